This design comes from an exercise in tuning for small area, a short achievable clock period and few clock cycles per item on the open sky130 flow, not from production work.
The RTL was checked by simulation tests, not by an equivalence proof against the original design.
Order is by start time. A run may have started before the one above it ended, and the first run may already hold edits.
Not every run is shown, and edits may drop behaviour that the tests do not exercise.

`design.v`:
```
module k_rom_ip (
	input  [5:0]  address,
	input         clken,
	input         clock,
	output reg [31:0] q
);
reg [5:0] addr_r;
reg [31:0] k;
always @ (*)
	case (addr_r)
	6'd0: k = 32'h428A2F98;
	6'd1: k = 32'h71374491;
	6'd2: k = 32'hB5C0FBCF;
	6'd3: k = 32'hE9B5DBA5;
	6'd4: k = 32'h3956C25B;
	6'd5: k = 32'h59F111F1;
	6'd6: k = 32'h923F82A4;
	6'd7: k = 32'hAB1C5ED5;
	6'd8: k = 32'hD807AA98;
	6'd9: k = 32'h12835B01;
	6'd10: k = 32'h243185BE;
	6'd11: k = 32'h550C7DC3;
	6'd12: k = 32'h72BE5D74;
	6'd13: k = 32'h80DEB1FE;
	6'd14: k = 32'h9BDC06A7;
	6'd15: k = 32'hC19BF174;
	6'd16: k = 32'hE49B69C1;
	6'd17: k = 32'hEFBE4786;
	6'd18: k = 32'h0FC19DC6;
	6'd19: k = 32'h240CA1CC;
	6'd20: k = 32'h2DE92C6F;
	6'd21: k = 32'h4A7484AA;
	6'd22: k = 32'h5CB0A9DC;
	6'd23: k = 32'h76F988DA;
	6'd24: k = 32'h983E5152;
	6'd25: k = 32'hA831C66D;
	6'd26: k = 32'hB00327C8;
	6'd27: k = 32'hBF597FC7;
	6'd28: k = 32'hC6E00BF3;
	6'd29: k = 32'hD5A79147;
	6'd30: k = 32'h06CA6351;
	6'd31: k = 32'h14292967;
	6'd32: k = 32'h27B70A85;
	6'd33: k = 32'h2E1B2138;
	6'd34: k = 32'h4D2C6DFC;
	6'd35: k = 32'h53380D13;
	6'd36: k = 32'h650A7354;
	6'd37: k = 32'h766A0ABB;
	6'd38: k = 32'h81C2C92E;
	6'd39: k = 32'h92722C85;
	6'd40: k = 32'hA2BFE8A1;
	6'd41: k = 32'hA81A664B;
	6'd42: k = 32'hC24B8B70;
	6'd43: k = 32'hC76C51A3;
	6'd44: k = 32'hD192E819;
	6'd45: k = 32'hD6990624;
	6'd46: k = 32'hF40E3585;
	6'd47: k = 32'h106AA070;
	6'd48: k = 32'h19A4C116;
	6'd49: k = 32'h1E376C08;
	6'd50: k = 32'h2748774C;
	6'd51: k = 32'h34B0BCB5;
	6'd52: k = 32'h391C0CB3;
	6'd53: k = 32'h4ED8AA4A;
	6'd54: k = 32'h5B9CCA4F;
	6'd55: k = 32'h682E6FF3;
	6'd56: k = 32'h748F82EE;
	6'd57: k = 32'h78A5636F;
	6'd58: k = 32'h84C87814;
	6'd59: k = 32'h8CC70208;
	6'd60: k = 32'h90BEFFFA;
	6'd61: k = 32'hA4506CEB;
	6'd62: k = 32'hBEF9A3F7;
	6'd63: k = 32'hC67178F2;
	default: k = 32'h0;
	endcase
always @ (posedge clock)
	if (clken)
		begin
			addr_r <= address;
			q <= k;
		end
endmodule
module ram_abc_ip (
	input  [3:0]  address_a,
	input  [3:0]  address_b,
	input         clock,
	input  [31:0] data_a,
	input  [31:0] data_b,
	input         enable,
	input         wren_a,
	input         wren_b,
	output reg [31:0] q_a,
	output reg [31:0] q_b
);
always @ (posedge clock)
	if (enable)
		begin
			if (wren_a)
				q_a <= data_a;
			if (wren_b)
				q_b <= data_b;
		end
endmodule
module m1_header_ram_ip (
	input  [4:0]  address_a,
	input  [4:0]  address_b,
	input         clock,
	input  [31:0] data_a,
	input  [31:0] data_b,
	input         enable,
	input         wren_a,
	input         wren_b,
	output reg [31:0] q_a,
	output reg [31:0] q_b
);
reg [31:0] mem [0:11];
reg [31:0] rd_a, rd_b;
function [31:0] rd;
	input [4:0] addr;
	begin
		if (addr < 5'd12)
			rd = mem[addr[3:0]];
		else if (addr == 5'd12)
			rd = 32'h80000000;
		else if (addr == 5'd23)
			rd = 32'h00000280;
		else
			rd = 32'h0;
	end
endfunction
always @ (posedge clock)
	if (enable)
		begin
			if (wren_a && address_a < 5'd12)
				mem[address_a[3:0]] <= data_a;
			if (wren_b && address_b < 5'd12)
				mem[address_b[3:0]] <= data_b;
			rd_a <= (wren_a && address_a < 5'd12) ? data_a : rd(address_a);
			rd_b <= (wren_b && address_b < 5'd12) ? data_b : rd(address_b);
			q_a <= rd_a;
			q_b <= rd_b;
		end
endmodule
module m2_header_ram_ip (
	input  [3:0]  address_a,
	input  [3:0]  address_b,
	input         clock,
	input  [31:0] data_a,
	input  [31:0] data_b,
	input         enable,
	input         wren_a,
	input         wren_b,
	output reg [31:0] q_a,
	output reg [31:0] q_b
);
reg [31:0] mem [0:7];
reg [31:0] rd_a, rd_b;
function [31:0] rd;
	input [3:0] addr;
	begin
		if (!addr[3])
			rd = mem[addr[2:0]];
		else if (addr == 4'd8)
			rd = 32'h80000000;
		else if (addr == 4'd15)
			rd = 32'h00000100;
		else
			rd = 32'h0;
	end
endfunction
always @ (posedge clock)
	if (enable)
		begin
			if (wren_a && !address_a[3])
				mem[address_a[2:0]] <= data_a;
			if (wren_b && !address_b[3])
				mem[address_b[2:0]] <= data_b;
			rd_a <= (wren_a && !address_a[3]) ? data_a : rd(address_a);
			rd_b <= (wren_b && !address_b[3]) ? data_b : rd(address_b);
			q_a <= rd_a;
			q_b <= rd_b;
		end
endmodule
module m1_comby (
input wire [31:0]	a,
input wire [31:0]	b,
input wire [31:0]	c,
input wire [31:0]	d,
input wire [31:0]	e,
input wire [31:0]	f,
input wire [31:0]	g,
input wire [31:0]	h,
input wire [31:0]	k,
input wire [31:0]	wt_in,
output wire [31:0] t1t2,
output wire [31:0] dt1
);
wire [31:0]	t1;
wire [31:0]	t2;
wire [31:0]	big_sigma0;
wire [31:0]	big_sigma1;
wire [31:0]	ch;
wire [31:0]	maj;
assign t1 = h + big_sigma1 + ch + k + wt_in;
assign t2 = big_sigma0 + maj;
assign t1t2 = t1 + t2;
assign dt1 = d + t1;
assign big_sigma0 = {a[1:0],a[31:2]} ^ {a[12:0],a[31:13]} ^ {a[21:0],a[31:22]};
assign big_sigma1 = {e[5:0],e[31:6]} ^ {e[10:0],e[31:11]} ^ {e[24:0],e[31:25]};
assign ch = (e & f) ^ (~e & g);
assign maj = (a & b) ^ (a & c) ^ (b & c);
endmodule
module m1_wt_reg
(
	input clk_h, 
	input m1_wt_reg_en,
	input [31:0] 	w_in,
	output reg 	[31:0] 	w14_t_2,
	output reg 	[31:0] 	w9_t_7,	
	output reg	[31:0] 	w1_t_15,						
	output reg	[31:0] 	w0_t_16
);
reg [31:0]		w15;
reg [31:0]		w13;
reg [31:0]		w12;
reg [31:0]		w11;
reg [31:0]		w10;
reg [31:0]		w8;
reg [31:0]		w7;
reg [31:0]		w6;
reg [31:0]		w5;
reg [31:0]		w4;
reg [31:0]		w3;
reg [31:0]		w2;
always @ (posedge clk_h)
				if (m1_wt_reg_en)
					begin
						w15 <= w_in;
						w14_t_2 <= w15;
						w13 <= w14_t_2;
						w12 <= w13;
						w11 <= w12;
						w10 <= w11;
					end
always @ (posedge clk_h)
				if (m1_wt_reg_en)
				begin
						w9_t_7 <= w10;
						w8 <= w9_t_7;
						w7 <= w8;
						w6 <= w7;
						w5 <= w6;
						w4 <= w5;
						w3 <= w4;
						w2 <= w3;
						w1_t_15 <= w2;
						w0_t_16 <= w1_t_15;
				end
endmodule
module m1_abc_reg (
		input clk_h, 
		input clk_h_en,
		input	[31:0]		m1_abc_data_in,
		input [31:0]		m1_e_data_in,
		input		wire			m1_abc_en,
output wire [31:0]	a,
output wire [31:0]	b,
output wire [31:0]	c,
output wire [31:0]	d,
output wire [31:0]	e,
output wire [31:0]	f,
output wire [31:0]	g,
output wire [31:0]	h
);
ram_abc_ip	ram_abc_ip_ab (
	.address_a ( 4'b0000 ),
	.address_b ( 4'b0001 ),
	.clock ( clk_h ),
	.data_a ( m1_abc_data_in ),
	.data_b ( a ),
	.enable ( 1'b1 ), 
	.wren_a ( m1_abc_en ),
	.wren_b ( m1_abc_en ),
	.q_a ( a ),
	.q_b ( b )
	);
ram_abc_ip	ram_abc_ip_cd (
	.address_a ( 4'b0000 ),
	.address_b ( 4'b0001 ),
	.clock ( clk_h ),
	.data_a ( b ),
	.data_b ( c),
	.enable ( 1'b1 ), 
	.wren_a ( m1_abc_en ),
	.wren_b ( m1_abc_en ),
	.q_a ( c ),
	.q_b ( d )
	);
ram_abc_ip	ram_abc_ip_ef (
	.address_a ( 4'b0000 ),
	.address_b ( 4'b0001 ),
	.clock ( clk_h ),
	.data_a ( m1_e_data_in ),
	.data_b ( e ),
	.enable ( 1'b1 ), 
	.wren_a ( m1_abc_en ),
	.wren_b ( m1_abc_en ),
	.q_a ( e ),
	.q_b ( f )
	);
ram_abc_ip	ram_abc_ip_gh (
	.address_a ( 4'b0000 ),
	.address_b ( 4'b0001 ),
	.clock ( clk_h ),
	.data_a ( f ),
	.data_b ( g ),
	.enable ( 1'b1 ), 
	.wren_a ( m1_abc_en ),
	.wren_b ( m1_abc_en ),
	.q_a ( g ),
	.q_b ( h )
	);
endmodule
module m1 (
		input 		clk_h, 
		input [31:0]	m1_next_nonce,
		input 		m1_wr_nonce,		
		input [4:0] 	m1_header_ram_addr_a,
		input [4:0] 	m1_header_ram_addr_b,
		input [31:0]	data_from_host,
		input				m1_header_ram_wren_a,
		input					m1_abc_en,
		input 				m1_abc_load,
		input 				m1_wt_reg_en,		
		input 				m1_wt_sw,
		input [5:0] 	m1_k_rom_address,
		input 			m1_k_rom_clkh_en,	
output wire [31:0]	m1_h_0_3,
output wire [31:0]	m1_h_4_7		
			);		
wire [31:0]			m1_header_ram_outa;
wire [31:0]			m1_header_ram_outb;
wire [31:0]			m1_abc_data_in;
wire [31:0]			m1_e_data_in;
wire [31:0]			a;
wire [31:0]			b;
wire [31:0]			c;
wire [31:0]			d;
wire [31:0]			e;
wire [31:0]			f;
wire [31:0]			g;
wire [31:0]			h;
wire [31:0]			wt_in_wire;
wire [31:0]			wt_in;
wire [31:0]			sigma0;
wire [31:0]			sigma1;
wire 	[31:0] 	w14_t_2;
wire 	[31:0] 	w9_t_7;
wire	[31:0] 	w1_t_15;					
wire	[31:0] 	w0_t_16;
wire [31:0] k;
wire [31:0] t1t2;
wire [31:0] dt1;
m1_header_ram_ip	m1_header_ram_ip (
	.address_a ( m1_header_ram_addr_a ),
	.address_b ( m1_header_ram_addr_b ),
	.clock ( clk_h ),	
	.data_a ( data_from_host ),
	.data_b ( m1_next_nonce ),	
	.enable ( 1'b1 ),	
	.wren_a ( m1_header_ram_wren_a ),
	.wren_b ( m1_wr_nonce ),
	.q_a ( m1_header_ram_outa ),
	.q_b ( m1_header_ram_outb )	
	);
assign m1_h_0_3 = m1_header_ram_outa + a;
assign m1_h_4_7 = m1_header_ram_outb + e;
m1_abc_reg m1_abc_reg  (
		.clk_h(clk_h), 
		.clk_h_en(m1_abc_en),
		.m1_abc_data_in(m1_abc_data_in),
		.m1_e_data_in(m1_e_data_in),
		.m1_abc_en(m1_abc_en),
		.a(a),
		.b(b),
		.c(c),
		.d(d),
		.e(e),
		.f(f),
		.g(g),
		.h(h)
);
assign m1_abc_data_in = m1_abc_load ? m1_header_ram_outa : t1t2;
assign m1_e_data_in  = m1_abc_load ?  m1_header_ram_outb : dt1;
m1_wt_reg 	m1_wt_reg (
	.clk_h(clk_h), 
	.m1_wt_reg_en(m1_wt_reg_en),
	.w_in(wt_in),
	.w14_t_2(w14_t_2),
	.w9_t_7(w9_t_7),	
	.w1_t_15(w1_t_15),						
	.w0_t_16(w0_t_16)
							);
assign sigma0 = {w1_t_15[6:0],w1_t_15[31:7]} ^ {w1_t_15[17:0],w1_t_15[31:18]} ^ {3'b000,w1_t_15[31:3]};
assign sigma1 = {w14_t_2[16:0],w14_t_2[31:17]} ^ {w14_t_2[18:0],w14_t_2[31:19]} ^ {10'b00_0000_0000,w14_t_2[31:10]};
assign wt_in_wire = sigma1 + w9_t_7 + sigma0 +  w0_t_16;
assign wt_in = m1_wt_sw ? wt_in_wire : m1_header_ram_outa;														
k_rom_ip	k_rom_ip (
	.address ( m1_k_rom_address ),
	.clken ( m1_k_rom_clkh_en ),
	.clock ( clk_h ),
	.q ( k )
	);
m1_comby m1_comby(
					.a(a),
					.b(b),
					.c(c),
					.d(d),
					.e(e),
					.f(f),
					.g(g),
					.h(h),
					.k(k),
					.wt_in(wt_in),
					.t1t2(t1t2),
					.dt1(dt1)
							);	
endmodule							
module m2_abc_reg (
		input clk_h, 
		input clk_h_en,
		input m2_abc_load,
		input	[31:0]		m2_abc_data_in,
		input [31:0]		m2_e_data_in,
output reg [31:0]	a,
output reg [31:0]	b,
output reg [31:0]	c,
output reg [31:0]	d,
output reg [31:0]	e,
output reg [31:0]	f,
output reg [31:0]	g,
output reg [31:0]	h
);
always @ (posedge clk_h)
			begin
					if (m2_abc_load)
						begin
								a <= 32'h6a09e667; 
								b <= 32'hbb67ae85; 
								c <= 32'h3c6ef372; 
								d <= 32'ha54ff53a; 
								e <= 32'h510e527f; 
								f <= 32'h9b05688c; 
								g <= 32'h1f83d9ab; 
								h <= 32'h5be0cd19; 
						end
					else if (clk_h_en)
						begin
								a <= m2_abc_data_in;
								b <= a;
								c <= b;
								d <= c;
								e <= m2_e_data_in;
								f <= e;
								g <= f;
								h <= g;
						end
			end
endmodule	
module m2 (
		input 	clk_h,  
		input	[31:0]	data_from_host,
		input 			target_en,
		input [3:0] 	m2_header_ram_addr_a,
		input [3:0] 	m2_header_ram_addr_b,
		input [31:0]	m1_h_0_3,
		input [31:0]	m1_h_4_7,	
		input				m2_header_ram_wren,
		input				m2_abc_en,
		input 			m2_abc_load,
		input				m2_wt_reg_en,
		input				m2_wt_sw,
		input [5:0] 	m2_k_rom_address,
		input 			m2_k_rom_clkh_en,
		input 			catch_bits,
		input 			host_break,		
output reg 			m2_ticket2moon
			);
wire [31:0]			m2_header_ram_outa;
wire [31:0]			m2_header_ram_outb;
wire [31:0]			m2_abc_data_in;
wire [31:0]			m2_e_data_in;
wire [31:0]			a;
wire [31:0]			b;
wire [31:0]			c;
wire [31:0]			d;
wire [31:0]			e;
wire [31:0]			f;
wire [31:0]			g;
wire [31:0]			h;
wire [31:0] 	m2_init_a;
wire [31:0] 	m2_init_b;
wire [31:0]			wt_in_wire;
wire [31:0]			wt_in;
wire [31:0]			sigma0;
wire [31:0]			sigma1;
wire 	[31:0] 	w14_t_2;
wire 	[31:0] 	w9_t_7;
wire	[31:0] 	w1_t_15;					
wire	[31:0] 	w0_t_16;
wire [31:0] k;
wire [31:0] t1t2;
wire [31:0] dt1;			
reg [31:0]	hash0, hash1,hash2,hash3,hash4,hash5,hash6,hash7;
reg 			catch_bits_r;
reg [255:0] target;
always @ (posedge clk_h)
	begin
		if (target_en)
			begin	
				target[31:0] <= data_from_host;
				target[63:32] <= target[31:0];
				target[95:64] <= target[63:32];
				target[127:96] <= target[95:64];
				target[159:128] <= target[127:96];
				target[191:160] <= target[159:128];
				target[223:192] <= target[191:160];
				target[255:224] <= target[223:192];
			end
	end
m2_header_ram_ip 	m2_header_ram_ip (
							.address_a ( m2_header_ram_addr_a ),
							.address_b ( m2_header_ram_addr_b ),
							.clock ( clk_h ),
							.data_a ( m1_h_0_3 ),
							.data_b ( m1_h_4_7 ),
							.enable ( 1'b1 ),
							.wren_a ( m2_header_ram_wren ),
							.wren_b ( m2_header_ram_wren ),
							.q_a ( m2_header_ram_outa ),
							.q_b ( m2_header_ram_outb )
							);
m2_abc_reg m2_abc_reg  (
		.clk_h(clk_h), 
		.clk_h_en(m2_abc_en),
		.m2_abc_load(m2_abc_load),
		.m2_abc_data_in(m2_abc_data_in),
		.m2_e_data_in(m2_e_data_in),
		.a(a),
		.b(b),
		.c(c),
		.d(d),
		.e(e),
		.f(f),
		.g(g),
		.h(h)
);
assign m2_abc_data_in =  t1t2; 
assign m2_e_data_in  =  dt1; 
m1_wt_reg 	m2_wt_reg (
	.clk_h(clk_h), 
	.m1_wt_reg_en(m2_wt_reg_en),
	.w_in(wt_in),
	.w14_t_2(w14_t_2),
	.w9_t_7(w9_t_7),	
	.w1_t_15(w1_t_15),						
	.w0_t_16(w0_t_16)
							);
assign sigma0 = {w1_t_15[6:0],w1_t_15[31:7]} ^ {w1_t_15[17:0],w1_t_15[31:18]} ^ {3'b000,w1_t_15[31:3]};
assign sigma1 = {w14_t_2[16:0],w14_t_2[31:17]} ^ {w14_t_2[18:0],w14_t_2[31:19]} ^ {10'b00_0000_0000,w14_t_2[31:10]};
assign wt_in_wire = sigma1 + w9_t_7 + sigma0 +  w0_t_16;
assign wt_in = m2_wt_sw ? wt_in_wire : m2_header_ram_outa;	
k_rom_ip	m2_k_rom_ip (
	.address ( m2_k_rom_address ),
	.clken ( m2_k_rom_clkh_en ),
	.clock ( clk_h ),
	.q ( k )
	);						
m1_comby m2_comby(
					.a(a),
					.b(b),
					.c(c),
					.d(d),
					.e(e),
					.f(f),
					.g(g),
					.h(h),
					.k(k),
					.wt_in(wt_in),
					.t1t2(t1t2),
					.dt1(dt1)
							);	
		always @ (posedge clk_h)
				catch_bits_r <= catch_bits;
		always @ (posedge clk_h)
			if (catch_bits)
				begin
					hash0 <= a + 32'h6a09e667; 
					hash1 <= b + 32'hbb67ae85; 
					hash2 <= c + 32'h3c6ef372; 
					hash3 <= d + 32'ha54ff53a; 
					hash4 <= e + 32'h510e527f; 
					hash5 <= f + 32'h9b05688c; 
					hash6 <= g + 32'h1f83d9ab; 
					hash7 <= h + 32'h5be0cd19; 
				end
		always @ (posedge clk_h)
			 if (catch_bits_r)
				m2_ticket2moon <= {hash7,hash6,hash5,hash4,hash3,hash2,hash1,hash0} <= target; 
			else	
				m2_ticket2moon <= 1'b0;
endmodule							
 module m1m2 (		
		input clk_h, 		 
		input [31:0]	m1_next_nonce,
		input 			m1_wr_nonce,		
		input [4:0] 	m1_header_ram_addr_a,
		input [4:0] 	m1_header_ram_addr_b,
		input [31:0]	data_from_host,
		input				m1_header_ram_wren_a,
		input					m1_abc_en,
		input 				m1_abc_load,
		input 				m1_wt_reg_en,		
		input 				m1_wt_sw,
		input [5:0] 	m1_k_rom_address,
		input 			m1_k_rom_clkh_en,	
		input				m2_target_en_t0,
		input [3:0] 	m2_header_ram_addr_a,
		input [3:0] 	m2_header_ram_addr_b,
		input				m2_header_ram_wren,
		input				m2_abc_en,
		input 			m2_abc_load,
		input				m2_wt_reg_en,
		input				m2_wt_sw,
		input [5:0] 	m2_k_rom_address,
		input 			m2_k_rom_clkh_en,
		input 			catch_bits,
		input 			host_break,
		output wire m2_ticket2moon
					);
wire [31:0]	m1_h_0_3;
wire [31:0]	m1_h_4_7;
wire [31:0]	m2_h_0_3;
wire [31:0]	m2_h_4_7;
m1 m1 (
		.clk_h(clk_h), 
		.m1_next_nonce(m1_next_nonce),
		.m1_wr_nonce(m1_wr_nonce),		
		.m1_header_ram_addr_a(m1_header_ram_addr_a),
		.m1_header_ram_addr_b(m1_header_ram_addr_b),
		.data_from_host(data_from_host),
		.m1_header_ram_wren_a(m1_header_ram_wren_a),
		.m1_abc_en(m1_abc_en),
		.m1_abc_load(m1_abc_load),
		.m1_wt_reg_en(m1_wt_reg_en),		
		.m1_wt_sw(m1_wt_sw),
		.m1_k_rom_address(m1_k_rom_address),
		.m1_k_rom_clkh_en(m1_k_rom_clkh_en),	
		.m1_h_0_3(m1_h_0_3),
		.m1_h_4_7(m1_h_4_7)	
							);
m2 m2 (
					.clk_h(clk_h),  
					.data_from_host(data_from_host),
					.target_en(m2_target_en_t0),
					.m2_header_ram_addr_a(m2_header_ram_addr_a),
					.m2_header_ram_addr_b(m2_header_ram_addr_b),
					.m1_h_0_3(m1_h_0_3),
					.m1_h_4_7(m1_h_4_7),	
					.m2_header_ram_wren(m2_header_ram_wren),
					.m2_abc_en(m2_abc_en),
					.m2_abc_load(m2_abc_load),
					.m2_wt_reg_en(m2_wt_reg_en),
					.m2_wt_sw(m2_wt_sw),
					.m2_k_rom_address(m2_k_rom_address),
					.m2_k_rom_clkh_en(m2_k_rom_clkh_en),
			.catch_bits(catch_bits),
			.host_break(host_break),
			.m2_ticket2moon(m2_ticket2moon)
							);
endmodule
module m1_sm (
		input clk_h, 
		input host_break,
		input lock,
		input	block_data_en,
		input header_rdy,
		input start_stop,
output reg		m1_header_ram_wren_a,
output reg		load_bits,
output reg		m1_abc_load_r,
output reg		m1_abc_en_r,
output reg		m1_wt_reg_en,
output reg		m1_wt_sw,
output reg		m1_wr_nonce,
output reg	[4:0] 	m1_header_ram_addr_a,
output reg	[4:0] 	m1_header_ram_addr_b,
output reg	[5:0] 	m1_k_rom_address,
output reg				m1_k_rom_clkh_en,
output reg 			go_m2
);
 localparam		M1_IDLE			 				= 4'b0000,
					M1_LOAD_HEADER_RDHOST		= 4'b0001,
					M1_LOAD_HEADER_BITS			= 4'b0010,
					M1_LOAD_HEADER_NONCE			= 4'b0011,
					M1_LOAD_HEADER_WRHDR			= 4'b0100,
					M1_INIT_M1		   			= 4'b0101,
					M1_INIT_K		   			= 4'b0110,
					M1_INIT_ABC						= 4'b0111,				
					M1_FIRST16			   = 4'b1000,
					M1_READ_HEADER_HASHS	= 4'b1001,
					M1_CALC_HASHS			= 4'b1010,
					M1_FINISH            = 4'b1011,
					M1_WAIT_INIT_M1		= 4'b1100;
reg [4:0]	load_num;
reg			load_num_en;
reg			time2k;
reg			time2abc;
reg			time2wt_sw;
reg			time2finish;
reg 			m1_time2rd_hashs;
reg 			round_abc_wt_one_shoot;
reg [6:0]	round_abc_wt;
reg			round_abc_wt_en;
reg			round_abc_wt_res;
(* keep *) reg [3:0]	hash_state;
(* keep *) reg [3:0]	hash_next_state;
reg 			header_loded;
reg			read_header;
reg				k_res;
reg				go_m2_r;
reg		m1_abc_load;
reg		m1_abc_en;
reg		time2loadnonce;
always @ (posedge clk_h)
begin
	if (host_break )
	hash_state <= M1_IDLE;
	else
	hash_state <= hash_next_state;
end
always @ (posedge clk_h)
begin
	m1_abc_load_r <= m1_abc_load;
	m1_abc_en_r <= m1_abc_en;
	go_m2 <= go_m2_r;
end
always @ (*)
begin
	load_num_en <= 1'b0;
	m1_header_ram_wren_a <= 1'b0;
	load_bits <= 1'b0;
	round_abc_wt_one_shoot <= 1'b0;
	round_abc_wt_en <= 1'b0;
	read_header <= 1'b0;
	m1_wr_nonce <= 1'b0;
	m1_abc_load <= 1'b0;
	m1_abc_en <= 1'b0;
	m1_wt_reg_en <= 1'b0;
	read_header <= 1'b0;		
	m1_k_rom_clkh_en <= 1'b0; 
	k_res <= 1'b0;
	m1_wt_sw <= 1'b0;
	go_m2_r <= 1'b0;
	time2loadnonce <= 1'b0;
	round_abc_wt_res <= 1'b0;
	case (hash_state)
			M1_IDLE: begin 
									if (block_data_en)
										begin
											hash_next_state <= M1_LOAD_HEADER_RDHOST; 
										end
									else 				
										begin
											hash_next_state <= M1_IDLE; 				
										end
						end
			M1_LOAD_HEADER_RDHOST: begin 	 
											m1_header_ram_wren_a <= 1'b1;
											load_num_en <= 1'b1;
											hash_next_state <= M1_LOAD_HEADER_BITS;
								end
			M1_LOAD_HEADER_BITS: begin  
											if (block_data_en)
												begin
													load_num_en <= 1'b1;
													m1_header_ram_wren_a <= 1'b1;
													hash_next_state <= M1_LOAD_HEADER_BITS;
												end
											else if (start_stop)  
														begin
															hash_next_state <= M1_INIT_M1;
														end
											else if (host_break)
															hash_next_state <= M1_IDLE;
											else 
															hash_next_state <= M1_LOAD_HEADER_BITS;
								end
			M1_LOAD_HEADER_NONCE: begin  
											load_num_en <= 1'b1;
											m1_header_ram_wren_a <= 1'b0; 
											hash_next_state <= M1_LOAD_HEADER_WRHDR;	
								end					
			M1_LOAD_HEADER_WRHDR: begin  
											load_num_en <= 1'b1;
											m1_header_ram_wren_a <= 1'b1;
											if (header_loded)
												begin	
													round_abc_wt_one_shoot <= 1'b1;
													round_abc_wt_en <= 1'b1;
													hash_next_state <= M1_INIT_M1;
												end
											else 
													hash_next_state <= M1_LOAD_HEADER_WRHDR;
								end
			M1_INIT_M1: begin  
											m1_abc_load <= 1'b1;
											m1_abc_en <= 1'b1;
											round_abc_wt_en <= 1'b1;
											read_header <= 1'b1;
											k_res <= 1'b1;
											hash_next_state <= M1_INIT_K;
								end
			M1_INIT_K: begin  
											round_abc_wt_en <= 1'b1;
											read_header <= 1'b1;
											m1_abc_load <= 1'b1;
											m1_abc_en <= 1'b1;
											if (time2k)
											begin 
											m1_k_rom_clkh_en <= 1'b1;
											m1_wt_reg_en <= 1'b1;
											hash_next_state <= M1_INIT_ABC;
											end
											else 
											hash_next_state <= M1_INIT_K;		
							end
			M1_INIT_ABC: begin  
											round_abc_wt_en <= 1'b1;
											read_header <= 1'b1;
											m1_abc_load <= 1'b1;
											m1_abc_en <= 1'b1;
											m1_k_rom_clkh_en <= 1'b1;
											m1_wt_reg_en <= 1'b1;
									if (time2abc)	begin
											m1_abc_load <= 1'b0;
											time2loadnonce <= 1'b1;
											hash_next_state <= M1_FIRST16;
														end
									else 				begin
											hash_next_state <= M1_INIT_ABC; 
														end
							end
			M1_FIRST16: begin  
											round_abc_wt_en <= 1'b1;
											read_header <= 1'b1;
											m1_abc_en <= 1'b1;
											m1_k_rom_clkh_en <= 1'b1;
											m1_wt_reg_en <= 1'b1;
											time2loadnonce <= 1'b1;
											if (time2wt_sw)
												begin
													m1_wr_nonce <= 1'b1;
													m1_wt_sw <= 1'b1;
													hash_next_state <= M1_READ_HEADER_HASHS;
												end
											else
											hash_next_state <= M1_FIRST16;
							end
			M1_READ_HEADER_HASHS: begin  
											round_abc_wt_en <= 1'b1;
											m1_abc_en <= 1'b1;
											m1_k_rom_clkh_en <= 1'b1;
											m1_wt_reg_en <= 1'b1;
											m1_wt_sw <= 1'b1;
											if (m1_time2rd_hashs)
											begin
											go_m2_r <= 1'b1;	
											hash_next_state <= M1_CALC_HASHS;
											end
											else
											hash_next_state <= M1_READ_HEADER_HASHS;
							end
			M1_CALC_HASHS: begin  
											round_abc_wt_en <= 1'b1;
											m1_abc_en <= 1'b1;
											m1_k_rom_clkh_en <= 1'b1;
											m1_wt_reg_en <= 1'b1;
											m1_wt_sw <= 1'b1;
											read_header <= 1'b1;
											if (time2finish)
												begin
												round_abc_wt_res <= 1'b1;
												read_header <= 1'b0;
												round_abc_wt_one_shoot <= 1'b1;
												round_abc_wt_en <= 1'b1;
												hash_next_state <= M1_FINISH;
												end
											else
													hash_next_state <= M1_CALC_HASHS;	
							end
			M1_FINISH	: begin  
										if (start_stop)
											begin
													round_abc_wt_en <= 1'b1;
													m1_abc_en <= 1'b1;
													m1_k_rom_clkh_en <= 1'b1;
													m1_wt_reg_en <= 1'b1;
													m1_wt_sw <= 1'b1;
													hash_next_state <= M1_INIT_M1;
											end
										else 
												hash_next_state <= M1_IDLE;
								end
			M1_WAIT_INIT_M1: begin 
													round_abc_wt_one_shoot <= 1'b1;
													round_abc_wt_en <= 1'b1;
													hash_next_state <= M1_INIT_M1;
							end
	default: 	begin 	hash_next_state <= M1_IDLE; end
	endcase
end
	always @ (posedge clk_h)
		begin		
				if (host_break)
							m1_header_ram_addr_a <= 5'b0;
				else if (round_abc_wt_one_shoot | m1_time2rd_hashs)
							m1_header_ram_addr_a <= 5'b00100;
				else if (read_header)
						m1_header_ram_addr_a <= m1_header_ram_addr_a + 5'b1;
				else if (m1_header_ram_wren_a | m1_wr_nonce)
							m1_header_ram_addr_a <= m1_header_ram_addr_a + 5'b1;			
		end
	always @ (posedge clk_h)
		begin		
				if (host_break | time2abc | time2loadnonce)
					m1_header_ram_addr_b <= 5'hb;
				else if (round_abc_wt_one_shoot | m1_time2rd_hashs)
							m1_header_ram_addr_b <= 5'b0;
				else if (read_header)
						m1_header_ram_addr_b <= m1_header_ram_addr_b + 5'b1;
		end						
	always @ (posedge clk_h)
				if (k_res)
					m1_k_rom_address <= 6'b0;
				else if (m1_k_rom_clkh_en)
					m1_k_rom_address <= m1_k_rom_address + 6'b000001;	
	always @ (posedge clk_h)
	begin
		if (host_break | ~load_num_en)
			load_num <= 5'b0;
		else if (load_num_en)
			load_num <= load_num + 5'b1;
	end
	always @ (posedge clk_h)
	begin				
		header_loded <= load_num == 5'h18; 
	end
	always @ (posedge clk_h)
	begin
		if (host_break | round_abc_wt_res)
				round_abc_wt <= 7'b0;
		else if (round_abc_wt_en )
				round_abc_wt <= round_abc_wt + 7'b1;
	end	
	always @ (posedge clk_h)
	begin
			time2k <= round_abc_wt == 7'h4; 
			time2abc <= round_abc_wt == 7'h5; 
			time2wt_sw <= round_abc_wt == 7'h16; 
			m1_time2rd_hashs <= round_abc_wt == 7'h40; 
			time2finish <= round_abc_wt == 7'h45; 
	end
endmodule
module m2_sm (
		input clk_h, 
		input host_break,
		input start_stop,
		input go_m2,
output reg		m2_header_ram_wren_a,
output reg		m2_abc_load,
output reg		m2_abc_en,
output reg		m2_wt_reg_en,
output reg		m2_wt_sw,
output reg	[3:0] 	m2_header_ram_addr_a,
output reg	[3:0] 	m2_header_ram_addr_b,
output reg	[5:0] 	m2_k_rom_address,
output reg				m2_k_rom_clkh_en,
output reg				catch_bits
);
 localparam		M2_IDLE			 				= 4'b0000,
					M2_LOAD_HEADER_WRHDR			= 4'b0001,
					M2_INIT_M2		   			= 4'b0010,
					M2_INIT_K		   			= 4'b0011,
					M2_INIT_K1						= 4'b0100,
					M2_INIT_ABC						= 4'b0101, 
					M2_FIRST16			   		= 4'b0110,
					M2_READ_HEADER_HASHS			= 4'b0111,
					M2_CALC_HASHS 					= 4'b1000;
reg		 	load_one_shoot_start;
reg [24:0]	load_num;
reg			load_num_en;
reg			read_header;
reg			time2k;
reg			time2wt_sw;
reg 			round_abc_wt_one_shoot;
reg [4:0]	round_abc_wt;
reg			round_abc_wt_en;
reg			round_abc_wt_res;
reg [3:0]	hash_state;
reg [3:0]	hash_next_state;
reg				k_res;
always @ (posedge clk_h)
begin
	if (host_break | ~start_stop)
	hash_state <= M2_IDLE;
	else
	hash_state <= hash_next_state;
end
always @ (*)
begin
	load_one_shoot_start <= 1'b0;
	load_num_en <= 1'b0;
	m2_header_ram_wren_a <= 1'b0;
	round_abc_wt_one_shoot <= 1'b0;
	round_abc_wt_en <= 1'b0;
	read_header <= 1'b0;
	m2_k_rom_clkh_en <= 1'b0;
	m2_abc_load <= 1'b0;
	m2_abc_en <= 1'b0;
	m2_wt_reg_en <= 1'b0;
	k_res <= 1'b0;
	m2_wt_sw <= 1'b0;
	catch_bits <= 1'b0;
	case (hash_state)
			M2_IDLE: begin 
									if (go_m2) 
										begin
											hash_next_state <= M2_LOAD_HEADER_WRHDR; 
										end
									else 				
										begin
											hash_next_state <= M2_IDLE; 				
										end
						end
			M2_LOAD_HEADER_WRHDR: begin  
												begin
													round_abc_wt_one_shoot <= 1'b1;
													round_abc_wt_en <= 1'b1;
													hash_next_state <= M2_INIT_M2;
												round_abc_wt_en <= 1'b1;
												m2_k_rom_clkh_en <= 1'b1;
												m2_wt_sw <= 1'b1;
												end		
								end
			M2_INIT_M2: begin  
											round_abc_wt_en <= 1'b1;
											m2_header_ram_wren_a <= 1'b1;
											k_res <= 1'b1;
												round_abc_wt_en <= 1'b1;
												m2_k_rom_clkh_en <= 1'b1;
												m2_wt_sw <= 1'b1;
											catch_bits <= 1'b1;
											hash_next_state <= M2_INIT_K;
								end
			M2_INIT_K: begin  
											m2_header_ram_wren_a <= 1'b1;
											round_abc_wt_en <= 1'b1;
											if (time2k)
											begin
											m2_k_rom_clkh_en <= 1'b1;
											read_header <= 1'b1;
											m2_header_ram_wren_a <= 1'b1;
											hash_next_state <= M2_INIT_K1;
											end
											else 
											hash_next_state <= M2_INIT_K;		
							end
			M2_INIT_K1: begin  
											round_abc_wt_en <= 1'b1;
											m2_abc_load <= 1'b1;
											m2_abc_en <= 1'b1;
											m2_k_rom_clkh_en <= 1'b1;
											read_header <= 1'b1;
											m2_wt_reg_en <= 1'b1;
											hash_next_state <= M2_INIT_ABC;
							end
			M2_INIT_ABC: begin  
												round_abc_wt_en <= 1'b1;
												read_header <= 1'b1;
												m2_abc_en <= 1'b1;
												m2_k_rom_clkh_en <= 1'b1;
												m2_wt_reg_en <= 1'b1;
												hash_next_state <= M2_FIRST16;
								end
			M2_FIRST16: begin  
												round_abc_wt_en <= 1'b1;
												read_header <= 1'b1;
												m2_abc_en <= 1'b1;
												m2_k_rom_clkh_en <= 1'b1;
												m2_wt_reg_en <= 1'b1;
												if (time2wt_sw)
													begin 
															m2_wt_sw <= 1'b1;
															hash_next_state <= M2_CALC_HASHS;
													end
												else
												hash_next_state <= M2_FIRST16;	
							end
			M2_CALC_HASHS: begin  
												m2_abc_en <= 1'b1;
												m2_wt_reg_en <= 1'b1;
												m2_k_rom_clkh_en <= 1'b1;
												m2_wt_sw <= 1'b1;	
												if (go_m2)
												begin
												m2_abc_en <= 1'b0;
												m2_wt_reg_en <= 1'b1;
												m2_k_rom_clkh_en <= 1'b1;
												m2_wt_sw <= 1'b1;	
												hash_next_state <= M2_LOAD_HEADER_WRHDR;
												end
											else
												hash_next_state <= M2_CALC_HASHS;
								end
									default: 	begin 	hash_next_state <= M2_IDLE; end
	endcase
end
	always @ (posedge clk_h)
		begin		
				if (host_break)
					begin
							m2_header_ram_addr_a <= 4'b0011;
							m2_header_ram_addr_b <= 4'b0111;
					end
				else if (round_abc_wt_one_shoot)
					begin
							m2_header_ram_addr_a <= 4'b0011;
							m2_header_ram_addr_b <= 4'b0111;
					end
							else if (read_header)
					begin
						m2_header_ram_addr_a <= m2_header_ram_addr_a + 1'b1;
						m2_header_ram_addr_b <= m2_header_ram_addr_b + 1'b1;
					end	
				else if (m2_header_ram_wren_a )
					begin
							m2_header_ram_addr_a <= m2_header_ram_addr_a - 1'b1;
							m2_header_ram_addr_b <= m2_header_ram_addr_b - 1'b1;
					end					
		end
	always @ (posedge clk_h)
				if (k_res)
					m2_k_rom_address <= 6'b0;
				else if (m2_k_rom_clkh_en)
					m2_k_rom_address <= m2_k_rom_address + 6'b000001;	
	always @ (posedge clk_h)
	begin
		if (load_num_en)
		begin
			load_num[24:1] <= load_num[23:0];
			load_num[0] <= load_one_shoot_start;
		end
	end
	always @ (posedge clk_h)
	begin
		if (host_break | round_abc_wt_res)
				round_abc_wt <= 5'b0;
		else if (round_abc_wt_en )
				round_abc_wt <= round_abc_wt + 5'b1;
	end	
	always @ (posedge clk_h)
	begin
			time2k <= round_abc_wt == 5'h3; 
			time2wt_sw <= round_abc_wt == 5'h15; 
			round_abc_wt_res <= round_abc_wt == 5'h17; 
	end	
	endmodule
module sha256d_miner (
	input             clk,
	input             rst,         
	input             run,         
	input             wr_blk,      
	input             wr_tgt,      
	input             wr_nonce,    
	input      [31:0] wdata,
	output reg        found,
	output reg [31:0] found_nonce
);
wire host_break = rst;
wire start_stop = run;
reg  [31:0] data_from_host;
reg         block_data_en;
reg         target_en;
reg         wr_start_nonce;
always @ (posedge clk)
	begin
		if (wr_blk | wr_tgt | wr_nonce)
			data_from_host <= wdata;
		block_data_en <= wr_blk;
		target_en <= wr_tgt;
		wr_start_nonce <= wr_nonce;
	end
reg [31:0]			m1_next_nonce_t0;
reg 					m1_wr_nonce_t0;
reg [4:0]			m1_header_ram_addr_a_t0;
reg [4:0]			m1_header_ram_addr_b_t0;
reg [31:0]			data_from_host_t0;
reg 					m1_header_ram_wren_a_t0;
reg 					m1_abc_en_t0;
reg 					m1_abc_load_t0;
reg 					m1_wt_reg_en_t0;
reg 					m1_wt_sw_t0;
reg [5:0]			m1_k_rom_address_t0;
reg 					m1_k_rom_clkh_en_t0;
reg [3:0]			m2_header_ram_addr_a_t0;
reg [3:0]			m2_header_ram_addr_b_t0;
reg 					m2_header_ram_wren_a_t0;
reg 					m2_abc_en_t0;
reg 					m2_abc_load_t0;
reg 					m2_wt_reg_en_t0;
reg 					m2_wt_sw_t0;
reg [5:0]			m2_k_rom_address_t0;
reg 					m2_k_rom_clkh_en_t0;
reg 					catch_bits_t0;
reg					m2_target_en_t0;
wire					m2_ticket2moon_t0;
wire 			m1_wr_nonce;
wire 			load_bits;
wire			go_m2;
wire [4:0] 		m1_header_ram_addr_a;
wire [4:0] 		m1_header_ram_addr_b;
wire			m1_header_ram_wren_a;
wire			m1_abc_en;
wire	 		m1_abc_load;
wire 			m1_wt_reg_en;
wire 			m1_wt_sw;
wire [5:0] 		m1_k_rom_address;
wire 			m1_k_rom_clkh_en;
wire [3:0] 		m2_header_ram_addr_a;
wire [3:0] 		m2_header_ram_addr_b;
wire			m2_header_ram_wren_a;
wire			m2_abc_en;
wire			m2_abc_load;
wire			m2_wt_reg_en;
wire			m2_wt_sw;
wire [5:0] 		m2_k_rom_address;
wire 			m2_k_rom_clkh_en;
wire 			catch_bits;
	m1_sm m1_sm(
					.clk_h(clk),
					.host_break(host_break),
					.lock(1'b1),
					.block_data_en(block_data_en),
					.header_rdy(block_data_en),
					.start_stop(start_stop),
					.m1_header_ram_wren_a(m1_header_ram_wren_a),
					.load_bits(load_bits),
					.m1_abc_load_r(m1_abc_load),
					.m1_abc_en_r(m1_abc_en),
					.m1_wt_reg_en(m1_wt_reg_en),
					.m1_wt_sw(m1_wt_sw),
					.m1_wr_nonce(m1_wr_nonce),
					.m1_header_ram_addr_a(m1_header_ram_addr_a),
					.m1_header_ram_addr_b(m1_header_ram_addr_b),
					.m1_k_rom_address(m1_k_rom_address),
					.m1_k_rom_clkh_en(m1_k_rom_clkh_en),
					.go_m2(go_m2)
					);
	m2_sm m2_sm(
					.clk_h(clk),
					.host_break(host_break),
					.start_stop(start_stop),
					.go_m2(go_m2),
					.m2_header_ram_wren_a(m2_header_ram_wren_a),
					.m2_abc_load(m2_abc_load),
					.m2_abc_en(m2_abc_en),
					.m2_wt_reg_en(m2_wt_reg_en),
					.m2_wt_sw(m2_wt_sw),
					.m2_header_ram_addr_a(m2_header_ram_addr_a),
					.m2_header_ram_addr_b(m2_header_ram_addr_b),
					.m2_k_rom_address(m2_k_rom_address),
					.m2_k_rom_clkh_en(m2_k_rom_clkh_en),
					.catch_bits(catch_bits)
					);
always @ (posedge clk)
		if (wr_start_nonce)
			m1_next_nonce_t0 <= {data_from_host[7:0],data_from_host[15:8],data_from_host[23:16],data_from_host[31:24]};
		else if (m1_wr_nonce_t0)
			m1_next_nonce_t0 <= m1_next_nonce_t0 + 32'h1;
always @ (posedge clk)
	begin
		m1_wr_nonce_t0 <= m1_wr_nonce;
		data_from_host_t0 <= {data_from_host[7:0],data_from_host[15:8],data_from_host[23:16],data_from_host[31:24]};
		m1_header_ram_addr_a_t0 <= m1_header_ram_addr_a;
		m1_header_ram_addr_b_t0 <= m1_header_ram_addr_b;
		m1_header_ram_wren_a_t0 <= m1_header_ram_wren_a;
		m1_abc_en_t0 <= m1_abc_en;
		m1_abc_load_t0 <= m1_abc_load;
		m1_wt_reg_en_t0 <= m1_wt_reg_en;
		m1_wt_sw_t0 <= m1_wt_sw;
		m1_k_rom_address_t0 <= m1_k_rom_address;
		m1_k_rom_clkh_en_t0 <= m1_k_rom_clkh_en;
		m2_target_en_t0 <= target_en;
		m2_header_ram_addr_a_t0 <= m2_header_ram_addr_a;
		m2_header_ram_addr_b_t0 <= m2_header_ram_addr_b;
		m2_header_ram_wren_a_t0 <= m2_header_ram_wren_a;
		m2_abc_en_t0 <= m2_abc_en;
		m2_abc_load_t0 <= m2_abc_load;
		m2_wt_reg_en_t0 <= m2_wt_reg_en;
		m2_wt_sw_t0 <= m2_wt_sw;
		m2_k_rom_address_t0 <= m2_k_rom_address;
		m2_k_rom_clkh_en_t0 <= m2_k_rom_clkh_en;
		catch_bits_t0 <= catch_bits;
	end
	m1m2 m1m2_t0 (
		.clk_h(clk),
		.m1_next_nonce(m1_next_nonce_t0),
		.m1_wr_nonce(m1_wr_nonce_t0),
		.m1_header_ram_addr_a(m1_header_ram_addr_a_t0),
		.m1_header_ram_addr_b(m1_header_ram_addr_b_t0),
		.data_from_host(data_from_host_t0),
		.m1_header_ram_wren_a(m1_header_ram_wren_a_t0),
		.m1_abc_en(m1_abc_en_t0),
		.m1_abc_load(m1_abc_load_t0),
		.m1_wt_reg_en(m1_wt_reg_en_t0),
		.m1_wt_sw(m1_wt_sw_t0),
		.m1_k_rom_address(m1_k_rom_address_t0),
		.m1_k_rom_clkh_en(m1_k_rom_clkh_en_t0),
		.m2_target_en_t0(m2_target_en_t0),
		.m2_header_ram_addr_a(m2_header_ram_addr_a_t0),
		.m2_header_ram_addr_b(m2_header_ram_addr_b_t0),
		.m2_header_ram_wren(m2_header_ram_wren_a_t0),
		.m2_abc_en(m2_abc_en_t0),
		.m2_abc_load(m2_abc_load_t0),
		.m2_wt_reg_en(m2_wt_reg_en_t0),
		.m2_wt_sw(m2_wt_sw_t0),
		.m2_k_rom_address(m2_k_rom_address_t0),
		.m2_k_rom_clkh_en(m2_k_rom_clkh_en_t0),
		.catch_bits(catch_bits_t0),
		.host_break(host_break),
		.m2_ticket2moon(m2_ticket2moon_t0)
				);
reg [1:0] catch_cnt;
always @ (posedge clk)
	if (host_break | ~start_stop)
		catch_cnt <= 2'd0;
	else if (catch_bits_t0 & (catch_cnt != 2'd3))
		catch_cnt <= catch_cnt + 2'd1;
always @ (posedge clk)
	begin
		found <= m2_ticket2moon_t0 & (catch_cnt == 2'd3);
		if (m2_ticket2moon_t0)
			found_nonce <= m1_next_nonce_t0 - 32'd3;
	end
endmodule
```
`run.sh`:
```
#!/bin/bash
# synth_recipe.tcl (not shown) runs the flow's synth.tcl, then flattens the netlist and writes it again
# the make line also repeats each setting of config.mk as NAME=value (left out here)
make -C /OpenROAD-flow-scripts/flow DESIGN_CONFIG=/design/flow/config.mk WORK_HOME=/design/flow/orfs CLKGATE_MAP_FILE= SYNTH_SCRIPT=/design/flow/synth_recipe.tcl finish
```
`config.mk`:
```
export PLATFORM = sky130hd
export DESIGN_NAME = sha256d_miner
export DESIGN_NICKNAME = sha256d_miner
export VERILOG_FILES = /design/flow/design.v
export SDC_FILE = /design/flow/constraint.sdc
export NUM_CORES = 4
export LEC_CHECK = 0
export CAP_MARGIN = 20
export CORE_MARGIN = 2
export CORE_UTILIZATION = 40
export SLEW_MARGIN = 20
```
`constraint.sdc`:
```
create_clock -name core_clock -period 12.0 [get_ports {clk}]
set_input_delay 2.4000 -clock core_clock [delete_from_list [all_inputs] [get_ports {clk}]]
set_output_delay 2.4000 -clock core_clock [all_outputs]
set_load 0.01 [all_outputs]
```
==> tab_implementation.tex, run 1 <==
\begin{tabular}{lr}
\hline
Metric & Value \\
\hline
\multicolumn{2}{l}{\textbf{STA}} \\
\quad Post-layout min period & roughly 11,000 ps \\
\quad RSZ-0062 raised after global routing & false \\
\quad Crit share post-route & between 80\% and 90\% \\
\quad Hold slack & between 300 and 400 ps \\
\quad Pins over their slew limit & 0 \\
\quad Maximum clock skew at final layout & between 50 and 60 ps \\
\quad Setup TNS after final layout & 0 ps \\
\quad Slew at the pin with the worst max-slew slack & 1240 ps \\
\quad Final Worst Setup Slack & roughly 1200 ps \\
\quad Fmax & approximately 93 MHz \\
\quad Relative max-transition margin & 16.7\% \\
\quad Number of failing setup endpoints in the final timing report & 0 \\
\quad Fin. Hold Viols & 0 \\
\multicolumn{2}{l}{\textbf{Routing}} \\
\quad Number of nets still failing antenna checks after routing & 0 \\
\quad Remaining design rule violation count & 0 \\
\quad Wire length per cell & roughly 26 um \\
\quad Routed Wire Length & approximately 470,000 um \\
\quad Routed vias & between 100k and 150k \\
\quad Via count normalized by instance count & between 5 and 6 \\
\quad First drt pass iteration count & 8 \\
\quad Starting DRT DRC Count & 11,600 \\
\multicolumn{2}{l}{\textbf{Cells and area}} \\
\quad Most common library cell in the layout ignoring fill and taps & edfxtp\_1 \\
\quad Final core occ & between 40 and 50\% \\
\quad Share of cells above drive strength 1 & 12.4\% \\
\quad Reg area & $\sim$90,000 um2 \\
\quad Multi-input combinational cell area & 66,700 um2 \\
\quad Area Overhead vs Synth & 11.4\% \\
\quad Flip-flop count of the largest register, all copies and words added & 384 \\
\quad Final-layout fill cell count & approximately 36,000 \\
\quad Most used cells in the layout excluding fill and tap cells & edfxtp\_1, nand2\_1, xnor2\_1, inv\_1, o21ai\_0 \\
\quad Net total in the final layout & 13,600 \\
\multicolumn{2}{l}{\textbf{Die}} \\
\quad Std cell rows & roughly 230 \\
\quad Core footprint & slightly above 400,000 um2 \\
\quad Floorplan die area & 409,000 um2 \\
\quad Initial cell density of the core & $\sim$40\% \\
\quad Die Width & 640 um \\
\quad Die outline height & $\sim$640 um \\
\quad I/O pins & 71 \\
\multicolumn{2}{l}{\textbf{Placement}} \\
\quad Worst setup timing slack at the placement stage & 1500 ps \\
\quad Count of port buffers added during placement & 70 \\
\quad Sum of net half-perimeters after detailed placement & 329,000 um \\
\quad GPL Wtd Cong & between 0.9 and 1 \\
\multicolumn{2}{l}{\textbf{Global routing}} \\
\quad Largest net degree at the start of global routing & around 180 \\
\quad Via count of the first global-routing pass & 97,500 \\
\quad Wire length of the first global-routing pass & 679,000 um \\
\quad Number of antenna violations at the first check in global routing & 25 \\
\quad Global-route congestion overflow total & 0 \\
\quad Global Route Usage Sum & $\sim$22\% \\
\multicolumn{2}{l}{\textbf{Clock network}} \\
\quad Clock tree from TritonCTS & built \\
\quad TritonCTS buffer count & around 340 \\
\quad Clock buffer depth & 4 \\
\quad Post-CTS resize count & 0 \\
\quad Hold-fix buffer count after cts & 0 \\
\quad Worst-Skew Late Latency & 990 ps \\
\quad Root cell of the clock tree & clkbuf\_16 \\
\quad CTS H-tree depth & 5 \\
\quad Clk pin slew, worst setup/hold paths & $\sim$70 ps \\
\quad Number of buffers inserted by post-CTS setup repair & 0 \\
\quad Clock net sink count & 3,203 \\
\multicolumn{2}{l}{\textbf{Setup path}} \\
\quad Max incr delay on CP & just over 700 ps \\
\quad Data required time at the worst endpoint & about 13,000 ps \\
\quad Signal arrival time at the worst endpoint & 11,630 ps \\
\quad Worst path slowest cell & o311ai\_0 \\
\quad Most common cell on crit path & fa\_1 \\
\quad Maximum fanout along the worst path & 7 \\
\quad Critical Path Source Type & flip-flop \\
\quad Category of the worst setup path capture point & flip-flop \\
\quad Worst setup path class & reg -> reg \\
\multicolumn{2}{l}{\textbf{Logic synthesis}} \\
\quad Flop and latch count out of synthesis & 3,203 \\
\quad Main flop type after synthesis & edfxtp\_1 \\
\quad Number of distinct library cells after synthesis & 100 \\
\quad Combined area of all synthesized cells & 162,000 um2 \\
\quad Synthesized netlist cell count & 12,700 \\
\quad Sequential fraction of the synthesis area & a little under three fifths \\
\quad Cell type contributing the most total cell area after synthesis & edfxtp\_1 \\
\quad Synthesized netlist net count & approximately 14,000 \\
\quad Fraction of synthesis flops using an asynchronous set or reset pin & 0\% \\
\quad Number of enable-type register cells in the synthesized netlist & around 2,600 \\
\quad Mean instance size in the synthesized netlist & roughly 13 um2 \\
\quad Dominant cells by area after synthesis & edfxtp\_1, dfxtp\_1, ha\_1, fa\_1, xnor2\_1 \\
\quad Yosys top cell area share & just under 50\% \\
\quad Ys Warns & 10 \\
\multicolumn{2}{l}{\textbf{Run status}} \\
\quad Outcome & finished clean \\
\multicolumn{2}{l}{\textbf{Worst hold path}} \\
\quad HP Class & reg -> reg \\
\multicolumn{2}{l}{\textbf{Flow run}} \\
\quad Max-Cap Viols & 0 \\
\hline
\end{tabular}
critical path, delay by kind of cell (launching register included):
kind / cells / cell delay [ps]
AND/OR/NAND/NOR: 6 / 1320
multiplexers: 1 / 330
buffers and inverters: 3 / 170
AO/OA/AOI/OAI: 14 / 3840
XOR/XNOR: 5 / 1240
adder cells (fa/ha/maj): 8 / 3250
flip-flops: 1 / 480
cell usage after synthesis (all sizes together), types with 73 or more instances:
library cell     n
mux4           226
nor3           175
xnor2          753
ha             624
a31oi           75
o21a            83
a21oi          514
dfxtp          599
o21ai          727
nand3          158
clkbuf         565
edfxtp        2604
xor2           302
mux2           501
mux2i          411
o31ai           77
inv            718
nand4           97
a21o           244
o211ai          82
fa             378
nor2b          107
a211oi         124
buf             96
nor2           614
nand2b          73
nand2          939
worst paths after layout:
check / from / endpoint / slack, ps / cells past startpoint
worst max register to register: m1m2_t0.m2.m2_wt_reg.w1_t_15[8]$_DFFE_PP_ / m1m2_t0.m2.m2_abc_reg.a[31]$_SDFFE_PP0P_ / 1250 / 37
worst min-delay path: m1m2_t0.m2.m2_header_ram_ip.rd_a[11]$_DFF_P_ / m1m2_t0.m2.m2_header_ram_ip.q_a[11]$_DFF_P_ / 310 / 0
worst min register to register: m1m2_t0.m2.m2_header_ram_ip.rd_a[11]$_DFF_P_ / m1m2_t0.m2.m2_header_ram_ip.q_a[11]$_DFF_P_ / 310 / 0
worst max-delay path: m1m2_t0.m2.m2_wt_reg.w1_t_15[8]$_DFFE_PP_ / m1m2_t0.m2.m2_abc_reg.a[31]$_SDFFE_PP0P_ / 1250 / 37
through the flow:
stage | cells | area (um2)
CTS | 18300 | 180000
floorplan | 12700 | 162000
global placement | 17700 | 169000
finish | 18300 | 180000
global route | 18300 | 180000
detailed placement | 17700 | 169000
logic make-up after synthesis:
kind of cell             after synthesis  synth area share (%)
AO/OA/AOI/OAI                       2379                  9.40
multiplexers                        1138                  9.18
adder cells (fa/ha/maj)             1032                  9.69
XOR/XNOR                            1059                  5.77
buffers and inverters               1385                  3.22
AND/OR/NAND/NOR                     2456                  6.98
flip-flops                          3203                  55.8
per-layer routing:
layer / track usage, % / wire length, um / share of wire (%)
met1: 33.5 / 211000 / 45
met2: 33.6 / 205000 / 44
met3: 3.44 / 37400 / 8.0
met4: 6.66 / 14700 / 3.1
met5: 0 / 44 / 0.0094
cell type report:
class | instances | area share, %
antenna | 14 | 0.0194
tap | 5405 | 3.75
sequential | 3203 | 50.1
clock buffer | 438 | 5.19
timing repair buffer | 269 | 1.24
inverter | 724 | 1.51
multi-input combinational | 8064 | 37.0
clock inverter | 190 | 1.16
Testbench counts, summed over its fixed seeds: cycles 131,506, items 1,790.
Power of run 1 is not shown: the default activity estimate is doubtful for this run.
==> inputs of run 2 (changes only) <==
==> design.v (replaced) <==
module sha256d_miner (
	input             clk,
	input             rst,
	input             run,
	input             wr_blk,
	input             wr_tgt,
	input             wr_nonce,
	input      [31:0] wdata,
	output reg        found,
	output reg [31:0] found_nonce
);
localparam [31:0] IV0 = 32'h6a09e667, IV1 = 32'hbb67ae85, IV2 = 32'h3c6ef372, IV3 = 32'ha54ff53a,
                  IV4 = 32'h510e527f, IV5 = 32'h9b05688c, IV6 = 32'h1f83d9ab, IV7 = 32'h5be0cd19;
localparam [31:0] CA = 32'hb97e58b5, CE = 32'h9cbf5a55;
wire [31:0] wd = {wdata[7:0], wdata[15:8], wdata[23:16], wdata[31:24]};
reg [255:0] mid;           
reg [31:0]  mrk, tim, bts;
always @(posedge clk)
	if (wr_blk) begin
		mid <= {mid[223:0], mrk};
		mrk <= tim;
		tim <= bts;
		bts <= wd;
	end
reg [255:0] q;
always @(posedge clk)
	if (wr_tgt | run)
		q <= {q[223:0], run ? q[255:224] : wd};
reg [5:0]  cyc;
reg [1:0]  vcnt;
reg [31:0] nonce;
always @(posedge clk) begin
	if (rst | ~run)
		cyc <= 6'd47;
	else
		cyc <= cyc + 6'd1;
	if (rst | ~run)
		vcnt <= 2'd0;
	else if (cyc == 6'd9 && vcnt != 2'd2)
		vcnt <= vcnt + 2'd1;
	if (wr_nonce)
		nonce <= wd;
	else if (run && cyc == 6'd50)
		nonce <= nonce + 32'd1;
end
reg [31:0] ins1;
always @(*)
	case (cyc)
	6'd47: ins1 = mrk;
	6'd48: ins1 = tim;
	6'd49: ins1 = bts;
	6'd50: ins1 = nonce;
	6'd51: ins1 = 32'h80000000;
	6'd62: ins1 = 32'h00000280;
	default: ins1 = 32'h0;
	endcase
wire ins1_en = (cyc >= 6'd47) && (cyc <= 6'd62);
wire st1 = (cyc == 6'd63);
wire [31:0] a1, b1, c1, e1, f1, g1, an1, en1;
sha_core #(.ENG(1)) u1 (
	.clk(clk),
	.k(kfun(cyc + 6'd1)),
	.hsrc_ovr(st1), .hsrc_v(mid[255:224]), .dsrc_v(mid[127:96]),
	.ld(st1), .ld_a(mid[31:0]), .ld_b(mid[63:32]), .ld_c(mid[95:64]),
	.ld_e(mid[159:128]), .ld_f(mid[191:160]), .ld_g(mid[223:192]),
	.ld_hkw(1'b0),
	.ins_en(ins1_en), .ins_v(ins1),
	.wl(1'b0), .wl_v(256'h0), .corr(32'h0),
	.a(a1), .b(b1), .c(c1), .e(e1), .f(f1), .g(g1), .an(an1), .en(en1)
);
wire [5:0] h2 = cyc - 6'd9;
reg [31:0] ins2;
always @(*)
	case (h2)
	6'd55: ins2 = 32'h80000000;
	6'd62: ins2 = 32'h00000100;
	default: ins2 = 32'h0;
	endcase
wire ins2_en = (h2 >= 6'd55) && (h2 <= 6'd62);
wire [2:0] cj = cyc[2:0] - 3'd6;
wire corr_en = (cyc >= 6'd6) && (cyc <= 6'd13);
wire [31:0] corr = corr_en ? mid[32*cj +: 32] : 32'h0;
wire h2_63 = (h2 == 6'd63);
wire h2_0 = (h2 == 6'd0);
wire [31:0] a2, b2, c2, e2, f2, g2, an2, en2;
sha_core #(.ENG(2)) u2 (
	.clk(clk),
	.k(kfun(h2 + 6'd1)),
	.hsrc_ovr(h2_63 | h2_0), .hsrc_v(h2_63 ? CA : IV6), .dsrc_v(h2_63 ? CE : IV2),
	.ld(h2_0), .ld_a(32'h0), .ld_b(IV0), .ld_c(IV1), .ld_e(32'h0), .ld_f(IV4), .ld_g(IV5),
	.ld_hkw(1'b1),
	.ins_en(ins2_en), .ins_v(ins2),
	.wl(st1), .wl_v({g1, f1, e1, en1, c1, b1, a1, an1}), .corr(corr),
	.a(a2), .b(b2), .c(c2), .e(e2), .f(f2), .g(g2), .an(an2), .en(en2)
);
reg [31:0] ivh, ivl;
always @(*)
	case (cyc[1:0])
	2'd2: begin ivh = IV7; ivl = IV3; end    
	2'd3: begin ivh = IV6; ivl = IV2; end    
	2'd0: begin ivh = IV5; ivl = IV1; end    
	default: begin ivh = IV4; ivl = IV0; end  
	endcase
wire [31:0] xh = e2 + ivh;
wire [31:0] xl = a2 + ivl;
wire [31:0] th = q[223:192];
wire [31:0] tl = q[95:64];
wire lt_h = xh < th, eq_h = xh == th;
wire lt_l = xl < tl, eq_l = xl == tl;
reg  acc_lth, acc_eqh, acc_ltl, acc_eql;
wire first = (cyc == 6'd6);
wire nlt_h = first ? lt_h : (acc_lth | (acc_eqh & lt_h));
wire neq_h = (first | acc_eqh) & eq_h;
wire nlt_l = first ? lt_l : (acc_ltl | (acc_eql & lt_l));
wire neq_l = (first | acc_eql) & eq_l;
wire win = nlt_h | (neq_h & (nlt_l | neq_l));
always @(posedge clk) begin
	acc_lth <= nlt_h;
	acc_eqh <= neq_h;
	acc_ltl <= nlt_l;
	acc_eql <= neq_l;
	found <= run & ~rst & (cyc == 6'd9) & (vcnt == 2'd2) & win;
	found_nonce <= nonce - 32'd3;
end
function [31:0] kfun(input [5:0] i);
	case (i)
	6'd0: kfun = 32'h428a2f98; 6'd1: kfun = 32'h71374491; 6'd2: kfun = 32'hb5c0fbcf; 6'd3: kfun = 32'he9b5dba5;
	6'd4: kfun = 32'h3956c25b; 6'd5: kfun = 32'h59f111f1; 6'd6: kfun = 32'h923f82a4; 6'd7: kfun = 32'hab1c5ed5;
	6'd8: kfun = 32'hd807aa98; 6'd9: kfun = 32'h12835b01; 6'd10: kfun = 32'h243185be; 6'd11: kfun = 32'h550c7dc3;
	6'd12: kfun = 32'h72be5d74; 6'd13: kfun = 32'h80deb1fe; 6'd14: kfun = 32'h9bdc06a7; 6'd15: kfun = 32'hc19bf174;
	6'd16: kfun = 32'he49b69c1; 6'd17: kfun = 32'hefbe4786; 6'd18: kfun = 32'h0fc19dc6; 6'd19: kfun = 32'h240ca1cc;
	6'd20: kfun = 32'h2de92c6f; 6'd21: kfun = 32'h4a7484aa; 6'd22: kfun = 32'h5cb0a9dc; 6'd23: kfun = 32'h76f988da;
	6'd24: kfun = 32'h983e5152; 6'd25: kfun = 32'ha831c66d; 6'd26: kfun = 32'hb00327c8; 6'd27: kfun = 32'hbf597fc7;
	6'd28: kfun = 32'hc6e00bf3; 6'd29: kfun = 32'hd5a79147; 6'd30: kfun = 32'h06ca6351; 6'd31: kfun = 32'h14292967;
	6'd32: kfun = 32'h27b70a85; 6'd33: kfun = 32'h2e1b2138; 6'd34: kfun = 32'h4d2c6dfc; 6'd35: kfun = 32'h53380d13;
	6'd36: kfun = 32'h650a7354; 6'd37: kfun = 32'h766a0abb; 6'd38: kfun = 32'h81c2c92e; 6'd39: kfun = 32'h92722c85;
	6'd40: kfun = 32'ha2bfe8a1; 6'd41: kfun = 32'ha81a664b; 6'd42: kfun = 32'hc24b8b70; 6'd43: kfun = 32'hc76c51a3;
	6'd44: kfun = 32'hd192e819; 6'd45: kfun = 32'hd6990624; 6'd46: kfun = 32'hf40e3585; 6'd47: kfun = 32'h106aa070;
	6'd48: kfun = 32'h19a4c116; 6'd49: kfun = 32'h1e376c08; 6'd50: kfun = 32'h2748774c; 6'd51: kfun = 32'h34b0bcb5;
	6'd52: kfun = 32'h391c0cb3; 6'd53: kfun = 32'h4ed8aa4a; 6'd54: kfun = 32'h5b9cca4f; 6'd55: kfun = 32'h682e6ff3;
	6'd56: kfun = 32'h748f82ee; 6'd57: kfun = 32'h78a5636f; 6'd58: kfun = 32'h84c87814; 6'd59: kfun = 32'h8cc70208;
	6'd60: kfun = 32'h90befffa; 6'd61: kfun = 32'ha4506ceb; 6'd62: kfun = 32'hbef9a3f7; default: kfun = 32'hc67178f2;
	endcase
endfunction
endmodule
module sha_core #(parameter ENG = 1) (
	input             clk,
	input      [31:0] k,          
	input             hsrc_ovr,   
	input      [31:0] hsrc_v,
	input      [31:0] dsrc_v,
	input             ld,         
	input      [31:0] ld_a, ld_b, ld_c, ld_e, ld_f, ld_g,
	input             ld_hkw,     
	input             ins_en,     
	input      [31:0] ins_v,
	input             wl,         
	input     [255:0] wl_v,
	input      [31:0] corr,       
	output reg [31:0] a, b, c, e, f, g,
	output     [31:0] an, en
);
reg [31:0] hkw, dhkw;
reg [511:0] w;    
function [31:0] rotr(input [31:0] x, input integer n);
	rotr = (x >> n) | (x << (32 - n));
endfunction
wire [31:0] s1 = rotr(e, 6) ^ rotr(e, 11) ^ rotr(e, 25);
wire [31:0] ch = (e & f) ^ (~e & g);
wire [31:0] s0 = rotr(a, 2) ^ rotr(a, 13) ^ rotr(a, 22);
wire [31:0] mj = (a & b) ^ (a & c) ^ (b & c);
wire [31:0] p1 = hkw ^ s1 ^ ch;
wire [31:0] q1 = ((hkw & s1) | (hkw & ch) | (s1 & ch)) << 1;
wire [31:0] p2 = s0 ^ mj ^ p1;
wire [31:0] q2 = ((s0 & mj) | (s0 & p1) | (mj & p1)) << 1;
wire [31:0] p3 = q1 ^ p2 ^ q2;
wire [31:0] q3 = ((q1 & p2) | (q1 & q2) | (p2 & q2)) << 1;
assign an = p3 + q3;
wire [31:0] pe = dhkw ^ s1 ^ ch;
wire [31:0] qe = ((dhkw & s1) | (dhkw & ch) | (s1 & ch)) << 1;
assign en = pe + qe;
always @(posedge clk)
	if (ld) begin
		a <= ld_hkw ? hkw : ld_a;
		b <= ld_b;
		c <= ld_c;
		e <= ld_hkw ? dhkw : ld_e;
		f <= ld_f;
		g <= ld_g;
	end else begin
		a <= an;
		b <= a;
		c <= b;
		e <= en;
		f <= e;
		g <= f;
	end
wire [31:0] hs = hsrc_ovr ? hsrc_v : g;
wire [31:0] ds = hsrc_ovr ? dsrc_v : c;
wire [31:0] w0 = w[31:0];
wire [31:0] ph = hs ^ k ^ w0;
wire [31:0] qh = ((hs & k) | (hs & w0) | (k & w0)) << 1;
wire [31:0] pd = ds ^ ph ^ qh;
wire [31:0] qd = ((ds & ph) | (ds & qh) | (ph & qh)) << 1;
always @(posedge clk) begin
	hkw <= ph + qh;
	dhkw <= pd + qd;
end
wire [31:0] w1 = w[63:32], w9 = w[319:288], w14 = w[479:448];
wire [31:0] g0 = rotr(w1, 7) ^ rotr(w1, 18) ^ (w1 >> 3);
wire [31:0] g1 = rotr(w14, 17) ^ rotr(w14, 19) ^ (w14 >> 10);
wire [31:0] m1 = g1 ^ w9 ^ g0;
wire [31:0] n1 = ((g1 & w9) | (g1 & g0) | (w9 & g0)) << 1;
wire [31:0] m2 = m1 ^ n1 ^ w0;
wire [31:0] n2 = ((m1 & n1) | (m1 & w0) | (n1 & w0)) << 1;
wire [31:0] wnew = ins_en ? ins_v : (m2 + n2);
wire [31:0] w2c = (ENG == 2) ? (w[95:64] + corr) : w[95:64];
always @(posedge clk) begin
	w[31:0] <= w[63:32];
	w[63:32] <= w2c;
	w[255:64] <= w[287:96];
	if (wl)
		w[511:256] <= wl_v;
	else
		w[511:256] <= {wnew, w[511:288]};
end
endmodule
==> run 2 against run 1 <==
Final cell count shrank 23%; critical path type unchanged; via count shrank 25%; worst hold slack got worse by 26 ps.
==> tab_implementation.tex, run 2 <==
\begin{tabular}{lr}
\hline
Metric & Value \\
\hline
\multicolumn{2}{l}{\textbf{Cells and area}} \\
\quad Most common library cell in the layout ignoring fill and taps & nand2\_1 \\
\quad Final-layout fill cell count & 25,100 (-31\%) \\
\quad Area Overhead vs Synth & 11.2\% \\
\quad Net total in the final layout & 11,400 (-16\%) \\
\quad Share of cells above drive strength 1 & 6.38\% (-6.0 points) \\
\quad Final core occ & 44.8\% (about the same) \\
\quad Most used cells in the layout excluding fill and tap cells & nand2\_1, dfxtp\_1, inv\_1, xnor2\_1, edfxtp\_1 \\
\quad Post-route cell area & 120,000 um2 (-33\%) \\
\multicolumn{2}{l}{\textbf{Placement}} \\
\quad Placed cell area & 113,000 um2 (-33\%) \\
\quad Count of port buffers added during placement & 70 (unchanged) \\
\quad GPL Wtd Cong & 0.988 (+7.0\%) \\
\quad Sum of net half-perimeters after detailed placement & 290,000 um (-12\%) \\
\multicolumn{2}{l}{\textbf{Logic synthesis}} \\
\quad Main flop type after synthesis & dfxtp\_1 \\
\quad Number of distinct library cells after synthesis & 90 (-10\%) \\
\quad Combined area of all synthesized cells & 108,000 um2 (-33\%) \\
\quad Dominant cells by area after synthesis & dfxtp\_1, edfxtp\_1, fa\_1, nand2\_1, xnor2\_1 \\
\quad Synthesized netlist cell count & 10,500 (-17\%) \\
\quad Fraction of synthesis flops using an asynchronous set or reset pin & 0\% (unchanged) \\
\quad Number of enable-type register cells in the synthesized netlist & 640 (-75\%) \\
\quad Sequential fraction of the synthesis area & 47.0\% (-8.7 points) \\
\quad Synth top cells by count & nand2\_1, dfxtp\_1, inv\_1, xnor2\_1, edfxtp\_1 \\
\quad Cell with the most instances after synthesis & nand2\_1 \\
\quad Ys Warns & 3 (-7) \\
\quad Synthesized netlist net count & 11,500 (-16\%) \\
\quad Yosys top cell area share & 29.3\% (-19 points) \\
\quad Mean instance size in the synthesized netlist & 10.3 um2 (-19\%) \\
\quad Flop and latch count out of synthesis & 2,221 (-31\%) \\
\quad Cell type contributing the most total cell area after synthesis & dfxtp\_1 \\
\multicolumn{2}{l}{\textbf{Routing}} \\
\quad Via count normalized by instance count & 5.42 (-3.3\%) \\
\quad First drt pass iteration count & 6 (-2) \\
\quad Remaining design rule violation count & 0 (unchanged) \\
\quad Starting DRT DRC Count & 8,033 (-31\%) \\
\quad Number of nets still failing antenna checks after routing & 0 (unchanged) \\
\quad Routed Wire Length & 372,000 um (-21\%) \\
\quad Wire length per cell & 26.3 um (+2.9\%) \\
\quad Routed vias & 76,600 (-25\%) \\
\multicolumn{2}{l}{\textbf{Die}} \\
\quad Initial cell density of the core & 40.3\% (+0.12 points) \\
\quad Die Width & 524 um (-18\%) \\
\quad Std cell rows & 190 (-18\%) \\
\quad Die outline height & 524 um (-18\%) \\
\quad I/O pins & 71 (unchanged) \\
\quad Floorplan die area & 275,000 um2 (-33\%) \\
\quad Core footprint & 268,000 um2 (-33\%) \\
\multicolumn{2}{l}{\textbf{Clock network}} \\
\quad TritonCTS buffer count & 235 (-31\%) \\
\quad Clock tree from TritonCTS & built \\
\quad Post-CTS resize count & 0 (unchanged) \\
\quad Number of buffers inserted by post-CTS setup repair & 0 (unchanged) \\
\quad Worst-Skew Late Latency & 930 ps (-60 ps) \\
\quad Clk pin slew, worst setup/hold paths & 60 ps (about the same) \\
\quad Root cell of the clock tree & clkbuf\_16 \\
\quad Clock net sink count & 2,221 (-31\%) \\
\quad CTS H-tree depth & 4 (-1) \\
\quad Hold-fix buffer count after cts & 0 (unchanged) \\
\quad Clock buffer depth & 4 (unchanged) \\
\multicolumn{2}{l}{\textbf{Setup path}} \\
\quad Category of the worst setup path capture point & flip-flop \\
\quad Critical Path Source Type & flip-flop \\
\quad Worst setup path class & reg -> reg \\
\quad Maximum fanout along the worst path & 32 (+25) \\
\quad Data required time at the worst endpoint & 12,800 ps (-80 ps) \\
\quad Worst Reg2Reg Path Length in Cells & 26 (-30\%) \\
\quad Endpoint of the lowest-slack register-to-register path & u2.dhkw[30]\$\_DFF\_P\_ \\
\quad Origin of the critical flop-to-flop path & cyc[1]\$\_SDFF\_PP1\_ \\
\quad Signal arrival time at the worst endpoint & 9740 ps (-1890 ps) \\
\quad Slack of the worst reg-to-reg path & 3070 ps (+1820 ps) \\
\multicolumn{2}{l}{\textbf{Global routing}} \\
\quad Number of antenna violations at the first check in global routing & 16 (-36\%) \\
\quad Wire length of the first global-routing pass & 532,000 um (-22\%) \\
\quad Global Route Usage Sum & 26.8\% (+4.3 points) \\
\quad Largest net degree at the start of global routing & 195 (+6.6\%) \\
\quad Global-route congestion overflow total & 0 (unchanged) \\
\quad Via count of the first global-routing pass & 74,500 (-24\%) \\
\multicolumn{2}{l}{\textbf{Worst hold path}} \\
\quad Worst Hold Path Cells & 0 (unchanged) \\
\quad Hold\_sp & u1.w[382]\$\_DFF\_P\_ \\
\quad Hold endpoint & u1.w[350]\$\_DFF\_P\_ \\
\quad HP Class & reg -> reg \\
\multicolumn{2}{l}{\textbf{STA}} \\
\quad Maximum clock skew at final layout & 104 ps (+45.7 ps) \\
\quad Hold slack & 286 ps (-26.2 ps) \\
\quad Fin. Hold Viols & 0 (unchanged) \\
\quad Number of failing setup endpoints in the final timing report & 0 (unchanged) \\
\quad Fmax & 112 MHz (+20\%) \\
\quad Setup TNS after final layout & 0 ps (unchanged) \\
\quad Post-layout min period & 8930 ps (-1820 ps) \\
\quad RSZ-0062 raised after global routing & false \\
\quad Pins over their slew limit & 0 (unchanged) \\
\quad Crit share post-route & 74.4\% (-15 points) \\
\quad Slew at the pin with the worst max-slew slack & 1200 ps (-42.7 ps) \\
\quad Relative max-transition margin & 17.9\% (+1.2 points) \\
\multicolumn{2}{l}{\textbf{Flow run}} \\
\quad Max-Cap Viols & 0 (unchanged) \\
\multicolumn{2}{l}{\textbf{Run status}} \\
\quad Outcome & finished clean \\
\hline
\end{tabular}
run 2: changes by cell type after synthesis, sizes merged, moves of 122 or more:
cell	change
nor2	-153
mux2i	-273
fa	+129
mux4	-154
mux2	-452
ha	-148
dfxtp	+982
nand2	+731
o21ai	-248
clkbuf	-122
edfxtp	-1964
run 2: how the worst max path moves through the flow:
stage | startpoint | to | slack [ps] | cells after the start
floorplan | cyc[0]$_SDFF_PP1_ | u2.dhkw[28]$_DFF_P_ | 4250 | 31
global placement | cyc[1]$_SDFF_PP1_ | u2.dhkw[28]$_DFF_P_ | 3250 | 28
global route | cyc[1]$_SDFF_PP1_ | u2.dhkw[30]$_DFF_P_ | 2510 | 26
detailed placement | cyc[1]$_SDFF_PP1_ | u2.dhkw[28]$_DFF_P_ | 3250 | 28
finish | cyc[1]$_SDFF_PP1_ | u2.dhkw[30]$_DFF_P_ | 3070 | 26
CTS | cyc[1]$_SDFF_PP1_ | u2.dhkw[28]$_DFF_P_ | 3270 | 28
run 2: area by class of cell:
cell class	instances	area (um2)	area share, %
inverter	806	3030	2.52
multi-input combinational	6930	52600	43.7
antenna	7	17.5	0.0146
tap	3552	4440	3.70
timing repair buffer	182	1650	1.37
clock buffer	318	6610	5.50
clock inverter	112	1040	0.863
sequential	2221	50900	42.3
run 2: stage by stage:
stage	worst slack, ps	cells
floorplan	4250	10500
global placement	3250	13700
detailed placement	3250	13700
CTS	3270	14100
global route	2510	14100
finish	3070	14100
run 2: logic make-up after synthesis:
group	Yosys count	share of synthesized area [%]
buffers and inverters	1310	4.57
and+or+nand+nor	2855	11.4
AOI/OAI and AO/OA	1883	11.1
muxes	259	3.29
xor gates and xnor gates	946	7.68
DFF	2221	47.0
adders and majority gates	987	14.9
run 2: worst max-delay path, stage by stage (launching register included):
cell and delay (ps):
dfxtp_4 520, inv_1 220, ha_1 350, xor2_1 810
inv_2 260, nor2_1 420, nand3b_1 380, xor2_4 770
buf_4 470, o311ai_0 270, buf_4 240, fa_1 540
inv_1 70, fa_1 490, inv_1 40, ha_1 300
o21ai_0 80, nor2_1 190, nor4_1 120, o31ai_1 810
a21bo_2 340, a41oi_1 220, a21oi_1 240, nor2b_1 200
o21ai_0 140, a21oi_1 180, xor2_1 180
run 2: metal layers:
| layer | GRT usage, % | vias to the layer above | wire (um) |
|---|---|---|---|
| met4 | 9.31 | 6 | 14300 |
| li1 | - | 35000 | - |
| met3 | 4.59 | 556 | 27000 |
| met5 | 0 | - | 41 |
| met2 | 40.5 | 2922 | 162000 |
| met1 | 38.5 | 38000 | 169000 |
Testbench counts for the RTL of run 2, summed over its fixed seeds: cycles 117,704, items 1,790.
Power of run 2 is not shown: default switching activity piles up to over one toggle a cycle in this logic, so the estimate is an artifact.
==> inputs of run 3 (changes only) <==
--- a/design.v
+++ b/design.v
@@ -29,37 +29,47 @@
 reg [5:0]  cyc;
 reg [1:0]  vcnt;
 reg [31:0] nonce;
-always @(posedge clk) begin
-	if (rst | ~run)
-		cyc <= 6'd47;
-	else
-		cyc <= cyc + 6'd1;
+reg [31:0] k1, k2;         
+wire [5:0] cn = (rst | ~run) ? 6'd47 : cyc + 6'd1;
+reg st1, i_mrk, i_tim, i_bts, i_non, i_80, i_280, ins1_en;
+reg ins2_en, i2_80, i2_100, h2_63, h2_0, cmp_first, cmp_last, n_inc;
+reg [7:0] csel;
+always @(posedge clk) begin
+	cyc <= cn;
+	st1 <= cn == 6'd63;
+	i_mrk <= cn == 6'd47;
+	i_tim <= cn == 6'd48;
+	i_bts <= cn == 6'd49;
+	i_non <= cn == 6'd50;
+	i_80 <= cn == 6'd51;
+	i_280 <= cn == 6'd62;
+	ins1_en <= (cn >= 6'd47) && (cn <= 6'd62);
+	ins2_en <= cn <= 6'd7;
+	i2_80 <= cn == 6'd0;
+	i2_100 <= cn == 6'd7;
+	h2_63 <= cn == 6'd8;
+	h2_0 <= cn == 6'd9;
+	cmp_first <= cn == 6'd6;
+	cmp_last <= cn == 6'd9;
+	n_inc <= cn == 6'd50;
+	csel <= (cn >= 6'd6 && cn <= 6'd13) ? (8'd1 << (cn[2:0] - 3'd6)) : 8'd0;
+	k1 <= kfun(cn + 6'd1);
+	k2 <= kfun(cn - 6'd8);
 	if (rst | ~run)
 		vcnt <= 2'd0;
-	else if (cyc == 6'd9 && vcnt != 2'd2)
+	else if (cmp_last && vcnt != 2'd2)
 		vcnt <= vcnt + 2'd1;
 	if (wr_nonce)
 		nonce <= wd;
-	else if (run && cyc == 6'd50)
+	else if (run && n_inc)
 		nonce <= nonce + 32'd1;
 end
-reg [31:0] ins1;
-always @(*)
-	case (cyc)
-	6'd47: ins1 = mrk;
-	6'd48: ins1 = tim;
-	6'd49: ins1 = bts;
-	6'd50: ins1 = nonce;
-	6'd51: ins1 = 32'h80000000;
-	6'd62: ins1 = 32'h00000280;
-	default: ins1 = 32'h0;
-	endcase
-wire ins1_en = (cyc >= 6'd47) && (cyc <= 6'd62);
-wire st1 = (cyc == 6'd63);
+wire [31:0] ins1 = ({32{i_mrk}} & mrk) | ({32{i_tim}} & tim) | ({32{i_bts}} & bts) |
+                   ({32{i_non}} & nonce) | {i_80, 21'h0, i_280, 1'b0, i_280, 7'h0};
 wire [31:0] a1, b1, c1, e1, f1, g1, an1, en1;
 sha_core #(.ENG(1)) u1 (
 	.clk(clk),
-	.k(kfun(cyc + 6'd1)),
+	.k(k1),
 	.hsrc_ovr(st1), .hsrc_v(mid[255:224]), .dsrc_v(mid[127:96]),
 	.ld(st1), .ld_a(mid[31:0]), .ld_b(mid[63:32]), .ld_c(mid[95:64]),
 	.ld_e(mid[159:128]), .ld_f(mid[191:160]), .ld_g(mid[223:192]),
@@ -68,24 +78,18 @@
 	.wl(1'b0), .wl_v(256'h0), .corr(32'h0),
 	.a(a1), .b(b1), .c(c1), .e(e1), .f(f1), .g(g1), .an(an1), .en(en1)
 );
-wire [5:0] h2 = cyc - 6'd9;
-reg [31:0] ins2;
-always @(*)
-	case (h2)
-	6'd55: ins2 = 32'h80000000;
-	6'd62: ins2 = 32'h00000100;
-	default: ins2 = 32'h0;
-	endcase
-wire ins2_en = (h2 >= 6'd55) && (h2 <= 6'd62);
-wire [2:0] cj = cyc[2:0] - 3'd6;
-wire corr_en = (cyc >= 6'd6) && (cyc <= 6'd13);
-wire [31:0] corr = corr_en ? mid[32*cj +: 32] : 32'h0;
-wire h2_63 = (h2 == 6'd63);
-wire h2_0 = (h2 == 6'd0);
+wire [31:0] ins2 = {i2_80, 22'h0, i2_100, 8'h0};
+reg [31:0] corr;
+integer j;
+always @(*) begin
+	corr = 32'h0;
+	for (j = 0; j < 8; j = j + 1)
+		corr = corr | ({32{csel[j]}} & mid[32*j +: 32]);
+end
 wire [31:0] a2, b2, c2, e2, f2, g2, an2, en2;
 sha_core #(.ENG(2)) u2 (
 	.clk(clk),
-	.k(kfun(h2 + 6'd1)),
+	.k(k2),
 	.hsrc_ovr(h2_63 | h2_0), .hsrc_v(h2_63 ? CA : IV6), .dsrc_v(h2_63 ? CE : IV2),
 	.ld(h2_0), .ld_a(32'h0), .ld_b(IV0), .ld_c(IV1), .ld_e(32'h0), .ld_f(IV4), .ld_g(IV5),
 	.ld_hkw(1'b1),
@@ -101,14 +105,14 @@
 	2'd0: begin ivh = IV5; ivl = IV1; end    
 	default: begin ivh = IV4; ivl = IV0; end  
 	endcase
-wire [31:0] xh = e2 + ivh;
-wire [31:0] xl = a2 + ivl;
+wire [31:0] xh = add_bk(e2, ivh);
+wire [31:0] xl = add_bk(a2, ivl);
 wire [31:0] th = q[223:192];
 wire [31:0] tl = q[95:64];
-wire lt_h = xh < th, eq_h = xh == th;
-wire lt_l = xl < tl, eq_l = xl == tl;
+wire lt_h = lt_tree(xh, th), eq_h = xh == th;
+wire lt_l = lt_tree(xl, tl), eq_l = xl == tl;
 reg  acc_lth, acc_eqh, acc_ltl, acc_eql;
-wire first = (cyc == 6'd6);
+wire first = cmp_first;
 wire nlt_h = first ? lt_h : (acc_lth | (acc_eqh & lt_h));
 wire neq_h = (first | acc_eqh) & eq_h;
 wire nlt_l = first ? lt_l : (acc_ltl | (acc_eql & lt_l));
@@ -119,9 +123,42 @@
 	acc_eqh <= neq_h;
 	acc_ltl <= nlt_l;
 	acc_eql <= neq_l;
-	found <= run & ~rst & (cyc == 6'd9) & (vcnt == 2'd2) & win;
+	found <= run & ~rst & cmp_last & (vcnt == 2'd2) & win;
 	found_nonce <= nonce - 32'd3;
 end
+function [31:0] add_bk(input [31:0] x, input [31:0] y);
+	reg [31:0] G, P;
+	integer l, i;
+	begin
+		G = x & y;
+		P = x ^ y;
+		for (l = 0; l < 5; l = l + 1)
+			for (i = (2 << l) - 1; i < 32; i = i + (2 << l)) begin
+				G[i] = G[i] | (P[i] & G[i - (1 << l)]);
+				P[i] = P[i] & P[i - (1 << l)];
+			end
+		for (l = 3; l >= 0; l = l - 1)
+			for (i = (3 << l) - 1; i < 32; i = i + (2 << l)) begin
+				G[i] = G[i] | (P[i] & G[i - (1 << l)]);
+				P[i] = P[i] & P[i - (1 << l)];
+			end
+		add_bk = (x ^ y) ^ {G[30:0], 1'b0};
+	end
+endfunction
+function lt_tree(input [31:0] x, input [31:0] t);
+	reg [31:0] G, P;
+	integer l, i;
+	begin
+		G = t & ~x;
+		P = t | ~x;
+		for (l = 0; l < 5; l = l + 1)
+			for (i = (2 << l) - 1; i < 32; i = i + (2 << l)) begin
+				G[i] = G[i] | (P[i] & G[i - (1 << l)]);
+				P[i] = P[i] & P[i - (1 << l)];
+			end
+		lt_tree = G[31];
+	end
+endfunction
 function [31:0] kfun(input [5:0] i);
 	case (i)
 	6'd0: kfun = 32'h428a2f98; 6'd1: kfun = 32'h71374491; 6'd2: kfun = 32'hb5c0fbcf; 6'd3: kfun = 32'he9b5dba5;
@@ -162,6 +199,25 @@
 );
 reg [31:0] hkw, dhkw;
 reg [511:0] w;    
+function [31:0] add_bk(input [31:0] x, input [31:0] y);
+	reg [31:0] G, P;
+	integer l, i;
+	begin
+		G = x & y;
+		P = x ^ y;
+		for (l = 0; l < 5; l = l + 1)
+			for (i = (2 << l) - 1; i < 32; i = i + (2 << l)) begin
+				G[i] = G[i] | (P[i] & G[i - (1 << l)]);
+				P[i] = P[i] & P[i - (1 << l)];
+			end
+		for (l = 3; l >= 0; l = l - 1)
+			for (i = (3 << l) - 1; i < 32; i = i + (2 << l)) begin
+				G[i] = G[i] | (P[i] & G[i - (1 << l)]);
+				P[i] = P[i] & P[i - (1 << l)];
+			end
+		add_bk = (x ^ y) ^ {G[30:0], 1'b0};
+	end
+endfunction
 function [31:0] rotr(input [31:0] x, input integer n);
 	rotr = (x >> n) | (x << (32 - n));
 endfunction
@@ -203,8 +259,8 @@
 wire [31:0] pd = ds ^ ph ^ qh;
 wire [31:0] qd = ((ds & ph) | (ds & qh) | (ph & qh)) << 1;
 always @(posedge clk) begin
-	hkw <= ph + qh;
-	dhkw <= pd + qd;
+	hkw <= add_bk(ph, qh);
+	dhkw <= add_bk(pd, qd);
 end
 wire [31:0] w1 = w[63:32], w9 = w[319:288], w14 = w[479:448];
 wire [31:0] g0 = rotr(w1, 7) ^ rotr(w1, 18) ^ (w1 >> 3);
@@ -213,8 +269,8 @@
 wire [31:0] n1 = ((g1 & w9) | (g1 & g0) | (w9 & g0)) << 1;
 wire [31:0] m2 = m1 ^ n1 ^ w0;
 wire [31:0] n2 = ((m1 & n1) | (m1 & w0) | (n1 & w0)) << 1;
-wire [31:0] wnew = ins_en ? ins_v : (m2 + n2);
-wire [31:0] w2c = (ENG == 2) ? (w[95:64] + corr) : w[95:64];
+wire [31:0] wnew = ins_en ? ins_v : add_bk(m2, n2);
+wire [31:0] w2c = (ENG == 2) ? add_bk(w[95:64], corr) : w[95:64];
 always @(posedge clk) begin
 	w[31:0] <= w[63:32];
 	w[63:32] <= w2c;
==> run 3 against run 2 <==
Still clean on timing, DRC and antenna; register-to-register slack better by 1200 ps; via count is 5.8% lower; global-route usage decreased by 0.45 points; sequential cell count increased by 86; critical path type unchanged; largest cell class is now flip-flops and latches; highest routed layer unchanged.
==> tab_implementation.tex, run 3 <==
\begin{tabular}{lr}
\hline
Metric & Value \\
\hline
\multicolumn{2}{l}{\textbf{STA}} \\
\quad Maximum clock skew at final layout & 110 ps (+6.32 ps) \\
\quad Slew at the pin with the worst max-slew slack & 1170 ps (-30.9 ps) \\
\quad Fmax & 130 MHz (+16\%) \\
\quad Setup TNS after final layout & 0 ps (unchanged) \\
\quad Relative max-transition margin & 21.9\% (+4.1 points) \\
\quad Number of failing setup endpoints in the final timing report & 0 (unchanged) \\
\quad Pins over their slew limit & 0 (unchanged) \\
\quad RSZ-0062 raised after global routing & false \\
\quad Fin. Hold Viols & 0 (unchanged) \\
\quad Crit share post-route & 64.1\% (-10 points) \\
\quad Post-layout min period & 7700 ps (-1240 ps) \\
\multicolumn{2}{l}{\textbf{Clock network}} \\
\quad CTS H-tree depth & 4 (unchanged) \\
\quad Hold-fix buffer count after cts & 0 (unchanged) \\
\quad Worst-Skew Late Latency & 940 ps (about the same) \\
\quad Post-CTS resize count & 0 (unchanged) \\
\quad Clock tree from TritonCTS & built \\
\quad Clk pin slew, worst setup/hold paths & 70 ps (about the same) \\
\quad Clock buffer depth & 4 (unchanged) \\
\quad Root cell of the clock tree & clkbuf\_16 \\
\quad Number of buffers inserted by post-CTS setup repair & 0 (unchanged) \\
\quad TritonCTS buffer count & 240 (+2.1\%) \\
\quad Clock net sink count & 2,307 (+3.9\%) \\
\multicolumn{2}{l}{\textbf{Logic synthesis}} \\
\quad Flop and latch count out of synthesis & 2,307 (+3.9\%) \\
\quad Main flop type after synthesis & dfxtp\_1 \\
\quad Combined area of all synthesized cells & 109,000 um2 (+0.81\%) \\
\quad Dominant cells by area after synthesis & dfxtp\_1, edfxtp\_1, fa\_1, ha\_1, xnor2\_1 \\
\quad Ys Warns & 3 (unchanged) \\
\quad Number of distinct library cells after synthesis & 84 (-6.7\%) \\
\quad Fraction of synthesis flops using an asynchronous set or reset pin & 0\% (unchanged) \\
\quad Synthesized netlist net count & 10,700 (-6.8\%) \\
\quad Cell with the most instances after synthesis & dfxtp\_1 \\
\quad Mean instance size in the synthesized netlist & 11.5 um2 (+11\%) \\
\quad Synthesized netlist cell count & 9,492 (-9.3\%) \\
\quad Yosys top cell area share & 30.6\% (+1.3 points) \\
\quad Synth top cells by count & dfxtp\_1, inv\_1, edfxtp\_1, fa\_1, xnor2\_1 \\
\quad Cell type contributing the most total cell area after synthesis & dfxtp\_1 \\
\quad Number of enable-type register cells in the synthesized netlist & 640 (unchanged) \\
\quad Sequential fraction of the synthesis area & 48.2\% (+1.2 points) \\
\multicolumn{2}{l}{\textbf{Routing}} \\
\quad Routed Wire Length & 371,000 um (-0.11\%) \\
\quad Routed vias & 72,100 (-5.8\%) \\
\quad Wire length per cell & 27.9 um (+6.2\%) \\
\quad Remaining design rule violation count & 0 (unchanged) \\
\quad Starting DRT DRC Count & 7,278 (-9.4\%) \\
\quad First drt pass iteration count & 8 (+2) \\
\quad Via count normalized by instance count & 5.43 (+0.17\%) \\
\quad Number of nets still failing antenna checks after routing & 0 (unchanged) \\
\multicolumn{2}{l}{\textbf{Setup path}} \\
\quad Worst Reg2Reg Path Length in Cells & 20 (-23\%) \\
\quad Data required time at the worst endpoint & 12,860 ps (+60 ps) \\
\quad Critical Path Source Type & flip-flop \\
\quad Endpoint of the lowest-slack register-to-register path & u1.dhkw[31]\$\_DFF\_P\_ \\
\quad Worst setup path class & reg -> reg \\
\quad Origin of the critical flop-to-flop path & st1\$\_DFF\_P\_ \\
\quad Maximum fanout along the worst path & 63 (+97\%) \\
\quad CP startpoint & st1\$\_DFF\_P\_ \\
\quad Max incr delay on CP & 880 ps (+70 ps) \\
\quad Slack of the worst reg-to-reg path & 4300 ps (+1240 ps) \\
\quad Category of the worst setup path capture point & flip-flop \\
\quad Signal arrival time at the worst endpoint & 8560 ps (-1180 ps) \\
\quad Crit path cell chain & buf\_4 > mux2\_2 > fa\_1 > inv\_1 > fa\_1 > inv\_1 > ha\_1 > a211oi\_1 > o21ai\_0 > and2\_1 > o31a\_1 > a31o\_2 > o31a\_1 > a221o\_1 > a21boi\_0 > o21ai\_0 > fa\_1 > xnor2\_1 > xnor2\_1 > xnor2\_1 \\
\quad Worst path slowest cell & dfxtp\_4 \\
\multicolumn{2}{l}{\textbf{Global routing}} \\
\quad Largest net degree at the start of global routing & 146 (-25\%) \\
\quad Number of antenna violations at the first check in global routing & 26 (+10) \\
\quad Global-route congestion overflow total & 0 (unchanged) \\
\quad Via count of the first global-routing pass & 71,700 (-3.8\%) \\
\quad Global Route Usage Sum & 26.3\% (-0.45 points) \\
\quad Wire length of the first global-routing pass & 525,000 um (-1.3\%) \\
\multicolumn{2}{l}{\textbf{Flow run}} \\
\quad Max-Cap Viols & 0 (unchanged) \\
\multicolumn{2}{l}{\textbf{Die}} \\
\quad Die Width & 526 um (+0.40\%) \\
\quad Floorplan die area & 277,000 um2 (+0.81\%) \\
\quad Core footprint & 271,000 um2 (+0.97\%) \\
\quad Std cell rows & 191 (+0.53\%) \\
\quad Initial cell density of the core & 40.2\% (-0.064 points) \\
\quad Die outline height & 526 um (+0.40\%) \\
\quad I/O pins & 71 (unchanged) \\
\multicolumn{2}{l}{\textbf{Cells and area}} \\
\quad Reg area & 52,600 um2 (+3.4\%) \\
\quad Final-layout fill cell count & 25,000 (-0.39\%) \\
\quad Multi-input combinational cell area & 50,900 um2 (-3.2\%) \\
\quad Most used cells in the layout excluding fill and tap cells & dfxtp\_1, inv\_1, edfxtp\_1, fa\_1, xnor2\_1 \\
\quad Area Overhead vs Synth & 11.8\% \\
\quad Most common library cell in the layout ignoring fill and taps & dfxtp\_1 \\
\quad Net total in the final layout & 10,700 (-6.0\%) \\
\quad Share of cells above drive strength 1 & 11.4\% (+5.0 points) \\
\multicolumn{2}{l}{\textbf{Worst hold path}} \\
\quad Hold\_sp & u2.w[104]\$\_DFF\_P\_ \\
\quad HP Class & reg -> reg \\
\quad Hold endpoint & u2.w[72]\$\_DFF\_P\_ \\
\quad Worst Hold Path Cells & 0 (unchanged) \\
\multicolumn{2}{l}{\textbf{Placement}} \\
\quad Count of port buffers added during placement & 70 (unchanged) \\
\quad GPL Wtd Cong & 1.00 (+1.5\%) \\
\quad Sum of net half-perimeters after detailed placement & 286,000 um (-1.5\%) \\
\multicolumn{2}{l}{\textbf{Run status}} \\
\quad Outcome & finished clean \\
\hline
\end{tabular}
[run 3: cell count changes after synthesis, sizes merged, moves of 55 or more]
cell    before   now
inv        803  1074
nand2     1670   447
xnor2      685   575
a22oi       59   195
o21ai      479   396
ha         476   544
mux2        49   439
nand2b     136    39
fa         507   628
dfxtp     1581  1667
a21oi      493   376
nor2       461   328
clkbuf     443   388
mux4        72     4
[run 3: worst max-delay path by stage]
stage | to | slack [ps] | depth (start not counted)
after global routing | u1.dhkw[31]$_DFF_P_ | 4000 | 20
final | u1.dhkw[31]$_DFF_P_ | 4300 | 20
after global placement | k1[6]$_DFF_P_ | 4410 | 14
after detailed placement | k1[6]$_DFF_P_ | 4290 | 14
after floorplan | q[0]$_DFFE_PP_ | 5440 | 3
after CTS | u1.dhkw[31]$_DFF_P_ | 4430 | 20
[run 3: logic make-up after synthesis]
| family | after synthesis | share of synthesized area (%) |
|---|---|---|
| adders and majority gates | 1176 | 17.8 |
| AOI/OAI and AO/OA | 1744 | 10.4 |
| DFF | 2307 | 48.2 |
| xor gates and xnor gates | 826 | 6.64 |
| buffers and inverters | 1514 | 5.24 |
| and+or+nand+nor | 1379 | 6.07 |
| muxes | 546 | 5.56 |
[run 3: layer usage]
layer	vias up	track usage (%)	wire length (um)
met1	36300	35.7	158000
met4	8	13.4	22300
met3	719	4.41	26900
met5	-	0	57
li1	32200	-	-
met2	2927	40.5	164000
[run 3: cell type report]
cell class	count	share of cell area, %
tap	3570	3.66
clock inverter	116	0.979
multi-input combinational	5671	41.7
clock buffer	327	5.71
inverter	1078	3.32
antenna	16	0.0328
sequential	2307	43.2
timing repair buffer	200	1.39
[run 3: per-stage QoR]
step / hold WS, ps / cell area, um2 / setup WS, ps / utilization, % / cells
CTS: 232 / 122000 / 4430 / 45.0 / 13300
detailed placement: 312 / 114000 / 4290 / 42.0 / 12800
floorplan: 310 / 109000 / 5440 / - / 9492
global route: 242 / 122000 / 4000 / 45.0 / 13300
global placement: 310 / 114000 / 4410 / 42.0 / 12800
finish: 231 / 122000 / 4300 / 45.0 / 13300
[run 3: worst max-delay path: cells and delay by family, from the launching register on]
family                     cells  cell delay, ps
muxes                          1             430
xor gates and xnor gates       3             500
buffers and inverters          3             890
adders and majority gates      4            1820
AOI/OAI and AO/OA              8            2700
DFF                            1             880
and+or+nand+nor                1             290
Testbench counts for the RTL of run 3, summed over its fixed seeds: cycles 117,704, items 1,790.
Power of run 3 is left out for the same reason.
==> inputs of run 4 (changes only) <==
--- a/config.mk
+++ b/config.mk
@@ -7,5 +7,6 @@
 export LEC_CHECK = 0
 export CAP_MARGIN = 20
 export CORE_MARGIN = 2
-export CORE_UTILIZATION = 40
+export CORE_UTILIZATION = 65
+export PLACE_DENSITY_LB_ADDON = 0.1
 export SLEW_MARGIN = 20
==> run 4 against run 3 <==
Via count rose by 4.1%; highest routed layer unchanged; largest cell class unchanged; critical endpoint unchanged; non-clock buffer count fell by 8; routed wire length fell by 0.61%; synthesized cell count did not move; clock skew fell by 32 ps; worst hold slack improved by 40 ps; final area fell by 1.7%; die area fell by 38%; critical path type unchanged; fmax rose by 4.5%.
==> tab_implementation.tex, run 4 <==
\begin{tabular}{lr}
\hline
Metric & Value \\
\hline
\multicolumn{2}{l}{\textbf{Routing}} \\
\quad First drt pass iteration count & 9 (+1) \\
\quad Number of nets still failing antenna checks after routing & 0 (unchanged) \\
\quad Via count normalized by instance count & 6.32 (+16\%) \\
\quad Wire length per cell & 31.1 um (+11\%) \\
\quad Length of routed wiring on met1 & 135,000 um (-15\%) \\
\quad Routed vias & 75,100 (+4.1\%) \\
\quad Starting DRT DRC Count & 9,000 (+24\%) \\
\quad Highest routed layer & met5 \\
\quad Remaining design rule violation count & 0 (unchanged) \\
\quad Routed Wire Length & 369,000 um (-0.61\%) \\
\quad Met3 Wirelength & 38,500 um (+43\%) \\
\quad Met2 routed WL & 161,000 um (-1.7\%) \\
\multicolumn{2}{l}{\textbf{Clock network}} \\
\quad Root cell of the clock tree & clkbuf\_16 \\
\quad Worst-Skew Late Latency & 900 ps (-40 ps) \\
\quad Number of buffers inserted by post-CTS setup repair & 0 (unchanged) \\
\quad Clock buffer depth & 3 (-1) \\
\quad Clock tree from TritonCTS & built \\
\quad TritonCTS buffer count & 222 (-7.5\%) \\
\quad CTS H-tree depth & 4 (unchanged) \\
\quad Hold-fix buffer count after cts & 0 (unchanged) \\
\quad Post-CTS resize count & 0 (unchanged) \\
\quad Clock net sink count & 2,307 (unchanged) \\
\quad Clk pin slew, worst setup/hold paths & 70 ps (about the same) \\
\multicolumn{2}{l}{\textbf{Setup path}} \\
\quad Data required time at the worst endpoint & 12,820 ps (-40 ps) \\
\quad Maximum fanout along the worst path & 69 (+9.5\%) \\
\quad Worst setup path class & reg -> reg \\
\quad Category of the worst setup path capture point & flip-flop \\
\quad Crit path cell chain & buf\_4 > mux2\_2 > fa\_1 > inv\_1 > fa\_1 > inv\_1 > ha\_1 > a211oi\_1 > o21ai\_0 > and2\_1 > o31a\_1 > a31o\_2 > o31a\_1 > a221o\_1 > a21boi\_0 > o21ai\_0 > fa\_1 > xnor2\_1 > xnor2\_1 > xnor2\_1 \\
\quad Critical Path Source Type & flip-flop \\
\quad Worst path slowest cell & buf\_4 \\
\quad Max incr delay on CP & 780 ps (-100 ps) \\
\quad Signal arrival time at the worst endpoint & 8180 ps (-380 ps) \\
\multicolumn{2}{l}{\textbf{Placement}} \\
\quad GPL Wtd Cong & 1.05 (+4.7\%) \\
\quad Sum of net half-perimeters after detailed placement & 272,000 um (-4.7\%) \\
\quad Count of port buffers added during placement & 70 (unchanged) \\
\multicolumn{2}{l}{\textbf{Logic synthesis}} \\
\quad Number of enable-type register cells in the synthesized netlist & 640 (unchanged) \\
\quad Yosys top cell area share & 30.6\% (unchanged) \\
\quad Mean instance size in the synthesized netlist & 11.5 um2 (unchanged) \\
\quad Synthesized netlist cell count & 9,492 (unchanged) \\
\quad Number of distinct library cells after synthesis & 84 (unchanged) \\
\quad Combined area of all synthesized cells & 109,000 um2 (unchanged) \\
\quad Main flop type after synthesis & dfxtp\_1 \\
\quad Synthesized netlist net count & 10,700 (unchanged) \\
\quad Synth top cells by count & dfxtp\_1, inv\_1, edfxtp\_1, fa\_1, xnor2\_1 \\
\quad Flop and latch count out of synthesis & 2,307 (unchanged) \\
\quad Cell with the most instances after synthesis & dfxtp\_1 \\
\quad Ys Warns & 3 (unchanged) \\
\quad Cell type contributing the most total cell area after synthesis & dfxtp\_1 \\
\quad Sequential fraction of the synthesis area & 48.2\% (unchanged) \\
\quad Fraction of synthesis flops using an asynchronous set or reset pin & 0\% (unchanged) \\
\quad Dominant cells by area after synthesis & dfxtp\_1, edfxtp\_1, fa\_1, ha\_1, xnor2\_1 \\
\multicolumn{2}{l}{\textbf{Global routing}} \\
\quad Largest net degree at the start of global routing & 138 (-5.5\%) \\
\quad Number of antenna violations at the first check in global routing & 17 (-35\%) \\
\quad Via count of the first global-routing pass & 75,300 (+5.1\%) \\
\quad Global Route Usage Sum & 43.0\% (+17 points) \\
\quad Wire length of the first global-routing pass & 524,000 um (-0.29\%) \\
\quad Global-route congestion overflow total & 0 (unchanged) \\
\multicolumn{2}{l}{\textbf{Flow run}} \\
\quad Max-Cap Viols & 0 (unchanged) \\
\multicolumn{2}{l}{\textbf{STA}} \\
\quad Fmax & 136 MHz (+4.5\%) \\
\quad Post-layout min period & 7360 ps (-333 ps) \\
\quad Setup TNS after final layout & 0 ps (unchanged) \\
\quad Crit share post-route & 61.4\% (-2.8 points) \\
\quad Relative max-transition margin & 7.57\% (-14 points) \\
\quad Maximum clock skew at final layout & 78.1 ps (-32.2 ps) \\
\quad Pins over their slew limit & 0 (unchanged) \\
\quad Number of failing setup endpoints in the final timing report & 0 (unchanged) \\
\quad Fin. Hold Viols & 0 (unchanged) \\
\quad Slew at the pin with the worst max-slew slack & 1380 ps (+216 ps) \\
\quad RSZ-0062 raised after global routing & false \\
\multicolumn{2}{l}{\textbf{Cells and area}} \\
\quad Most common library cell in the layout ignoring fill and taps & dfxtp\_1 \\
\quad Most used cells in the layout excluding fill and tap cells & dfxtp\_1, inv\_1, edfxtp\_1, fa\_1, xnor2\_1 \\
\quad Share of cells above drive strength 1 & 11.2\% (-0.26 points) \\
\quad Area Overhead vs Synth & 9.91\% \\
\quad Final-layout fill cell count & 11,100 (-56\%) \\
\quad Net total in the final layout & 10,700 (-0.24\%) \\
\multicolumn{2}{l}{\textbf{Die}} \\
\quad Die outline height & 414 um (-21\%) \\
\quad I/O pins & 71 (unchanged) \\
\quad Std cell rows & 150 (-21\%) \\
\quad Floorplan die area & 171,000 um2 (-38\%) \\
\quad Die Width & 414 um (-21\%) \\
\quad Initial cell density of the core & 65.3\% (+25 points) \\
\quad Core footprint & 167,000 um2 (-38\%) \\
\multicolumn{2}{l}{\textbf{Worst hold path}} \\
\quad HP Class & reg -> reg \\
\multicolumn{2}{l}{\textbf{Run status}} \\
\quad Outcome & finished clean \\
\hline
\end{tabular}
## run 4: cell type report
type	count	area [um2]	area share [%]
Clock inverter	129	1490	1.24
Timing Repair Buffer	192	1640	1.37
Sequential cell	2307	52600	43.9
Clock buffer	293	6390	5.33
Multi-Input combinational cell	5671	50900	42.5
Inverter	1078	4050	3.38
Antenna cell	7	17.5	0.0146
Tap cell	2204	2760	2.30
## run 4: final timing paths
check                          from             endpoint  slack, ps  cells after the start
setup / recovery        st1$_DFF_P_  u1.dhkw[31]$_DFF_P_       4640                     20
hold / removal    u1.w[487]$_DFF_P_    u1.w[455]$_DFF_P_        270                      0
setup reg to reg        st1$_DFF_P_  u1.dhkw[31]$_DFF_P_       4640                     20
hold reg to reg   u1.w[487]$_DFF_P_    u1.w[455]$_DFF_P_        270                      0
## run 4: cell families (layout without fill, tap and decap cells)
group	count (synthesis)	after routing	synth area share, %
other cells	0	7	0
fa+ha+maj	1176	1176	17.8
simple gates	1379	1379	6.07
flops	2307	2307	48.2
mux	546	546	5.56
buf+inv	1514	1692	5.24
xor+xnor	826	826	6.64
compound gates	1744	1744	10.4
## run 4: worst max-delay path: cells and delay by family, from the launching register on
kind	cells	cell delay (ps)
muxes	1	440
AOI/OAI and AO/OA	8	2590
and+or+nand+nor	1	200
buffers and inverters	3	920
DFF	1	670
adders and majority gates	4	1820
xor gates and xnor gates	3	560
## run 4: per-stage QoR
step / instances / worst slack (ps) / hold slack (ps) / utilization, % / cell area, um2
after floorplan: 9492 / 5440 / 310 / - / 109000
after global placement: 11500 / 4460 / 310 / 67.1 / 112000
after detailed placement: 11500 / 4420 / 312 / 67.1 / 112000
after CTS: 11900 / 4790 / 272 / 71.8 / 120000
after global routing: 11900 / 4360 / 290 / 71.8 / 120000
final: 11900 / 4640 / 271 / 71.8 / 120000
## run 4: metal layers
layer,track usage [%],vias to the layer above
met5,0,-
li1,-,32100
met2,64.8,4614
met3,9.87,1265
met1,54.2,37100
met4,32.2,8
Power of run 4 is left out for the same reason.
==> inputs of run 5 (changes only) <==
--- a/design.v
+++ b/design.v
@@ -31,12 +31,16 @@
 reg [31:0] nonce;
 reg [31:0] k1, k2;         
 wire [5:0] cn = (rst | ~run) ? 6'd47 : cyc + 6'd1;
+(* keep *) reg st1h;
+(* keep *) reg st1w;
 reg st1, i_mrk, i_tim, i_bts, i_non, i_80, i_280, ins1_en;
 reg ins2_en, i2_80, i2_100, h2_63, h2_0, cmp_first, cmp_last, n_inc;
 reg [7:0] csel;
 always @(posedge clk) begin
 	cyc <= cn;
 	st1 <= cn == 6'd63;
+	st1h <= cn == 6'd63;
+	st1w <= cn == 6'd63;
 	i_mrk <= cn == 6'd47;
 	i_tim <= cn == 6'd48;
 	i_bts <= cn == 6'd49;
@@ -62,22 +66,10 @@
 	if (wr_nonce)
 		nonce <= wd;
 	else if (run && n_inc)
-		nonce <= nonce + 32'd1;
+		nonce <= nonce + 32'd2;
 end
-wire [31:0] ins1 = ({32{i_mrk}} & mrk) | ({32{i_tim}} & tim) | ({32{i_bts}} & bts) |
-                   ({32{i_non}} & nonce) | {i_80, 21'h0, i_280, 1'b0, i_280, 7'h0};
-wire [31:0] a1, b1, c1, e1, f1, g1, an1, en1;
-sha_core #(.ENG(1)) u1 (
-	.clk(clk),
-	.k(k1),
-	.hsrc_ovr(st1), .hsrc_v(mid[255:224]), .dsrc_v(mid[127:96]),
-	.ld(st1), .ld_a(mid[31:0]), .ld_b(mid[63:32]), .ld_c(mid[95:64]),
-	.ld_e(mid[159:128]), .ld_f(mid[191:160]), .ld_g(mid[223:192]),
-	.ld_hkw(1'b0),
-	.ins_en(ins1_en), .ins_v(ins1),
-	.wl(1'b0), .wl_v(256'h0), .corr(32'h0),
-	.a(a1), .b(b1), .c(c1), .e(e1), .f(f1), .g(g1), .an(an1), .en(en1)
-);
+wire [31:0] ins1c = ({32{i_mrk}} & mrk) | ({32{i_tim}} & tim) | ({32{i_bts}} & bts) |
+                    {i_80, 21'h0, i_280, 1'b0, i_280, 7'h0};
 wire [31:0] ins2 = {i2_80, 22'h0, i2_100, 8'h0};
 reg [31:0] corr;
 integer j;
@@ -86,17 +78,6 @@
 	for (j = 0; j < 8; j = j + 1)
 		corr = corr | ({32{csel[j]}} & mid[32*j +: 32]);
 end
-wire [31:0] a2, b2, c2, e2, f2, g2, an2, en2;
-sha_core #(.ENG(2)) u2 (
-	.clk(clk),
-	.k(k2),
-	.hsrc_ovr(h2_63 | h2_0), .hsrc_v(h2_63 ? CA : IV6), .dsrc_v(h2_63 ? CE : IV2),
-	.ld(h2_0), .ld_a(32'h0), .ld_b(IV0), .ld_c(IV1), .ld_e(32'h0), .ld_f(IV4), .ld_g(IV5),
-	.ld_hkw(1'b1),
-	.ins_en(ins2_en), .ins_v(ins2),
-	.wl(st1), .wl_v({g1, f1, e1, en1, c1, b1, a1, an1}), .corr(corr),
-	.a(a2), .b(b2), .c(c2), .e(e2), .f(f2), .g(g2), .an(an2), .en(en2)
-);
 reg [31:0] ivh, ivl;
 always @(*)
 	case (cyc[1:0])
@@ -105,26 +86,64 @@
 	2'd0: begin ivh = IV5; ivl = IV1; end    
 	default: begin ivh = IV4; ivl = IV0; end  
 	endcase
-wire [31:0] xh = add_bk(e2, ivh);
-wire [31:0] xl = add_bk(a2, ivl);
 wire [31:0] th = q[223:192];
 wire [31:0] tl = q[95:64];
-wire lt_h = lt_tree(xh, th), eq_h = xh == th;
-wire lt_l = lt_tree(xl, tl), eq_l = xl == tl;
-reg  acc_lth, acc_eqh, acc_ltl, acc_eql;
-wire first = cmp_first;
-wire nlt_h = first ? lt_h : (acc_lth | (acc_eqh & lt_h));
-wire neq_h = (first | acc_eqh) & eq_h;
-wire nlt_l = first ? lt_l : (acc_ltl | (acc_eql & lt_l));
-wire neq_l = (first | acc_eql) & eq_l;
-wire win = nlt_h | (neq_h & (nlt_l | neq_l));
+wire [1:0] wins;
+wire [31:0] a1_0, b1_0, c1_0, e1_0, f1_0, g1_0, an1_0, en1_0;
+sha_core #(.ENG(1)) u1_0 (
+	.clk(clk),
+	.k(k1),
+	.hsrc_ovr(st1h), .hsrc_v(mid[255:224]), .dsrc_v(mid[127:96]),
+	.ld(st1), .ld_a(mid[31:0]), .ld_b(mid[63:32]), .ld_c(mid[95:64]),
+	.ld_e(mid[159:128]), .ld_f(mid[191:160]), .ld_g(mid[223:192]),
+	.ld_hkw(1'b0),
+	.ins_en(ins1_en), .ins_v(ins1c | ({32{i_non}} & nonce)),
+	.wl(1'b0), .wl_v(256'h0), .corr(32'h0),
+	.a(a1_0), .b(b1_0), .c(c1_0), .e(e1_0), .f(f1_0), .g(g1_0), .an(an1_0), .en(en1_0)
+);
+wire [31:0] a2_0, b2_0, c2_0, e2_0, f2_0, g2_0, an2_0, en2_0;
+sha_core #(.ENG(2)) u2_0 (
+	.clk(clk),
+	.k(k2),
+	.hsrc_ovr(h2_63 | h2_0), .hsrc_v(h2_63 ? CA : IV6), .dsrc_v(h2_63 ? CE : IV2),
+	.ld(h2_0), .ld_a(32'h0), .ld_b(IV0), .ld_c(IV1), .ld_e(32'h0), .ld_f(IV4), .ld_g(IV5),
+	.ld_hkw(1'b1),
+	.ins_en(ins2_en), .ins_v(ins2),
+	.wl(st1w), .wl_v({g1_0, f1_0, e1_0, en1_0, c1_0, b1_0, a1_0, an1_0}), .corr(corr),
+	.a(a2_0), .b(b2_0), .c(c2_0), .e(e2_0), .f(f2_0), .g(g2_0), .an(an2_0), .en(en2_0)
+);
+cmp_unit cu_0 (.clk(clk), .first(cmp_first), .xe(e2_0), .xa(a2_0), .ivh(ivh), .ivl(ivl),
+	.th(th), .tl(tl), .win(wins[0]));
+wire [31:0] a1_1, b1_1, c1_1, e1_1, f1_1, g1_1, an1_1, en1_1;
+sha_core #(.ENG(1)) u1_1 (
+	.clk(clk),
+	.k(k1),
+	.hsrc_ovr(st1h), .hsrc_v(mid[255:224]), .dsrc_v(mid[127:96]),
+	.ld(st1), .ld_a(mid[31:0]), .ld_b(mid[63:32]), .ld_c(mid[95:64]),
+	.ld_e(mid[159:128]), .ld_f(mid[191:160]), .ld_g(mid[223:192]),
+	.ld_hkw(1'b0),
+	.ins_en(ins1_en), .ins_v(ins1c | ({32{i_non}} & (nonce + 32'd1))),
+	.wl(1'b0), .wl_v(256'h0), .corr(32'h0),
+	.a(a1_1), .b(b1_1), .c(c1_1), .e(e1_1), .f(f1_1), .g(g1_1), .an(an1_1), .en(en1_1)
+);
+wire [31:0] a2_1, b2_1, c2_1, e2_1, f2_1, g2_1, an2_1, en2_1;
+sha_core #(.ENG(2)) u2_1 (
+	.clk(clk),
+	.k(k2),
+	.hsrc_ovr(h2_63 | h2_0), .hsrc_v(h2_63 ? CA : IV6), .dsrc_v(h2_63 ? CE : IV2),
+	.ld(h2_0), .ld_a(32'h0), .ld_b(IV0), .ld_c(IV1), .ld_e(32'h0), .ld_f(IV4), .ld_g(IV5),
+	.ld_hkw(1'b1),
+	.ins_en(ins2_en), .ins_v(ins2),
+	.wl(st1w), .wl_v({g1_1, f1_1, e1_1, en1_1, c1_1, b1_1, a1_1, an1_1}), .corr(corr),
+	.a(a2_1), .b(b2_1), .c(c2_1), .e(e2_1), .f(f2_1), .g(g2_1), .an(an2_1), .en(en2_1)
+);
+cmp_unit cu_1 (.clk(clk), .first(cmp_first), .xe(e2_1), .xa(a2_1), .ivh(ivh), .ivl(ivl),
+	.th(th), .tl(tl), .win(wins[1]));
+reg [0:0] pend;
 always @(posedge clk) begin
-	acc_lth <= nlt_h;
-	acc_eqh <= neq_h;
-	acc_ltl <= nlt_l;
-	acc_eql <= neq_l;
-	found <= run & ~rst & cmp_last & (vcnt == 2'd2) & win;
-	found_nonce <= nonce - 32'd3;
+	pend <= cmp_last ? (wins[1:1] & {1{vcnt == 2'd2}}) : (pend >> 1);
+	found <= run & ~rst & (cmp_last ? ((vcnt == 2'd2) & wins[0]) : pend[0]);
+	found_nonce <= nonce + {26'h0, cyc} - 32'd15;
 end
 function [31:0] add_bk(input [31:0] x, input [31:0] y);
 	reg [31:0] G, P;
@@ -180,6 +199,62 @@
 	endcase
 endfunction
 endmodule
+module cmp_unit (
+	input         clk,
+	input         first,
+	input  [31:0] xe, xa, ivh, ivl, th, tl,
+	output        win
+);
+wire [31:0] xh = xe + ivh;
+wire [31:0] xl = xa + ivl;
+wire lt_h = lt_tree(xh, th), eq_h = xh == th;
+wire lt_l = lt_tree(xl, tl), eq_l = xl == tl;
+reg  acc_lth, acc_eqh, acc_ltl, acc_eql;
+wire nlt_h = first ? lt_h : (acc_lth | (acc_eqh & lt_h));
+wire neq_h = (first | acc_eqh) & eq_h;
+wire nlt_l = first ? lt_l : (acc_ltl | (acc_eql & lt_l));
+wire neq_l = (first | acc_eql) & eq_l;
+assign win = nlt_h | (neq_h & (nlt_l | neq_l));
+always @(posedge clk) begin
+	acc_lth <= nlt_h;
+	acc_eqh <= neq_h;
+	acc_ltl <= nlt_l;
+	acc_eql <= neq_l;
+end
+function [31:0] add_bk(input [31:0] x, input [31:0] y);
+	reg [31:0] G, P;
+	integer l, i;
+	begin
+		G = x & y;
+		P = x ^ y;
+		for (l = 0; l < 5; l = l + 1)
+			for (i = (2 << l) - 1; i < 32; i = i + (2 << l)) begin
+				G[i] = G[i] | (P[i] & G[i - (1 << l)]);
+				P[i] = P[i] & P[i - (1 << l)];
+			end
+		for (l = 3; l >= 0; l = l - 1)
+			for (i = (3 << l) - 1; i < 32; i = i + (2 << l)) begin
+				G[i] = G[i] | (P[i] & G[i - (1 << l)]);
+				P[i] = P[i] & P[i - (1 << l)];
+			end
+		add_bk = (x ^ y) ^ {G[30:0], 1'b0};
+	end
+endfunction
+function lt_tree(input [31:0] x, input [31:0] t);
+	reg [31:0] G, P;
+	integer l, i;
+	begin
+		G = t & ~x;
+		P = t | ~x;
+		for (l = 0; l < 5; l = l + 1)
+			for (i = (2 << l) - 1; i < 32; i = i + (2 << l)) begin
+				G[i] = G[i] | (P[i] & G[i - (1 << l)]);
+				P[i] = P[i] & P[i - (1 << l)];
+			end
+		lt_tree = G[31];
+	end
+endfunction
+endmodule
 module sha_core #(parameter ENG = 1) (
 	input             clk,
 	input      [31:0] k,          
@@ -259,8 +334,8 @@
 wire [31:0] pd = ds ^ ph ^ qh;
 wire [31:0] qd = ((ds & ph) | (ds & qh) | (ph & qh)) << 1;
 always @(posedge clk) begin
-	hkw <= add_bk(ph, qh);
-	dhkw <= add_bk(pd, qd);
+	hkw <= ph + qh;
+	dhkw <= pd + qd;
 end
 wire [31:0] w1 = w[63:32], w9 = w[319:288], w14 = w[479:448];
 wire [31:0] g0 = rotr(w1, 7) ^ rotr(w1, 18) ^ (w1 >> 3);
@@ -269,8 +344,8 @@
 wire [31:0] n1 = ((g1 & w9) | (g1 & g0) | (w9 & g0)) << 1;
 wire [31:0] m2 = m1 ^ n1 ^ w0;
 wire [31:0] n2 = ((m1 & n1) | (m1 & w0) | (n1 & w0)) << 1;
-wire [31:0] wnew = ins_en ? ins_v : add_bk(m2, n2);
-wire [31:0] w2c = (ENG == 2) ? add_bk(w[95:64], corr) : w[95:64];
+wire [31:0] wnew = ins_en ? ins_v : (m2 + n2);
+wire [31:0] w2c = (ENG == 2) ? (w[95:64] + corr) : w[95:64];
 always @(posedge clk) begin
 	w[31:0] <= w[63:32];
 	w[63:32] <= w2c;
==> run 5 against run 4 <==
Still clean on timing, DRC and antenna; routed wire length is 100% higher; critical path depth is 9 higher; global-route usage is 7.1 points higher; non-clock buffer count is 55 higher; first-iteration DRC count grew to 2.5 times the previous value; final cell count is 88% higher; clock-buffer cell count is 207 higher; via count is 92% higher; clock skew is 61 ps higher; largest cell class is now multi-input gates.
==> tab_implementation.tex, run 5 <==
\begin{tabular}{lr}
\hline
Metric & Value \\
\hline
\multicolumn{2}{l}{\textbf{Die}} \\
\quad Die Width & 545 um (+32\%) \\
\quad Die outline height & 545 um (+32\%) \\
\quad I/O pins & 71 (unchanged) \\
\quad Std cell rows & 198 (+32\%) \\
\quad Core footprint & 291,000 um2 (+74\%) \\
\quad Initial cell density of the core & 65.3\% (about the same) \\
\quad Floorplan die area & 296,000 um2 (+73\%) \\
\multicolumn{2}{l}{\textbf{Global routing}} \\
\quad Number of antenna violations at the first check in global routing & 109 (+92) \\
\quad Global Route Usage Sum & 50.1\% (+7.1 points) \\
\quad Global-route congestion overflow total & 0 (unchanged) \\
\quad Via count of the first global-routing pass & 140,000 (+85\%) \\
\quad Wire length of the first global-routing pass & 1,040,000 um (+98\%) \\
\quad Largest net degree at the start of global routing & 208 (+51\%) \\
\multicolumn{2}{l}{\textbf{STA}} \\
\quad Fin. Hold Viols & 0 (unchanged) \\
\quad Setup TNS after final layout & 0 ps (unchanged) \\
\quad Pins over their slew limit & 0 (unchanged) \\
\quad Post-layout min period & 7150 ps (-210 ps) \\
\quad Final Worst Setup Slack & 4850 ps (+210 ps) \\
\quad RSZ-0062 raised after global routing & false \\
\quad Maximum clock skew at final layout & 139 ps (+61.2 ps) \\
\quad Number of failing setup endpoints in the final timing report & 0 (unchanged) \\
\quad Slew at the pin with the worst max-slew slack & 1340 ps (-42.9 ps) \\
\quad Fmax & 140 MHz (+2.9\%) \\
\quad Relative max-transition margin & 10.4\% (+2.8 points) \\
\quad Crit share post-route & 59.6\% (-1.8 points) \\
\multicolumn{2}{l}{\textbf{Setup path}} \\
\quad Origin of the critical flop-to-flop path & cyc[1]\$\_DFF\_P\_ \\
\quad Most common cell on crit path & o21bai\_1 \\
\quad Number of cells on the critical path & 29 (+45\%) \\
\quad Category of the worst setup path capture point & flip-flop \\
\quad Slack of the worst reg-to-reg path & 4850 ps (+210 ps) \\
\quad Worst setup path class & reg -> reg \\
\quad Worst Reg2Reg Path Length in Cells & 29 (+45\%) \\
\quad Critical Path Source Type & flip-flop \\
\quad Worst path slowest cell & ha\_1 \\
\quad Max incr delay on CP & 640 ps (-140 ps) \\
\quad Maximum fanout along the worst path & 16 (-77\%) \\
\quad Endpoint of the lowest-slack register-to-register path & pend\$\_SDFF\_PN0\_ \\
\quad Signal arrival time at the worst endpoint & 8010 ps (-170 ps) \\
\quad Worst Path Buf+Inv & 3 (unchanged) \\
\quad Family with the most delay on the worst path & compound AO/OA/AOI/OAI gates \\
\quad CP startpoint & cyc[1]\$\_DFF\_P\_ \\
\quad End of the critical path & pend\$\_SDFF\_PN0\_ \\
\quad Data required time at the worst endpoint & 12,860 ps (+40 ps) \\
\multicolumn{2}{l}{\textbf{Routing}} \\
\quad Via count normalized by instance count & 6.45 (+2.0\%) \\
\quad Routed Wire Length & 750,000 um (+100\%) \\
\quad Number of nets still failing antenna checks after routing & 0 (unchanged) \\
\quad Wire length per cell & 33.5 um (+8.0\%) \\
\quad Starting DRT DRC Count & 22,800 (+150\%) \\
\quad First drt pass iteration count & 13 (+4) \\
\quad Remaining design rule violation count & 0 (unchanged) \\
\quad Routed vias & 144,000 (+92\%) \\
\multicolumn{2}{l}{\textbf{Clock network}} \\
\quad Clock buffer depth & 4 (+1) \\
\quad Worst-Skew Late Latency & 1050 ps (+150 ps) \\
\quad Number of buffers inserted by post-CTS setup repair & 0 (unchanged) \\
\quad CTS H-tree depth & 5 (+1) \\
\quad Clk pin slew, worst setup/hold paths & 70 ps (about the same) \\
\quad Clock tree from TritonCTS & built \\
\quad Hold-fix buffer count after cts & 0 (unchanged) \\
\quad TritonCTS buffer count & 376 (+69\%) \\
\quad Clock net sink count & 3,848 (+67\%) \\
\quad Post-CTS resize count & 0 (unchanged) \\
\quad Root cell of the clock tree & clkbuf\_16 \\
\multicolumn{2}{l}{\textbf{Cells and area}} \\
\quad Share of cells above drive strength 1 & 8.95\% (-2.2 points) \\
\quad Most common library cell in the layout ignoring fill and taps & dfxtp\_1 \\
\quad Area Overhead vs Synth & 9.59\% \\
\quad Most used cells in the layout excluding fill and tap cells & dfxtp\_1, inv\_1, xnor2\_1, nand2\_1, ha\_1 \\
\quad Final core occ & 71.6\% (-0.26 points) \\
\quad Net total in the final layout & 20,200 (+89\%) \\
\multicolumn{2}{l}{\textbf{Placement}} \\
\quad Worst setup timing slack at the placement stage & 4170 ps (-251 ps) \\
\quad Count of port buffers added during placement & 70 (unchanged) \\
\quad Sum of net half-perimeters after detailed placement & 567,000 um (+110\%) \\
\quad GPL Wtd Cong & 1.10 (+4.4\%) \\
\multicolumn{2}{l}{\textbf{Worst hold path}} \\
\quad HP Class & reg -> reg \\
\multicolumn{2}{l}{\textbf{Logic synthesis}} \\
\quad Ys Warns & 4 (+1) \\
\quad Synthesized netlist net count & 20,300 (+90\%) \\
\quad Mean instance size in the synthesized netlist & 10.5 um2 (-8.8\%) \\
\quad Synthesized netlist cell count & 18,100 (+91\%) \\
\quad Combined area of all synthesized cells & 190,000 um2 (+74\%) \\
\multicolumn{2}{l}{\textbf{Run status}} \\
\quad Outcome & finished clean \\
\multicolumn{2}{l}{\textbf{Flow run}} \\
\quad Max-Cap Viols & 0 (unchanged) \\
\hline
\end{tabular}
==> run 5: worst reg2reg max path, delay by kind of cell, from the launching register on <==
family,cells,cell delay [ps]
adder cells (fa/ha/maj),4,1650
buffers and inverters,3,870
flip-flops,1,300
AO/OA/AOI/OAI,20,3970
AND/OR/NAND/NOR,1,120
XOR/XNOR,1,160
==> run 5: through the flow <==
stage	hold WS (ps)	area (um2)	std cells
after floorplan	310	190000	18100
after global placement	310	194000	21600
after detailed placement	312	194000	21600
after CTS	253	208000	22300
after global routing	264	208000	22300
final	262	208000	22400
==> run 5: per-layer routing <==
metal	track usage [%]	share of wire, %	vias up
li1	-	-	60400
met1	60.8	35	69300
met2	69.4	40	11200
met3	20.7	15	3212
met4	40.7	10	58
met5	1.80	0.10	-
==> run 5: worst min-delay path by stage <==
stage / to / cells past startpoint / from
after CTS: u1_0.w[339]$_DFF_P_ / 0 / u1_0.w[371]$_DFF_P_
final: u1_0.w[339]$_DFF_P_ / 0 / u1_0.w[371]$_DFF_P_
after detailed placement: u1_0.w[173]$_DFF_P_ / 0 / u1_0.w[205]$_DFF_P_
after global placement: u1_1.w[79]$_DFF_P_ / 0 / u1_1.w[111]$_DFF_P_
after floorplan: u1_0.w[100]$_DFF_P_ / 0 / u1_0.w[132]$_DFF_P_
after global routing: u1_0.w[339]$_DFF_P_ / 0 / u1_0.w[371]$_DFF_P_
==> run 5: cell type report <==
cell class | count | area [um2]
Fill cell | 19800 | 82700
Sequential cell | 3848 | 83500
Multi-Input combinational cell | 11400 | 95900
Clock inverter | 197 | 2750
Clock buffer | 500 | 10600
Tap cell | 3900 | 4880
Inverter | 2182 | 8200
Timing Repair Buffer | 247 | 2170
Antenna cell | 74 | 185
Testbench counts for the RTL of run 5, summed over its fixed seeds: cycles 60,820, items 1,790.
Power of run 5 is left out for the same reason.
==> inputs of run 6 (changes only) <==
--- a/config.mk
+++ b/config.mk
@@ -9,4 +9,5 @@
 export CORE_MARGIN = 2
 export CORE_UTILIZATION = 65
 export PLACE_DENSITY_LB_ADDON = 0.1
+export SETUP_SLACK_MARGIN = 5
 export SLEW_MARGIN = 20
==> run 6 against run 5 <==
Worst hold slack got worse by 1.1 ps; synthesized area did not move; final area barely moved; fmax rose by 5.6%; utilization barely moved; non-clock buffer count did not move; critical endpoint is now u2_0.dhkw[31]$_DFF_P_; die area did not move; still clean on timing, DRC and antenna; synthesized cell count did not move.
==> tab_implementation.tex, run 6 <==
\begin{tabular}{lr}
\hline
Metric & Value \\
\hline
\multicolumn{2}{l}{\textbf{STA}} \\
\quad Fin. Hold Viols & 0 (unchanged) \\
\quad Post-layout min period & 6770 ps (-381 ps) \\
\quad Crit share post-route & 56.4\% (-3.2 points) \\
\quad Maximum clock skew at final layout & 140 ps (+0.330 ps) \\
\quad Relative max-transition margin & 8.65\% (-1.8 points) \\
\quad Fmax & 148 MHz (+5.6\%) \\
\quad Slew at the pin with the worst max-slew slack & 1370 ps (+26.2 ps) \\
\quad Pins over their slew limit & 0 (unchanged) \\
\quad RSZ-0062 raised after global routing & false \\
\quad Number of failing setup endpoints in the final timing report & 0 (unchanged) \\
\quad Setup TNS after final layout & 0 ps (unchanged) \\
\multicolumn{2}{l}{\textbf{Routing}} \\
\quad Starting DRT DRC Count & 22,400 (-1.7\%) \\
\quad Number of nets still failing antenna checks after routing & 0 (unchanged) \\
\quad Routed Wire Length & 750,000 um (about the same) \\
\quad Wire length per cell & 33.5 um (about the same) \\
\quad First drt pass iteration count & 15 (+2) \\
\quad Routed vias & 145,000 (+0.30\%) \\
\quad Via count normalized by instance count & 6.46 (+0.22\%) \\
\quad Remaining design rule violation count & 0 (unchanged) \\
\multicolumn{2}{l}{\textbf{Global routing}} \\
\quad Global-route congestion overflow total & 0 (unchanged) \\
\quad Largest net degree at the start of global routing & 208 (unchanged) \\
\quad Number of antenna violations at the first check in global routing & 109 (unchanged) \\
\quad Via count of the first global-routing pass & 140,000 (+0.020\%) \\
\quad Wire length of the first global-routing pass & 1,040,000 um (about the same) \\
\quad Global Route Usage Sum & 50.1\% (about the same) \\
\multicolumn{2}{l}{\textbf{Clock network}} \\
\quad Root cell of the clock tree & clkbuf\_16 \\
\quad Clock net sink count & 3,848 (unchanged) \\
\quad Clk pin slew, worst setup/hold paths & 80 ps (about the same) \\
\quad Hold-fix buffer count after cts & 0 (unchanged) \\
\quad Post-CTS resize count & 2 (+2) \\
\quad CTS H-tree depth & 5 (unchanged) \\
\quad Clock buffer depth & 4 (unchanged) \\
\quad Worst-Skew Late Latency & 1050 ps (about the same) \\
\quad Clock tree from TritonCTS & built \\
\quad TritonCTS buffer count & 376 (unchanged) \\
\quad Number of buffers inserted by post-CTS setup repair & 0 (unchanged) \\
\multicolumn{2}{l}{\textbf{Setup path}} \\
\quad Maximum fanout along the worst path & 36 (+20) \\
\quad Critical Path Source Type & flip-flop \\
\quad Worst setup path class & reg -> reg \\
\quad Crit path cell chain & buf\_4 > or2\_2 > buf\_4 > nor2\_1 > fa\_1 > inv\_1 > fa\_1 > ha\_1 > inv\_1 > fa\_1 > nor2b\_1 > o21ai\_1 > a21boi\_1 > o21ai\_1 > a21boi\_1 > o211a\_1 > a311o\_1 > o21ai\_1 > o41ai\_1 > a221oi\_1 > xnor2\_1 \\
\quad Data required time at the worst endpoint & 12,860 ps (about the same) \\
\quad Worst Reg2Reg Path Length in Cells & 21 (-28\%) \\
\quad Signal arrival time at the worst endpoint & 7630 ps (-380 ps) \\
\quad Worst path slowest cell & o41ai\_1 \\
\quad Category of the worst setup path capture point & flip-flop \\
\quad Max incr delay on CP & 880 ps (+240 ps) \\
\multicolumn{2}{l}{\textbf{Placement}} \\
\quad GPL Wtd Cong & 1.10 (unchanged) \\
\quad Placed instance count & 21,600 (unchanged) \\
\quad Count of port buffers added during placement & 70 (unchanged) \\
\quad Sum of net half-perimeters after detailed placement & 567,000 um (unchanged) \\
\multicolumn{2}{l}{\textbf{Logic synthesis}} \\
\quad Synthesized netlist cell count & 18,100 (unchanged) \\
\quad Mean instance size in the synthesized netlist & 10.5 um2 (unchanged) \\
\quad Ys Warns & 4 (unchanged) \\
\quad Synthesized netlist net count & 20,300 (unchanged) \\
\quad Combined area of all synthesized cells & 190,000 um2 (unchanged) \\
\multicolumn{2}{l}{\textbf{Cells and area}} \\
\quad Area Overhead vs Synth & 9.64\% (about the same) \\
\quad Most common library cell in the layout ignoring fill and taps & dfxtp\_1 \\
\quad Non-filler instance count after layout & 22,400 (+0.085\%) \\
\quad Final-layout fill cell count & 19,800 (-0.055\%) \\
\quad Most used cells in the layout excluding fill and tap cells & dfxtp\_1, inv\_1, xnor2\_1, nand2\_1, ha\_1 \\
\quad Share of cells above drive strength 1 & 8.98\% (+0.033 points) \\
\quad Net total in the final layout & 20,200 (unchanged) \\
\multicolumn{2}{l}{\textbf{Die}} \\
\quad Die Width & 545 um (unchanged) \\
\quad Core footprint & 291,000 um2 (unchanged) \\
\quad Floorplan die area & 296,000 um2 (unchanged) \\
\quad Die outline height & 545 um (unchanged) \\
\quad Initial cell density of the core & 65.3\% (unchanged) \\
\quad Std cell rows & 198 (unchanged) \\
\quad I/O pins & 71 (unchanged) \\
\multicolumn{2}{l}{\textbf{Run status}} \\
\quad Outcome & finished clean \\
\multicolumn{2}{l}{\textbf{Worst hold path}} \\
\quad Worst Hold Path Cells & 0 (unchanged) \\
\quad HP Class & reg -> reg \\
\multicolumn{2}{l}{\textbf{Flow run}} \\
\quad Max-Cap Viols & 0 (unchanged) \\
\hline
\end{tabular}
## run 6: cell type report
cell class | count | area (um2) | area share [%]
Antenna cell | 93 | 233 | 0.112
Clock buffer | 500 | 10600 | 5.09
Clock inverter | 197 | 2750 | 1.32
Inverter | 2182 | 8200 | 3.94
Multi-Input combinational cell | 11400 | 95900 | 46.1
Sequential cell | 3848 | 83500 | 40.1
Tap cell | 3900 | 4880 | 2.34
Timing Repair Buffer | 247 | 2170 | 1.04
## run 6: per-stage QoR
stage	util (%)	setup slack [ps]	hold slack [ps]	cell area (um2)
6_report	71.6	5230	261	208000
5_1_grt	71.5	5000	264	208000
4_1_cts	71.5	5140	253	208000
3_5_place_dp	66.9	4170	312	194000
3_3_place_gp	66.9	4120	310	194000
2_1_floorplan	-	5320	310	190000
## run 6: worst max-delay path: cells and delay by family (launching register included)
family	cells	cell delay, ps
AOI/OAI and AO/OA	9	2990
adders and majority gates	4	1240
buffers and inverters	4	1200
and+or+nand+nor	3	690
DFF	1	310
xor gates and xnor gates	1	170
## run 6: path summary, 6_finish.rpt
check	from	to	slack, ps
max reg2reg	h2_63$_DFF_P_	u2_0.dhkw[31]$_DFF_P_	5230
min reg2reg	u1_0.w[371]$_DFF_P_	u1_0.w[339]$_DFF_P_	260
max	h2_63$_DFF_P_	u2_0.dhkw[31]$_DFF_P_	5230
min	u1_0.w[371]$_DFF_P_	u1_0.w[339]$_DFF_P_	260
## run 6: routing by layer
layer | part of all wire (%) | up-vias | global-route usage (%)
met4 | 10 | 60 | 40.7
li1 | - | 60400 | -
met1 | 35 | 69500 | 60.7
met5 | 0.11 | - | 1.77
met3 | 15 | 3210 | 20.8
met2 | 40 | 11400 | 69.4
Power of run 6 is left out for the same reason.
==> inputs of run 7 (changes only) <==
--- a/design.v
+++ b/design.v
@@ -22,15 +22,33 @@
 		tim <= bts;
 		bts <= wd;
 	end
-reg [255:0] q;
-always @(posedge clk)
-	if (wr_tgt | run)
-		q <= {q[223:0], run ? q[255:224] : wd};
+reg [263:0] q;
+reg [2:0]   tcnt;
+reg [31:0]  ivt;
+always @(*)
+	case (tcnt)
+	3'd0: ivt = IV7; 3'd1: ivt = IV6; 3'd2: ivt = IV5; 3'd3: ivt = IV4;
+	3'd4: ivt = IV3; 3'd5: ivt = IV2; 3'd6: ivt = IV1; default: ivt = IV0;
+	endcase
+reg [31:0]  wt;
+reg         wt_v, run_r;
+wire [32:0] tsub = {1'b0, wt} - {1'b0, ivt};
+always @(posedge clk) begin
+	wt <= wd;
+	wt_v <= wr_tgt & ~rst;
+	run_r <= run & ~rst;
+	if (rst)
+		tcnt <= 3'd0;
+	else if (wt_v)
+		tcnt <= tcnt + 3'd1;
+	if (wt_v | run_r)
+		q <= {q[230:0], run_r ? q[263:231] : tsub};
+end
 reg [5:0]  cyc;
 reg [1:0]  vcnt;
 reg [31:0] nonce;
 reg [31:0] k1, k2;         
-wire [5:0] cn = (rst | ~run) ? 6'd47 : cyc + 6'd1;
+wire [5:0] cn = run_r ? cyc + 6'd1 : 6'd47;
 (* keep *) reg st1h;
 (* keep *) reg st1w;
 reg st1, i_mrk, i_tim, i_bts, i_non, i_80, i_280, ins1_en;
@@ -59,13 +77,13 @@
 	csel <= (cn >= 6'd6 && cn <= 6'd13) ? (8'd1 << (cn[2:0] - 3'd6)) : 8'd0;
 	k1 <= kfun(cn + 6'd1);
 	k2 <= kfun(cn - 6'd8);
-	if (rst | ~run)
+	if (~run_r)
 		vcnt <= 2'd0;
 	else if (cmp_last && vcnt != 2'd2)
 		vcnt <= vcnt + 2'd1;
 	if (wr_nonce)
 		nonce <= wd;
-	else if (run && n_inc)
+	else if (run_r && n_inc)
 		nonce <= nonce + 32'd2;
 end
 wire [31:0] ins1c = ({32{i_mrk}} & mrk) | ({32{i_tim}} & tim) | ({32{i_bts}} & bts) |
@@ -86,8 +104,8 @@
 	2'd0: begin ivh = IV5; ivl = IV1; end    
 	default: begin ivh = IV4; ivl = IV0; end  
 	endcase
-wire [31:0] th = q[223:192];
-wire [31:0] tl = q[95:64];
+wire [32:0] th = q[230:198];
+wire [32:0] tl = q[98:66];
 wire [1:0] wins;
 wire [31:0] a1_0, b1_0, c1_0, e1_0, f1_0, g1_0, an1_0, en1_0;
 sha_core #(.ENG(1)) u1_0 (
@@ -113,7 +131,7 @@
 	.a(a2_0), .b(b2_0), .c(c2_0), .e(e2_0), .f(f2_0), .g(g2_0), .an(an2_0), .en(en2_0)
 );
 cmp_unit cu_0 (.clk(clk), .first(cmp_first), .xe(e2_0), .xa(a2_0), .ivh(ivh), .ivl(ivl),
-	.th(th), .tl(tl), .win(wins[0]));
+	.th(th[31:0]), .bh(th[32]), .tl(tl[31:0]), .bl(tl[32]), .win(wins[0]));
 wire [31:0] a1_1, b1_1, c1_1, e1_1, f1_1, g1_1, an1_1, en1_1;
 sha_core #(.ENG(1)) u1_1 (
 	.clk(clk),
@@ -138,7 +156,7 @@
 	.a(a2_1), .b(b2_1), .c(c2_1), .e(e2_1), .f(f2_1), .g(g2_1), .an(an2_1), .en(en2_1)
 );
 cmp_unit cu_1 (.clk(clk), .first(cmp_first), .xe(e2_1), .xa(a2_1), .ivh(ivh), .ivl(ivl),
-	.th(th), .tl(tl), .win(wins[1]));
+	.th(th[31:0]), .bh(th[32]), .tl(tl[31:0]), .bl(tl[32]), .win(wins[1]));
 reg [0:0] pend;
 always @(posedge clk) begin
 	pend <= cmp_last ? (wins[1:1] & {1{vcnt == 2'd2}}) : (pend >> 1);
@@ -178,6 +196,20 @@
 		lt_tree = G[31];
 	end
 endfunction
+function cy_tree(input [31:0] x, input [31:0] c);
+	reg [31:0] G, P;
+	integer l, i;
+	begin
+		G = x & c;
+		P = x | c;
+		for (l = 0; l < 5; l = l + 1)
+			for (i = (2 << l) - 1; i < 32; i = i + (2 << l)) begin
+				G[i] = G[i] | (P[i] & G[i - (1 << l)]);
+				P[i] = P[i] & P[i - (1 << l)];
+			end
+		cy_tree = G[31];
+	end
+endfunction
 function [31:0] kfun(input [5:0] i);
 	case (i)
 	6'd0: kfun = 32'h428a2f98; 6'd1: kfun = 32'h71374491; 6'd2: kfun = 32'hb5c0fbcf; 6'd3: kfun = 32'he9b5dba5;
@@ -203,12 +235,12 @@
 	input         clk,
 	input         first,
 	input  [31:0] xe, xa, ivh, ivl, th, tl,
+	input         bh, bl,
 	output        win
 );
-wire [31:0] xh = xe + ivh;
-wire [31:0] xl = xa + ivl;
-wire lt_h = lt_tree(xh, th), eq_h = xh == th;
-wire lt_l = lt_tree(xl, tl), eq_l = xl == tl;
+wire ovh = cy_tree(xe, ivh), ovl = cy_tree(xa, ivl);
+wire lt_h = (ovh == bh) ? lt_tree(xe, th) : ovh, eq_h = xe == th;
+wire lt_l = (ovl == bl) ? lt_tree(xa, tl) : ovl, eq_l = xa == tl;
 reg  acc_lth, acc_eqh, acc_ltl, acc_eql;
 wire nlt_h = first ? lt_h : (acc_lth | (acc_eqh & lt_h));
 wire neq_h = (first | acc_eqh) & eq_h;
@@ -254,6 +286,20 @@
 		lt_tree = G[31];
 	end
 endfunction
+function cy_tree(input [31:0] x, input [31:0] c);
+	reg [31:0] G, P;
+	integer l, i;
+	begin
+		G = x & c;
+		P = x | c;
+		for (l = 0; l < 5; l = l + 1)
+			for (i = (2 << l) - 1; i < 32; i = i + (2 << l)) begin
+				G[i] = G[i] | (P[i] & G[i - (1 << l)]);
+				P[i] = P[i] & P[i - (1 << l)];
+			end
+		cy_tree = G[31];
+	end
+endfunction
 endmodule
 module sha_core #(parameter ENG = 1) (
 	input             clk,
@@ -307,8 +353,12 @@
 wire [31:0] p3 = q1 ^ p2 ^ q2;
 wire [31:0] q3 = ((q1 & p2) | (q1 & q2) | (p2 & q2)) << 1;
 assign an = p3 + q3;
-wire [31:0] pe = dhkw ^ s1 ^ ch;
-wire [31:0] qe = ((dhkw & s1) | (dhkw & ch) | (s1 & ch)) << 1;
+reg [31:0] d;
+always @(posedge clk)
+	d <= ld ? dsrc_v : c;
+wire [31:0] pe = (ENG == 1) ? (p1 ^ q1 ^ d) : (dhkw ^ s1 ^ ch);
+wire [31:0] qe = (ENG == 1) ? (((p1 & q1) | (p1 & d) | (q1 & d)) << 1) :
+                              (((dhkw & s1) | (dhkw & ch) | (s1 & ch)) << 1);
 assign en = pe + qe;
 always @(posedge clk)
 	if (ld) begin
--- a/config.mk
+++ b/config.mk
@@ -5,9 +5,9 @@
 export SDC_FILE = /design/flow/constraint.sdc
 export NUM_CORES = 4
 export LEC_CHECK = 0
+export ABC_AREA = 1
 export CAP_MARGIN = 20
 export CORE_MARGIN = 2
-export CORE_UTILIZATION = 65
+export CORE_UTILIZATION = 55
 export PLACE_DENSITY_LB_ADDON = 0.1
-export SETUP_SLACK_MARGIN = 5
 export SLEW_MARGIN = 20
==> run 7 against run 6 <==
The layout now fails its checks (max-capacitance violations, max-slew violations); die area rose by 17%; register-to-register slack better by 870 ps; worst hold slack gained 37 ps; routed wire length is 13% higher; sequential cell count up 45; largest cell class unchanged; highest routed layer unchanged.
==> tab_implementation.tex, run 7 <==
\begin{tabular}{lr}
\hline
Metric & Value \\
\hline
\multicolumn{2}{l}{\textbf{Cells and area}} \\
\quad Net total in the final layout & 22,700 (+12\%) \\
\quad Post-route cell area & 207,000 um2 (-0.44\%) \\
\quad Reg area & 84,400 um2 (+1.2\%) \\
\quad Final-layout fill cell count & 28,400 (+43\%) \\
\quad Area Overhead vs Synth & 10.3\% \\
\quad Most used cells in the layout excluding fill and tap cells & nand2\_1, inv\_1, dfxtp\_1, o21ai\_0, a21oi\_1 \\
\quad Multi-input combinational cell area & 88,600 um2 (-7.7\%) \\
\quad Most common library cell in the layout ignoring fill and taps & nand2\_1 \\
\quad Share of cells above drive strength 1 & 5.16\% (-3.8 points) \\
\multicolumn{2}{l}{\textbf{Clock network}} \\
\quad Worst-Skew Late Latency & 1040 ps (about the same) \\
\quad Clock buffer depth & 4 (unchanged) \\
\quad Clock net sink count & 3,893 (+1.2\%) \\
\quad TritonCTS buffer count & 391 (+4.0\%) \\
\quad Clock tree from TritonCTS & built \\
\quad Clk pin slew, worst setup/hold paths & 70 ps (about the same) \\
\quad CTS H-tree depth & 5 (unchanged) \\
\quad Hold-fix buffer count after cts & 0 (unchanged) \\
\quad Root cell of the clock tree & clkbuf\_16 \\
\quad Post-CTS resize count & 0 (-2) \\
\quad Number of buffers inserted by post-CTS setup repair & 0 (unchanged) \\
\multicolumn{2}{l}{\textbf{Die}} \\
\quad Std cell rows & 214 (+8.1\%) \\
\quad I/O pins & 71 (unchanged) \\
\quad Initial cell density of the core & 55.3\% (-10 points) \\
\quad Die Width & 588 um (+8.1\%) \\
\quad Floorplan die area & 346,000 um2 (+17\%) \\
\quad Core footprint & 340,000 um2 (+17\%) \\
\quad Die outline height & 588 um (+8.1\%) \\
\multicolumn{2}{l}{\textbf{Placement}} \\
\quad Count of port buffers added during placement & 70 (unchanged) \\
\quad GPL Wtd Cong & 1.12 (+2.3\%) \\
\quad Sum of net half-perimeters after detailed placement & 686,000 um (+21\%) \\
\quad Placed cell area & 193,000 um2 (-0.66\%) \\
\multicolumn{2}{l}{\textbf{Logic synthesis}} \\
\quad Ys Warns & 4 (unchanged) \\
\quad Synthesized netlist net count & 22,700 (+12\%) \\
\quad Combined area of all synthesized cells & 188,000 um2 (-1.1\%) \\
\quad Mean instance size in the synthesized netlist & 9.06 um2 (-14\%) \\
\quad Synthesized netlist cell count & 20,700 (+14\%) \\
\multicolumn{2}{l}{\textbf{Setup path}} \\
\quad Data required time at the worst endpoint & 12,930 ps (+70 ps) \\
\quad Slack of the worst reg-to-reg path & 6100 ps (+870 ps) \\
\quad Signal arrival time at the worst endpoint & 6840 ps (-790 ps) \\
\quad Category of the worst setup path capture point & flip-flop \\
\quad Maximum fanout along the worst path & 29 (-19\%) \\
\quad Endpoint of the lowest-slack register-to-register path & k1[13]\$\_DFF\_P\_ \\
\quad Critical Path Source Type & flip-flop \\
\quad Origin of the critical flop-to-flop path & cyc[0]\$\_DFF\_P\_ \\
\quad Worst setup path class & reg -> reg \\
\quad Worst Reg2Reg Path Length in Cells & 18 (-14\%) \\
\multicolumn{2}{l}{\textbf{Routing}} \\
\quad Wire length per cell & 33.1 um (-1.3\%) \\
\quad Via count normalized by instance count & 6.01 (-7.1\%) \\
\quad Starting DRT DRC Count & 22,900 (+2.4\%) \\
\quad Routed Wire Length & 850,000 um (+13\%) \\
\quad Routed vias & 154,000 (+6.8\%) \\
\quad Remaining design rule violation count & 0 (unchanged) \\
\quad First drt pass iteration count & 9 (-6) \\
\quad Number of nets still failing antenna checks after routing & 0 (unchanged) \\
\multicolumn{2}{l}{\textbf{Global routing}} \\
\quad Met3 usage & 18.4\% (-2.4 points) \\
\quad Wire length of the first global-routing pass & 1,150,000 um (+11\%) \\
\quad Number of antenna violations at the first check in global routing & 130 (+19\%) \\
\quad Via count of the first global-routing pass & 148,000 (+6.0\%) \\
\quad Global-route congestion overflow total & 0 (unchanged) \\
\quad Met2 demand-to-capacity share in global routing & 66.6\% (-2.8 points) \\
\quad Largest net degree at the start of global routing & 165 (-21\%) \\
\quad Global Route Usage Sum & 48.1\% (-1.9 points) \\
\quad Met1 usage & 59.2\% (-1.5 points) \\
\quad Most used routing layer in global routing & met2 \\
\multicolumn{2}{l}{\textbf{STA}} \\
\quad Setup TNS after final layout & 0 ps (unchanged) \\
\quad Number of failing setup endpoints in the final timing report & 0 (unchanged) \\
\quad Relative max-transition margin & -1.14\% (-9.8 points) \\
\quad Crit share post-route & 49.2\% (-7.3 points) \\
\quad Slew at the pin with the worst max-slew slack & 1500 ps (+135 ps) \\
\quad RSZ-0062 raised after global routing & false \\
\quad Pins over their slew limit & 2 (+2) \\
\quad Post-layout min period & 5900 ps (-872 ps) \\
\quad Fin. Hold Viols & 0 (unchanged) \\
\quad Maximum clock skew at final layout & 122 ps (-17.2 ps) \\
\quad Fmax & 169 MHz (+15\%) \\
\multicolumn{2}{l}{\textbf{Worst hold path}} \\
\quad HP Class & reg -> reg \\
\quad Worst Hold Path Cells & 0 (unchanged) \\
\quad Hold endpoint & u1\_0.w[202]\$\_DFF\_P\_ \\
\quad Hold\_sp & u1\_0.w[234]\$\_DFF\_P\_ \\
\multicolumn{2}{l}{\textbf{Run status}} \\
\quad Outcome & failed layout checks \\
\quad Reasons for failing layout checks & max-capacitance violations, max-slew violations \\
\multicolumn{2}{l}{\textbf{Flow run}} \\
\quad Max-Cap Viols & 1 (+1) \\
\hline
\end{tabular}
==> run 7: cell count changes in the layout (fill, tap and decap cells not counted), moves of 151 or more <==
cell,delta
a21o_1,-365
a21oi_1,+326
a22oi_1,-151
inv_1,+1122
mux2_2,-505
nand2_1,+2255
nand3_1,+481
nor2_1,+366
nor2b_1,-234
o21ai_0,+831
xnor2_1,-852
xor2_1,+432
==> run 7: worst max path at each step <==
stage / from / endpoint / slack (ps) / depth (start not counted)
detailed placement: cyc[0]$_DFF_P_ / k1[20]$_DFF_P_ / 6260 / 17
finish: cyc[0]$_DFF_P_ / k1[13]$_DFF_P_ / 6100 / 18
global route: cyc[0]$_DFF_P_ / k1[13]$_DFF_P_ / 5700 / 18
CTS: cyc[0]$_DFF_P_ / k1[20]$_DFF_P_ / 6240 / 17
global placement: u2_0.e[8]$_DFF_P_ / u2_0.a[26]$_DFF_P_ / 6490 / 25
floorplan: run_r$_DFF_P_ / q[0]$_DFFE_PP_ / 4870 / 4
==> run 7: stage by stage <==
stage / std cells / hold WS (ps) / util (%) / worst slack (ps)
2_1_floorplan: 20700 / 310 / - / 4870
3_3_place_gp: 24900 / 310 / 56.8 / 6490
3_5_place_dp: 24900 / 312 / 56.9 / 6260
4_1_cts: 25600 / 280 / 60.9 / 6240
5_1_grt: 25600 / 298 / 60.9 / 5700
6_report: 25700 / 298 / 61.0 / 6100
==> run 7: layout make-up <==
type / count / area share [%]
multi-input cells: 12900 / 42.7
inverters: 3313 / 6.01
flip-flops and latches: 3893 / 40.7
clock inverters: 215 / 1.35
well taps: 4536 / 2.74
repair buffers: 250 / 1.04
diodes: 103 / 0.124
clock buffers: 517 / 5.28
==> run 7: critical path: stages, from the launching register on <==
cell and delay, ps:
dfxtp_1 640, inv_1 260, ha_1 350, buf_4 280
nor2_1 710, inv_1 570, ha_1 460, inv_1 210
ha_1 160, buf_4 340, clkinv_1 420, buf_4 350
nor2_1 230, inv_1 230, nand2_1 130, nand2_1 80
nand2_1 100, o21ai_0 90, a32oi_1 220
==> run 7: metal layers <==
layer,up-vias,wire [um]
li1,66400,-
met1,74100,312000
met2,11100,337000
met3,2841,116000
met4,64,85800
met5,-,616
Testbench counts for the RTL of run 7, summed over its fixed seeds: cycles 60,844, items 1,790.
Power of run 7 is left out for the same reason.
==> inputs of run 8 (changes only) <==
--- a/design.v
+++ b/design.v
@@ -48,17 +48,19 @@
 reg [1:0]  vcnt;
 reg [31:0] nonce;
 reg [31:0] k1, k2;         
+reg [5:0]  ka1, ka2;       
 wire [5:0] cn = run_r ? cyc + 6'd1 : 6'd47;
-(* keep *) reg st1h;
-(* keep *) reg st1w;
+reg st1h, st1w;    
 reg st1, i_mrk, i_tim, i_bts, i_non, i_80, i_280, ins1_en;
 reg ins2_en, i2_80, i2_100, h2_63, h2_0, cmp_first, cmp_last, n_inc;
-reg [7:0] csel;
+reg [31:0] corr;    
+wire [2:0] cj_n = cn[2:0] - 3'd6;
+integer j;
 always @(posedge clk) begin
 	cyc <= cn;
 	st1 <= cn == 6'd63;
-	st1h <= cn == 6'd63;
-	st1w <= cn == 6'd63;
+	st1h <= i_280 & run_r;
+	st1w <= i_280;
 	i_mrk <= cn == 6'd47;
 	i_tim <= cn == 6'd48;
 	i_bts <= cn == 6'd49;
@@ -74,9 +76,14 @@
 	cmp_first <= cn == 6'd6;
 	cmp_last <= cn == 6'd9;
 	n_inc <= cn == 6'd50;
-	csel <= (cn >= 6'd6 && cn <= 6'd13) ? (8'd1 << (cn[2:0] - 3'd6)) : 8'd0;
-	k1 <= kfun(cn + 6'd1);
-	k2 <= kfun(cn - 6'd8);
+	corr <= 32'h0;
+	for (j = 0; j < 8; j = j + 1)
+		if (cn >= 6'd6 && cn <= 6'd13 && cj_n == j)
+			corr <= mid[32*j +: 32];
+	ka1 <= cn + 6'd2;
+	ka2 <= cn - 6'd7;
+	k1 <= kfun(ka1);
+	k2 <= kfun(ka2);
 	if (~run_r)
 		vcnt <= 2'd0;
 	else if (cmp_last && vcnt != 2'd2)
@@ -89,13 +96,6 @@
 wire [31:0] ins1c = ({32{i_mrk}} & mrk) | ({32{i_tim}} & tim) | ({32{i_bts}} & bts) |
                     {i_80, 21'h0, i_280, 1'b0, i_280, 7'h0};
 wire [31:0] ins2 = {i2_80, 22'h0, i2_100, 8'h0};
-reg [31:0] corr;
-integer j;
-always @(*) begin
-	corr = 32'h0;
-	for (j = 0; j < 8; j = j + 1)
-		corr = corr | ({32{csel[j]}} & mid[32*j +: 32]);
-end
 reg [31:0] ivh, ivl;
 always @(*)
 	case (cyc[1:0])
@@ -348,11 +348,7 @@
 wire [31:0] mj = (a & b) ^ (a & c) ^ (b & c);
 wire [31:0] p1 = hkw ^ s1 ^ ch;
 wire [31:0] q1 = ((hkw & s1) | (hkw & ch) | (s1 & ch)) << 1;
-wire [31:0] p2 = s0 ^ mj ^ p1;
-wire [31:0] q2 = ((s0 & mj) | (s0 & p1) | (mj & p1)) << 1;
-wire [31:0] p3 = q1 ^ p2 ^ q2;
-wire [31:0] q3 = ((q1 & p2) | (q1 & q2) | (p2 & q2)) << 1;
-assign an = p3 + q3;
+assign an = hkw + s1 + ch + s0 + mj;
 reg [31:0] d;
 always @(posedge clk)
 	d <= ld ? dsrc_v : c;
--- a/config.mk
+++ b/config.mk
@@ -6,8 +6,8 @@
 export NUM_CORES = 4
 export LEC_CHECK = 0
 export ABC_AREA = 1
-export CAP_MARGIN = 20
+export CAP_MARGIN = 40
 export CORE_MARGIN = 2
-export CORE_UTILIZATION = 55
-export PLACE_DENSITY_LB_ADDON = 0.1
-export SLEW_MARGIN = 20
+export CORE_UTILIZATION = 45
+export SETUP_SLACK_MARGIN = 5
+export SLEW_MARGIN = 40
==> run 8 against run 7 <==
The run now finishes clean; register-to-register slack got worse by 630 ps; final cell count rose by 6.9%; routed wire length increased by 10%; non-clock buffer count grew 31; final area rose by 3.1%; fmax shrank 9.7%; utilization down 11 points; synthesized cell count grew 2.5%; worst hold slack worse by 7.0 ps; first-iteration DRC count fell by 7.9%; critical path type unchanged; critical endpoint is now corr[23]$_DFF_P_.
==> tab_implementation.tex, run 8 <==
\begin{tabular}{lr}
\hline
Metric & Value \\
\hline
\multicolumn{2}{l}{\textbf{Logic synthesis}} \\
\quad Number of distinct library cells after synthesis & 76 \\
\quad Flop and latch count out of synthesis & 3,930 \\
\quad Combined area of all synthesized cells & 191,000 um2 (+1.9\%) \\
\quad Dominant cells by area after synthesis & dfxtp\_1, fa\_1, edfxtp\_1, inv\_1, ha\_1 \\
\quad Mean instance size in the synthesized netlist & 9.00 um2 (-0.62\%) \\
\quad Synthesized netlist cell count & 21,300 (+2.5\%) \\
\quad Yosys top cell area share & between 30 and 40\% \\
\quad Cell type contributing the most total cell area after synthesis & dfxtp\_1 \\
\quad Main flop type after synthesis & dfxtp\_1 \\
\quad Synth top cells by count & inv\_1, nand2\_1, dfxtp\_1, o21ai\_0, a21oi\_1 \\
\quad Number of enable-type register cells in the synthesized netlist & around 650 \\
\quad Synthesized netlist net count & 23,300 (+2.6\%) \\
\quad Cell with the most instances after synthesis & inv\_1 \\
\quad Ys Warns & 4 (unchanged) \\
\quad Fraction of synthesis flops using an asynchronous set or reset pin & 0\% \\
\quad Sequential fraction of the synthesis area & between 40 and 50\% \\
\multicolumn{2}{l}{\textbf{STA}} \\
\quad Number of failing setup endpoints in the final timing report & 0 (unchanged) \\
\quad Setup TNS after final layout & 0 ps (unchanged) \\
\quad Post-layout min period & 6540 ps (+634 ps) \\
\quad Pins over their slew limit & 0 (-2) \\
\quad RSZ-0062 raised after global routing & false \\
\quad Fmax & 153 MHz (-9.7\%) \\
\quad Maximum clock skew at final layout & 115 ps (-7.04 ps) \\
\quad Relative max-transition margin & 32.0\% (+33 points) \\
\quad Crit share post-route & 54.5\% (+5.3 points) \\
\quad Fin. Hold Viols & 0 (unchanged) \\
\quad Slew at the pin with the worst max-slew slack & 1010 ps (-489 ps) \\
\multicolumn{2}{l}{\textbf{Setup path}} \\
\quad Signal arrival time at the worst endpoint & 7390 ps (+550 ps) \\
\quad Data required time at the worst endpoint & 12,850 ps (-80 ps) \\
\quad Worst setup path class & reg -> reg \\
\quad Endpoint of the lowest-slack register-to-register path & corr[23]\$\_DFF\_P\_ \\
\quad Maximum fanout along the worst path & 33 (+14\%) \\
\quad Slack of the worst reg-to-reg path & 5460 ps (-630 ps) \\
\quad Origin of the critical flop-to-flop path & ka1[0]\$\_DFF\_P\_ \\
\quad Category of the worst setup path capture point & flip-flop \\
\quad Worst Reg2Reg Path Length in Cells & 17 (-1) \\
\quad Critical Path Source Type & flip-flop \\
\multicolumn{2}{l}{\textbf{Global routing}} \\
\quad Largest net degree at the start of global routing & 158 (-4.2\%) \\
\quad Number of antenna violations at the first check in global routing & 159 (+22\%) \\
\quad Wire length of the first global-routing pass & 1,250,000 um (+8.0\%) \\
\quad Via count of the first global-routing pass & 146,000 (-1.3\%) \\
\quad Global Route Usage Sum & 42.5\% (-5.6 points) \\
\quad Global-route congestion overflow total & 0 (unchanged) \\
\multicolumn{2}{l}{\textbf{Placement}} \\
\quad Count of port buffers added during placement & 70 (unchanged) \\
\quad GPL Wtd Cong & 1.10 (-2.1\%) \\
\quad Sum of net half-perimeters after detailed placement & 781,000 um (+14\%) \\
\multicolumn{2}{l}{\textbf{Cells and area}} \\
\quad Most used cells in the layout excluding fill and tap cells & inv\_1, nand2\_1, dfxtp\_1, o21ai\_0, a21oi\_1 \\
\quad Multi-input combinational cell area & 90,700 um2 (+2.4\%) \\
\quad Most common library cell in the layout ignoring fill and taps & inv\_1 \\
\quad Area Overhead vs Synth & 11.7\% \\
\quad Net total in the final layout & 23,300 (+2.6\%) \\
\quad Final-layout fill cell count & 40,300 (+42\%) \\
\quad Reg area & 85,200 um2 (+0.94\%) \\
\quad Share of cells above drive strength 1 & 5.61\% (+0.45 points) \\
\multicolumn{2}{l}{\textbf{Die}} \\
\quad Floorplan die area & 431,000 um2 (+24\%) \\
\quad Die outline height & 656 um (+12\%) \\
\quad Initial cell density of the core & 45.2\% (-10 points) \\
\quad Std cell rows & 239 (+12\%) \\
\quad Core footprint & 424,000 um2 (+25\%) \\
\quad I/O pins & 71 (unchanged) \\
\quad Die Width & 656 um (+12\%) \\
\multicolumn{2}{l}{\textbf{Clock network}} \\
\quad Clock tree from TritonCTS & built \\
\quad Clock buffer depth & 4 (unchanged) \\
\quad Post-CTS resize count & 0 (unchanged) \\
\quad Clk pin slew, worst setup/hold paths & 60 ps (about the same) \\
\quad Hold-fix buffer count after cts & 0 (unchanged) \\
\quad CTS H-tree depth & 5 (unchanged) \\
\quad TritonCTS buffer count & 414 (+5.9\%) \\
\quad Number of buffers inserted by post-CTS setup repair & 0 (unchanged) \\
\quad Clock net sink count & 3,930 (+0.95\%) \\
\quad Worst-Skew Late Latency & 1070 ps (+30 ps) \\
\quad Root cell of the clock tree & clkbuf\_16 \\
\multicolumn{2}{l}{\textbf{Routing}} \\
\quad Wire length per cell & 34.1 um (+3.3\%) \\
\quad First drt pass iteration count & 9 (unchanged) \\
\quad Routed Wire Length & 939,000 um (+10\%) \\
\quad Starting DRT DRC Count & 21,100 (-7.9\%) \\
\quad Via count normalized by instance count & 5.65 (-5.9\%) \\
\quad Remaining design rule violation count & 0 (unchanged) \\
\quad Routed vias & 155,000 (+0.55\%) \\
\quad Number of nets still failing antenna checks after routing & 0 (unchanged) \\
\multicolumn{2}{l}{\textbf{Worst hold path}} \\
\quad Worst Hold Path Cells & 0 (unchanged) \\
\quad Hold endpoint & u2\_0.w[92]\$\_DFF\_P\_ \\
\quad HP Class & reg -> reg \\
\quad Hold\_sp & u2\_0.w[124]\$\_DFF\_P\_ \\
\multicolumn{2}{l}{\textbf{Flow run}} \\
\quad Max-Cap Viols & 0 (-1) \\
\multicolumn{2}{l}{\textbf{Run status}} \\
\quad Outcome & finished clean \\
\hline
\end{tabular}
## run 8: routing by layer
layer  part of all wire, %  global-route usage, %
met1                    40                   55.1
met2                    41                   61.3
met3                    11                   11.0
met4                   8.7                   30.8
met5                 0.017                      0
## run 8: how the worst max path moves through the flow
stage | cells after the start | start | slack [ps] | end
floorplan | 25 | u2_0.a[3]$_DFF_P_ | 7380 | u2_0.a[31]$_DFF_P_
global placement | 17 | ka1[0]$_DFF_P_ | 5360 | corr[22]$_DFF_P_
detailed placement | 17 | ka1[0]$_DFF_P_ | 5280 | corr[23]$_DFF_P_
CTS | 17 | ka1[0]$_DFF_P_ | 5120 | corr[23]$_DFF_P_
global route | 17 | ka1[0]$_DFF_P_ | 5300 | corr[23]$_DFF_P_
finish | 17 | ka1[0]$_DFF_P_ | 5460 | corr[23]$_DFF_P_
## run 8: final cells by class
class,instances,share of cell area [%]
multi-input cells,13100,42.4
flip-flops and latches,3930,39.9
inverters,3562,6.26
clock buffers,584,5.61
well taps,5663,3.31
repair buffers,281,1.18
clock inverters,194,1.11
diodes,198,0.232
## run 8: critical path, cell delays in order (launching register included)
cell and delay, ps:
dfxtp_2 660, inv_1 430, ha_1 920, inv_1 640, nand2_1 400, ha_1 250, inv_1 90, o21ai_1 170
o21a_4 500, nand2_8 150, nor3_4 140, buf_4 530, inv_1 610, buf_4 420, o21ai_0 120, inv_1 70
nand2_1 70, nand2_1 60
## run 8: per-stage QoR
stage / cell area [um2] / setup slack (ps) / util [%] / hold slack [ps] / std cells
2_1_floorplan: 191000 / 7380 / - / 310 / 21300
3_5_place_dp: 199000 / 5280 / 46.9 / 312 / 26500
5_1_grt: 214000 / 5300 / 50.4 / 296 / 27400
4_1_cts: 213000 / 5120 / 50.3 / 288 / 27300
6_report: 214000 / 5460 / 50.5 / 291 / 27500
3_3_place_gp: 198000 / 5360 / 46.8 / 310 / 26500
## run 8: cell families (layout without fill, tap and decap cells)
family	after synthesis	count (layout)	share of synthesized area [%]
AO/OA/AOI/OAI	3911	3911	11.1
XOR/XNOR	1424	1424	6.51
adder cells (fa/ha/maj)	2012	2012	17.1
buffers and inverters	4260	4621	8.39
flip-flops	3930	3930	44.5
other	0	198	0
AND/OR/NAND/NOR	5734	5734	12.4
Testbench counts for the RTL of run 8, summed over its fixed seeds: cycles 60,844, items 1,790.
Power of run 8 is left out for the same reason.
==> inputs of run 9 (changes only) <==
--- a/design.v
+++ b/design.v
@@ -91,7 +91,7 @@
 	if (wr_nonce)
 		nonce <= wd;
 	else if (run_r && n_inc)
-		nonce <= nonce + 32'd2;
+		nonce <= nonce + 32'd3;
 end
 wire [31:0] ins1c = ({32{i_mrk}} & mrk) | ({32{i_tim}} & tim) | ({32{i_bts}} & bts) |
                     {i_80, 21'h0, i_280, 1'b0, i_280, 7'h0};
@@ -106,7 +106,7 @@
 	endcase
 wire [32:0] th = q[230:198];
 wire [32:0] tl = q[98:66];
-wire [1:0] wins;
+wire [2:0] wins;
 wire [31:0] a1_0, b1_0, c1_0, e1_0, f1_0, g1_0, an1_0, en1_0;
 sha_core #(.ENG(1)) u1_0 (
 	.clk(clk),
@@ -157,11 +157,36 @@
 );
 cmp_unit cu_1 (.clk(clk), .first(cmp_first), .xe(e2_1), .xa(a2_1), .ivh(ivh), .ivl(ivl),
 	.th(th[31:0]), .bh(th[32]), .tl(tl[31:0]), .bl(tl[32]), .win(wins[1]));
-reg [0:0] pend;
+wire [31:0] a1_2, b1_2, c1_2, e1_2, f1_2, g1_2, an1_2, en1_2;
+sha_core #(.ENG(1)) u1_2 (
+	.clk(clk),
+	.k(k1),
+	.hsrc_ovr(st1h), .hsrc_v(mid[255:224]), .dsrc_v(mid[127:96]),
+	.ld(st1), .ld_a(mid[31:0]), .ld_b(mid[63:32]), .ld_c(mid[95:64]),
+	.ld_e(mid[159:128]), .ld_f(mid[191:160]), .ld_g(mid[223:192]),
+	.ld_hkw(1'b0),
+	.ins_en(ins1_en), .ins_v(ins1c | ({32{i_non}} & (nonce + 32'd2))),
+	.wl(1'b0), .wl_v(256'h0), .corr(32'h0),
+	.a(a1_2), .b(b1_2), .c(c1_2), .e(e1_2), .f(f1_2), .g(g1_2), .an(an1_2), .en(en1_2)
+);
+wire [31:0] a2_2, b2_2, c2_2, e2_2, f2_2, g2_2, an2_2, en2_2;
+sha_core #(.ENG(2)) u2_2 (
+	.clk(clk),
+	.k(k2),
+	.hsrc_ovr(h2_63 | h2_0), .hsrc_v(h2_63 ? CA : IV6), .dsrc_v(h2_63 ? CE : IV2),
+	.ld(h2_0), .ld_a(32'h0), .ld_b(IV0), .ld_c(IV1), .ld_e(32'h0), .ld_f(IV4), .ld_g(IV5),
+	.ld_hkw(1'b1),
+	.ins_en(ins2_en), .ins_v(ins2),
+	.wl(st1w), .wl_v({g1_2, f1_2, e1_2, en1_2, c1_2, b1_2, a1_2, an1_2}), .corr(corr),
+	.a(a2_2), .b(b2_2), .c(c2_2), .e(e2_2), .f(f2_2), .g(g2_2), .an(an2_2), .en(en2_2)
+);
+cmp_unit cu_2 (.clk(clk), .first(cmp_first), .xe(e2_2), .xa(a2_2), .ivh(ivh), .ivl(ivl),
+	.th(th[31:0]), .bh(th[32]), .tl(tl[31:0]), .bl(tl[32]), .win(wins[2]));
+reg [1:0] pend;
 always @(posedge clk) begin
-	pend <= cmp_last ? (wins[1:1] & {1{vcnt == 2'd2}}) : (pend >> 1);
+	pend <= cmp_last ? (wins[2:1] & {2{vcnt == 2'd2}}) : (pend >> 1);
 	found <= run & ~rst & (cmp_last ? ((vcnt == 2'd2) & wins[0]) : pend[0]);
-	found_nonce <= nonce + {26'h0, cyc} - 32'd15;
+	found_nonce <= nonce + {26'h0, cyc} - 32'd18;
 end
 function [31:0] add_bk(input [31:0] x, input [31:0] y);
 	reg [31:0] G, P;
--- a/config.mk
+++ b/config.mk
@@ -8,6 +8,6 @@
 export ABC_AREA = 1
 export CAP_MARGIN = 40
 export CORE_MARGIN = 2
-export CORE_UTILIZATION = 45
+export CORE_UTILIZATION = 42
 export SETUP_SLACK_MARGIN = 5
 export SLEW_MARGIN = 40
==> run 9 against run 8 <==
Synthesized area increased by 40%; sequential share of layout area decreased by 1.1 points; fmax increased by 6.1%; sequential cell count increased by 1541; non-clock buffer count increased by 81; global-route usage decreased by 2.7 points; setup slack improved by 370 ps; synthesized cell count increased by 41%; via count increased by 39%; critical path type unchanged.
==> tab_implementation.tex, run 9 <==
\begin{tabular}{lr}
\hline
Metric & Value \\
\hline
\multicolumn{2}{l}{\textbf{Run status}} \\
\quad Outcome & finished clean \\
\multicolumn{2}{l}{\textbf{Logic synthesis}} \\
\quad Dominant cells by area after synthesis & dfxtp\_1, fa\_1, edfxtp\_1, inv\_1, ha\_1 \\
\quad Main flop type after synthesis & dfxtp\_1 \\
\quad Cell type contributing the most total cell area after synthesis & dfxtp\_1 \\
\quad Cell with the most instances after synthesis & inv\_1 \\
\quad Yosys top cell area share & 36.1\% (+1.8 points) \\
\quad Mean instance size in the synthesized netlist & 8.95 um2 (-0.53\%) \\
\quad Combined area of all synthesized cells & 268,000 um2 (+40\%) \\
\quad Synthesized netlist net count & 32,900 (+41\%) \\
\quad Synth top cells by count & inv\_1, dfxtp\_1, nand2\_1, o21ai\_0, a21oi\_1 \\
\quad Synthesized netlist cell count & 29,900 (+41\%) \\
\quad Number of distinct library cells after synthesis & 74 (-2.6\%) \\
\quad Ys Warns & 4 (unchanged) \\
\quad Sequential fraction of the synthesis area & 43.4\% (-1.1 points) \\
\quad Flop and latch count out of synthesis & 5,471 (+39\%) \\
\quad Fraction of synthesis flops using an asynchronous set or reset pin & 0\% (unchanged) \\
\quad Number of enable-type register cells in the synthesized netlist & 648 (unchanged) \\
\multicolumn{2}{l}{\textbf{Routing}} \\
\quad Starting DRT DRC Count & 28,300 (+34\%) \\
\quad First drt pass iteration count & 8 (-1) \\
\quad Remaining design rule violation count & 0 (unchanged) \\
\quad Routed Wire Length & 1,320,000 um (+41\%) \\
\quad Number of nets still failing antenna checks after routing & 0 (unchanged) \\
\quad Wire length per cell & 34.0 um (-0.56\%) \\
\quad Via count normalized by instance count & 5.54 (-1.8\%) \\
\quad Routed vias & 216,000 (+39\%) \\
\multicolumn{2}{l}{\textbf{STA}} \\
\quad Hold slack & 259 ps (-32.0 ps) \\
\quad Pins over their slew limit & 0 (unchanged) \\
\quad Maximum clock skew at final layout & 85.2 ps (-30.2 ps) \\
\quad Slew at the pin with the worst max-slew slack & 1160 ps (+145 ps) \\
\quad RSZ-0062 raised after global routing & false \\
\quad Crit share post-route & 51.3\% (-3.1 points) \\
\quad Fmax & 162 MHz (+6.1\%) \\
\quad Fin. Hold Viols & 0 (unchanged) \\
\quad Relative max-transition margin & 22.7\% (-9.3 points) \\
\quad Number of failing setup endpoints in the final timing report & 0 (unchanged) \\
\quad Setup TNS after final layout & 0 ps (unchanged) \\
\quad Post-layout min period & 6160 ps (-375 ps) \\
\multicolumn{2}{l}{\textbf{Setup path}} \\
\quad Category of the worst setup path capture point & flip-flop \\
\quad Origin of the critical flop-to-flop path & u1\_2.a[3]\$\_DFF\_P\_ \\
\quad CP startpoint & u1\_2.a[3]\$\_DFF\_P\_ \\
\quad Critical Path Source Type & flip-flop \\
\quad Worst path slowest cell & dfxtp\_1 \\
\quad Worst setup path class & reg -> reg \\
\quad Signal arrival time at the worst endpoint & 7170 ps (-220 ps) \\
\quad Max incr delay on CP & 570 ps (-350 ps) \\
\quad Data required time at the worst endpoint & 13,010 ps (+160 ps) \\
\quad Maximum fanout along the worst path & 5 (-85\%) \\
\multicolumn{2}{l}{\textbf{Die}} \\
\quad Std cell rows & 293 (+23\%) \\
\quad Initial cell density of the core & 42.1\% (-3.1 points) \\
\quad Floorplan die area & 643,000 um2 (+49\%) \\
\quad Die Width & 802 um (+22\%) \\
\quad Die outline height & 802 um (+22\%) \\
\quad Core footprint & 636,000 um2 (+50\%) \\
\quad I/O pins & 71 (unchanged) \\
\multicolumn{2}{l}{\textbf{Worst hold path}} \\
\quad HP Class & reg -> reg \\
\quad Hold\_sp & u1\_2.w[84]\$\_DFF\_P\_ \\
\multicolumn{2}{l}{\textbf{Clock network}} \\
\quad Clk pin slew, worst setup/hold paths & 60 ps (about the same) \\
\quad Number of buffers inserted by post-CTS setup repair & 0 (unchanged) \\
\quad Clock buffer depth & 4 (unchanged) \\
\quad CTS H-tree depth & 6 (+1) \\
\quad Clock net sink count & 5,471 (+39\%) \\
\quad Hold-fix buffer count after cts & 0 (unchanged) \\
\quad Root cell of the clock tree & clkbuf\_16 \\
\quad Worst-Skew Late Latency & 1190 ps (+120 ps) \\
\quad TritonCTS buffer count & 598 (+44\%) \\
\quad Post-CTS resize count & 0 (unchanged) \\
\quad Clock tree from TritonCTS & built \\
\multicolumn{2}{l}{\textbf{Global routing}} \\
\quad Global-route congestion overflow total & 0 (unchanged) \\
\quad Number of antenna violations at the first check in global routing & 163 (+2.5\%) \\
\quad Largest net degree at the start of global routing & 200 (+27\%) \\
\quad Via count of the first global-routing pass & 203,000 (+39\%) \\
\quad Met3 usage & 12.8\% (+1.9 points) \\
\quad Global Route Usage Sum & 39.8\% (-2.7 points) \\
\quad Met1 usage & 51.9\% (-3.2 points) \\
\quad Wire length of the first global-routing pass & 1,750,000 um (+40\%) \\
\quad Met2 demand-to-capacity share in global routing & 55.3\% (-6.0 points) \\
\quad Most used routing layer in global routing & met2 \\
\multicolumn{2}{l}{\textbf{Cells and area}} \\
\quad Final-layout fill cell count & 61,600 (+53\%) \\
\quad Most used cells in the layout excluding fill and tap cells & inv\_1, dfxtp\_1, nand2\_1, o21ai\_0, a21oi\_1 \\
\quad Most common library cell in the layout ignoring fill and taps & inv\_1 \\
\quad Net total in the final layout & 32,900 (+41\%) \\
\quad Reg area & 116,000 um2 (+36\%) \\
\quad Final core occ & 47.1\% (-3.3 points) \\
\quad Area Overhead vs Synth & 12.0\% \\
\quad Multi-input combinational cell area & 129,000 um2 (+43\%) \\
\quad Share of cells above drive strength 1 & 5.79\% (+0.18 points) \\
\quad Non-filler instance count after layout & 38,900 (+42\%) \\
\multicolumn{2}{l}{\textbf{Placement}} \\
\quad Count of port buffers added during placement & 70 (unchanged) \\
\quad GPL Wtd Cong & 1.10 (-0.11\%) \\
\quad Sum of net half-perimeters after detailed placement & 1,100,000 um (+41\%) \\
\quad Placed instance count & 37,700 (+42\%) \\
\multicolumn{2}{l}{\textbf{Flow run}} \\
\quad Max-Cap Viols & 0 (unchanged) \\
\hline
\end{tabular}
==> run 9: changes by cell type after synthesis, moves of 401 or more <==
cell	previous run	this run
dfxtp_1	3282	4823
inv_1	3545	5043
nand2_1	3315	4529
o21ai_0	1861	2701
a21oi_1	1320	1877
fa_1	998	1496
ha_1	1014	1451
nor2_1	1097	1498
==> run 9: final cells by class <==
| cell class | instances | area share, % |
|---|---|---|
| Tap cell | 8407 | 3.51 |
| Multi-Input combinational cell | 18400 | 43.2 |
| Clock inverter | 305 | 1.42 |
| Timing Repair Buffer | 362 | 1.09 |
| Antenna cell | 123 | 0.103 |
| Clock buffer | 788 | 5.57 |
| Inverter | 5063 | 6.35 |
| Sequential cell | 5471 | 38.8 |
==> run 9: final timing paths <==
check,end,slack (ps),cells after the start
setup / recovery,u1_2.a[29]$_DFF_P_,5840,25
hold / removal,u1_2.w[52]$_DFF_P_,260,0
setup reg to reg,u1_2.a[29]$_DFF_P_,5840,25
hold reg to reg,u1_2.w[52]$_DFF_P_,260,0
==> run 9: per-stage QoR <==
stage | cell area (um2) | setup slack [ps]
2_1_floorplan | 268000 | 7410
3_3_place_gp | 277000 | 5920
3_5_place_dp | 278000 | 5960
4_1_cts | 299000 | 5960
5_1_grt | 299000 | 5570
6_report | 300000 | 5840
==> run 9: routing by layer <==
layer	wire length, um	vias to the layer above	share of wire, %
met5	1160	-	0.088
li1	-	95000	-
met1	530000	106000	40
met3	150000	2639	11
met4	117000	114	8.8
met2	523000	12400	40
==> run 9: worst max-delay path: cells and delay by family, from the launching register on <==
kind            cells  cell delay [ps]
simple gates       13             1760
flops               1              570
compound gates      1              520
fa+ha+maj           5             2170
xor+xnor            2              550
buf+inv             4              410
==> run 9: logic make-up after synthesis <==
group,count (synthesis),share of synthesized area [%]
AO/OA/AOI/OAI,5512,11.1
XOR/XNOR,2112,6.92
adder cells (fa/ha/maj),2953,18.0
buffers and inverters,6028,8.48
flip-flops,5471,43.4
AND/OR/NAND/NOR,7810,12.1
Testbench counts for the RTL of run 9, summed over its fixed seeds: cycles 41,972, items 1,790.
Power of run 9 is left out for the same reason.
==> inputs of run 10 (changes only) <==
--- a/design.v
+++ b/design.v
@@ -54,7 +54,8 @@
 reg st1, i_mrk, i_tim, i_bts, i_non, i_80, i_280, ins1_en;
 reg ins2_en, i2_80, i2_100, h2_63, h2_0, cmp_first, cmp_last, n_inc;
 reg [31:0] corr;    
-wire [2:0] cj_n = cn[2:0] - 3'd6;
+wire [2:0] cj_n = cn[2:0] - 3'd5;    
+reg  [7:0] csel;                        
 integer j;
 always @(posedge clk) begin
 	cyc <= cn;
@@ -76,9 +77,10 @@
 	cmp_first <= cn == 6'd6;
 	cmp_last <= cn == 6'd9;
 	n_inc <= cn == 6'd50;
+	csel <= (cn >= 6'd5 && cn <= 6'd12) ? (8'd1 << cj_n) : 8'd0;
 	corr <= 32'h0;
 	for (j = 0; j < 8; j = j + 1)
-		if (cn >= 6'd6 && cn <= 6'd13 && cj_n == j)
+		if (csel[j])
 			corr <= mid[32*j +: 32];
 	ka1 <= cn + 6'd2;
 	ka2 <= cn - 6'd7;
@@ -91,7 +93,7 @@
 	if (wr_nonce)
 		nonce <= wd;
 	else if (run_r && n_inc)
-		nonce <= nonce + 32'd3;
+		nonce <= nonce + 32'd2;
 end
 wire [31:0] ins1c = ({32{i_mrk}} & mrk) | ({32{i_tim}} & tim) | ({32{i_bts}} & bts) |
                     {i_80, 21'h0, i_280, 1'b0, i_280, 7'h0};
@@ -106,7 +108,7 @@
 	endcase
 wire [32:0] th = q[230:198];
 wire [32:0] tl = q[98:66];
-wire [2:0] wins;
+wire [1:0] wins;
 wire [31:0] a1_0, b1_0, c1_0, e1_0, f1_0, g1_0, an1_0, en1_0;
 sha_core #(.ENG(1)) u1_0 (
 	.clk(clk),
@@ -157,36 +159,11 @@
 );
 cmp_unit cu_1 (.clk(clk), .first(cmp_first), .xe(e2_1), .xa(a2_1), .ivh(ivh), .ivl(ivl),
 	.th(th[31:0]), .bh(th[32]), .tl(tl[31:0]), .bl(tl[32]), .win(wins[1]));
-wire [31:0] a1_2, b1_2, c1_2, e1_2, f1_2, g1_2, an1_2, en1_2;
-sha_core #(.ENG(1)) u1_2 (
-	.clk(clk),
-	.k(k1),
-	.hsrc_ovr(st1h), .hsrc_v(mid[255:224]), .dsrc_v(mid[127:96]),
-	.ld(st1), .ld_a(mid[31:0]), .ld_b(mid[63:32]), .ld_c(mid[95:64]),
-	.ld_e(mid[159:128]), .ld_f(mid[191:160]), .ld_g(mid[223:192]),
-	.ld_hkw(1'b0),
-	.ins_en(ins1_en), .ins_v(ins1c | ({32{i_non}} & (nonce + 32'd2))),
-	.wl(1'b0), .wl_v(256'h0), .corr(32'h0),
-	.a(a1_2), .b(b1_2), .c(c1_2), .e(e1_2), .f(f1_2), .g(g1_2), .an(an1_2), .en(en1_2)
-);
-wire [31:0] a2_2, b2_2, c2_2, e2_2, f2_2, g2_2, an2_2, en2_2;
-sha_core #(.ENG(2)) u2_2 (
-	.clk(clk),
-	.k(k2),
-	.hsrc_ovr(h2_63 | h2_0), .hsrc_v(h2_63 ? CA : IV6), .dsrc_v(h2_63 ? CE : IV2),
-	.ld(h2_0), .ld_a(32'h0), .ld_b(IV0), .ld_c(IV1), .ld_e(32'h0), .ld_f(IV4), .ld_g(IV5),
-	.ld_hkw(1'b1),
-	.ins_en(ins2_en), .ins_v(ins2),
-	.wl(st1w), .wl_v({g1_2, f1_2, e1_2, en1_2, c1_2, b1_2, a1_2, an1_2}), .corr(corr),
-	.a(a2_2), .b(b2_2), .c(c2_2), .e(e2_2), .f(f2_2), .g(g2_2), .an(an2_2), .en(en2_2)
-);
-cmp_unit cu_2 (.clk(clk), .first(cmp_first), .xe(e2_2), .xa(a2_2), .ivh(ivh), .ivl(ivl),
-	.th(th[31:0]), .bh(th[32]), .tl(tl[31:0]), .bl(tl[32]), .win(wins[2]));
-reg [1:0] pend;
+reg [0:0] pend;
 always @(posedge clk) begin
-	pend <= cmp_last ? (wins[2:1] & {2{vcnt == 2'd2}}) : (pend >> 1);
+	pend <= cmp_last ? (wins[1:1] & {1{vcnt == 2'd2}}) : (pend >> 1);
 	found <= run & ~rst & (cmp_last ? ((vcnt == 2'd2) & wins[0]) : pend[0]);
-	found_nonce <= nonce + {26'h0, cyc} - 32'd18;
+	found_nonce <= nonce + {26'h0, cyc} - 32'd15;
 end
 function [31:0] add_bk(input [31:0] x, input [31:0] y);
 	reg [31:0] G, P;
--- a/config.mk
+++ b/config.mk
@@ -8,6 +8,6 @@
 export ABC_AREA = 1
 export CAP_MARGIN = 40
 export CORE_MARGIN = 2
-export CORE_UTILIZATION = 42
+export CORE_UTILIZATION = 50
 export SETUP_SLACK_MARGIN = 5
 export SLEW_MARGIN = 40
==> run 10 against run 9 <==
Setup slack worse by 67 ps; clock-buffer cell count is 227 lower; global-route usage is 2.3 points higher; critical path depth is 3 lower; fmax is 1.1% lower; first-iteration DRC count is 25% lower; sequential share of layout area is 1.7 points higher; utilization is 8.5 points higher; critical endpoint is now u2_0.w[275]$_DFF_P_.
==> tab_implementation.tex, run 10 <==
\begin{tabular}{lr}
\hline
Metric & Value \\
\hline
\multicolumn{2}{l}{\textbf{Die}} \\
\quad Floorplan die area & 387,000 um2 (-40\%) \\
\quad Initial cell density of the core & 50.3\% (+8.2 points) \\
\quad I/O pins & 71 (unchanged) \\
\quad Core footprint & 379,000 um2 (-40\%) \\
\quad Die outline height & 622 um (-22\%) \\
\quad Die Width & 622 um (-22\%) \\
\quad Std cell rows & 226 (-23\%) \\
\multicolumn{2}{l}{\textbf{Routing}} \\
\quad Via count normalized by instance count & 5.71 (+3.0\%) \\
\quad Number of nets still failing antenna checks after routing & 0 (unchanged) \\
\quad Starting DRT DRC Count & 21,200 (-25\%) \\
\quad Wire length per cell & 31.6 um (-7.1\%) \\
\quad Routed vias & 151,000 (-30\%) \\
\quad Routed Wire Length & 835,000 um (-37\%) \\
\quad First drt pass iteration count & 8 (unchanged) \\
\quad Remaining design rule violation count & 0 (unchanged) \\
\multicolumn{2}{l}{\textbf{Global routing}} \\
\quad Wire length of the first global-routing pass & 1,130,000 um (-36\%) \\
\quad Global-route congestion overflow total & 0 (unchanged) \\
\quad Via count of the first global-routing pass & 141,000 (-31\%) \\
\quad Global Route Usage Sum & 42.1\% (+2.3 points) \\
\quad Largest net degree at the start of global routing & 196 (-2.0\%) \\
\quad Number of antenna violations at the first check in global routing & 154 (-5.5\%) \\
\multicolumn{2}{l}{\textbf{Cells and area}} \\
\quad Most used cells in the layout excluding fill and tap cells & inv\_1, nand2\_1, dfxtp\_1, o21ai\_0, a21oi\_1 \\
\quad Share of cells above drive strength 1 & 5.44\% (-0.35 points) \\
\quad Non-filler instance count after layout & 26,500 (-32\%) \\
\quad Area Overhead vs Synth & 10.7\% \\
\quad Most common library cell in the layout ignoring fill and taps & inv\_1 \\
\quad Final-layout fill cell count & 34,600 (-44\%) \\
\quad Net total in the final layout & 23,000 (-30\%) \\
\quad Post-route cell area & 211,000 um2 (-30\%) \\
\multicolumn{2}{l}{\textbf{Clock network}} \\
\quad Post-CTS resize count & 0 (unchanged) \\
\quad Hold-fix buffer count after cts & 0 (unchanged) \\
\quad CTS H-tree depth & 5 (-1) \\
\quad Number of buffers inserted by post-CTS setup repair & 0 (unchanged) \\
\quad TritonCTS buffer count & 401 (-33\%) \\
\quad Worst-Skew Late Latency & 1040 ps (-150 ps) \\
\quad Clock net sink count & 3,938 (-28\%) \\
\quad Root cell of the clock tree & clkbuf\_16 \\
\quad Clk pin slew, worst setup/hold paths & 60 ps (about the same) \\
\quad Clock tree from TritonCTS & built \\
\quad Clock buffer depth & 4 (unchanged) \\
\multicolumn{2}{l}{\textbf{Logic synthesis}} \\
\quad Ys Warns & 4 (unchanged) \\
\quad Yosys top cell area share & 34.5\% (-1.6 points) \\
\quad Synth top cells by count & inv\_1, dfxtp\_1, nand2\_1, o21ai\_0, a21oi\_1 \\
\quad Number of enable-type register cells in the synthesized netlist & 648 (unchanged) \\
\quad Synthesized netlist cell count & 21,000 (-30\%) \\
\quad Combined area of all synthesized cells & 191,000 um2 (-29\%) \\
\quad Mean instance size in the synthesized netlist & 9.08 um2 (+1.5\%) \\
\quad Cell type contributing the most total cell area after synthesis & dfxtp\_1 \\
\quad Fraction of synthesis flops using an asynchronous set or reset pin & 0\% (unchanged) \\
\quad Sequential fraction of the synthesis area & 44.7\% (+1.3 points) \\
\quad Flop and latch count out of synthesis & 3,938 (-28\%) \\
\quad Main flop type after synthesis & dfxtp\_1 \\
\quad Synthesized netlist net count & 23,100 (-30\%) \\
\quad Dominant cells by area after synthesis & dfxtp\_1, fa\_1, edfxtp\_1, ha\_1, inv\_1 \\
\quad Cell with the most instances after synthesis & inv\_1 \\
\quad Number of distinct library cells after synthesis & 82 (+11\%) \\
\multicolumn{2}{l}{\textbf{STA}} \\
\quad Final Worst Setup Slack & 5770 ps (-67.0 ps) \\
\quad Pins over their slew limit & 0 (unchanged) \\
\quad Slew at the pin with the worst max-slew slack & 1070 ps (-92.0 ps) \\
\quad Post-layout min period & 6230 ps (+67.0 ps) \\
\quad Fin. Hold Viols & 0 (unchanged) \\
\quad Fmax & 161 MHz (-1.1\%) \\
\quad RSZ-0062 raised after global routing & false \\
\quad Setup TNS after final layout & 0 ps (unchanged) \\
\quad Crit share post-route & 51.9\% (+0.56 points) \\
\quad Maximum clock skew at final layout & 92.5 ps (+7.26 ps) \\
\quad Relative max-transition margin & 28.7\% (+6.0 points) \\
\quad Number of failing setup endpoints in the final timing report & 0 (unchanged) \\
\multicolumn{2}{l}{\textbf{Worst hold path}} \\
\quad HP Class & reg -> reg \\
\multicolumn{2}{l}{\textbf{Run status}} \\
\quad Outcome & finished clean \\
\multicolumn{2}{l}{\textbf{Placement}} \\
\quad Placed cell area & 197,000 um2 (-29\%) \\
\quad Sum of net half-perimeters after detailed placement & 686,000 um (-38\%) \\
\quad Worst setup timing slack at the placement stage & 6030 ps (+63.4 ps) \\
\quad Placed instance count & 25,600 (-32\%) \\
\quad Count of port buffers added during placement & 70 (unchanged) \\
\quad GPL Wtd Cong & 1.14 (+3.8\%) \\
\multicolumn{2}{l}{\textbf{Setup path}} \\
\quad Maximum fanout along the worst path & 5 (unchanged) \\
\quad Worst setup path class & reg -> reg \\
\quad Critical Path Source Type & flip-flop \\
\quad Signal arrival time at the worst endpoint & 7160 ps (about the same) \\
\quad Data required time at the worst endpoint & 12,930 ps (-80 ps) \\
\quad Category of the worst setup path capture point & flip-flop \\
\multicolumn{2}{l}{\textbf{Flow run}} \\
\quad Max-Cap Viols & 0 (unchanged) \\
\hline
\end{tabular}
## run 10: stage by stage
step	hold slack (ps)	utilization, %
4_1_cts	287	55.5
5_1_grt	296	55.6
2_1_floorplan	310	-
3_5_place_dp	312	51.9
3_3_place_gp	309	51.8
6_report	294	55.7
## run 10: logic make-up after synthesis
kind of cell	synth area share (%)
AO/OA/AOI/OAI	11.7
buffers and inverters	8.16
adder cells (fa/ha/maj)	17.2
flip-flops	44.7
XOR/XNOR	6.67
AND/OR/NAND/NOR	11.6
## run 10: cell type report
| type | count | area (um2) | area share [%] |
|---|---|---|---|
| flip-flops and latches | 3938 | 85400 | 40.4 |
| clock buffers | 561 | 11500 | 5.47 |
| clock inverters | 186 | 2120 | 1.00 |
| inverters | 3427 | 12900 | 6.10 |
| multi-input cells | 12900 | 90300 | 42.8 |
| well taps | 5016 | 6280 | 2.97 |
| repair buffers | 270 | 2400 | 1.14 |
| diodes | 115 | 288 | 0.136 |
## run 10: worst paths after layout
check,from,cells after the start,slack [ps],end
setup reg to reg,u1_0.a[2]$_DFF_P_,22,5770,u2_0.w[275]$_DFF_P_
setup / recovery,u1_0.a[2]$_DFF_P_,22,5770,u2_0.w[275]$_DFF_P_
hold / removal,u2_1.w[204]$_DFF_P_,0,290,u2_1.w[172]$_DFF_P_
hold reg to reg,u2_1.w[204]$_DFF_P_,0,290,u2_1.w[172]$_DFF_P_
## run 10: layer usage
| metal | GRT usage (%) | share of wire [%] | up-vias |
|---|---|---|---|
| met1 | 54.5 | 39 | 73000 |
| li1 | - | - | 67100 |
| met4 | 27.3 | 7.9 | 78 |
| met3 | 14.1 | 12 | 1989 |
| met2 | 60.1 | 41 | 8891 |
| met5 | 0 | 0.059 | - |
## run 10: worst max-delay path, cell delays in order, from the launching register on
cell and delay, ps:
dfxtp_1 710, xnor2_1 200, xor2_1 610, fa_1 300
inv_1 70, fa_1 540, inv_1 50, fa_1 420
inv_1 60, ha_1 250, inv_1 100, fa_1 480
o21ai_1 270, nand2_1 120, nand3_1 220, nand2_1 80
nand2_1 150, a21oi_1 160, o21ai_1 280, a21oi_1 130
xnor2_1 690, nand2_1 170, nand2_1 100
Testbench counts for the RTL of run 10, summed over its fixed seeds: cycles 60,844, items 1,790.
Power of run 10 is left out for the same reason.
==> inputs of run 11 (changes only) <==
--- a/config.mk
+++ b/config.mk
@@ -8,6 +8,6 @@
 export ABC_AREA = 1
 export CAP_MARGIN = 40
 export CORE_MARGIN = 2
-export CORE_UTILIZATION = 50
+export CORE_UTILIZATION = 58
 export SETUP_SLACK_MARGIN = 5
 export SLEW_MARGIN = 40
==> run 11 against run 10 <==
Die area down 14%; setup slack improved by 320 ps; still clean on timing, DRC and antenna; synthesized cell count unchanged; register-to-register slack better by 320 ps.
==> tab_implementation.tex, run 11 <==
\begin{tabular}{lr}
\hline
Metric & Value \\
\hline
\multicolumn{2}{l}{\textbf{Run status}} \\
\quad Outcome & finished clean \\
\multicolumn{2}{l}{\textbf{Setup path}} \\
\quad Origin of the critical flop-to-flop path & u1\_1.a[3]\$\_DFF\_P\_ \\
\quad Category of the worst setup path capture point & flip-flop \\
\quad Critical Path Source Type & flip-flop \\
\quad Worst Path Buf+Inv & 4 (unchanged) \\
\quad Maximum fanout along the worst path & 5 (unchanged) \\
\quad Family with the most delay on the worst path & adder cells \\
\quad Slack of the worst reg-to-reg path & 6090 ps (+320 ps) \\
\quad Worst path slowest cell & dfxtp\_1 \\
\quad Worst setup path class & reg -> reg \\
\quad Max incr delay on CP & 670 ps (-40 ps) \\
\quad Crit path cell chain & xnor2\_1 > xor2\_1 > inv\_1 > fa\_1 > fa\_1 > inv\_1 > fa\_1 > inv\_1 > ha\_1 > inv\_1 > fa\_1 > o21ai\_1 > nand2\_1 > nand3\_1 > nand2\_1 > nand2\_2 > a21oi\_1 > o21ai\_1 > a21oi\_1 > xnor2\_1 > nand2\_1 > nand2\_1 \\
\quad Endpoint of the lowest-slack register-to-register path & u1\_1.a[19]\$\_DFF\_P\_ \\
\quad Data required time at the worst endpoint & 12,890 ps (-40 ps) \\
\quad Worst Reg2Reg Path Length in Cells & 22 (unchanged) \\
\quad Signal arrival time at the worst endpoint & 6810 ps (-350 ps) \\
\multicolumn{2}{l}{\textbf{STA}} \\
\quad RSZ-0062 raised after global routing & false \\
\quad Slew at the pin with the worst max-slew slack & 1200 ps (+134 ps) \\
\quad Number of failing setup endpoints in the final timing report & 0 (unchanged) \\
\quad Crit share post-route & 49.3\% (-2.6 points) \\
\quad Post-layout min period & 5910 ps (-316 ps) \\
\quad Pins over their slew limit & 0 (unchanged) \\
\quad Fmax & 169 MHz (+5.4\%) \\
\quad Setup TNS after final layout & 0 ps (unchanged) \\
\quad Relative max-transition margin & 20.1\% (-8.7 points) \\
\quad Fin. Hold Viols & 0 (unchanged) \\
\quad Maximum clock skew at final layout & 107 ps (+14.4 ps) \\
\quad Hold slack & 270 ps (-24.2 ps) \\
\multicolumn{2}{l}{\textbf{Cells and area}} \\
\quad Share of cells above drive strength 1 & 5.35\% (-0.091 points) \\
\quad Area Overhead vs Synth & 10.0\% \\
\quad Most common library cell in the layout ignoring fill and taps & inv\_1 \\
\quad Net total in the final layout & 23,000 (-0.16\%) \\
\quad Multi-input combinational cell area & 90,300 um2 (about the same) \\
\quad Most used cells in the layout excluding fill and tap cells & inv\_1, nand2\_1, dfxtp\_1, o21ai\_0, a21oi\_1 \\
\quad Reg area & 85,400 um2 (about the same) \\
\quad Final-layout fill cell count & 26,900 (-22\%) \\
\multicolumn{2}{l}{\textbf{Flow run}} \\
\quad Max-Cap Viols & 0 (unchanged) \\
\multicolumn{2}{l}{\textbf{Logic synthesis}} \\
\quad Synthesized netlist net count & 23,100 (unchanged) \\
\quad Cell type contributing the most total cell area after synthesis & dfxtp\_1 \\
\quad Dominant cells by area after synthesis & dfxtp\_1, fa\_1, edfxtp\_1, ha\_1, inv\_1 \\
\quad Synth top cells by count & inv\_1, dfxtp\_1, nand2\_1, o21ai\_0, a21oi\_1 \\
\quad Mean instance size in the synthesized netlist & 9.08 um2 (unchanged) \\
\quad Ys Warns & 4 (unchanged) \\
\quad Combined area of all synthesized cells & 191,000 um2 (unchanged) \\
\quad Synthesized netlist cell count & 21,000 (unchanged) \\
\quad Flop and latch count out of synthesis & 3,938 (unchanged) \\
\quad Main flop type after synthesis & dfxtp\_1 \\
\quad Yosys top cell area share & 34.5\% (unchanged) \\
\quad Cell with the most instances after synthesis & inv\_1 \\
\quad Number of enable-type register cells in the synthesized netlist & 648 (unchanged) \\
\quad Sequential fraction of the synthesis area & 44.7\% (unchanged) \\
\quad Number of distinct library cells after synthesis & 82 (unchanged) \\
\quad Fraction of synthesis flops using an asynchronous set or reset pin & 0\% (unchanged) \\
\multicolumn{2}{l}{\textbf{Worst hold path}} \\
\quad Hold\_sp & u1\_1.w[174]\$\_DFF\_P\_ \\
\quad HP Class & reg -> reg \\
\quad Worst Hold Path Cells & 0 (unchanged) \\
\quad Hold endpoint & u1\_1.w[142]\$\_DFF\_P\_ \\
\multicolumn{2}{l}{\textbf{Die}} \\
\quad Die Width & 578 um (-7.1\%) \\
\quad Std cell rows & 210 (-7.1\%) \\
\quad Floorplan die area & 334,000 um2 (-14\%) \\
\quad I/O pins & 71 (unchanged) \\
\quad Core footprint & 327,000 um2 (-14\%) \\
\quad Initial cell density of the core & 58.3\% (+8.0 points) \\
\quad Die outline height & 578 um (-7.1\%) \\
\multicolumn{2}{l}{\textbf{Routing}} \\
\quad Remaining design rule violation count & 0 (unchanged) \\
\quad Via count normalized by instance count & 6.06 (+6.1\%) \\
\quad Number of nets still failing antenna checks after routing & 0 (unchanged) \\
\quad Routed vias & 156,000 (+3.3\%) \\
\quad First drt pass iteration count & 10 (+2) \\
\quad Starting DRT DRC Count & 23,700 (+12\%) \\
\quad Routed Wire Length & 836,000 um (about the same) \\
\quad Wire length per cell & 32.5 um (+2.8\%) \\
\multicolumn{2}{l}{\textbf{Clock network}} \\
\quad Hold-fix buffer count after cts & 0 (unchanged) \\
\quad Root cell of the clock tree & clkbuf\_16 \\
\quad Clock net sink count & 3,938 (unchanged) \\
\quad CTS H-tree depth & 5 (unchanged) \\
\quad Post-CTS resize count & 0 (unchanged) \\
\quad Worst-Skew Late Latency & 1050 ps (about the same) \\
\quad Clock buffer depth & 4 (unchanged) \\
\quad Clk pin slew, worst setup/hold paths & 70 ps (about the same) \\
\quad Clock tree from TritonCTS & built \\
\quad TritonCTS buffer count & 389 (-3.0\%) \\
\quad Number of buffers inserted by post-CTS setup repair & 0 (unchanged) \\
\multicolumn{2}{l}{\textbf{Global routing}} \\
\quad Global Route Usage Sum & 49.1\% (+7.0 points) \\
\quad Number of antenna violations at the first check in global routing & 131 (-15\%) \\
\quad Largest net degree at the start of global routing & 175 (-11\%) \\
\quad Global-route congestion overflow total & 0 (unchanged) \\
\quad Via count of the first global-routing pass & 146,000 (+3.9\%) \\
\quad Wire length of the first global-routing pass & 1,130,000 um (+0.50\%) \\
\multicolumn{2}{l}{\textbf{Placement}} \\
\quad GPL Wtd Cong & 1.14 (about the same) \\
\quad Count of port buffers added during placement & 70 (unchanged) \\
\quad Sum of net half-perimeters after detailed placement & 673,000 um (-1.9\%) \\
\hline
\end{tabular}
-- run 11: cell counts after synthesis --
Identical to the previous run, type by type.
-- run 11: final cells by class --
cell class / count / share of cell area [%]
Antenna cell: 129 / 0.154
Clock inverter: 208 / 1.15
Timing Repair Buffer: 246 / 1.04
Inverter: 3427 / 6.14
Tap cell: 4346 / 2.59
Multi-Input combinational cell: 12900 / 43.0
Sequential cell: 3938 / 40.7
Clock buffer: 516 / 5.21
-- run 11: routing by layer --
layer  part of all wire [%]  track usage (%)  wire length, um
met1                     36             60.9           304000
met3                     15             21.1           124000
met2                     40             67.6           330000
met5                   0.12            0.596             1030
met4                    9.1             36.3            75900
-- run 11: worst max path at each step --
stage	cells after the start	start	to
floorplan	4	run_r$_DFF_P_	q[0]$_DFFE_PP_
global placement	22	u1_1.a[3]$_DFF_P_	u2_1.w[275]$_DFF_P_
detailed placement	22	u1_1.a[3]$_DFF_P_	u2_1.w[275]$_DFF_P_
CTS	22	u1_1.a[3]$_DFF_P_	u1_1.a[19]$_DFF_P_
global route	22	u1_1.a[3]$_DFF_P_	u2_1.w[275]$_DFF_P_
finish	22	u1_1.a[3]$_DFF_P_	u1_1.a[19]$_DFF_P_
-- run 11: cells by family after synthesis --
logic type / share of synthesized area (%)
flip-flops: 44.7
buffers and inverters: 8.16
AO/OA/AOI/OAI: 11.7
XOR/XNOR: 6.67
AND/OR/NAND/NOR: 11.6
adder cells (fa/ha/maj): 17.2
-- run 11: metrics by stage --
step	util, %	setup WS, ps	cell area (um2)	cells
floorplan	-	7390	191000	21000
global placement	59.8	6140	196000	24900
detailed placement	59.9	6290	196000	24900
CTS	64.0	6280	209000	25600
global route	64.0	5980	210000	25600
finish	64.1	6090	210000	25800
Power of run 11 is left out for the same reason.
==> inputs of run 12 (changes only) <==
--- a/design.v
+++ b/design.v
@@ -93,7 +93,7 @@
 	if (wr_nonce)
 		nonce <= wd;
 	else if (run_r && n_inc)
-		nonce <= nonce + 32'd2;
+		nonce <= nonce + 32'd3;
 end
 wire [31:0] ins1c = ({32{i_mrk}} & mrk) | ({32{i_tim}} & tim) | ({32{i_bts}} & bts) |
                     {i_80, 21'h0, i_280, 1'b0, i_280, 7'h0};
@@ -108,7 +108,7 @@
 	endcase
 wire [32:0] th = q[230:198];
 wire [32:0] tl = q[98:66];
-wire [1:0] wins;
+wire [2:0] wins;
 wire [31:0] a1_0, b1_0, c1_0, e1_0, f1_0, g1_0, an1_0, en1_0;
 sha_core #(.ENG(1)) u1_0 (
 	.clk(clk),
@@ -159,11 +159,36 @@
 );
 cmp_unit cu_1 (.clk(clk), .first(cmp_first), .xe(e2_1), .xa(a2_1), .ivh(ivh), .ivl(ivl),
 	.th(th[31:0]), .bh(th[32]), .tl(tl[31:0]), .bl(tl[32]), .win(wins[1]));
-reg [0:0] pend;
+wire [31:0] a1_2, b1_2, c1_2, e1_2, f1_2, g1_2, an1_2, en1_2;
+sha_core #(.ENG(1)) u1_2 (
+	.clk(clk),
+	.k(k1),
+	.hsrc_ovr(st1h), .hsrc_v(mid[255:224]), .dsrc_v(mid[127:96]),
+	.ld(st1), .ld_a(mid[31:0]), .ld_b(mid[63:32]), .ld_c(mid[95:64]),
+	.ld_e(mid[159:128]), .ld_f(mid[191:160]), .ld_g(mid[223:192]),
+	.ld_hkw(1'b0),
+	.ins_en(ins1_en), .ins_v(ins1c | ({32{i_non}} & (nonce + 32'd2))),
+	.wl(1'b0), .wl_v(256'h0), .corr(32'h0),
+	.a(a1_2), .b(b1_2), .c(c1_2), .e(e1_2), .f(f1_2), .g(g1_2), .an(an1_2), .en(en1_2)
+);
+wire [31:0] a2_2, b2_2, c2_2, e2_2, f2_2, g2_2, an2_2, en2_2;
+sha_core #(.ENG(2)) u2_2 (
+	.clk(clk),
+	.k(k2),
+	.hsrc_ovr(h2_63 | h2_0), .hsrc_v(h2_63 ? CA : IV6), .dsrc_v(h2_63 ? CE : IV2),
+	.ld(h2_0), .ld_a(32'h0), .ld_b(IV0), .ld_c(IV1), .ld_e(32'h0), .ld_f(IV4), .ld_g(IV5),
+	.ld_hkw(1'b1),
+	.ins_en(ins2_en), .ins_v(ins2),
+	.wl(st1w), .wl_v({g1_2, f1_2, e1_2, en1_2, c1_2, b1_2, a1_2, an1_2}), .corr(corr),
+	.a(a2_2), .b(b2_2), .c(c2_2), .e(e2_2), .f(f2_2), .g(g2_2), .an(an2_2), .en(en2_2)
+);
+cmp_unit cu_2 (.clk(clk), .first(cmp_first), .xe(e2_2), .xa(a2_2), .ivh(ivh), .ivl(ivl),
+	.th(th[31:0]), .bh(th[32]), .tl(tl[31:0]), .bl(tl[32]), .win(wins[2]));
+reg [1:0] pend;
 always @(posedge clk) begin
-	pend <= cmp_last ? (wins[1:1] & {1{vcnt == 2'd2}}) : (pend >> 1);
+	pend <= cmp_last ? (wins[2:1] & {2{vcnt == 2'd2}}) : (pend >> 1);
 	found <= run & ~rst & (cmp_last ? ((vcnt == 2'd2) & wins[0]) : pend[0]);
-	found_nonce <= nonce + {26'h0, cyc} - 32'd15;
+	found_nonce <= nonce + {26'h0, cyc} - 32'd18;
 end
 function [31:0] add_bk(input [31:0] x, input [31:0] y);
 	reg [31:0] G, P;
--- a/config.mk
+++ b/config.mk
@@ -8,6 +8,6 @@
 export ABC_AREA = 1
 export CAP_MARGIN = 40
 export CORE_MARGIN = 2
-export CORE_UTILIZATION = 58
+export CORE_UTILIZATION = 45
 export SETUP_SLACK_MARGIN = 5
 export SLEW_MARGIN = 40
==> run 12 against run 11 <==
First-iteration DRC count up 13%; register-to-register slack worse by 420 ps; critical endpoint is now u2_0.dhkw[31]$_DFF_P_; setup slack worse by 420 ps; die area up 80%; final area up 42%; utilization down 14 points; worst hold slack better by 16 ps; still clean; synthesized cell count up 42%.
==> tab_implementation.tex, run 12 <==
\begin{tabular}{lr}
\hline
Metric & Value \\
\hline
\multicolumn{2}{l}{\textbf{Setup path}} \\
\quad Data required time at the worst endpoint & 13,030 ps (+140 ps) \\
\quad Maximum fanout along the worst path & 63 (+58) \\
\quad Worst Path Buf+Inv & 5 (+1) \\
\quad Max incr delay on CP & 620 ps (-50 ps) \\
\quad Worst setup path class & reg -> reg \\
\quad Critical Path Source Type & flip-flop \\
\quad Crit path cell chain & buf\_4 > nor2\_1 > clkinv\_2 > buf\_12 > nor2\_1 > fa\_1 > inv\_1 > fa\_1 > ha\_1 > inv\_1 > fa\_1 > o21ai\_0 > a21boi\_1 > o21ai\_2 > nand3\_1 > nand3\_1 > nand3\_1 > nand2\_1 > nand3b\_1 > nand2\_1 > xnor2\_1 \\
\quad Worst path slowest cell & clkinv\_2 \\
\quad Category of the worst setup path capture point & flip-flop \\
\quad Family with the most delay on the worst path & buffers and inverters \\
\quad Signal arrival time at the worst endpoint & 7360 ps (+550 ps) \\
\multicolumn{2}{l}{\textbf{STA}} \\
\quad Setup TNS after final layout & 0 ps (unchanged) \\
\quad Post-layout min period & 6330 ps (+420 ps) \\
\quad Fmax & 158 MHz (-6.6\%) \\
\quad Crit share post-route & 52.8\% (+3.5 points) \\
\quad Relative max-transition margin & 31.8\% (+12 points) \\
\quad Pins over their slew limit & 0 (unchanged) \\
\quad Fin. Hold Viols & 0 (unchanged) \\
\quad Hold slack & 286 ps (+16.2 ps) \\
\quad Number of failing setup endpoints in the final timing report & 0 (unchanged) \\
\quad Maximum clock skew at final layout & 90.8 ps (-16.1 ps) \\
\quad Final Worst Setup Slack & 5670 ps (-420 ps) \\
\quad RSZ-0062 raised after global routing & false \\
\quad Slew at the pin with the worst max-slew slack & 1020 ps (-184 ps) \\
\multicolumn{2}{l}{\textbf{Logic synthesis}} \\
\quad Synth top cells by count & inv\_1, dfxtp\_1, nand2\_1, o21ai\_0, a21oi\_1 \\
\quad Synthesized netlist net count & 32,800 (+42\%) \\
\quad Main flop type after synthesis & dfxtp\_1 \\
\quad Dominant cells by area after synthesis & dfxtp\_1, fa\_1, edfxtp\_1, inv\_1, ha\_1 \\
\quad Cell with the most instances after synthesis & inv\_1 \\
\quad Yosys top cell area share & 36.1\% (+1.6 points) \\
\quad Combined area of all synthesized cells & 268,000 um2 (+40\%) \\
\quad Mean instance size in the synthesized netlist & 8.99 um2 (-1.0\%) \\
\quad Flop and latch count out of synthesis & 5,479 (+39\%) \\
\quad Ys Warns & 4 (unchanged) \\
\quad Number of enable-type register cells in the synthesized netlist & 648 (unchanged) \\
\quad Synthesized netlist cell count & 29,800 (+42\%) \\
\quad Sequential fraction of the synthesis area & 43.4\% (-1.3 points) \\
\quad Fraction of synthesis flops using an asynchronous set or reset pin & 0\% (unchanged) \\
\quad Number of distinct library cells after synthesis & 80 (-2.4\%) \\
\quad Cell type contributing the most total cell area after synthesis & dfxtp\_1 \\
\multicolumn{2}{l}{\textbf{Die}} \\
\quad Std cell rows & 283 (+35\%) \\
\quad Die outline height & 775 um (+34\%) \\
\quad Die Width & 775 um (+34\%) \\
\quad Core footprint & 593,000 um2 (+81\%) \\
\quad Floorplan die area & 601,000 um2 (+80\%) \\
\quad Initial cell density of the core & 45.1\% (-13 points) \\
\quad I/O pins & 71 (unchanged) \\
\multicolumn{2}{l}{\textbf{Placement}} \\
\quad Sum of net half-perimeters after detailed placement & 1,040,000 um (+54\%) \\
\quad GPL Wtd Cong & 1.09 (-4.7\%) \\
\quad Count of port buffers added during placement & 70 (unchanged) \\
\quad Worst setup timing slack at the placement stage & 5660 ps (-632 ps) \\
\quad Placed instance count & 37,100 (+49\%) \\
\multicolumn{2}{l}{\textbf{Clock network}} \\
\quad Clk pin slew, worst setup/hold paths & 70 ps (about the same) \\
\quad Root cell of the clock tree & clkbuf\_16 \\
\quad TritonCTS buffer count & 593 (+52\%) \\
\quad Hold-fix buffer count after cts & 0 (unchanged) \\
\quad Clock net sink count & 5,479 (+39\%) \\
\quad Number of buffers inserted by post-CTS setup repair & 0 (unchanged) \\
\quad Clock buffer depth & 4 (unchanged) \\
\quad CTS H-tree depth & 6 (+1) \\
\quad Clock tree from TritonCTS & built \\
\quad Worst-Skew Late Latency & 1180 ps (+130 ps) \\
\quad Post-CTS resize count & 0 (unchanged) \\
\multicolumn{2}{l}{\textbf{Global routing}} \\
\quad Number of antenna violations at the first check in global routing & 197 (+50\%) \\
\quad Wire length of the first global-routing pass & 1,670,000 um (+47\%) \\
\quad Via count of the first global-routing pass & 201,000 (+37\%) \\
\quad Largest net degree at the start of global routing & 195 (+11\%) \\
\quad Global Route Usage Sum & 40.4\% (-8.7 points) \\
\quad Global-route congestion overflow total & 0 (unchanged) \\
\multicolumn{2}{l}{\textbf{Routing}} \\
\quad Routed vias & 214,000 (+37\%) \\
\quad Remaining design rule violation count & 0 (unchanged) \\
\quad Via count normalized by instance count & 5.58 (-7.9\%) \\
\quad Met3 Wirelength & 136,000 um (+9.4\%) \\
\quad Length of routed wiring on met1 & 486,000 um (+60\%) \\
\quad Met2 routed WL & 504,000 um (+53\%) \\
\quad Routed Wire Length & 1,250,000 um (+49\%) \\
\quad Starting DRT DRC Count & 26,800 (+13\%) \\
\quad Number of nets still failing antenna checks after routing & 0 (unchanged) \\
\quad Wire length per cell & 32.6 um (+0.42\%) \\
\quad First drt pass iteration count & 10 (unchanged) \\
\quad Highest routed layer & met5 \\
\multicolumn{2}{l}{\textbf{Cells and area}} \\
\quad Most used cells in the layout excluding fill and tap cells & inv\_1, dfxtp\_1, nand2\_1, o21ai\_0, a21oi\_1 \\
\quad Most common library cell in the layout ignoring fill and taps & inv\_1 \\
\quad Area Overhead vs Synth & 11.6\% \\
\quad Net total in the final layout & 32,800 (+43\%) \\
\quad Final-layout fill cell count & 56,100 (+110\%) \\
\quad Share of cells above drive strength 1 & 6.06\% (+0.70 points) \\
\quad Non-filler instance count after layout & 38,300 (+49\%) \\
\multicolumn{2}{l}{\textbf{Worst hold path}} \\
\quad HP Class & reg -> reg \\
\multicolumn{2}{l}{\textbf{Run status}} \\
\quad Outcome & finished clean \\
\multicolumn{2}{l}{\textbf{Flow run}} \\
\quad Max-Cap Viols & 0 (unchanged) \\
\hline
\end{tabular}
[run 12: cell count changes after synthesis, moves of 89 or more]
cell      before   now
o21ai_0     1831  2665
clkbuf_1     612   829
nor2_1      1078  1407
nand2_1     3269  4556
inv_1       3395  4909
xnor2_1      646   918
nand3_1      590   849
or2_2        114   226
fa_1         998  1496
ha_1        1021  1458
dfxtp_1     3290  4831
a21oi_1     1376  2019
nor3_1       178   267
xor2_1       808  1200
[run 12: cell families (layout without fill, tap and decap cells)]
group,after synthesis,after routing,share of synthesized area [%]
other,0,198,0
flip-flops,5479,5479,43.4
adder cells (fa/ha/maj),2957,2957,18.0
AND/OR/NAND/NOR,7627,7627,11.8
XOR/XNOR,2118,2118,6.93
AO/OA/AOI/OAI,5690,5690,11.6
buffers and inverters,5912,6429,8.33
[run 12: path summary, 6_finish.rpt]
path,start,to,slack (ps),cells past startpoint
setup / recovery,h2_63$_DFF_P_,u2_0.dhkw[31]$_DFF_P_,5670,21
hold / removal,u1_0.w[72]$_DFF_P_,u1_0.w[40]$_DFF_P_,290,0
setup reg to reg,h2_63$_DFF_P_,u2_0.dhkw[31]$_DFF_P_,5670,21
hold reg to reg,u1_0.w[72]$_DFF_P_,u1_0.w[40]$_DFF_P_,290,0
[run 12: metrics by stage]
step | utilization, % | cell area [um2]
after floorplan | - | 268000
after global placement | 46.7 | 277000
after detailed placement | 46.8 | 278000
after CTS | 50.2 | 298000
after global routing | 50.3 | 298000
final | 50.3 | 299000
[run 12: final cells by class]
| cell class | instances | area [um2] | share of cell area, % |
|---|---|---|---|
| Multi-Input combinational cell | 18400 | 130000 | 43.4 |
| Sequential cell | 5479 | 116000 | 38.9 |
| Inverter | 4943 | 18600 | 6.22 |
| Clock buffer | 808 | 16800 | 5.61 |
| Tap cell | 7837 | 9810 | 3.28 |
| Clock inverter | 267 | 3640 | 1.22 |
| Timing Repair Buffer | 411 | 3520 | 1.18 |
| Antenna cell | 198 | 495 | 0.166 |
[run 12: layer usage]
layer  GRT usage (%)  vias up
li1                -    94900
met1            51.6   104000
met2            57.3    12000
met3            11.6     2882
met4            31.9       88
met5               0        -
[run 12: worst register-to-register path, cell delays in order (launching register included)]
cell and delay (ps):
dfxtp_2 480, buf_4 350, nor2_1 410, clkinv_2 620, buf_12 460, nor2_1 300
fa_1 210, inv_1 80, fa_1 550, ha_1 190, inv_1 70, fa_1 450
o21ai_0 540, a21boi_1 270, o21ai_2 310, nand3_1 110, nand3_1 210, nand3_1 120
nand2_1 150, nand3b_1 100, nand2_1 100, xnor2_1 140
Testbench counts for the RTL of run 12, summed over its fixed seeds: cycles 41,972, items 1,790.
Power of run 12 is left out for the same reason.

==> what the ideal ports hide <==
The results above use ideal ports. As a check the final layouts listed here were re-extracted and re-timed, cells and wires unchanged. Step 1 assumes that a clkbuf_16 drives the clock port and a buf_2 every other input. Step 2 also shifts input and output timing later by t, the mid clock arrival at the registers, as if the neighbouring blocks saw the same clock. Slacks: ideal ports / drivers / drivers and shift; pairs: ideal ports / drivers.
run | t, ns | slack for setup (ns) | hold WS [ns] | latest minus earliest clock arrival (ns) | pins driven straight from the clock port
run 1 | 1.065 | 1.245 / 1.245 / 1.245 | 0.312 / 0.312 / 0.312 | 0.063 / 0.062 | 1
run 2 | 0.971 | 3.066 / 3.066 / 3.066 | 0.286 / 0.286 / 0.286 | 0.108 / 0.108 | 1
run 3 | 0.992 | 4.302 / 4.302 / 4.153 | 0.231 / 0.231 / 0.231 | 0.111 / 0.111 | 1
run 4 | 0.951 | 4.635 / 4.635 / 4.242 | 0.271 / 0.271 / 0.271 | 0.092 / 0.093 | 1
run 5 | 1.103 | 4.845 / 4.845 / 4.376 | 0.262 / 0.262 / 0.262 | 0.148 / 0.147 | 1
run 6 | 1.100 | 5.226 / 5.226 / 4.342 | 0.261 / 0.261 / 0.261 | 0.148 / 0.148 | 1
run 7 | 1.127 | 6.098 / 6.098 / 6.098 | 0.298 / 0.298 / 0.298 | 0.163 / 0.163 | 1
run 8 | 1.137 | 5.465 / 5.465 / 5.465 | 0.291 / 0.291 / 0.291 | 0.119 / 0.120 | 1
run 9 | 1.279 | 5.840 / 5.840 / 5.840 | 0.259 / 0.259 / 0.259 | 0.090 / 0.090 | 1
run 10 | 1.114 | 5.773 / 5.773 / 5.773 | 0.294 / 0.294 / 0.294 | 0.098 / 0.098 | 1
run 11 | 1.116 | 6.089 / 6.089 / 6.089 | 0.270 / 0.270 / 0.270 | 0.113 / 0.114 | 1
run 12 | 1.261 | 5.669 / 5.669 / 5.669 | 0.286 / 0.286 / 0.286 | 0.118 / 0.119 | 1
The setup slack of run 6, which loses most, moves by 0.000 ns with the drivers and by -0.884 ns with both steps.
